Context: an optimization exercise on an open-source flow, tuned for small area. The choices shown serve that exercise and are no tape-out recipe.
Where RTL was checked, it was by simulation tests only, not by an equivalence proof against the original.
The runs stand in the order in which they began. Some may have run side by side, so a run need not build on the results above it, and the first need not be the original design.
Some runs may be left out. An edit can pass the tests and still lose a function that they never use.
For runs 4 to 6, 8 and 9, only the layout was checked, not whether the RTL still works.
In runs 15 to 23 the design's own scripts or RTL, not TritonCTS, make the clock network.
The clock input has no modelled driver; a real chip could not lean on it and would need a root buffer or a full tree.
Power figures rest on the tool's default switching activity, not on a simulated workload.

`design/flow/config.mk`:
```
export PLATFORM = sky130hd
export DESIGN_NAME = fft_butterfly
export DESIGN_NICKNAME = fft_butterfly
export VERILOG_FILES = /design/flow/design.v
export SDC_FILE = /design/flow/constraint.sdc
export NUM_CORES = 4
export LEC_CHECK = 0
export CAP_MARGIN = 20
export CORE_MARGIN = 2
export CORE_UTILIZATION = 40
export SLEW_MARGIN = 20
```
`design/flow/constraint.sdc`:
```
create_clock -name core_clock -period 10.0 [get_ports {Clock}]
set_input_delay 2.0000 -clock core_clock [delete_from_list [all_inputs] [get_ports {Clock}]]
set_output_delay 2.0000 -clock core_clock [all_outputs]
set_load 0.01 [all_outputs]
```
`design/flow/design.v`:
```
module adder(output logic signed [7:0] result, 
                   input logic signed [7:0] a, b
);
    assign result = a + b;
endmodule
module signed_mult(output logic signed [15:0] result, 
                   input logic signed [7:0] a, b
);
    assign result = a * b;
endmodule
module mem (
    output logic [7:0] dout_re,    
    output logic [7:0] dout_im,    
    input  logic [2:0] address     
);
    always_comb begin
        case (address)
            3'd0: begin dout_re = 8'b01111111; dout_im = 8'b00000000; end  
            3'd1: begin dout_re = 8'b01011011; dout_im = 8'b10100101; end  
            3'd2: begin dout_re = 8'b00000000; dout_im = 8'b10000000; end  
            3'd3: begin dout_re = 8'b10100101; dout_im = 8'b10100101; end  
            3'd4: begin dout_re = 8'b10000000; dout_im = 8'b00000000; end  
            3'd5: begin dout_re = 8'b10100101; dout_im = 8'b01011011; end  
            3'd6: begin dout_re = 8'b01111111; dout_im = 8'b01111111; end  
            default: begin dout_re = 8'b01011011; dout_im = 8'b01011011; end  
        endcase
    end
endmodule
module debounce(
    input  logic clk,
    input  logic nReset,
    input  logic raw,
    output logic debounced
);
    parameter integer DEBOUNCE_TIME = 15;
    localparam integer CW = $clog2(DEBOUNCE_TIME + 1);
    logic [CW-1:0] counter;   
    logic        last_raw;
    always_ff @(posedge clk, negedge nReset) begin
        if (!nReset) begin
            counter    <= '0;
            last_raw   <= 1'b0;
            debounced  <= 1'b0;
        end else begin
            if (raw != last_raw) begin
                counter  <= '0;
                last_raw <= raw;
            end else if (counter < DEBOUNCE_TIME) begin
                counter <= counter + 1'b1;
            end else begin
                debounced <= raw;
            end
        end
    end
endmodule
module controller(
    output logic store_W, store_B, 
    output logic calc_ReWB, 
    output logic calc_ImY,
    output logic calc_ImZ,
    output logic store_A,
    output logic calc_ReZ2,
    output logic calc_ReZ,
    output logic calc_ReY,
    output logic display_ReY, display_ImY, display_ReZ, display_ImZ, clear,
    input  logic Clock,
    input  logic nReset,
    input  logic ReadyIn   
);
    typedef enum logic [4:0] {
        IDLE, WAITW, READW, WAITB, READB, 
        CALC_REWB, 
        CALC_IMY,  
        CALC_IMZ,    
        WAITA, 
        READA,      
        CALC_REZ2,  
        CALC_REZ,   
        CALC_REY,   
        DISPLAY_REY,
        DISPLAY_IMY,
        DISPLAY_REZ,
        DISPLAY_IMZ
    } state_t;
    state_t state;
    always_ff @(posedge Clock, negedge nReset) begin
        if (!nReset)
            state <= IDLE;
        else begin
            case (state)
                IDLE:      if (ReadyIn == 0) state <= WAITW; 
                WAITW:     if (ReadyIn == 1) state <= READW;
                READW:     if (ReadyIn == 0) state <= WAITB;
                WAITB:     if (ReadyIn == 1) state <= READB;
                READB:     state <= CALC_REWB;
                CALC_REWB: state <= CALC_IMY;
                CALC_IMY:  state <= CALC_IMZ;
                CALC_IMZ:  if (ReadyIn == 0) state <= WAITA;
                WAITA:     if (ReadyIn == 1) state <= READA;
                READA:     state <= CALC_REZ2;
                CALC_REZ2: state <= CALC_REZ;
                CALC_REZ:  state <= CALC_REY;
                CALC_REY:  state <= DISPLAY_REY;
                DISPLAY_REY: if (ReadyIn == 0) state <= DISPLAY_IMY;
                DISPLAY_IMY: if (ReadyIn == 1) state <= DISPLAY_REZ;
                DISPLAY_REZ: if (ReadyIn == 0) state <= DISPLAY_IMZ;
                DISPLAY_IMZ: if (ReadyIn == 1) state <= IDLE;
                default:   state <= IDLE;
            endcase
        end
    end
    always_comb begin
        clear       = 0;
        store_W     = 0;
        store_B     = 0;
        calc_ReWB   = 0;
        calc_ImY    = 0;
        calc_ImZ    = 0;
        store_A     = 0;
        calc_ReZ2   = 0;
        calc_ReZ    = 0;
        calc_ReY    = 0;
        display_ReY = 0;
        display_ImY = 0;
        display_ReZ = 0;
        display_ImZ = 0;
        case (state)
            IDLE:       clear = 1;
            READW:      store_W = 1;
            READB:      store_B = 1;
            CALC_REWB:  calc_ReWB = 1;
            CALC_IMY:   calc_ImY  = 1;
            CALC_IMZ:   calc_ImZ  = 1;
            READA:      store_A   = 1;
            CALC_REZ2:  calc_ReZ2 = 1;
            CALC_REZ:   calc_ReZ  = 1;
            CALC_REY:   calc_ReY  = 1;
            DISPLAY_REY: display_ReY = 1;
            DISPLAY_IMY: display_ImY = 1;
            DISPLAY_REZ: display_ReZ = 1;
            DISPLAY_IMZ: display_ImZ = 1;
            default:    ; 
        endcase
    end
endmodule
module datapath (
    output logic [7:0] result,
    input  logic [7:0] dataIn,
    input  logic       Clock, nReset,
    input  logic store_W, store_B, 
    input  logic calc_ReWB, calc_ImY, calc_ImZ, 
    input  logic store_A,
    input  logic calc_ReZ2, calc_ReZ, calc_ReY,
    input  logic display_ReY, display_ImY, display_ReZ, display_ImZ,
    input  logic clear
);
    logic signed [7:0] Re_W, Im_W, Re_A, Re_B, Re_WB, Re_WB_2, Re_Y, Im_Y, Re_Z, Im_Z;
    wire [7:0] ReW_mem, ImW_mem;
    mem mem_inst(.dout_re(ReW_mem), .dout_im(ImW_mem), .address(dataIn[2:0]));
    logic signed [7:0]  input_a, input_b;
    logic signed [15:0] mult_result;
    logic signed [7:0]  adder_result;
    signed_mult mult_inst(.result(mult_result), .a(input_a), .b(input_b));
    adder add_inst(.result(adder_result), .a(input_a), .b(input_b));
    always_ff @(posedge Clock or negedge nReset) begin
        if (!nReset) begin
            result <= 0;
            Re_W   <= 0;
            Im_W   <= 0;
            Re_A   <= 0;
            Re_B   <= 0;
            Re_WB  <= 0;
            Re_WB_2<= 0;
            Re_Y   <= 0;
            Im_Y   <= 0;
            Re_Z   <= 0;
            Im_Z   <= 0;
        end 
        else begin
            if(clear) 
                result <= 0;
            else if(store_W) begin
                Re_W  <= ReW_mem;
                Im_W  <= ImW_mem;
            end
            else if(store_B)   Re_B <= dataIn;
            else if(store_A)   Re_A <= dataIn;
            if (calc_ReWB)  Re_WB  <= mult_result[14:7];
            if (calc_ImY)   Im_Y   <= mult_result[14:7];
            if (calc_ImZ)   Im_Z   <= adder_result;
            if (calc_ReY)   Re_Y   <= adder_result;
            if (calc_ReZ2)  Re_WB_2<= adder_result;
            if (calc_ReZ)   Re_Z   <= adder_result;
            if      (display_ReY) result <= Re_Y;
            else if (display_ImY) result <= Im_Y;
            else if (display_ReZ) result <= Re_Z;
            else if (display_ImZ) result <= Im_Z;
        end
    end
    always_comb begin
        input_a  = '0;
        input_b  = '0;
        if (calc_ReWB) begin
            input_a = Re_W; 
            input_b = Re_B;
        end
        if (calc_ImY) begin
            input_a = Im_W;
            input_b = Re_B;
        end
        if (calc_ImZ) begin
            input_a = ~Im_Y;
            input_b = 1;
        end
        if (calc_ReY) begin
            input_a = Re_A;
            input_b = Re_WB;
        end
        if (calc_ReZ2) begin
            input_a = ~Re_WB;
            input_b = 1;
        end
        if (calc_ReZ) begin
            input_a = Re_A;
            input_b = Re_WB_2;
        end
    end
endmodule
module fft_butterfly(
    output logic [7:0] result,
    input  logic       Clock,
    input  logic       nReset,  
    input  logic       ReadyIn, 
    input  logic [7:0] dataIn
);
    logic debouncedReady;
    logic       store_W, store_B;
    logic       calc_ReWB, calc_ImY, calc_ImZ;
    logic       store_A;
    logic       calc_ReZ2, calc_ReZ, calc_ReY;
    logic       display_ReY, display_ImY, display_ReZ, display_ImZ;
    logic       clear;
    debounce debouncer (
        .clk(Clock),
        .nReset(nReset),
        .raw(ReadyIn),
        .debounced(debouncedReady)
    );
    controller ctrl (
        .store_W(store_W),
        .store_B(store_B),
        .calc_ReWB(calc_ReWB),
        .calc_ImY(calc_ImY),
        .calc_ImZ(calc_ImZ),
        .store_A(store_A),
        .calc_ReZ2(calc_ReZ2),
        .calc_ReZ(calc_ReZ),
        .calc_ReY(calc_ReY),
        .display_ReY(display_ReY),
        .display_ImY(display_ImY),
        .display_ReZ(display_ReZ),
        .display_ImZ(display_ImZ),
        .clear(clear),
        .Clock(Clock),
        .nReset(nReset),
        .ReadyIn(debouncedReady)
    );
    datapath datapath_inst ( 
        .result(result),
        .dataIn(dataIn),
        .Clock(Clock),
        .nReset(nReset),
        .store_W(store_W),
        .store_B(store_B),
        .calc_ReWB(calc_ReWB),
        .calc_ImY(calc_ImY),
        .calc_ImZ(calc_ImZ),
        .store_A(store_A),
        .calc_ReZ2(calc_ReZ2),
        .calc_ReZ(calc_ReZ),
        .calc_ReY(calc_ReY),
        .display_ReY(display_ReY),
        .display_ImY(display_ImY),
        .display_ReZ(display_ReZ),
        .display_ImZ(display_ImZ),
        .clear(clear)
    );
endmodule
```
`design/flow/run.sh`:
```
#!/bin/bash
# synth_recipe.tcl (not shown) runs the flow's synth.tcl, then flattens the netlist and writes it again
# the make line also repeats each setting of config.mk as NAME=value (left out here)
make -C /OpenROAD-flow-scripts/flow DESIGN_CONFIG=/design/flow/config.mk WORK_HOME=/design/flow/orfs CLKGATE_MAP_FILE= SYNTH_SCRIPT=/design/flow/synth_recipe.tcl finish
```
==> flow_summary.json, run 1 <==
{
  "run_status": "complete, no violations",
  "max_slew_margin_pct": 27.2,
  "crit_arrival_ps": 7450,
  "port-buffer-count": 18,
  "ys_seq_elements": 91,
  "instances_no_fill": 950,
  "via_count": 5073,
  "leakagePower_nw": 3.62,
  "met3_usage_pct": 2.96,
  "antenna_left": 0,
  "ys.flop_type": "dfrtp_1",
  "startpoint": "ctrl.state[2]",
  "powerDensity_nw_per_um2": 231,
  "synthSimpleGateAreaFrac_pct": 15.9,
  "coreArea_um2": 16700,
  "clk_latency_ps": 350,
  "synth_compound_area_share_pct": 11.2,
  "startpoint_type": "flop",
  "yosysSeqAreaShare_pct": 33.1,
  "worst_clock_skew_ps": 8.29,
  "stdcell_area_um2": 7520,
  "synthAdderAreaFrac_pct": 20.8,
  "worstMarginPinSlew_ps": 1090,
  "rr_worst_depth": 20,
  "synth_top_area_share_pct": 33.1,
  "wl_per_cell_um": 17.6,
  "yosysWarnings": 4,
  "path_class": "flop to flop",
  "final.setup.tns_ps": 0,
  "numCtsBuffers": 9,
  "worstSetupEndpointType": "flop",
  "synth_top_family_by_area": "adder cells",
  "start_util_pct": 41.2,
  "ctsHoldBuffers": 0,
  "grt.total_usage_pct": 19.4,
  "grt_pass1_vias": 5267,
  "totalWireLength_um": 16700,
  "grt_pass1_wl_um": 27600,
  "ir_drop_mv": 0.101,
  "dp.cells": 934,
  "fmax_mhz": 138,
  "post-route-period-util_pct": 72.3,
  "synth-xor-area-share_pct": 3.67,
  "fin_ws_ps": 2770,
  "muxShareOfSynthArea_pct": 8.76,
  "cts_resized": 0,
  "met2_usage_pct": 32.6,
  "place_ws_ps": 2880,
  "post_drt_via_cell_ratio": 5.34,
  "synth.avg_cell_area_um2": 9.55,
  "route.detailed.drc": 0,
  "layout-drive-gt1-share_pct": 12.1,
  "syn_area_um2": 6890,
  "synth.area.top_cells": "dfrtp_1, fa_1, mux2_2",
  "dieArea_um2": 18300,
  "die_w_um": 135,
  "synth_top_area_cell": "dfrtp_1",
  "ctsHtreeMaxLevel": 3,
  "synth_cell_type_count": 64,
  "min_period_ps": 7230,
  "clockBufferDepth": 2,
  "synth_edf_count": 0,
  "row_count": 47,
  "fin_nets": 820,
  "async_reset_ff_share_pct": 100,
  "maxCapViolCount": 0,
  "setup_viol_count_final": 0,
  "cts_tree": "built",
  "holdPathStages": 2,
  "required_ps": 10220,
  "hold_ws_ps": 491,
  "hold_path.class": "flop to flop",
  "ioPinCount": 19,
  "cp_max_fo": 24,
  "antennaDiodeCount": 0,
  "maxSlewViolCount": 0,
  "post_cts_buffers": 0,
  "antenna_found_initial": 0,
  "dr.pass1.iters": 5,
  "nFillCells": 1607,
  "final_hold_viol_count": 0,
  "grt_max_degree": 47,
  "area_delta_synth_final_pct": 9.17,
  "placed_area_um2": 7230,
  "synth.net_count": 816,
  "synth_cells": 721,
  "use_met1_pct": 26.1,
  "gp_congestion": 0.959,
  "rsz0062_at_grt": "no",
  "overflow": 0,
  "hold_start": "datapath_inst.Im_W[7]",
  "dp_hpwl_um": 13200,
  "die_h_um": 135,
  "yosys-top-cells-count": "nand2_1, dfrtp_1, nor2_1, inv_1, fa_1",
  "synthMostInstantiatedCell": "nand2_1",
  "clock_sinks": 91,
  "r2r_start": "ctrl.state[2]",
  "cts.reportedPaths.clkPinSlew_ps": 70,
  "grt-busiest-layer": "met2",
  "cts_root_buffer": "clkbuf_16",
  "drt_iter0_drc": 349
}
## kinds of logic (layout without fill, tap and decap cells)
kind of cell,count (synthesis),after routing
xor gates and xnor gates,28,28
buffers and inverters,114,123
muxes,54,54
adders and majority gates,84,84
and+or+nand+nor,243,243
AOI/OAI and AO/OA,107,107
DFF,91,91
## area by class of cell
type	count	area (um2)	share of cell area [%]
Clock buffer	9	225	3.00
Clock inverter	7	57.6	0.765
Inverter	86	323	4.29
Multi-Input combinational cell	516	4160	55.3
Sequential cell	91	2280	30.3
Tap cell	220	275	3.66
Timing Repair Buffer	21	200	2.66
## state kept, by name (all words and copies together), names as in the netlist
register and count:
datapath_inst.Re_B 8, debouncer.counter 4, datapath_inst.Re_Y 8, datapath_inst.Re_W 4, datapath_inst.Im_Z 8, datapath_inst.Re_WB 8, debouncer.debounced 1, datapath_inst.Re_WB_2 8
datapath_inst.Im_W 4, debouncer.last_raw 1, datapath_inst.Re_A 8, datapath_inst.Im_Y 8, ctrl.state 5, datapath_inst.result 8, datapath_inst.Re_Z 8
## stage by stage
stage	util, %	power [mW]
2_1_floorplan	-	1.15
3_3_place_gp	43.3	1.38
3_5_place_dp	43.3	1.42
4_1_cts	45.0	1.75
5_1_grt	45.0	1.87
6_report	45.0	1.74
## placed cells by master, fill, tap and decap left out, types with 6 or more instances in the layout
cell type | netlist | final
nand3_1 | 14 | 14
inv_1 | 81 | 81
a21oi_1 | 30 | 30
nor2_1 | 82 | 82
dfrtp_1 | 91 | 91
mux2_2 | 46 | 46
a21o_1 | 6 | 6
clkdlybuf4s50_1 | 0 | 17
xor2_1 | 9 | 9
xnor2_1 | 18 | 18
o21ai_0 | 17 | 17
mux2i_1 | 7 | 7
clkbuf_16 | 0 | 9
a22oi_1 | 15 | 15
nand2_1 | 100 | 100
nor2b_1 | 9 | 9
fa_1 | 51 | 51
ha_1 | 33 | 33
## final timing paths
check / endpoint / slack, ps
max: datapath_inst.Im_Y[7] / 2770
min: datapath_inst.Im_W[7] / 490
max reg2reg: datapath_inst.Im_Y[7] / 2770
min reg2reg: datapath_inst.Im_W[7] / 490
max in group asynchronous: datapath_inst.Re_Z[3] / 7320
min in group asynchronous: debouncer.counter[1] / 1660
## routing by layer
layer / vias up / share of wire, %
met5: - / 0
met4: 0 / 1.9
met3: 20 / 4.5
met2: 120 / 49
met1: 2541 / 45
li1: 2392 / -
## power by group
| group | internal, mW | switching (mW) |
|---|---|---|
| Sequential | 0.512 | 0.117 |
| Clock | 0.172 | 0.153 |
| Combinational | 0.322 | 0.461 |
| Total | 1.01 | 0.732 |
## worst max-delay path, cell delays in order (launching register included)
cell      delay (ps)
dfrtp_1          740
nand2_1          260
nor2_1           890
nand2_1          170
a221oi_2         540
inv_2            110
ha_1             280
fa_1             510
fa_1             530
fa_1             550
inv_1             50
fa_1             530
inv_1             40
ha_1             210
or3_1            380
a21oi_1          120
a21oi_1          170
o41ai_1          600
nor2_1           110
mux2i_1          200
nand3_1          100
==> inputs of run 2 (changes only) <==
==> design/flow/design.v (replaced) <==
module adder(output logic [7:0] result,
             input  logic [7:0] a, b,
             input  logic       cin
);
    assign result = a + b + {7'd0, cin};
endmodule
module signed_mult(output logic [7:0] result,
                   output logic       inexact,
                   input  logic [7:0] b,
                   input  logic [2:0] address
);
    logic [6:0]  u;
    logic [13:0] u91;
    logic [7:0]  f91, f127;
    assign u    = b[6:0];
    assign u91  = {u, 6'd0} + {2'd0, u, 4'd0} + {3'd0, u, 3'd0} + {5'd0, u, 1'b0} + {7'd0, u};
    assign f91  = {1'b0, u91[13:7]} + (b[7] ? 8'ha5 : 8'h00);
    assign f127 = {1'b0, u} - {7'd0, |u} + (b[7] ? 8'h81 : 8'h00);
    always_comb begin
        if (address[0])                   result = f91;
        else if (address[1] ^ address[2]) result = b;
        else                              result = f127;
    end
    assign inexact = address[0] & (|u);
endmodule
module mem (
    output logic neg,           
    output logic zero,          
    input  logic im,            
    input  logic [2:0] address
);
    always_comb begin
        case ({im, address})
            4'b0_000: begin neg = 0; zero = 0; end
            4'b0_001: begin neg = 0; zero = 0; end
            4'b0_010: begin neg = 0; zero = 1; end
            4'b0_011: begin neg = 1; zero = 0; end
            4'b0_100: begin neg = 1; zero = 0; end
            4'b0_101: begin neg = 1; zero = 0; end
            4'b0_110: begin neg = 0; zero = 0; end
            4'b0_111: begin neg = 0; zero = 0; end
            4'b1_000: begin neg = 0; zero = 1; end
            4'b1_001: begin neg = 1; zero = 0; end
            4'b1_010: begin neg = 1; zero = 0; end
            4'b1_011: begin neg = 1; zero = 0; end
            4'b1_100: begin neg = 0; zero = 1; end
            4'b1_101: begin neg = 0; zero = 0; end
            4'b1_110: begin neg = 0; zero = 0; end
            default:  begin neg = 0; zero = 0; end
        endcase
    end
endmodule
module debounce(
    input  logic clk,
    input  logic nReset,
    input  logic raw,
    output logic debounced
);
    logic [3:0] counter;
    logic       last_raw;
    always_ff @(posedge clk, negedge nReset) begin
        if (!nReset) begin
            counter   <= '0;
            last_raw  <= 1'b0;
            debounced <= 1'b0;
        end else begin
            if (raw != last_raw) begin
                counter  <= '0;
                last_raw <= raw;
            end else if (counter != 4'd15) begin
                counter <= counter + 1'b1;
            end else begin
                debounced <= raw;
            end
        end
    end
endmodule
module controller(
    output logic       load_W, load_B, load_A,
    output logic       show,       
    output logic [1:0] sel,        
    input  logic       Clock,
    input  logic       nReset,
    input  logic       ReadyIn     
);
    localparam logic [4:0]
        DREY   = 5'd0,  DIMY1 = 5'd1,  DIMY  = 5'd2,  DREZ1 = 5'd3,
        DREZ   = 5'd4,  DIMZ1 = 5'd5,  DIMZ  = 5'd6,  IDLEZ = 5'd7,
        IDLE   = 5'd8,  WAITW = 5'd9,  READW = 5'd10, WAITB = 5'd11,
        READB  = 5'd12, WB0   = 5'd13, WAITA = 5'd14, READA = 5'd15,
        C1     = 5'd16, C2    = 5'd17, C3    = 5'd18, DREY0 = 5'd19;
    logic [4:0] state;
    logic       adv;
    always_comb begin
        case (state)
            DREY, DREZ, IDLE, READW, WB0:  adv = !ReadyIn;
            DIMY, DIMZ, WAITW, WAITB, WAITA: adv = ReadyIn;
            default:                       adv = 1'b1;
        endcase
    end
    always_ff @(posedge Clock, negedge nReset) begin
        if (!nReset)
            state <= IDLE;
        else if (adv)
            state <= (state == DREY0) ? DREY : state + 1'b1;
    end
    assign load_W = (state == READW);
    assign load_B = (state == READB);
    assign load_A = (state == READA);
    assign show   = (state[4:3] == 2'b00);
    assign sel    = state[2:1];
endmodule
module datapath (
    output logic [7:0] result,
    input  logic [7:0] dataIn,
    input  logic       Clock,
    input  logic       load_W, load_B, load_A,
    input  logic       show,
    input  logic [1:0] sel
);
    logic [2:0] idx;
    logic [7:0] Re_B, Re_A;
    always_ff @(posedge Clock) begin
        if (load_W) idx  <= dataIn[2:0];
        if (load_B) Re_B <= dataIn;
        if (load_A) Re_A <= dataIn;
    end
    logic       wneg, wzero, inexact;
    logic [7:0] mag;
    mem mem_inst(.neg(wneg), .zero(wzero), .im(sel[0]), .address(idx));
    signed_mult mult_inst(.result(mag), .inexact(inexact), .b(Re_B), .address(idx));
    logic       t, k;
    logic [7:0] opa, opb, sum;
    assign t   = sel[1] ^ wneg;           
    assign k   = wneg & inexact;          
    assign opa = (show & !sel[0]) ? Re_A : 8'd0;
    assign opb = (show & !wzero) ? (mag ^ {8{t}}) : 8'd0;
    adder add_inst(.result(sum), .a(opa), .b(opb), .cin(show & !wzero & (t ^ k)));
    assign result = sum;
endmodule
module fft_butterfly(
    output logic [7:0] result,
    input  logic       Clock,
    input  logic       nReset,
    input  logic       ReadyIn,
    input  logic [7:0] dataIn
);
    logic debouncedReady;
    logic load_W, load_B, load_A, show;
    logic [1:0] sel;
    debounce debouncer (
        .clk(Clock), .nReset(nReset), .raw(ReadyIn), .debounced(debouncedReady)
    );
    controller ctrl (
        .load_W(load_W), .load_B(load_B), .load_A(load_A),
        .show(show), .sel(sel),
        .Clock(Clock), .nReset(nReset), .ReadyIn(debouncedReady)
    );
    datapath datapath_inst (
        .result(result), .dataIn(dataIn), .Clock(Clock),
        .load_W(load_W), .load_B(load_B), .load_A(load_A),
        .show(show), .sel(sel)
    );
endmodule
==> run 2 against run 1 <==
  * Die area shrank 50%
  * Sequential cell count shrank 61
  * Synthesized cell count is 48% lower
  * Fmax down 21%
  * Sequential share of layout area is 7.8 points lower
  * Wire length shrank 57%
  * Register-to-register slack improved by 5000 ps
  * Design area shrank 50%
  * Synthesized area decreased by 51%
  * Final cell count fell by 48%
  * Critical path type is now flop to output port
  * Via count decreased by 49%
  * Still clean on timing, DRC and antenna
  * Critical endpoint is now result[7]
  * Hold slack improved by 4.7 ps
==> flow_summary.json, run 2 <==
{
  "hold_end": "debouncer.debounced",
  "cts_resized": 0,
  "synth_edf_count": 19,
  "drt_iter0_drc": 112,
  "wl_per_cell_um": 14.5,
  "port-buffer-count": 18,
  "holdPathStages": 2,
  "totalWireLength_um": 7160,
  "synth_cells": 372,
  "via_count": 2588,
  "post_drt_via_cell_ratio": 5.25,
  "cpMostUsedCell": "xnor2_1",
  "final.setup.tns_ps": 0,
  "cts.reportedPaths.clkPinSlew_ps": 70,
  "grt_pass1_vias": 2559,
  "startpoint_type": "flop",
  "clk_latency_ps": 280,
  "ys.flop_type": "edfxtp_1",
  "row_count": 33,
  "hold_start": "debouncer.last_raw",
  "worst_clock_skew_ps": 4.54,
  "synth_cell_type_count": 57,
  "yosysSeqAreaShare_pct": 25.0,
  "required_ps": 8000,
  "run_status": "complete, no violations",
  "final_hold_viol_count": 0,
  "syn_area_um2": 3390,
  "ctsHtreeMaxLevel": 2,
  "slowest_delay_ps": 550,
  "maxSlewViolCount": 0,
  "worstSetupEndpointType": "output port",
  "critPathTopFamily": "adder cells",
  "r2r_setup_slack_ps": 7760,
  "dr.pass1.iters": 4,
  "crit_arrival_ps": 7100,
  "cts_root_buffer": "clkbuf_8",
  "setup_viol_count_final": 0,
  "clock_sinks": 30,
  "r2r_start": "ctrl.state[1]",
  "synth.area.top_cells": "ha_1, edfxtp_1, fa_1",
  "synthMostInstantiatedCell": "ha_1",
  "max_slew_margin_pct": 54.0,
  "rr_worst_depth": 8,
  "die_h_um": 96.0,
  "worstMarginPinSlew_ps": 690,
  "clockBufferDepth": 2,
  "die_w_um": 96.0,
  "grt.total_usage_pct": 16.9,
  "synth_top_area_share_pct": 18.8,
  "ioPinCount": 19,
  "overflow": 0,
  "antenna_left": 0,
  "gp_congestion": 0.838,
  "synth_top_area_cell": "ha_1",
  "final_common_cell": "ha_1",
  "antenna_found_initial": 0,
  "antennaDiodeCount": 0,
  "crit_slowest_cell": "clkdlybuf4s50_1",
  "ys_seq_elements": 30,
  "dp_hpwl_um": 6030,
  "start_util_pct": 41.2,
  "async_reset_ff_share_pct": 36.7,
  "fin_nets": 463,
  "maxCapViolCount": 0,
  "path_buf_inv": 3,
  "yosys-top-cells-count": "ha_1, inv_1, nand2_1, nor2_1, a21oi_1",
  "post_cts_buffers": 0,
  "route.detailed.drc": 0,
  "synth.avg_cell_area_um2": 9.11,
  "min_period_ps": 9100,
  "layout_common_cells": "ha_1, inv_1, nand2_1, nor2_1, a21oi_1",
  "area_delta_synth_final_pct": 11.3,
  "coreArea_um2": 8220,
  "dieArea_um2": 9220,
  "cts_tree": "built",
  "numCtsBuffers": 5,
  "hold_path.class": "flop to flop",
  "post-route-period-util_pct": 91.0,
  "rsz0062_at_grt": "no",
  "grt_max_degree": 23,
  "fmax_mhz": 110,
  "cp_max_fo": 6,
  "synth.net_count": 448,
  "grt_pass1_wl_um": 12100,
  "yosysWarnings": 5,
  "path_class": "flop to output port",
  "ctsHoldBuffers": 0,
  "layout-drive-gt1-share_pct": 5.67,
  "top_regs": "datapath_inst.Re_A: 8 flops, datapath_inst.Re_B: 8 flops, ctrl.state: 5 flops",
  "r2r_end": "ctrl.state[2]",
  "nFillCells": 789
}
## run 2: cell type report
type | count | area (um2) | area share [%]
multi-input cells | 296 | 2360 | 62.7
flip-flops and latches | 30 | 847 | 22.5
repair buffers | 19 | 188 | 4.98
inverters | 35 | 131 | 3.48
well taps | 105 | 131 | 3.48
clock buffers | 5 | 68.8 | 1.83
clock inverters | 3 | 40.0 | 1.06
## run 2: metrics by stage
stage / utilization [%] / setup WS, ps / area (um2) / hold WS (ps) / instances
2_1_floorplan: - / 2190 / 3390 / 463 / 372
3_3_place_gp: 44.5 / 1340 / 3660 / 475 / 485
3_5_place_dp: 44.6 / 1210 / 3660 / 484 / 485
4_1_cts: 45.9 / 868 / 3770 / 502 / 493
5_1_grt: 45.9 / 315 / 3770 / 521 / 493
6_report: 45.9 / 899 / 3770 / 496 / 493
## run 2: routing by layer
| metal | routed length [um] | vias up | GRT usage (%) |
|---|---|---|---|
| met2 | 3370 | 37 | 28.2 |
| li1 | - | 1337 | - |
| met5 | 0 | - | 0 |
| met1 | 3490 | 1204 | 23.4 |
| met3 | 176 | 10 | 1.64 |
| met4 | 116 | 0 | 4.64 |
## run 2: logic make-up (layout without fill, tap and decap cells)
family,after synthesis,after routing,synth area share (%)
fa+ha+maj,66,66,27.4
flops,30,30,25.0
xor+xnor,31,31,8.23
buf+inv,46,62,5.39
compound gates,80,80,15.1
simple gates,115,115,17.7
mux,4,4,1.22
## run 2: worst max-delay path by stage
stage,startpoint,to,slack (ps),cells past startpoint
6_report,datapath_inst.Re_B[2],result[7],900,27
5_1_grt,datapath_inst.Re_B[2],result[7],320,27
4_1_cts,datapath_inst.Re_B[2],result[7],870,27
3_5_place_dp,datapath_inst.Re_B[2],result[7],1210,27
3_3_place_gp,datapath_inst.Re_B[2],result[7],1340,27
2_1_floorplan,datapath_inst.Re_B[2],result[7],2190,26
## run 2: worst register-to-register path, stage by stage, from the launching register on
cell and delay [ps]:
dfrtp_1 540, inv_1 160, ha_1 230, o22a_1 230
or3_1 350, nand2_1 90, nand2_1 110, nand2_1 100
mux2_2 320
Power of run 2 is not shown: the default activity estimate is doubtful for this run.
==> inputs of run 3 (changes only) <==
--- a/design/flow/design.v
+++ b/design/flow/design.v
@@ -1,2 +1,3 @@
 module adder(output logic [7:0] result,
+             output logic       cout,
              input  logic [7:0] a, b,
@@ -4,22 +5,10 @@
 );
-    assign result = a + b + {7'd0, cin};
+    assign {cout, result} = {1'b0, a} + {1'b0, b} + {8'd0, cin};
 endmodule
-module signed_mult(output logic [7:0] result,
-                   output logic       inexact,
-                   input  logic [7:0] b,
+module signed_mult(output logic [7:0] m2,
+                   output logic       exact,    
                    input  logic [2:0] address
 );
-    logic [6:0]  u;
-    logic [13:0] u91;
-    logic [7:0]  f91, f127;
-    assign u    = b[6:0];
-    assign u91  = {u, 6'd0} + {2'd0, u, 4'd0} + {3'd0, u, 3'd0} + {5'd0, u, 1'b0} + {7'd0, u};
-    assign f91  = {1'b0, u91[13:7]} + (b[7] ? 8'ha5 : 8'h00);
-    assign f127 = {1'b0, u} - {7'd0, |u} + (b[7] ? 8'h81 : 8'h00);
-    always_comb begin
-        if (address[0])                   result = f91;
-        else if (address[1] ^ address[2]) result = b;
-        else                              result = f127;
-    end
-    assign inexact = address[0] & (|u);
+    assign m2    = address[0] ? 8'd182 : 8'd254;
+    assign exact = !address[0] & (address[1] ^ address[2]);
 endmodule
@@ -79,7 +68,8 @@
     output logic       load_W, load_B, load_A,
-    output logic       show,       
-    output logic [1:0] sel,        
+    output logic       step, last,   
+    output logic       show,         
+    output logic [1:0] sel,          
     input  logic       Clock,
     input  logic       nReset,
-    input  logic       ReadyIn     
+    input  logic       ReadyIn       
 );
@@ -89,4 +79,5 @@
         IDLE   = 5'd8,  WAITW = 5'd9,  READW = 5'd10, WAITB = 5'd11,
-        READB  = 5'd12, WB0   = 5'd13, WAITA = 5'd14, READA = 5'd15,
-        C1     = 5'd16, C2    = 5'd17, C3    = 5'd18, DREY0 = 5'd19;
+        READB  = 5'd15, S0    = 5'd16, S7    = 5'd23,
+        WB0    = 5'd24, WAITA = 5'd25, READA = 5'd26,
+        C1     = 5'd27, C2    = 5'd28, C3    = 5'd29, DREY0 = 5'd30;
     logic [4:0] state;
@@ -95,5 +86,5 @@
         case (state)
-            DREY, DREZ, IDLE, READW, WB0:  adv = !ReadyIn;
+            DREY, DREZ, IDLE, READW, WB0:    adv = !ReadyIn;
             DIMY, DIMZ, WAITW, WAITB, WAITA: adv = ReadyIn;
-            default:                       adv = 1'b1;
+            default:                         adv = 1'b1;
         endcase
@@ -103,4 +94,9 @@
             state <= IDLE;
-        else if (adv)
-            state <= (state == DREY0) ? DREY : state + 1'b1;
+        else if (adv) begin
+            case (state)
+                WAITB:   state <= READB;
+                DREY0:   state <= DREY;
+                default: state <= state + 1'b1;
+            endcase
+        end
     end
@@ -109,2 +105,4 @@
     assign load_A = (state == READA);
+    assign step   = (state[4:3] == 2'b10);
+    assign last   = (state == S7);
     assign show   = (state[4:3] == 2'b00);
@@ -117,2 +115,3 @@
     input  logic       load_W, load_B, load_A,
+    input  logic       step, last,
     input  logic       show,
@@ -121,20 +120,29 @@
     logic [2:0] idx;
-    logic [7:0] Re_B, Re_A;
+    logic [7:0] Re_A, Re_B;
+    logic       inexact;
+    logic [7:0] m2;
+    logic       exact;
+    signed_mult mult_inst(.m2(m2), .exact(exact), .address(idx));
+    logic       wneg, wzero;
+    mem mem_inst(.neg(wneg), .zero(wzero), .im(sel[0]), .address(idx));
+    logic       use_b, t, k, bit_b, cin, cout;
+    logic [7:0] opa, opb, sum;
+    assign use_b = show & !wzero;
+    assign t     = use_b & (sel[1] ^ wneg);    
+    assign k     = wneg & inexact;             
+    assign bit_b = step & Re_A[0];             
+    assign opa   = (show & !sel[0]) ? Re_A :
+                   bit_b ? (last ? ~m2 : m2) : 8'd0;
+    assign opb   = (use_b | step) ? (Re_B ^ {8{t}}) : 8'd0;
+    assign cin   = (use_b & (t ^ k)) | (last & bit_b);
+    adder add_inst(.result(sum), .cout(cout), .a(opa), .b(opb), .cin(cin));
     always_ff @(posedge Clock) begin
-        if (load_W) idx  <= dataIn[2:0];
-        if (load_B) Re_B <= dataIn;
-        if (load_A) Re_A <= dataIn;
+        if (load_W) idx <= dataIn[2:0];
+        if (load_B) inexact <= idx[0] & (|dataIn[6:0]);
+        if (load_B | load_A) Re_A <= dataIn;
+        else if (step)       Re_A <= {1'b0, Re_A[7:1]};
+        if (load_B)              Re_B <= exact ? dataIn : 8'd0;
+        else if (step & !exact)  Re_B <= {cout ^ (last & bit_b), sum[7:1]};
     end
-    logic       wneg, wzero, inexact;
-    logic [7:0] mag;
-    mem mem_inst(.neg(wneg), .zero(wzero), .im(sel[0]), .address(idx));
-    signed_mult mult_inst(.result(mag), .inexact(inexact), .b(Re_B), .address(idx));
-    logic       t, k;
-    logic [7:0] opa, opb, sum;
-    assign t   = sel[1] ^ wneg;           
-    assign k   = wneg & inexact;          
-    assign opa = (show & !sel[0]) ? Re_A : 8'd0;
-    assign opb = (show & !wzero) ? (mag ^ {8{t}}) : 8'd0;
-    adder add_inst(.result(sum), .a(opa), .b(opb), .cin(show & !wzero & (t ^ k)));
-    assign result = sum;
+    assign result = show ? sum : 8'd0;
 endmodule
@@ -148,3 +156,3 @@
     logic debouncedReady;
-    logic load_W, load_B, load_A, show;
+    logic load_W, load_B, load_A, step, last, show;
     logic [1:0] sel;
@@ -155,2 +163,3 @@
         .load_W(load_W), .load_B(load_B), .load_A(load_A),
+        .step(step), .last(last),
         .show(show), .sel(sel),
@@ -161,2 +170,3 @@
         .load_W(load_W), .load_B(load_B), .load_A(load_A),
+        .step(step), .last(last),
         .show(show), .sel(sel)
==> run 3 against run 2 <==
  * Utilization rose by 1.6 points
  * Clock skew grew 8.4 ps
  * Critical path depth fell by 14
  * Largest cell class unchanged
==> flow_summary.json, run 3 <==
{
  "wl_per_cell_um": 15.8,
  "ioPinCount": 19,
  "p_clk_share_pct": 16.3,
  "run_status": "complete, no violations",
  "synthMostInstantiatedCell": "nand2_1",
  "yosysSeqAreaShare_pct": 39.7,
  "worst_clock_skew_ps": 13.0,
  "powerDensity_nw_per_um2": 357,
  "fmax_mhz": 157,
  "fin_nets": 271,
  "drt_iter0_drc": 84,
  "synth.area.top_cells": "edfxtp_1, dfrtp_1, ha_1",
  "switchingPower_uw": 367,
  "row_count": 27,
  "crit_chain": "maj3_1 > nand2_1 > o21ai_0 > o21bai_1 > mux2i_1 > fa_1 > fa_1 > a21o_1 > a21oi_1 > o21ai_0 > xnor2_1 > nor2_1 > clkdlybuf4s50_1",
  "grt_max_degree": 18,
  "dieArea_um2": 6140,
  "final_hold_viol_count": 0,
  "setup_viol_count_final": 0,
  "startpoint_type": "flop",
  "nFillCells": 536,
  "synth_top_area_share_pct": 27.2,
  "top_regs": "datapath_inst.Re_A: 8 flops, datapath_inst.Re_B: 8 flops, ctrl.state: 5 flops",
  "layout-drive-gt1-share_pct": 7.72,
  "clk_latency_ps": 290,
  "maxSlewViolCount": 0,
  "post_cts_buffers": 0,
  "synth.net_count": 255,
  "path_class": "flop to output port",
  "crit_arrival_ps": 4370,
  "p_comb_share_pct": 55.9,
  "async_reset_ff_share_pct": 35.5,
  "leakagePower_nw": 1.08,
  "ctsHoldBuffers": 0,
  "instances_no_fill": 318,
  "synth.avg_cell_area_um2": 9.65,
  "numCtsBuffers": 5,
  "cts_tree": "built",
  "area_delta_synth_final_pct": 16.2,
  "cp_max_fo": 11,
  "maxCapViolCount": 0,
  "final_common_cell": "nand2_1",
  "clock_sinks": 31,
  "antenna_left": 0,
  "cts.reportedPaths.clkPinSlew_ps": 80,
  "intPower_uw": 549,
  "seq_power_share_pct": 27.9,
  "port-buffer-count": 18,
  "cts_root_buffer": "clkbuf_8",
  "rsz0062_at_grt": "no",
  "max_slew_margin_pct": 47.0,
  "gp_congestion": 0.842,
  "totalWireLength_um": 5010,
  "post_drt_via_cell_ratio": 5.39,
  "via_count": 1714,
  "swShare_pct": 40.1,
  "start_util_pct": 40.9,
  "layout_common_cells": "nand2_1, edfxtp_1, nor2_1",
  "yosys-top-cells-count": "nand2_1, edfxtp_1, nor2_1, o21ai_0, ha_1",
  "synth_top_area_cell": "edfxtp_1",
  "die_w_um": 78.3,
  "syn_area_um2": 2210,
  "min_period_ps": 6370,
  "hold_path.class": "flop to flop",
  "crit_slowest_cell": "clkdlybuf4s50_1",
  "grt_pass1_wl_um": 8290,
  "ys_seq_elements": 31,
  "grt_pass1_vias": 1690,
  "route.detailed.drc": 0,
  "cts_resized": 0,
  "fin_ws_ps": 3630,
  "antenna_found_initial": 0,
  "place_ws_ps": 4010,
  "ir_drop_mv": 0.196,
  "synth_cell_type_count": 45,
  "required_ps": 8000,
  "synth_cells": 229,
  "worstSetupEndpointType": "output port",
  "final.setup.tns_ps": 0,
  "yosysWarnings": 4,
  "ys.flop_type": "edfxtp_1",
  "synth_edf_count": 20,
  "antennaDiodeCount": 0,
  "die_h_um": 78.3,
  "multi_input_area_um2": 1250,
  "dr.pass1.iters": 4,
  "ctsHtreeMaxLevel": 2,
  "overflow": 0,
  "clockBufferDepth": 2,
  "post-route-period-util_pct": 63.7,
  "hold_ws_ps": 510,
  "regArea_um2": 877,
  "worstMarginPinSlew_ps": 793,
  "dp_hpwl_um": 3750,
  "coreArea_um2": 5410,
  "dp.cells": 310,
  "grt.total_usage_pct": 17.7,
  "slowest_delay_ps": 540
}
[run 3: worst paths after layout]
check | start | cells after the start | end | slack [ps]
hold reg to reg | debouncer.last_raw | 2 | debouncer.debounced | 510
setup reg to reg | ctrl.state[1] | 12 | datapath_inst.Re_B[5] | 6130
setup / recovery | ctrl.state[1] | 13 | result[6] | 3630
max in group asynchronous | nReset | 1 | ctrl.state[3] | 7600
min in group asynchronous | nReset | 1 | debouncer.last_raw | 2050
hold / removal | debouncer.last_raw | 2 | debouncer.debounced | 510
[run 3: layer usage]
layer | vias to the layer above | share of wire (%) | track usage, %
met5 | - | 0 | 0
met4 | 0 | 1.8 | 7.89
met3 | 8 | 2.8 | 3.33
met2 | 39 | 47 | 28.3
met1 | 806 | 48 | 23.5
li1 | 861 | - | -
[run 3: cells by family (layout without fill, tap and decap cells)]
group,count (synthesis),count (layout),synth area share [%]
AOI/OAI and AO/OA,59,59,17.1
and+or+nand+nor,73,73,15.6
muxes,19,19,9.22
DFF,31,31,39.7
adders and majority gates,16,16,9.62
xor gates and xnor gates,13,13,5.15
buffers and inverters,18,35,3.57
[run 3: critical path, delay by kind of cell, from the launching register on]
kind                       cells  cell delay [ps]
adders and majority gates      3             1330
AOI/OAI and AO/OA              5             1170
buffers and inverters          1              540
DFF                            1              510
muxes                          1              190
and+or+nand+nor                2              180
xor gates and xnor gates       1              160
[run 3: cell type report]
class | count | share of cell area, %
Timing Repair Buffer | 18 | 7.01
Clock buffer | 6 | 2.83
Clock inverter | 2 | 2.34
Multi-Input combinational cell | 180 | 48.9
Sequential cell | 31 | 34.1
Inverter | 9 | 1.32
Tap cell | 72 | 3.51
[run 3: per-stage QoR]
| step | instance area [um2] | total power, mW | util (%) |
|---|---|---|---|
| 6_report | 2570 | 0.916 | 47.5 |
| 5_1_grt | 2570 | 0.996 | 47.5 |
| 4_1_cts | 2570 | 0.923 | 47.5 |
| 3_5_place_dp | 2440 | 0.770 | 45.1 |
| 3_3_place_gp | 2440 | 0.768 | 45.1 |
| 2_1_floorplan | 2210 | 0.617 | - |
[run 3: power groups by stage]
stage / Clock (mW) / Sequential (mW) / Combinational, mW
5_1_grt: 0.159 / 0.262 / 0.575
2_1_floorplan: 0 / 0.227 / 0.390
3_5_place_dp: 0 / 0.257 / 0.512
3_3_place_gp: 0 / 0.256 / 0.512
6_report: 0.149 / 0.255 / 0.512
4_1_cts: 0.153 / 0.255 / 0.515
==> inputs of run 4 (changes only) <==
--- a/design/flow/design.v
+++ b/design/flow/design.v
@@ -5,3 +5,9 @@
 );
-    assign {cout, result} = {1'b0, a} + {1'b0, b} + {8'd0, cin};
+    logic [8:0] c;
+    assign c[0] = cin;
+    for (genvar i = 0; i < 8; i++) begin : g_fa
+        assign result[i] = a[i] ^ b[i] ^ c[i];
+        assign c[i+1]    = (a[i] & b[i]) | (a[i] & c[i]) | (b[i] & c[i]);
+    end
+    assign cout = c[8];
 endmodule
==> design/flow/flow/run.sh (new file) <==
#!/bin/bash
# Layout flow: the standard flow, with
#  - the smallest buffer on the ports;
#  - clock tree synthesis without dummy loads.
# Each tool's output is logged by ORFS under orfs/logs; make's output goes to
# flow.log here.
set -euo pipefail
W=$PWD
F=$W/flow
sed "s#^source \$::env(SCRIPTS_DIR)/synth_preamble.tcl\$#&\nlset abc_args 1 $F/abc_area.script#" \
    "$FLOW_HOME/scripts/synth.tcl" > synth_core.tcl
sed "s#^source \$::env(SCRIPTS_DIR)/synth.tcl\$#source $W/synth_core.tcl#" \
    synth_recipe.tcl > synth_area.tcl
grep -q "lset abc_args 1" synth_core.tcl
grep -q "synth_core.tcl" synth_area.tcl
CTS="-sink_clustering_enable -repair_clock_nets -dont_use_dummy_load"
[ -f "$F/cts_args" ] && CTS=$(cat "$F/cts_args")
bash standard.sh "SYNTH_SCRIPT=$W/synth_area.tcl" \
    "BUFFER_PORTS_ARGS=-buffer_cell sky130_fd_sc_hd__buf_1" \
    "CTS_ARGS=$CTS" finish > flow.log 2>&1
==> design/flow/flow/abc_area.script (new file) <==
strash
dch -f
map -a
strash
dch -f
map -a
strash
dch -f
map -a
topo
==> design/flow/standard.sh (new file) <==
#!/bin/bash
# synth_recipe.tcl (not shown) runs the flow's synth.tcl, then flattens the netlist and writes it again
# the make line also repeats each setting of config.mk as NAME=value (left out here)
make -C /OpenROAD-flow-scripts/flow DESIGN_CONFIG=/design/flow/config.mk WORK_HOME=/design/flow/orfs CLKGATE_MAP_FILE= SYNTH_SCRIPT=/design/flow/synth_recipe.tcl "${@:-finish}"
removed: design/flow/run.sh
==> run 4 against run 3 <==
  * Final cell count shrank 6.9%
  * Count of clock-buffer cells in the layout down 1
  * Critical path type unchanged
  * Via count shrank 11%
  * Design area is 17% lower
  * Fmax shrank 13%
  * Die area is 12% lower
  * Largest cell class unchanged
  * Hold slack got worse by 23 ps
  * Critical path depth up 7
==> flow_summary.json, run 4 <==
{
  "ctsHoldBuffers": 0,
  "nFillCells": 482,
  "run_status": "complete, no violations",
  "hold_path.class": "flop to flop",
  "drt_iter0_drc": 114,
  "synth_top_family_by_area": "simple AND/OR/NAND/NOR gates",
  "via_count": 1529,
  "post-route-period-util_pct": 73.4,
  "multi_input_area_um2": 898,
  "clockBufferDepth": 2,
  "final.setup.tns_ps": 0,
  "final_hold_viol_count": 0,
  "worstMarginPinSlew_ps": 832,
  "hold_ws_ps": 487,
  "crit_arrival_ps": 5340,
  "grt_pass1_wl_um": 6770,
  "synth.avg_cell_area_um2": 8.78,
  "synth_top_area_share_pct": 31.3,
  "fmax_mhz": 136,
  "post_drt_via_cell_ratio": 5.17,
  "clock_sinks": 31,
  "final_common_cell": "clkinv_1",
  "syn_area_um2": 1920,
  "ioPinCount": 19,
  "antennaDiodeCount": 0,
  "gp_congestion": 0.874,
  "ys.flop_type": "edfxtp_1",
  "route.detailed.drc": 0,
  "layout-drive-gt1-share_pct": 3.31,
  "cts_resized": 0,
  "synth_compound_area_share_pct": 16.3,
  "grt_pass1_vias": 1358,
  "synth.area.top_cells": "edfxtp_1, dfrtp_1, fa_1",
  "clk_latency_ps": 280,
  "numCtsBuffers": 5,
  "min_period_ps": 7340,
  "antenna_left": 0,
  "finish.utilization_pct": 45.4,
  "maxSlewViolCount": 0,
  "synth-xor-area-share_pct": 0.911,
  "grt_max_degree": 17,
  "cts.reportedPaths.clkPinSlew_ps": 60,
  "worst_clock_skew_ps": 10.7,
  "place_ws_ps": 2920,
  "cts_root_buffer": "clkbuf_8",
  "met2_usage_pct": 21.8,
  "synthSimpleGateAreaFrac_pct": 17.3,
  "row_count": 25,
  "rsz0062_at_grt": "no",
  "synth_cells": 219,
  "regArea_um2": 877,
  "cp_max_fo": 16,
  "antenna_found_initial": 0,
  "worstSetupEndpointType": "output port",
  "start_util_pct": 41.0,
  "synth_edf_count": 20,
  "r2r_setup_slack_ps": 4750,
  "synthAdderAreaFrac_pct": 12.2,
  "path_class": "flop to output port",
  "synth_top_area_cell": "edfxtp_1",
  "async_reset_ff_share_pct": 35.5,
  "grt-busiest-layer": "met1",
  "synth.net_count": 244,
  "port-buffer-count": 18,
  "die_h_um": 73.3,
  "wl_per_cell_um": 13.7,
  "max_slew_margin_pct": 44.4,
  "totalWireLength_um": 4060,
  "ctsHtreeMaxLevel": 2,
  "layout_common_cells": "clkinv_1, nand2_1, nor2_1",
  "fin_ws_ps": 2660,
  "met3_usage_pct": 4.25,
  "cts_tree": "built",
  "synthMostInstantiatedCell": "clkinv_1",
  "yosysWarnings": 4,
  "muxShareOfSynthArea_pct": 0,
  "grt.total_usage_pct": 17.3,
  "yosys-top-cells-count": "clkinv_1, nand2_1, nor2_1, o21ai_0, edfxtp_1",
  "fin_nets": 269,
  "required_ps": 8000,
  "use_met1_pct": 27.8,
  "dieArea_um2": 5380,
  "dr.pass1.iters": 4,
  "top_regs": "datapath_inst.Re_A: 8 flops, datapath_inst.Re_B: 8 flops, ctrl.state: 5 flops",
  "die_w_um": 73.3,
  "setup_viol_count_final": 0,
  "overflow": 0,
  "area_delta_synth_final_pct": 10.8,
  "yosysSeqAreaShare_pct": 45.6,
  "dp_hpwl_um": 3240,
  "maxCapViolCount": 0,
  "startpoint_type": "flop",
  "ys_seq_elements": 31,
  "post_cts_buffers": 0,
  "coreArea_um2": 4690,
  "synth_cell_type_count": 26
}
## run 4: changes by cell type after synthesis, moves of 8 or more
cell | before | now
a21o_1 | 9 | 0
clkinv_1 | 0 | 38
inv_1 | 9 | 0
mux2i_1 | 11 | 0
nand3_1 | 2 | 10
nor2_1 | 19 | 29
## run 4: area by class of cell
cell class | count | share of cell area, %
repair buffers | 19 | 3.53
well taps | 54 | 3.17
flip-flops and latches | 31 | 41.2
inverters | 38 | 6.70
multi-input cells | 149 | 42.2
clock buffers | 5 | 3.23
## run 4: path summary, 6_finish.rpt
| path | from | endpoint | cells after the start |
|---|---|---|---|
| min reg2reg | debouncer.counter[3] | debouncer.counter[3] | 1 |
| min in group asynchronous | nReset | debouncer.counter[2] | 1 |
| max in group asynchronous | nReset | ctrl.state[4] | 1 |
| max | ctrl.state[4] | result[7] | 20 |
| min | debouncer.counter[3] | debouncer.counter[3] | 1 |
| max reg2reg | ctrl.state[4] | datapath_inst.Re_B[6] | 19 |
## run 4: worst max-delay path, stage by stage, from the launching register on
cell and delay, ps:
dfrtp_1 420, nor2_1 150, clkinv_1 260, a211oi_1 410
nand3_1 450, o21ai_0 380, fa_1 240, fa_1 170
clkinv_1 70, fa_1 380, fa_1 390, fa_1 370
clkinv_1 60, fa_1 170, clkinv_1 80, fa_1 370
clkinv_1 60, fa_1 400, clkinv_1 70, nor2_1 40
buf_1 130
## run 4: stage by stage
| step | instance area [um2] | std cells |
|---|---|---|
| after floorplan | 1920 | 219 |
| after global placement | 2060 | 291 |
| after detailed placement | 2060 | 291 |
| after CTS | 2130 | 296 |
| after global routing | 2130 | 296 |
| final | 2130 | 296 |
## run 4: kinds of logic after synthesis
kind of cell               after synthesis
adders and majority gates               14
DFF                                     31
and+or+nand+nor                         81
AOI/OAI and AO/OA                       52
buffers and inverters                   39
xor gates and xnor gates                 2
## run 4: routing by layer
layer | vias to the layer above | routed length, um
li1 | 790 | -
met1 | 705 | 2190
met2 | 27 | 1640
met3 | 7 | 149
met4 | 0 | 76
met5 | - | 0
Power of run 4 is not shown: the default activity estimate is doubtful for this run.
==> inputs of run 5 (changes only) <==
--- a/design/flow/design.v
+++ b/design/flow/design.v
@@ -17,4 +17,4 @@
 );
-    assign m2    = address[0] ? 8'd182 : 8'd254;
     assign exact = !address[0] & (address[1] ^ address[2]);
+    assign m2    = address[0] ? 8'd182 : {7'b1111111, exact};
 endmodule
@@ -74,3 +74,4 @@
     output logic       load_W, load_B, load_A,
-    output logic       step, last,   
+    output logic       step, first, last,   
+    output logic [2:0] k,            
     output logic       show,         
@@ -112,3 +113,5 @@
     assign step   = (state[4:3] == 2'b10);
+    assign first  = (state == S0);
     assign last   = (state == S7);
+    assign k      = state[2:0];
     assign show   = (state[4:3] == 2'b00);
@@ -121,3 +124,4 @@
     input  logic       load_W, load_B, load_A,
-    input  logic       step, last,
+    input  logic       step, first, last,
+    input  logic [2:0] k,
     input  logic       show,
@@ -133,12 +137,12 @@
     mem mem_inst(.neg(wneg), .zero(wzero), .im(sel[0]), .address(idx));
-    logic       use_b, t, k, bit_b, cin, cout;
+    logic       use_b, t, ceil_b, bit_b, cin, cout;
     logic [7:0] opa, opb, sum;
-    assign use_b = show & !wzero;
-    assign t     = use_b & (sel[1] ^ wneg);    
-    assign k     = wneg & inexact;             
-    assign bit_b = step & Re_A[0];             
-    assign opa   = (show & !sel[0]) ? Re_A :
-                   bit_b ? (last ? ~m2 : m2) : 8'd0;
-    assign opb   = (use_b | step) ? (Re_B ^ {8{t}}) : 8'd0;
-    assign cin   = (use_b & (t ^ k)) | (last & bit_b);
+    assign use_b  = show & !wzero;
+    assign t      = use_b & (sel[1] ^ wneg);           
+    assign ceil_b = wneg & inexact & idx[0];           
+    assign bit_b  = step & Re_A[k];                    
+    assign opa    = (show & !sel[0]) ? Re_A :
+                    bit_b ? (last ? ~m2 : m2) : 8'd0;
+    assign opb    = (use_b | (step & !first)) ? (Re_B ^ {8{t}}) : 8'd0;
+    assign cin    = (use_b & (t ^ ceil_b)) | (step & (last ? bit_b : exact));
     adder add_inst(.result(sum), .cout(cout), .a(opa), .b(opb), .cin(cin));
@@ -146,7 +150,5 @@
         if (load_W) idx <= dataIn[2:0];
-        if (load_B) inexact <= idx[0] & (|dataIn[6:0]);
+        if (load_B) inexact <= |dataIn[6:0];
         if (load_B | load_A) Re_A <= dataIn;
-        else if (step)       Re_A <= {1'b0, Re_A[7:1]};
-        if (load_B)              Re_B <= exact ? dataIn : 8'd0;
-        else if (step & !exact)  Re_B <= {cout ^ (last & bit_b), sum[7:1]};
+        if (step) Re_B <= {cout ^ (last & bit_b), sum[7:1]};
     end
@@ -162,3 +164,4 @@
     logic debouncedReady;
-    logic load_W, load_B, load_A, step, last, show;
+    logic load_W, load_B, load_A, step, first, last, show;
+    logic [2:0] k;
     logic [1:0] sel;
@@ -169,3 +172,3 @@
         .load_W(load_W), .load_B(load_B), .load_A(load_A),
-        .step(step), .last(last),
+        .step(step), .first(first), .last(last), .k(k),
         .show(show), .sel(sel),
@@ -176,3 +179,3 @@
         .load_W(load_W), .load_B(load_B), .load_A(load_A),
-        .step(step), .last(last),
+        .step(step), .first(first), .last(last), .k(k),
         .show(show), .sel(sel)
==> design/flow/flow/cts_args (new file) <==
-repair_clock_nets -dont_use_dummy_load -buf_list sky130_fd_sc_hd__clkbuf_8 -root_buf sky130_fd_sc_hd__clkbuf_8 -sink_clustering_enable -sink_clustering_size 64 -sink_clustering_max_diameter 1000
==> run 5 against run 4 <==
  * Hold slack improved by 24 ps
  * Still clean
  * Register-to-register slack got worse by 150 ps
  * Final cell count fell by 4.1%
  * Worst setup slack got worse by 300 ps
  * Sequential share of layout area rose by 1.3 points
  * Count of clock-buffer cells in the layout did not move
  * Synthesized area fell by 2.9%
  * Clock skew rose by 2.9 ps
==> flow_summary.json, run 5 <==
{
  "synth.net_count": 235,
  "top_regs": "datapath_inst.Re_A: 8 flops, datapath_inst.Re_B: 8 flops, ctrl.state: 5 flops",
  "post_cts_buffers": 0,
  "synthMostInstantiatedCell": "clkinv_1",
  "clk_latency_ps": 280,
  "worst_clock_skew_ps": 13.6,
  "r2r_start": "ctrl.state[4]",
  "crit_slowest_cell": "nor2_1",
  "yosys-top-cells-count": "clkinv_1, nor2_1, o21ai_0, edfxtp_1, nand2_1",
  "max_slew_margin_pct": 36.7,
  "worstSetupEndpoint": "result[7]",
  "grt_pass1_wl_um": 6220,
  "dp_hpwl_um": 2700,
  "cts.reportedPaths.clkPinSlew_ps": 60,
  "syn_area_um2": 1870,
  "yosysWarnings": 4,
  "via_count": 1419,
  "synth.area.top_cells": "edfxtp_1, dfrtp_1, fa_1",
  "final_hold_viol_count": 0,
  "coreArea_um2": 4410,
  "route.detailed.drc": 0,
  "maxCapViolCount": 0,
  "final.setup.tns_ps": 0,
  "synth.avg_cell_area_um2": 8.89,
  "ys.flop_type": "edfxtp_1",
  "final_common_cell": "clkinv_1",
  "layout_common_cells": "clkinv_1, nor2_1, o21ai_0",
  "grt_max_degree": 12,
  "numCtsBuffers": 5,
  "grt.total_usage_pct": 15.6,
  "synth_top_area_share_pct": 32.2,
  "path_class": "flop to output port",
  "antenna_found_initial": 0,
  "hold_ws_ps": 511,
  "crit_chain": "clkinv_1 > nor2_1 > clkinv_1 > a31oi_1 > o21ai_0 > nor2_1 > clkinv_1 > o21ai_0 > fa_1 > clkinv_1 > fa_1 > fa_1 > fa_1 > clkinv_1 > fa_1 > clkinv_1 > fa_1 > clkinv_1 > fa_1 > clkinv_1 > nor2_1 > buf_1",
  "fmax_mhz": 131,
  "overflow": 0,
  "post_drt_via_cell_ratio": 5.00,
  "synth_cells": 210,
  "startpoint": "ctrl.state[4]",
  "totalWireLength_um": 3400,
  "synth_top_area_cell": "edfxtp_1",
  "path_buf_inv": 9,
  "layout-drive-gt1-share_pct": 3.02,
  "synth_edf_count": 20,
  "row_count": 24,
  "cts_root_buffer": "clkbuf_8",
  "die_w_um": 72.3,
  "ctsHtreeMaxLevel": 2,
  "dieArea_um2": 5230,
  "antenna_left": 0,
  "port-buffer-count": 18,
  "r2r_end": "datapath_inst.Re_B[6]",
  "worstMarginPinSlew_ps": 940,
  "hold_path.class": "flop to flop",
  "async_reset_ff_share_pct": 35.5,
  "fin_ws_ps": 2370,
  "start_util_pct": 42.3,
  "clockBufferDepth": 2,
  "place_ws_ps": 2630,
  "area_delta_synth_final_pct": 10.6,
  "rr_worst_depth": 19,
  "wl_per_cell_um": 12.0,
  "gp_congestion": 0.942,
  "ctsHoldBuffers": 0,
  "maxSlewViolCount": 0,
  "slowest_delay_ps": 710,
  "cts_resized": 0,
  "antennaDiodeCount": 0,
  "setup_viol_count_final": 0,
  "cpMostUsedCell": "clkinv_1",
  "required_ps": 8000,
  "worst-path-stages": 22,
  "stdcell_area_um2": 2060,
  "dr.pass1.iters": 4,
  "startpoint_type": "flop",
  "cts_tree": "built",
  "clock_sinks": 31,
  "post-route-period-util_pct": 76.3,
  "rsz0062_at_grt": "no",
  "drt_iter0_drc": 118,
  "critPathTopFamily": "adder cells",
  "placed_area_um2": 2000,
  "run_status": "complete, no violations",
  "min_period_ps": 7630,
  "ioPinCount": 19,
  "r2r_setup_slack_ps": 4600,
  "grt_pass1_vias": 1369,
  "cp_max_fo": 11,
  "die_h_um": 72.3,
  "fin_nets": 259,
  "worstSetupEndpointType": "output port",
  "synth_cell_type_count": 24,
  "crit_arrival_ps": 5630,
  "ys_seq_elements": 31,
  "yosysSeqAreaShare_pct": 47.0
}
==> run 5: worst reg2reg max path, delay by kind of cell, from the launching register on <==
| kind | cells | cell delay (ps) |
|---|---|---|
| adder cells (fa/ha/maj) | 7 | 2320 |
| AND/OR/NAND/NOR | 2 | 950 |
| buffers and inverters | 7 | 900 |
| AO/OA/AOI/OAI | 3 | 570 |
| flip-flops | 1 | 410 |
==> run 5: kinds of logic (layout without fill, tap and decap cells) <==
group | after synthesis | in the layout | synth area share, %
AOI/OAI and AO/OA | 50 | 50 | 14.8
buffers and inverters | 42 | 64 | 8.44
DFF | 31 | 31 | 47.0
and+or+nand+nor | 68 | 68 | 14.8
adders and majority gates | 14 | 14 | 12.6
xor gates and xnor gates | 5 | 5 | 2.35
==> run 5: worst min-delay path by stage <==
stage / start / slack [ps] / cells after the start / to
floorplan: debouncer.counter[3] / 470 / 1 / debouncer.counter[3]
global placement: debouncer.counter[3] / 500 / 1 / debouncer.counter[3]
detailed placement: debouncer.counter[3] / 500 / 1 / debouncer.counter[3]
CTS: debouncer.counter[3] / 510 / 1 / debouncer.counter[3]
global route: debouncer.counter[3] / 550 / 1 / debouncer.counter[3]
finish: debouncer.counter[3] / 510 / 1 / debouncer.counter[3]
==> run 5: per-layer routing <==
layer | part of all wire [%] | GRT usage (%)
met1 | 50 | 22.1
met2 | 43 | 22.9
met3 | 5.8 | 4.72
met4 | 1.5 | 5.03
met5 | 0 | 0
==> run 5: final cells by class <==
type / instances / area (um2)
tap: 52 / 65.1
timing repair buffer: 18 / 67.6
inverter: 41 / 154
fill: 445 / 2350
clock buffer: 5 / 68.8
sequential: 31 / 877
multi-input combinational: 137 / 832
==> run 5: stage by stage <==
| step | utilization [%] | cells |
|---|---|---|
| 6_report | 46.8 | 284 |
| 5_1_grt | 46.8 | 284 |
| 4_1_cts | 46.8 | 284 |
| 3_5_place_dp | 45.2 | 279 |
| 3_3_place_gp | 45.2 | 279 |
| 2_1_floorplan | - | 210 |
Power of run 5 is not shown: the default activity estimate is doubtful for this run.
==> inputs of run 6 (changes only) <==
==> design/flow/flow/cts_args (replaced) <==
-repair_clock_nets -dont_use_dummy_load -buf_list sky130_fd_sc_hd__clkbuf_4 -root_buf sky130_fd_sc_hd__clkbuf_4 -sink_clustering_enable -sink_clustering_size 64 -sink_clustering_max_diameter 1000
==> run 6 against run 5 <==
  * Still clean
  * Fmax shrank 0.95%
  * Sequential cell count is the same
  * Hold slack gained 4.6 ps
  * First-iteration DRC count shrank 4.2%
  * Synthesized area is the same
  * Sequential share of layout area grew 0.65 points
  * Non-clock buffer count is the same
  * Synthesized cell count is the same
  * Utilization shrank 0.71 points
  * Via count shrank 0.85%
  * Largest cell class unchanged
==> flow_summary.json, run 6 <==
{
  "antenna_found_initial": 0,
  "worstSetupEndpointType": "output port",
  "grt.total_usage_pct": 15.6,
  "ctsHtreeMaxLevel": 2,
  "port-buffer-count": 18,
  "rsz0062_at_grt": "no",
  "crit_chain": "clkinv_1 > nor2_1 > clkinv_1 > a31oi_1 > o21ai_0 > nor2_1 > clkinv_1 > o21ai_0 > fa_1 > clkinv_1 > fa_1 > fa_1 > fa_1 > clkinv_1 > fa_1 > clkinv_1 > fa_1 > clkinv_1 > fa_1 > clkinv_1 > nor2_1 > buf_1",
  "via_count": 1407,
  "wl_per_cell_um": 12.0,
  "cp_max_fo": 11,
  "startpoint_type": "flop",
  "hold_ws_ps": 516,
  "fmax_mhz": 130,
  "fin_nets": 259,
  "crit_arrival_ps": 5710,
  "route.detailed.drc": 0,
  "synth_cells": 210,
  "clk_latency_ps": 330,
  "min_period_ps": 7710,
  "synth_edf_count": 20,
  "setup_viol_count_final": 0,
  "ctsHoldBuffers": 0,
  "post-route-period-util_pct": 77.1,
  "top_regs": "datapath_inst.Re_A: 8 flops, datapath_inst.Re_B: 8 flops, ctrl.state: 5 flops",
  "final_common_cell": "clkinv_1",
  "clockBufferDepth": 2,
  "run_status": "complete, no violations",
  "clock_sinks": 31,
  "yosysSeqAreaShare_pct": 47.0,
  "synth.area.top_cells": "edfxtp_1, dfrtp_1, fa_1",
  "numCtsBuffers": 5,
  "synth.avg_cell_area_um2": 8.89,
  "dr.pass1.iters": 4,
  "path_class": "flop to output port",
  "hold_path.class": "flop to flop",
  "worst_clock_skew_ps": 21.1,
  "area_delta_synth_final_pct": 8.91,
  "yosysWarnings": 4,
  "drt_iter0_drc": 113,
  "final_hold_viol_count": 0,
  "ys_seq_elements": 31,
  "totalWireLength_um": 3390,
  "cts.reportedPaths.clkPinSlew_ps": 100,
  "dieArea_um2": 5230,
  "synth.net_count": 235,
  "syn_area_um2": 1870,
  "post_cts_buffers": 0,
  "synth_top_area_share_pct": 32.2,
  "die_h_um": 72.3,
  "layout-drive-gt1-share_pct": 3.02,
  "die_w_um": 72.3,
  "synthMostInstantiatedCell": "clkinv_1",
  "row_count": 24,
  "overflow": 0,
  "required_ps": 8000,
  "slowest_delay_ps": 700,
  "final.setup.tns_ps": 0,
  "cts_root_buffer": "clkbuf_4",
  "start_util_pct": 42.3,
  "crit_slowest_cell": "nor2_1",
  "path_buf_inv": 9,
  "grt_pass1_vias": 1371,
  "grt_max_degree": 12,
  "post_drt_via_cell_ratio": 4.95,
  "layout_common_cells": "clkinv_1, nor2_1, o21ai_0",
  "max_slew_margin_pct": 34.1,
  "synth_cell_type_count": 24,
  "antenna_left": 0,
  "dp.cells": 279,
  "cts_resized": 0,
  "finish.utilization_pct": 46.1,
  "gp_congestion": 0.942,
  "ioPinCount": 19,
  "cts_tree": "built",
  "grt_pass1_wl_um": 6210,
  "ys.flop_type": "edfxtp_1",
  "instances_no_fill": 284,
  "dp_hpwl_um": 2700,
  "async_reset_ff_share_pct": 35.5,
  "critPathTopFamily": "adder cells",
  "coreArea_um2": 4410,
  "cpMostUsedCell": "clkinv_1",
  "synth_top_area_cell": "edfxtp_1",
  "worstMarginPinSlew_ps": 978,
  "maxSlewViolCount": 0,
  "antennaDiodeCount": 0,
  "yosys-top-cells-count": "clkinv_1, nor2_1, o21ai_0, edfxtp_1, nand2_1",
  "maxCapViolCount": 0
}
## run 6: cell type report
cell class,count,area (um2)
fillers,454,2380
multi-input cells,137,832
well taps,52,65.1
clock buffers,5,37.5
repair buffers,18,67.6
flip-flops and latches,31,877
inverters,41,154
## run 6: path summary, 6_finish.rpt
kind | from | end | slack, ps | cells past startpoint
max | ctrl.state[4] | result[7] | 2290 | 22
max reg2reg | ctrl.state[4] | datapath_inst.Re_B[6] | 4580 | 19
min | debouncer.counter[3] | debouncer.counter[3] | 520 | 1
min in group asynchronous | nReset | debouncer.last_raw | 1640 | 1
max in group asynchronous | nReset | ctrl.state[1] | 7930 | 1
min reg2reg | debouncer.counter[3] | debouncer.counter[3] | 520 | 1
## run 6: layer usage
metal / routed length (um) / part of all wire [%] / global-route usage (%)
met5: 0 / 0 / 0
met3: 173 / 5.1 / 4.72
met2: 1470 / 43 / 22.9
met4: 54 / 1.6 / 5.03
met1: 1700 / 50 / 22.1
## run 6: worst reg2reg max path, cell delays in order (launching register included)
cell and delay, ps:
dfrtp_1 420, clkinv_1 170, nor2_1 700, clkinv_1 330
a31oi_1 260, o21ai_0 140, nor2_1 250, clkinv_1 140
o21ai_0 180, fa_1 250, clkinv_1 70, fa_1 380
fa_1 390, fa_1 370, clkinv_1 60, fa_1 160
clkinv_1 70, fa_1 360, clkinv_1 60, fa_1 420
## run 6: kinds of logic after synthesis
group                    synth area share, %
adder cells (fa/ha/maj)                 12.6
XOR/XNOR                                2.35
buffers and inverters                   8.44
flip-flops                              47.0
AO/OA/AOI/OAI                           14.8
AND/OR/NAND/NOR                         14.8
## run 6: per-stage QoR
stage | worst slack, ps | cell area (um2)
4_1_cts | 2250 | 2030
3_3_place_gp | 2650 | 2000
5_1_grt | 1720 | 2030
2_1_floorplan | 3450 | 1870
3_5_place_dp | 2630 | 2000
6_report | 2290 | 2030
Power of run 6 is not shown: the default activity estimate is doubtful for this run.
==> inputs of run 7 (changes only) <==
--- a/design/flow/design.v
+++ b/design/flow/design.v
@@ -55,5 +55,10 @@
     logic       last_raw;
+    always_ff @(posedge clk) begin
+        if (raw != last_raw)
+            counter <= '0;
+        else if (counter != 4'd15)
+            counter <= counter + 1'b1;
+    end
     always_ff @(posedge clk, negedge nReset) begin
         if (!nReset) begin
-            counter   <= '0;
             last_raw  <= 1'b0;
@@ -61,10 +66,5 @@
         end else begin
-            if (raw != last_raw) begin
-                counter  <= '0;
-                last_raw <= raw;
-            end else if (counter != 4'd15) begin
-                counter <= counter + 1'b1;
-            end else begin
+            last_raw <= raw;
+            if (raw == last_raw && counter == 4'd15)
                 debounced <= raw;
-            end
         end
@@ -83,15 +83,62 @@
     localparam logic [4:0]
-        DREY   = 5'd0,  DIMY1 = 5'd1,  DIMY  = 5'd2,  DREZ1 = 5'd3,
-        DREZ   = 5'd4,  DIMZ1 = 5'd5,  DIMZ  = 5'd6,  IDLEZ = 5'd7,
-        IDLE   = 5'd8,  WAITW = 5'd9,  READW = 5'd10, WAITB = 5'd11,
-        READB  = 5'd15, S0    = 5'd16, S7    = 5'd23,
-        WB0    = 5'd24, WAITA = 5'd25, READA = 5'd26,
-        C1     = 5'd27, C2    = 5'd28, C3    = 5'd29, DREY0 = 5'd30;
-    logic [4:0] state;
-    logic       adv;
+        IDLE   = 5'd8,
+        WAITW  = 5'd9,
+        READW  = 5'd10,
+        WAITB  = 5'd11,
+        READB  = 5'd15,
+        S0     = 5'd16,
+        S1     = 5'd17,
+        S2     = 5'd18,
+        S3     = 5'd19,
+        S4     = 5'd20,
+        S5     = 5'd21,
+        S6     = 5'd22,
+        S7     = 5'd23,
+        WB0    = 5'd24,
+        WAITA  = 5'd25,
+        READA  = 5'd26,
+        C1     = 5'd27,
+        C2     = 5'd28,
+        C3     = 5'd29,
+        DREY0  = 5'd30,
+        DREY   = 5'd0,
+        DIMY1  = 5'd1,
+        DIMY   = 5'd2,
+        DREZ1  = 5'd3,
+        DREZ   = 5'd4,
+        DIMZ1  = 5'd5,
+        DIMZ   = 5'd6,
+        IDLEZ  = 5'd7;
+    logic [4:0] state, next;
     always_comb begin
         case (state)
-            DREY, DREZ, IDLE, READW, WB0:    adv = !ReadyIn;
-            DIMY, DIMZ, WAITW, WAITB, WAITA: adv = ReadyIn;
-            default:                         adv = 1'b1;
+            IDLE  : next = !ReadyIn ? WAITW : IDLE;
+            WAITW : next = ReadyIn ? READW : WAITW;
+            READW : next = !ReadyIn ? WAITB : READW;
+            WAITB : next = ReadyIn ? READB : WAITB;
+            READB : next = S0;
+            S0    : next = S1;
+            S1    : next = S2;
+            S2    : next = S3;
+            S3    : next = S4;
+            S4    : next = S5;
+            S5    : next = S6;
+            S6    : next = S7;
+            S7    : next = WB0;
+            WB0   : next = !ReadyIn ? WAITA : WB0;
+            WAITA : next = ReadyIn ? READA : WAITA;
+            READA : next = C1;
+            C1    : next = C2;
+            C2    : next = C3;
+            C3    : next = DREY0;
+            DREY0 : next = DREY;
+            DREY  : next = !ReadyIn ? DIMY1 : DREY;
+            DIMY1 : next = DIMY;
+            DIMY  : next = ReadyIn ? DREZ1 : DIMY;
+            DREZ1 : next = DREZ;
+            DREZ  : next = !ReadyIn ? DIMZ1 : DREZ;
+            DIMZ1 : next = DIMZ;
+            DIMZ  : next = ReadyIn ? IDLEZ : DIMZ;
+            IDLEZ : next = IDLE;
+            default: next = 5'bx;
         endcase
@@ -101,9 +148,4 @@
             state <= IDLE;
-        else if (adv) begin
-            case (state)
-                WAITB:   state <= READB;
-                DREY0:   state <= DREY;
-                default: state <= state + 1'b1;
-            endcase
-        end
+        else
+            state <= next;
     end
@@ -112,3 +154,3 @@
     assign load_A = (state == READA);
-    assign step   = (state[4:3] == 2'b10);
+    assign step   = (state[4:3] == 2'd2);
     assign first  = (state == S0);
@@ -116,4 +158,15 @@
     assign k      = state[2:0];
-    assign show   = (state[4:3] == 2'b00);
-    assign sel    = state[2:1];
+    always_comb begin
+        case (state)
+            DREY  : begin show = 1'b1; sel = 2'd0; end
+            DIMY1 : begin show = 1'b1; sel = 2'd0; end
+            DIMY  : begin show = 1'b1; sel = 2'd1; end
+            DREZ1 : begin show = 1'b1; sel = 2'd1; end
+            DREZ  : begin show = 1'b1; sel = 2'd2; end
+            DIMZ1 : begin show = 1'b1; sel = 2'd2; end
+            DIMZ  : begin show = 1'b1; sel = 2'd3; end
+            IDLEZ : begin show = 1'b1; sel = 2'd3; end
+            default: begin show = 1'b0; sel = 2'bx; end
+        endcase
+    end
 endmodule
==> run 7 against run 6 <==
  * First-iteration DRC count decreased by 56%
  * Worst setup slack better by 38 ps
  * Critical path type unchanged
  * Count of clock-buffer cells in the layout unchanged
  * Synthesized cell count down 1.9%
  * Non-clock buffer count rose by 1
  * Die area fell by 3.7%
  * Fmax grew 0.49%
  * Final cell count shrank 0.70%
  * Synthesized area decreased by 4.0%
  * Clock skew rose by 11 ps
  * Sequential share of layout area increased by 0.35 points
  * Design area down 3.1%
==> flow_summary.json, run 7 <==
{
  "ioPinCount": 19,
  "path_class": "flop to output port",
  "clk_latency_ps": 340,
  "maxCapViolCount": 0,
  "synth_top_area_cell": "edfxtp_1",
  "port-buffer-count": 18,
  "clock_sinks": 31,
  "wl_met2_um": 1570,
  "grt_max_degree": 15,
  "maxSlewViolCount": 0,
  "clockBufferDepth": 2,
  "final.setup.tns_ps": 0,
  "overflow": 0,
  "run_status": "complete, no violations",
  "dr.pass1.iters": 4,
  "wl_per_cell_um": 12.6,
  "layout_common_cells": "nor2_1, clkinv_1, nand2_1",
  "async_reset_ff_share_pct": 22.6,
  "antenna_found_initial": 0,
  "startpoint_type": "flop",
  "top_regs": "datapath_inst.Re_A: 8 flops, datapath_inst.Re_B: 8 flops, ctrl.state: 5 flops",
  "totalWireLength_um": 3560,
  "setup_viol_count_final": 0,
  "grt.total_usage_pct": 16.3,
  "synth.net_count": 226,
  "hold_path.class": "flop to flop",
  "wl_met1_um": 1790,
  "synth_cell_type_count": 28,
  "synth.avg_cell_area_um2": 8.70,
  "cts_tree": "built",
  "antenna_left": 0,
  "synth.area.top_cells": "edfxtp_1, fa_1, nor2_1",
  "ctsHoldBuffers": 0,
  "dieArea_um2": 5030,
  "r2r_start": "ctrl.state[4]",
  "rsz0062_at_grt": "no",
  "worstSetupEndpointType": "output port",
  "yosys-top-cells-count": "nor2_1, clkinv_1, nand2_1, edfxtp_1, o21ai_0",
  "gp_congestion": 0.903,
  "syn_area_um2": 1790,
  "top_layer": "met4",
  "die_w_um": 71.0,
  "row_count": 24,
  "start_util_pct": 41.5,
  "cts_resized": 0,
  "fmax_mhz": 130,
  "post_drt_via_cell_ratio": 5.03,
  "ys_seq_elements": 31,
  "via_count": 1418,
  "yosysSeqAreaShare_pct": 47.8,
  "fin_nets": 252,
  "coreArea_um2": 4320,
  "final_hold_viol_count": 0,
  "worstMarginPinSlew_ps": 473,
  "r2r_setup_slack_ps": 4630,
  "ctsHtreeMaxLevel": 2,
  "numCtsBuffers": 5,
  "crit_arrival_ps": 5670,
  "worst_clock_skew_ps": 31.9,
  "dp_hpwl_um": 2820,
  "drt_iter0_drc": 50,
  "max_slew_margin_pct": 68.4,
  "synth_edf_count": 20,
  "startpoint": "ctrl.state[4]",
  "post_cts_buffers": 0,
  "cts_root_buffer": "clkbuf_4",
  "layout-drive-gt1-share_pct": 3.91,
  "synthMostInstantiatedCell": "nor2_1",
  "hold_ws_ps": 478,
  "final_common_cell": "nor2_1",
  "cts.reportedPaths.clkPinSlew_ps": 100,
  "die_h_um": 71.0,
  "nFillCells": 439,
  "grt_pass1_wl_um": 6380,
  "post-route-period-util_pct": 76.7,
  "route.detailed.drc": 0,
  "hold_start": "debouncer.counter[1]",
  "powerDensity_nw_per_um2": 259,
  "ir_drop_mv": 0.0757,
  "ys.flop_type": "edfxtp_1",
  "area_delta_synth_final_pct": 9.91,
  "min_period_ps": 7670,
  "leakagePower_nw": 0.702,
  "synth_top_area_share_pct": 33.5,
  "required_ps": 8000,
  "synth_cells": 206,
  "met3_length_um": 131,
  "grt_pass1_vias": 1365,
  "cp_max_fo": 14,
  "antennaDiodeCount": 0,
  "yosysWarnings": 4
}
## run 7: cell families (layout without fill, tap and decap cells)
family                     Yosys count  in the layout  synth area share, %
DFF                                 31             31                 47.8
and+or+nand+nor                     85             85                 19.3
buffers and inverters               34             58                 7.12
adders and majority gates            9              9                 9.63
xor gates and xnor gates             2              2                0.977
AOI/OAI and AO/OA                   45             45                 15.2
## run 7: area by class of cell
cell class / count / area (um2) / area share [%]
tap: 52 / 65.1 / 3.30
timing repair buffer: 19 / 75.1 / 3.81
inverter: 34 / 128 / 6.48
clock buffer: 5 / 37.5 / 1.90
multi-input combinational: 141 / 808 / 41.0
sequential: 31 / 857 / 43.5
## run 7: where the power goes
| group | switching [mW] | internal, mW |
|---|---|---|
| Sequential | 0.0216 | 0.174 |
| Combinational | 0.163 | 0.0885 |
| Clock | 0.0395 | 0.0234 |
| Total | 0.224 | 0.286 |
## run 7: metrics by stage
| stage | instances | util (%) | instance area [um2] | total power [mW] | setup WS (ps) |
|---|---|---|---|---|---|
| 2_1_floorplan | 206 | - | 1790 | 0.384 | 3270 |
| 4_1_cts | 282 | 45.6 | 1970 | 0.515 | 2260 |
| 6_report | 282 | 45.6 | 1970 | 0.510 | 2330 |
| 5_1_grt | 282 | 45.6 | 1970 | 0.562 | 1760 |
| 3_3_place_gp | 277 | 44.7 | 1930 | 0.449 | 2720 |
| 3_5_place_dp | 277 | 44.7 | 1930 | 0.451 | 2630 |
## run 7: worst max-delay path: stages (launching register included)
cell	delay [ps]
dfrtp_1	430
nor2_1	160
clkinv_1	340
nor2_1	490
o21ai_0	160
nand2_1	130
nand3_1	240
o21a_1	280
nand2_1	100
o21ai_0	110
fa_1	430
fa_1	370
clkinv_1	60
fa_1	170
fa_1	180
fa_1	170
clkinv_1	70
fa_1	360
clkinv_1	60
fa_1	160
clkinv_1	70
fa_1	500
clkinv_1	60
nor2_1	90
buf_1	170
## run 7: path summary, 6_finish.rpt
kind / depth (start not counted) / endpoint
max: 24 / result[7]
min: 2 / debouncer.counter[1]
max reg2reg: 23 / datapath_inst.Re_B[6]
min reg2reg: 2 / debouncer.counter[1]
max in group asynchronous: 1 / ctrl.state[3]
min in group asynchronous: 1 / debouncer.last_raw
## run 7: per-layer routing
layer  up-vias  global-route usage (%)
met3         6                    4.27
met2        28                    25.5
met5         -                       0
met1       630                    21.9
li1        754                       -
met4         0                    6.29
==> inputs of run 8 (changes only) <==
--- a/design/flow/design.v
+++ b/design/flow/design.v
@@ -58,3 +58,3 @@
             counter <= '0;
-        else if (counter != 4'd15)
+        else
             counter <= counter + 1'b1;
==> design/flow/flow/abc_area.script (replaced) <==
&get -n
&st
&syn2
&dch -f
&nf -a -R 1000
&st
&syn2
&dch -f
&nf -a -R 1000
&put
==> run 8 against run 7 <==
  * Still clean on timing, DRC and antenna
  * Via count decreased by 6.1%
  * Clock power decreased by 2%
  * First-iteration DRC count up 98%
  * Synthesized area did not move
  * Sequential share of layout area hardly changed
  * Clock skew fell by 11 ps
  * Sequential cell count unchanged
  * Count of clock-buffer cells in the layout unchanged
  * Sequential power is about 30% higher
  * Combinational power increased by 24%
  * Register-to-register slack improved by 240 ps
  * Critical path type unchanged
  * Largest cell class is now multi-input gates
  * Largest power group unchanged
==> flow_summary.json, run 8 <==
{
  "top_regs": "datapath_inst.Re_A: 8 flops, datapath_inst.Re_B: 8 flops, ctrl.state: 5 flops",
  "async_reset_ff_share_pct": 22.6,
  "synth_top_area_share_pct": 33.5,
  "leakagePower_nw": 0.705,
  "setup_viol_count_final": 0,
  "r2r_setup_slack_ps": 4870,
  "post_cts_buffers": 0,
  "path_class": "flop to output port",
  "startpoint_type": "flop",
  "area_delta_synth_final_pct": 9.84,
  "overflow": 0,
  "wl_per_cell_um": 13.4,
  "max_slew_margin_pct": 53.2,
  "numCtsBuffers": 5,
  "yosysWarnings": 4,
  "ctsHoldBuffers": 0,
  "critPathTopFamily": "adder cells",
  "gp_congestion": 0.790,
  "totalWireLength_um": 3430,
  "final_hold_viol_count": 0,
  "layout-drive-gt1-share_pct": 3.94,
  "maxCapViolCount": 0,
  "r2r_start": "ctrl.state[4]",
  "instances_no_fill": 255,
  "rsz0062_at_grt": "no",
  "clock_sinks": 31,
  "grt_max_degree": 21,
  "row_count": 24,
  "synth_top_area_cell": "edfxtp_1",
  "min_period_ps": 7460,
  "coreArea_um2": 4320,
  "cts.reportedPaths.clkPinSlew_ps": 90,
  "cp_max_fo": 17,
  "antenna_left": 0,
  "maxSlewViolCount": 0,
  "worstMarginPinSlew_ps": 697,
  "crit_chain": "or2_0 > nor2_1 > a21oi_1 > o21ai_0 > o21ai_0 > a21oi_1 > fa_1 > fa_1 > clkinv_1 > fa_1 > fa_1 > fa_1 > clkinv_1 > fa_1 > clkinv_1 > fa_1 > clkinv_1 > fa_1 > and2_0 > buf_1",
  "hold_start": "debouncer.counter[0]",
  "grt_pass1_vias": 1172,
  "post-route-period-util_pct": 74.6,
  "cts_tree": "built",
  "crit_arrival_ps": 5460,
  "route.detailed.drc": 0,
  "stdcell_area_um2": 1970,
  "ys_seq_elements": 31,
  "holdPathStages": 1,
  "die_h_um": 71.0,
  "die_w_um": 71.0,
  "final_common_cell": "nor2_1",
  "grt.total_usage_pct": 14.7,
  "antenna_found_initial": 0,
  "synth.area.top_cells": "edfxtp_1, fa_1, dfrtp_1",
  "worst_clock_skew_ps": 20.9,
  "start_util_pct": 41.5,
  "antennaDiodeCount": 0,
  "synth_cell_type_count": 33,
  "ctsHtreeMaxLevel": 2,
  "synthMostInstantiatedCell": "nor2_1",
  "synth_cells": 180,
  "layout_common_cells": "nor2_1, edfxtp_1, a21oi_1",
  "dieArea_um2": 5030,
  "drt_iter0_drc": 99,
  "dp.cells": 250,
  "crit_slowest_cell": "dfrtp_1",
  "synth.net_count": 200,
  "synth_edf_count": 20,
  "yosysSeqAreaShare_pct": 47.8,
  "worstSetupEndpointType": "output port",
  "path_buf_inv": 5,
  "run_status": "complete, no violations",
  "ioPinCount": 19,
  "post_drt_via_cell_ratio": 5.22,
  "cts_root_buffer": "clkbuf_4",
  "r2r_end": "datapath_inst.Re_B[6]",
  "slowest_delay_ps": 550,
  "port-buffer-count": 18,
  "fmax_mhz": 134,
  "required_ps": 8000,
  "hold_end": "debouncer.counter[0]",
  "clockBufferDepth": 2,
  "rr_worst_depth": 18,
  "synth.avg_cell_area_um2": 9.96,
  "dr.pass1.iters": 4,
  "hold_path.class": "flop to flop",
  "cpMostUsedCell": "fa_1",
  "dp_hpwl_um": 2570,
  "fin_nets": 225,
  "ys.flop_type": "edfxtp_1",
  "syn_area_um2": 1790,
  "final.setup.tns_ps": 0,
  "ir_drop_mv": 0.107,
  "clk_latency_ps": 330,
  "cts_resized": 0,
  "yosys-top-cells-count": "nor2_1, edfxtp_1, a21oi_1, o21ai_0, nand2_1",
  "powerDensity_nw_per_um2": 319,
  "placed_area_um2": 1930,
  "via_count": 1332,
  "grt_pass1_wl_um": 5690
}
## run 8: layout make-up
class                           count  area [um2]
Fill cell                         432        2350
Tap cell                           52        65.1
Timing Repair Buffer               18        67.6
Sequential cell                    31         857
Clock buffer                        5        37.5
Inverter                           12        45.0
Multi-Input combinational cell    137         897
## run 8: per-stage QoR
step                hold WS, ps  worst slack (ps)  utilization [%]  total power [mW]
detailed placement          438              2660             44.5             0.569
finish                      450              2540             45.5             0.628
floorplan                   418              3180                -             0.485
global route                490              2030             45.5             0.693
CTS                         456              2260             45.4             0.631
global placement            436              2760             44.5             0.568
## run 8: how the worst max path moves through the flow
stage	cells after the start	to	startpoint
floorplan	19	result[7]	ctrl.state[1]
global route	20	result[7]	ctrl.state[4]
detailed placement	20	result[7]	ctrl.state[1]
global placement	20	result[7]	ctrl.state[1]
CTS	20	result[7]	ctrl.state[1]
finish	20	result[7]	ctrl.state[4]
## run 8: kinds of logic (layout without fill, tap and decap cells)
logic type	Yosys count	in the layout	synth area share [%]
adder cells (fa/ha/maj)	9	9	9.63
buffers and inverters	12	35	2.51
AND/OR/NAND/NOR	68	68	18.1
multiplexers	4	4	3.00
XOR/XNOR	7	7	3.42
AO/OA/AOI/OAI	49	49	15.5
flip-flops	31	31	47.8
## run 8: report_power, final
part | leakage, nW | internal, mW | switching [mW]
clock | 0.0230 | 0.0234 | 0.0380
combinational | 0.379 | 0.129 | 0.182
sequential | 0.303 | 0.201 | 0.0546
## run 8: routing by layer
layer	vias up	GRT usage, %	part of all wire (%)
met4	0	5.66	1.6
met1	603	22.4	53
met5	-	0	0
met2	32	19.7	41
li1	692	-	-
met3	5	4.27	4.8
==> inputs of run 9 (changes only) <==
==> design/flow/flow/abc_area.script (replaced) <==
&get -n
&st
&dch -f
&nf -a -R 1000
&st
&dch -f
&nf -a -R 1000
&put
==> run 9 against run 8 <==
  * Utilization down 0.53 points
  * Synthesized area down 1.7%
  * Critical path depth up 1
  * Final cell count down 0.39%
  * Highest routed layer unchanged
  * Clock skew down 2.5 ps
  * Fmax down 7.4%
  * Largest power group unchanged
==> flow_summary.json, run 9 <==
{
  "run_status": "complete, no violations",
  "powerDensity_nw_per_um2": 290,
  "ir_drop_mv": 0.131,
  "yosysSeqAreaShare_pct": 48.6,
  "syn_area_um2": 1760,
  "fin_nets": 224,
  "totalWireLength_um": 3750,
  "max_slew_margin_pct": 48.4,
  "cts_tree": "built",
  "die_h_um": 70.4,
  "antenna_left": 0,
  "clock_sinks": 31,
  "final.setup.tns_ps": 0,
  "ys_seq_elements": 31,
  "holdPathStages": 1,
  "cts.reportedPaths.clkPinSlew_ps": 100,
  "grt_pass1_vias": 1369,
  "synth.area.top_cells": "edfxtp_1, fa_1, dfrtp_1",
  "startpoint_type": "flop",
  "antennaDiodeCount": 0,
  "coreArea_um2": 4290,
  "post-route-period-util_pct": 80.5,
  "layout-drive-gt1-share_pct": 2.97,
  "setup_viol_count_final": 0,
  "synth_top_area_share_pct": 34.1,
  "ctsHtreeMaxLevel": 2,
  "top_regs": "datapath_inst.Re_A: 8 flops, datapath_inst.Re_B: 8 flops, ctrl.state: 5 flops",
  "dr.pass1.iters": 5,
  "path_class": "flop to output port",
  "hold_path.class": "flop to flop",
  "worst_clock_skew_ps": 18.4,
  "post_drt_via_cell_ratio": 5.44,
  "final_hold_viol_count": 0,
  "worstSetupEndpointType": "output port",
  "die_w_um": 70.4,
  "place_ws_ps": 2270,
  "area_delta_synth_final_pct": 9.65,
  "gp_congestion": 0.829,
  "post_cts_buffers": 0,
  "async_reset_ff_share_pct": 22.6,
  "instances_no_fill": 254,
  "cp_max_fo": 15,
  "port-buffer-count": 18,
  "start_util_pct": 41.1,
  "dp.cells": 249,
  "layout_common_cells": "nor2_1, nand2_1, edfxtp_1",
  "ioPinCount": 19,
  "wl_per_cell_um": 14.7,
  "grt_max_degree": 16,
  "synth.avg_cell_area_um2": 9.85,
  "cts_resized": 0,
  "fin_ws_ps": 1950,
  "crit_arrival_ps": 6050,
  "numCtsBuffers": 5,
  "clk_latency_ps": 330,
  "maxCapViolCount": 0,
  "drt_iter0_drc": 57,
  "fmax_mhz": 124,
  "maxSlewViolCount": 0,
  "yosysWarnings": 4,
  "dp_hpwl_um": 2860,
  "yosys-top-cells-count": "nand2_1, nor2_1, edfxtp_1, a21oi_1, o21ai_0",
  "rr_worst_depth": 19,
  "clockBufferDepth": 2,
  "synth_cell_type_count": 33,
  "synth_top_area_cell": "edfxtp_1",
  "hold_ws_ps": 464,
  "cts_root_buffer": "clkbuf_4",
  "worstMarginPinSlew_ps": 766,
  "synth_cells": 179,
  "ctsHoldBuffers": 0,
  "ys.flop_type": "edfxtp_1",
  "overflow": 0,
  "required_ps": 8000,
  "grt.total_usage_pct": 16.6,
  "row_count": 24,
  "synth_edf_count": 20,
  "rsz0062_at_grt": "no",
  "synth.net_count": 199,
  "via_count": 1383,
  "antenna_found_initial": 0,
  "route.detailed.drc": 0,
  "dieArea_um2": 4950,
  "min_period_ps": 8050,
  "grt_pass1_wl_um": 6410,
  "leakagePower_nw": 0.691
}
-- run 9: layout make-up --
type	count	area, um2
Sequential cell	31	857
Clock buffer	5	37.5
Tap cell	52	65.1
Multi-Input combinational cell	139	872
Timing Repair Buffer	18	67.6
Inverter	9	33.8
Fill cell	417	2360
-- run 9: cell families after synthesis --
family	after synthesis	share of synthesized area, %
fa+ha+maj	9	9.79
simple gates	81	21.9
xor+xnor	7	3.48
compound gates	41	13.6
mux	1	0.639
buf+inv	9	1.92
flops	31	48.6
-- run 9: final timing paths --
check | endpoint | from | slack, ps
max | result[7] | ctrl.state[4] | 1950
min | debouncer.counter[0] | debouncer.counter[0] | 460
max reg2reg | datapath_inst.Re_B[6] | ctrl.state[4] | 4270
min reg2reg | debouncer.counter[0] | debouncer.counter[0] | 460
max in group asynchronous | ctrl.state[3] | nReset | 8160
min in group asynchronous | debouncer.debounced | nReset | 1540
-- run 9: power by group --
group          leakage (nW)  total [mW]  internal (mW)  switching (mW)
Sequential            0.300       0.215          0.179          0.0353
Clock                0.0230      0.0618         0.0234          0.0383
Combinational         0.368       0.285          0.107           0.178
-- run 9: critical path: stages, from the launching register on --
cell and delay, ps:
dfrtp_1 560, or2_0 450, nor2_1 500, o21ai_0 160, and2_0 240, o21ai_0 140
o21ai_0 350, a21oi_1 290, fa_1 220, fa_1 170, clkinv_1 80, fa_1 390
fa_1 410, fa_1 390, clkinv_1 60, fa_1 160, clkinv_1 70, fa_1 360
clkinv_1 60, fa_1 410, and2_0 140, buf_1 120
-- run 9: metrics by stage --
stage	area [um2]	total power, mW	utilization [%]
final	1930	0.562	45.0
after global routing	1930	0.615	45.0
after CTS	1930	0.566	45.0
after detailed placement	1900	0.503	44.1
after global placement	1900	0.495	44.1
after floorplan	1760	0.417	-
-- run 9: metal layers --
| metal | part of all wire (%) | global-route usage, % |
|---|---|---|
| met1 | 45 | 21.1 |
| met5 | 0 | 0 |
| met2 | 48 | 27.4 |
| met4 | 1.4 | 5.13 |
| met3 | 5.8 | 4.76 |
==> inputs of run 10 (changes only) <==
--- a/design/flow/design.v
+++ b/design/flow/design.v
@@ -58,3 +58,3 @@
             counter <= '0;
-        else
+        else if (counter != 4'd15)
             counter <= counter + 1'b1;
==> design/flow/flow/abc_area.script (replaced) <==
&get -n
&st
&syn2
&dch -f
&nf -a -R 1000
&st
&syn2
&dch -f
&nf -a -R 1000
&put
==> run 10 against run 9 <==
  * Wire length down 4.2%
  * Synthesized cell count down 5.6%
  * Highest routed layer unchanged
  * Register-to-register slack worse by 130 ps
  * Critical endpoint unchanged
  * Final cell count decreased by 3.9%
==> flow_summary.json, run 10 <==
{
  "worst_clock_skew_ps": 12.3,
  "wl_per_cell_um": 14.7,
  "startpoint_type": "flop",
  "cpMostUsedCell": "fa_1",
  "synth.avg_cell_area_um2": 10.4,
  "post_cts_buffers": 0,
  "synth_cells": 169,
  "fmax_mhz": 122,
  "antenna_left": 0,
  "async_reset_ff_share_pct": 22.6,
  "critPathTopFamily": "adder cells",
  "rsz0062_at_grt": "no",
  "clk_latency_ps": 320,
  "crit_arrival_ps": 6190,
  "layout_common_cells": "edfxtp_1, nand2_1, a21oi_1, buf_1, nor2_1",
  "yosysWarnings": 4,
  "cts.reportedPaths.clkPinSlew_ps": 80,
  "path_buf_inv": 5,
  "synth.net_count": 189,
  "multi_input_area_um2": 862,
  "slowest_delay_ps": 820,
  "grt_pass1_vias": 1302,
  "crit_slowest_cell": "o21ai_0",
  "ioPinCount": 19,
  "dieArea_um2": 4940,
  "antenna_found_initial": 0,
  "min_period_ps": 8190,
  "fin_nets": 214,
  "run_status": "complete, no violations",
  "final_hold_viol_count": 0,
  "cts_resized": 0,
  "clockBufferDepth": 2,
  "post-route-period-util_pct": 81.9,
  "start_util_pct": 40.9,
  "layout-drive-gt1-share_pct": 4.17,
  "nFillCells": 425,
  "die_w_um": 70.3,
  "top_regs": "datapath_inst.Re_A: 8 flops, datapath_inst.Re_B: 8 flops, ctrl.state: 5 flops",
  "area_delta_synth_final_pct": 9.69,
  "instances_no_fill": 244,
  "grt_pass1_wl_um": 6220,
  "dr.pass1.iters": 4,
  "synth_edf_count": 20,
  "cts_root_buffer": "clkbuf_4",
  "dp_hpwl_um": 2740,
  "coreArea_um2": 4290,
  "synthMostInstantiatedCell": "edfxtp_1",
  "ctsHoldBuffers": 0,
  "crit_chain": "nor2_1 > a31oi_1 > nor3_1 > a21oi_1 > o21ai_0 > and2_0 > nand2_1 > o21ai_0 > fa_1 > fa_1 > clkinv_1 > fa_1 > fa_1 > fa_1 > clkinv_1 > fa_1 > clkinv_1 > fa_1 > clkinv_1 > fa_1 > and2_0 > buf_1",
  "numCtsBuffers": 5,
  "synth_top_area_share_pct": 34.2,
  "maxSlewViolCount": 0,
  "antennaDiodeCount": 0,
  "via_count": 1359,
  "maxCapViolCount": 0,
  "worstMarginPinSlew_ps": 1020,
  "clock_sinks": 31,
  "gp_congestion": 0.815,
  "synth_top_area_cell": "edfxtp_1",
  "final.setup.tns_ps": 0,
  "path_class": "flop to output port",
  "finish.utilization_pct": 44.9,
  "cts_tree": "built",
  "synth.area.top_cells": "edfxtp_1, fa_1, dfrtp_1",
  "route.detailed.drc": 0,
  "totalWireLength_um": 3590,
  "final_common_cell": "edfxtp_1",
  "port-buffer-count": 18,
  "dp.cells": 239,
  "syn_area_um2": 1760,
  "post_drt_via_cell_ratio": 5.57,
  "cp_max_fo": 9,
  "yosysSeqAreaShare_pct": 48.8,
  "overflow": 0,
  "grt.total_usage_pct": 16.3,
  "row_count": 24,
  "synth_cell_type_count": 34,
  "yosys-top-cells-count": "edfxtp_1, a21oi_1, nand2_1, nor2_1, o21ai_0",
  "worstSetupEndpointType": "output port",
  "r2r_setup_slack_ps": 4140,
  "required_ps": 8000,
  "drt_iter0_drc": 44,
  "hold_path.class": "flop to flop",
  "die_h_um": 70.3,
  "max_slew_margin_pct": 31.5,
  "setup_viol_count_final": 0,
  "ctsHtreeMaxLevel": 2,
  "ys.flop_type": "edfxtp_1",
  "ys_seq_elements": 31,
  "grt_max_degree": 20,
  "regArea_um2": 857
}
## run 10: cell count changes after synthesis, moves of 2 or more
cell      delta
mux4_2       +2
and2_0       -2
nor2_1       -4
nor3_1       -4
xnor2_1      +2
mux2i_1      +2
nand2_1      -3
a222oi_1     -2
nor2b_1      -5
nor4_1       +2
## run 10: cell type report
class	instances	area share, %
clock buffers	5	1.95
repair buffers	18	3.51
inverters	10	1.95
flip-flops and latches	31	44.5
well taps	52	3.38
multi-input cells	128	44.7
## run 10: cells by family (layout without fill, tap and decap cells)
family                   Yosys count  after routing  synth area share (%)
AO/OA/AOI/OAI                     41             41                  13.3
XOR/XNOR                           9              9                  4.49
adder cells (fa/ha/maj)            9              9                  9.83
buffers and inverters             10             33                  2.14
flip-flops                        31             31                  48.8
multiplexers                       5              5                  4.34
AND/OR/NAND/NOR                   64             64                  17.1
## run 10: path summary, 6_finish.rpt
kind / start / end / depth (start not counted)
setup / recovery: ctrl.state[4] / result[7] / 22
hold / removal: debouncer.counter[3] / debouncer.counter[2] / 2
setup reg to reg: ctrl.state[4] / datapath_inst.Re_B[6] / 20
hold reg to reg: debouncer.counter[3] / debouncer.counter[2] / 2
max in group asynchronous: nReset / ctrl.state[3] / 1
min in group asynchronous: nReset / debouncer.debounced / 1
## run 10: routing by layer
| metal | track usage (%) | vias up | share of wire [%] |
|---|---|---|---|
| li1 | - | 659 | - |
| met1 | 21.8 | 662 | 45 |
| met2 | 24.7 | 30 | 49 |
| met3 | 4.04 | 8 | 3.6 |
| met4 | 7.91 | 0 | 2.3 |
| met5 | 0 | - | 0 |
## run 10: worst reg2reg max path, stage by stage (launching register included)
cell and delay [ps]:
dfrtp_1 470, nor2_1 510, a31oi_1 160, nor3_1 190
a21oi_1 100, o21ai_0 820, and2_0 380, nand2_1 80
o21ai_0 110, fa_1 240, fa_1 170, clkinv_1 70
fa_1 380, fa_1 390, fa_1 380, clkinv_1 60
fa_1 160, clkinv_1 80, fa_1 380, clkinv_1 70
fa_1 420
## run 10: per-stage QoR
step | area [um2] | hold slack (ps) | setup WS (ps)
after floorplan | 1760 | 488 | 3000
after global placement | 1890 | 503 | 2220
after detailed placement | 1890 | 517 | 2170
after CTS | 1930 | 533 | 1800
after global routing | 1930 | 556 | 1250
final | 1930 | 532 | 1810
Power of run 10 is not shown: the default activity estimate is doubtful for this run.
==> inputs of run 11 (changes only) <==
--- a/design/flow/design.v
+++ b/design/flow/design.v
@@ -58,3 +58,3 @@
             counter <= '0;
-        else if (counter != 4'd15)
+        else
             counter <= counter + 1'b1;
@@ -86,3 +86,3 @@
         READW  = 5'd10,
-        WAITB  = 5'd11,
+        WAITB  = 5'd14,
         READB  = 5'd15,
@@ -99,6 +99,6 @@
         READA  = 5'd26,
-        C1     = 5'd27,
-        C2     = 5'd28,
+        C1     = 5'd28,
+        C2     = 5'd27,
         C3     = 5'd29,
-        DREY0  = 5'd30,
+        DREY0  = 5'd31,
         DREY   = 5'd0,
@@ -203,3 +203,3 @@
         if (load_W) idx <= dataIn[2:0];
-        if (load_B) inexact <= |dataIn[6:0];
+        if (first) inexact <= |Re_A[6:0];
         if (load_B | load_A) Re_A <= dataIn;
==> design/flow/flow/abc_area.script (replaced) <==
&get -n
&st
&syn2
&dch -f
&nf -a -R 1000
&st
&syn2
&dch -f
&nf -a -R 1000
&put
strash
dch -f
map -a
topo
==> run 11 against run 10 <==
  * Global-route usage down 1.8 points
  * Utilization up 1.9 points
  * Design area down 0.84%
  * Register-to-register slack about the same
  * Fmax about the same
  * Wire length down 8.6%
  * Final cell count up 9.4%
  * Clock skew up 11 ps
  * First-iteration DRC count up 120%
  * Non-clock buffer count unchanged
  * Worst setup slack worse by 7.3 ps
  * Hold slack worse by 56 ps
  * Critical path type unchanged
  * Highest routed layer unchanged
==> flow_summary.json, run 11 <==
{
  "layout_common_cells": "nor2_1, clkinv_1, nand2_1, a21oi_1, edfxtp_1",
  "grt_pass1_vias": 1232,
  "path_class": "flop to output port",
  "synth_top_family_by_area": "compound AO/OA/AOI/OAI gates",
  "totalWireLength_um": 3280,
  "area_delta_synth_final_pct": 10.0,
  "maxCapViolCount": 0,
  "final.setup.tns_ps": 0,
  "dieArea_um2": 4880,
  "synth.area.top_cells": "edfxtp_1, fa_1, dfrtp_1",
  "dp_hpwl_um": 2530,
  "top_regs": "datapath_inst.Re_A: 8 flops, datapath_inst.Re_B: 8 flops, ctrl.state: 5 flops",
  "start_util_pct": 42.5,
  "synth.net_count": 214,
  "ys_seq_elements": 31,
  "muxShareOfSynthArea_pct": 0,
  "synth_top_area_cell": "edfxtp_1",
  "worst_clock_skew_ps": 23.3,
  "post_cts_buffers": 0,
  "clockBufferDepth": 2,
  "hold_start": "debouncer.counter[0]",
  "fmax_mhz": 122,
  "syn_area_um2": 1740,
  "synth_top_area_share_pct": 34.6,
  "numCtsBuffers": 5,
  "max_slew_margin_pct": 35.3,
  "layout-drive-gt1-share_pct": 3.69,
  "cts.reportedPaths.clkPinSlew_ps": 100,
  "required_ps": 8000,
  "overflow": 0,
  "ioPinCount": 19,
  "hold_path.class": "flop to flop",
  "worstSetupEndpointType": "output port",
  "post_drt_via_cell_ratio": 5.11,
  "run_status": "complete, no violations",
  "synthAdderAreaFrac_pct": 9.94,
  "synth_cell_type_count": 24,
  "synthSimpleGateAreaFrac_pct": 15.6,
  "final_hold_viol_count": 0,
  "synth_cells": 194,
  "clk_latency_ps": 330,
  "synthMostInstantiatedCell": "nor2_1",
  "wl_per_cell_um": 12.3,
  "grt.total_usage_pct": 14.5,
  "r2r_setup_slack_ps": 4150,
  "gp_congestion": 0.854,
  "clock_sinks": 31,
  "dr.pass1.iters": 4,
  "final_common_cell": "nor2_1",
  "die_w_um": 69.9,
  "rr_worst_depth": 23,
  "die_h_um": 69.9,
  "startpoint_type": "flop",
  "holdPathStages": 1,
  "async_reset_ff_share_pct": 22.6,
  "ys.flop_type": "edfxtp_1",
  "via_count": 1364,
  "synth_compound_area_share_pct": 16.2,
  "r2r_start": "ctrl.state[4]",
  "r2r_end": "datapath_inst.Re_B[7]",
  "yosysSeqAreaShare_pct": 49.4,
  "synth-xor-area-share_pct": 1.51,
  "synth.avg_cell_area_um2": 8.95,
  "cts_resized": 0,
  "yosysWarnings": 4,
  "grt_pass1_wl_um": 5530,
  "ctsHtreeMaxLevel": 2,
  "ctsHoldBuffers": 0,
  "min_period_ps": 8200,
  "row_count": 23,
  "cp_max_fo": 10,
  "yosys-top-cells-count": "nor2_1, clkinv_1, a21oi_1, edfxtp_1, nand2_1",
  "setup_viol_count_final": 0,
  "post-route-period-util_pct": 82.0,
  "maxSlewViolCount": 0,
  "drt_iter0_drc": 96,
  "synth_edf_count": 20,
  "cts_root_buffer": "clkbuf_4",
  "crit_arrival_ps": 6200,
  "fin_nets": 239,
  "antenna_found_initial": 0,
  "antenna_left": 0,
  "hold_end": "debouncer.counter[0]",
  "antennaDiodeCount": 0,
  "coreArea_um2": 4090,
  "cts_tree": "built",
  "worstMarginPinSlew_ps": 969,
  "port-buffer-count": 18,
  "nFillCells": 397,
  "route.detailed.drc": 0,
  "rsz0062_at_grt": "no",
  "grt_max_degree": 12
}
[run 11: cell count changes after synthesis, sizes merged, moves of 3 or more]
cell	previous run	this run
xnor2	6	1
o21ai	11	17
nand2b	3	0
nand3	7	3
and2	5	1
nor2	17	37
a21o	4	0
clkinv	10	34
a2111oi	0	3
a31oi	2	6
[run 11: how the worst max path moves through the flow]
stage           endpoint           from  depth (start not counted)
2_1_floorplan  result[7]  ctrl.state[4]                         24
3_3_place_gp   result[7]  ctrl.state[4]                         25
3_5_place_dp   result[7]  ctrl.state[4]                         25
4_1_cts        result[7]  ctrl.state[4]                         25
5_1_grt        result[7]  ctrl.state[4]                         25
6_report       result[7]  ctrl.state[4]                         25
[run 11: cell families after synthesis]
kind of cell,Yosys count
buffers and inverters,34
AO/OA/AOI/OAI,50
AND/OR/NAND/NOR,67
flip-flops,31
XOR/XNOR,3
adder cells (fa/ha/maj),9
[run 11: metrics by stage]
stage	cells	hold WS [ps]	util, %	instance area (um2)	worst slack, ps
2_1_floorplan	194	430	-	1740	2800
6_report	267	476	46.8	1910	1800
4_1_cts	267	486	46.8	1910	1750
3_3_place_gp	262	453	45.8	1870	2240
5_1_grt	267	505	46.8	1910	1220
3_5_place_dp	262	461	45.8	1870	2100
[run 11: layer usage]
| metal | up-vias | GRT usage (%) | part of all wire, % |
|---|---|---|---|
| met3 | 8 | 4.33 | 5.0 |
| li1 | 703 | - | - |
| met4 | 0 | 5.56 | 1.7 |
| met5 | - | 0 | 0 |
| met2 | 42 | 21.1 | 44 |
| met1 | 611 | 20.4 | 49 |
[run 11: worst max-delay path, cell delays in order, from the launching register on]
cell	delay [ps]
dfrtp_1	450
nor2_1	240
clkinv_1	320
nor2_1	370
clkinv_1	190
a21oi_1	150
a21oi_1	80
nor3_1	680
clkinv_1	150
nand2_1	240
a21oi_1	130
fa_1	420
fa_1	370
clkinv_1	60
fa_1	170
fa_1	180
fa_1	170
clkinv_1	70
fa_1	360
clkinv_1	60
fa_1	150
clkinv_1	70
fa_1	500
clkinv_1	60
nor2_1	90
buf_1	160
[run 11: final cells by class]
type	count	area [um2]	share of cell area (%)
flip-flops and latches	31	857	44.9
repair buffers	18	67.6	3.54
clock buffers	5	37.5	1.96
multi-input cells	129	758	39.7
well taps	50	62.6	3.27
inverters	34	128	6.68
Power of run 11 is not shown: the default activity estimate is doubtful for this run.
==> inputs of run 12 (changes only) <==
==> design/flow/flow/abc_area.script (replaced) <==
&get -n
&st
&syn2
&dch -f
&nf -a -R 1000
&st
&syn2
&dch -f
&nf -a -R 1000
&put
==> run 12 against run 11 <==
  * Clock skew decreased by 12 ps
  * Die area down 0.89%
  * Worst setup slack better by 170 ps
  * Sequential cell count is the same
  * Global-route usage rose by 1.2 points
  * Critical path type unchanged
  * Via count fell by 2.3%
  * Critical endpoint unchanged
  * Wire length is 2.5% higher
  * Synthesized cell count fell by 12%
  * Non-clock buffer count did not move
  * Highest routed layer unchanged
==> flow_summary.json, run 12 <==
{
  "via_count": 1333,
  "post-route-period-util_pct": 80.3,
  "grt_pass1_wl_um": 5930,
  "antennaDiodeCount": 0,
  "startpoint_type": "flop",
  "grt_max_degree": 18,
  "synthMostInstantiatedCell": "a21oi_1",
  "dp_hpwl_um": 2620,
  "top_regs": "datapath_inst.Re_A: 8 flops, datapath_inst.Re_B: 8 flops, ctrl.state: 5 flops",
  "max_slew_margin_pct": 34.6,
  "yosys-top-cells-count": "a21oi_1, edfxtp_1, nor2_1, clkinv_1, nand2_1",
  "ys_seq_elements": 31,
  "dp.cells": 238,
  "dr.pass1.iters": 4,
  "synth_edf_count": 20,
  "antenna_left": 0,
  "dieArea_um2": 4840,
  "grt_pass1_vias": 1245,
  "worstMarginPinSlew_ps": 974,
  "fin_nets": 215,
  "start_util_pct": 42.4,
  "clk_latency_ps": 320,
  "row_count": 23,
  "cp_max_fo": 13,
  "synth_top_area_cell": "edfxtp_1",
  "min_period_ps": 8030,
  "cts_resized": 0,
  "clockBufferDepth": 2,
  "worstSetupEndpointType": "output port",
  "cts_root_buffer": "clkbuf_4",
  "grt.total_usage_pct": 15.7,
  "totalWireLength_um": 3360,
  "post_drt_via_cell_ratio": 5.49,
  "async_reset_ff_share_pct": 22.6,
  "ctsHoldBuffers": 0,
  "syn_area_um2": 1720,
  "crit_arrival_ps": 6030,
  "die_w_um": 69.6,
  "yosysWarnings": 4,
  "crit_chain": "nor2_1 > a31oi_1 > nor3_1 > a21oi_1 > o21ai_0 > and2_0 > nand2_1 > o21ai_0 > fa_1 > fa_1 > clkinv_1 > fa_1 > fa_1 > fa_1 > clkinv_1 > fa_1 > clkinv_1 > fa_1 > clkinv_1 > fa_1 > and2_0 > buf_1",
  "final_hold_viol_count": 0,
  "synth_cell_type_count": 31,
  "die_h_um": 69.6,
  "layout-drive-gt1-share_pct": 3.11,
  "gp_congestion": 0.806,
  "setup_viol_count_final": 0,
  "synth.avg_cell_area_um2": 10.1,
  "coreArea_um2": 4060,
  "fmax_mhz": 125,
  "run_status": "complete, no violations",
  "wl_per_cell_um": 13.8,
  "slowest_delay_ps": 640,
  "route.detailed.drc": 0,
  "overflow": 0,
  "cts_tree": "built",
  "ioPinCount": 19,
  "worst_clock_skew_ps": 11.5,
  "ctsHtreeMaxLevel": 2,
  "area_delta_synth_final_pct": 9.75,
  "path_class": "flop to output port",
  "layout_common_cells": "a21oi_1, edfxtp_1, nor2_1",
  "synth.area.top_cells": "edfxtp_1, fa_1, dfrtp_1",
  "hold_path.class": "flop to flop",
  "maxCapViolCount": 0,
  "maxSlewViolCount": 0,
  "drt_iter0_drc": 56,
  "crit_slowest_cell": "o21ai_0",
  "port-buffer-count": 18,
  "antenna_found_initial": 0,
  "cts.reportedPaths.clkPinSlew_ps": 90,
  "ys.flop_type": "edfxtp_1",
  "clock_sinks": 31,
  "synth_cells": 170,
  "post_cts_buffers": 0,
  "yosysSeqAreaShare_pct": 49.8,
  "final.setup.tns_ps": 0,
  "rsz0062_at_grt": "no",
  "numCtsBuffers": 5,
  "cpMostUsedCell": "fa_1",
  "required_ps": 8000,
  "final_common_cell": "a21oi_1",
  "synth.net_count": 190,
  "instances_no_fill": 243,
  "synth_top_area_share_pct": 34.9
}
## run 12: changes by cell type in the layout (fill, tap and decap cells not counted), sizes merged, moves of 3 or more
cell,change
clkinv,-22
and2,+4
a21o,+3
a31oi,-4
nor3,+8
o21ai,-7
nand2,-8
xnor2,+3
a21oi,+4
nor2b,+3
nor2,-18
## run 12: cell families after synthesis
kind of cell | share of synthesized area, %
buf+inv | 2.62
compound gates | 15.8
xor+xnor | 3.56
fa+ha+maj | 10.0
simple gates | 17.0
flops | 49.8
mux | 1.16
## run 12: layout make-up
| class | count | area, um2 |
|---|---|---|
| Clock buffer | 5 | 37.5 |
| Fill cell | 394 | 2170 |
| Inverter | 12 | 45.0 |
| Multi-Input combinational cell | 127 | 818 |
| Sequential cell | 31 | 857 |
| Tap cell | 50 | 62.6 |
| Timing Repair Buffer | 18 | 67.6 |
## run 12: metal layers
layer	GRT usage (%)	share of wire, %
met1	19.7	43
met2	25.2	48
met3	5.38	7.2
met4	5.88	1.5
met5	0	0
## run 12: path summary, 6_finish.rpt
kind,depth (start not counted),endpoint,start,slack [ps]
max reg2reg,20,datapath_inst.Re_B[6],ctrl.state[4],4300
max,22,result[7],ctrl.state[4],1970
min reg2reg,1,debouncer.counter[0],debouncer.counter[0],450
min,1,debouncer.counter[0],debouncer.counter[0],450
min in group asynchronous,1,ctrl.state[0],nReset,1560
max in group asynchronous,1,ctrl.state[3],nReset,8120
## run 12: stage by stage
step / cell area [um2] / util (%) / hold slack [ps] / setup WS, ps
finish: 1890 / 46.5 / 451 / 1970
global route: 1890 / 46.5 / 492 / 1430
CTS: 1890 / 46.5 / 456 / 1940
detailed placement: 1850 / 45.6 / 435 / 2330
global placement: 1850 / 45.6 / 439 / 2430
floorplan: 1720 / - / 418 / 3040
## run 12: worst max-delay path, delay by kind of cell, from the launching register on
kind	cells	cell delay [ps]
compound gates	4	990
fa+ha+maj	8	2470
simple gates	5	1320
flops	1	520
buf+inv	5	390
Power of run 12 is not shown: the default activity estimate is doubtful for this run.
==> inputs of run 13 (changes only) <==
==> design/flow/flow/abc_area.script (replaced) <==
&get -n
&st
&deepsyn -T 60
&syn2
&dch -f
&nf -a -R 1000
&st
&syn2
&dch -f
&nf -a -R 1000
&put
==> run 13 against run 12 <==
  * Still clean on timing, DRC and antenna
  * Synthesized area is 2.7% lower
  * Wire length is 2.1% higher
  * Synthesized cell count is 4.7% lower
  * Via count is 2.2% lower
  * Design area is 2.2% lower
  * Fmax is 5.1% higher
  * Worst setup slack better by 390 ps
  * Sequential cell count stayed put
  * Die area is 2.5% lower
  * Sequential share of layout area is 1.0 points higher
  * Non-clock buffer count stayed put
==> flow_summary.json, run 13 <==
{
  "path_class": "flop to output port",
  "fin_nets": 207,
  "layout_common_cells": "nor2_1, edfxtp_1, a21oi_1",
  "crit_arrival_ps": 5640,
  "r2r_setup_slack_ps": 4690,
  "clock_sinks": 31,
  "synth.net_count": 182,
  "yosysWarnings": 4,
  "fmax_mhz": 131,
  "drt_iter0_drc": 77,
  "synth.area.top_cells": "edfxtp_1, fa_1, dfrtp_1",
  "dieArea_um2": 4720,
  "final.setup.tns_ps": 0,
  "synth_cells": 162,
  "start_util_pct": 41.9,
  "nFillCells": 384,
  "worstMarginPinSlew_ps": 701,
  "top_regs": "datapath_inst.Re_A: 8 flops, datapath_inst.Re_B: 8 flops, ctrl.state: 5 flops",
  "worst_clock_skew_ps": 16.5,
  "cts.reportedPaths.clkPinSlew_ps": 100,
  "ctsHtreeMaxLevel": 2,
  "ys_seq_elements": 31,
  "startpoint_type": "flop",
  "clk_latency_ps": 330,
  "wl_per_cell_um": 14.6,
  "r2r_end": "datapath_inst.Re_B[6]",
  "synth_edf_count": 20,
  "min_period_ps": 7640,
  "maxCapViolCount": 0,
  "antenna_left": 0,
  "final_common_cell": "nor2_1",
  "ys.flop_type": "edfxtp_1",
  "overflow": 0,
  "layout-drive-gt1-share_pct": 3.78,
  "post_drt_via_cell_ratio": 5.55,
  "clockBufferDepth": 2,
  "dp_hpwl_um": 2600,
  "run_status": "complete, no violations",
  "grt_pass1_wl_um": 5820,
  "rr_worst_depth": 18,
  "synth_cell_type_count": 31,
  "grt.total_usage_pct": 17.3,
  "synth.avg_cell_area_um2": 10.3,
  "cts_resized": 0,
  "synth_top_area_share_pct": 35.9,
  "final_hold_viol_count": 0,
  "async_reset_ff_share_pct": 22.6,
  "holdPathStages": 1,
  "numCtsBuffers": 5,
  "totalWireLength_um": 3440,
  "die_h_um": 68.7,
  "dr.pass1.iters": 4,
  "yosysSeqAreaShare_pct": 51.2,
  "antenna_found_initial": 0,
  "synthMostInstantiatedCell": "nor2_1",
  "area_delta_synth_final_pct": 10.3,
  "ioPinCount": 19,
  "post-route-period-util_pct": 76.4,
  "syn_area_um2": 1670,
  "die_w_um": 68.7,
  "via_count": 1304,
  "r2r_start": "ctrl.state[1]",
  "maxSlewViolCount": 0,
  "row_count": 23,
  "startpoint": "ctrl.state[1]",
  "antennaDiodeCount": 0,
  "cts_tree": "built",
  "hold_path.class": "flop to flop",
  "port-buffer-count": 18,
  "gp_congestion": 0.966,
  "synth_top_area_cell": "edfxtp_1",
  "cts_root_buffer": "clkbuf_4",
  "ctsHoldBuffers": 0,
  "worstSetupEndpointType": "output port",
  "coreArea_um2": 4000,
  "grt_pass1_vias": 1282,
  "post_cts_buffers": 0,
  "setup_viol_count_final": 0,
  "max_slew_margin_pct": 52.9,
  "cp_max_fo": 18,
  "grt_max_degree": 19,
  "required_ps": 8000,
  "rsz0062_at_grt": "no",
  "worstSetupEndpoint": "result[7]",
  "yosys-top-cells-count": "nor2_1, edfxtp_1, a21oi_1, clkinv_1, nand2_1",
  "route.detailed.drc": 0
}
[run 13: cells by family after synthesis]
family | after synthesis | synth area share (%)
AOI/OAI and AO/OA | 41 | 14.4
xor gates and xnor gates | 8 | 4.18
DFF | 31 | 51.2
buffers and inverters | 12 | 2.69
muxes | 2 | 1.20
adders and majority gates | 9 | 10.3
and+or+nand+nor | 59 | 16.0
[run 13: cell type report]
cell class	instances	area [um2]	share of cell area, %
well taps	50	62.6	3.39
inverters	12	45.0	2.44
multi-input cells	119	777	42.1
flip-flops and latches	31	857	46.4
clock buffers	5	37.5	2.03
repair buffers	18	67.6	3.66
[run 13: per-layer routing]
metal  vias up  wire length, um  track usage [%]
li1        625                -                -
met1       608             1490             22.0
met2        64             1600             27.2
met3         7              274             5.03
met4         0               75             8.58
met5         -                0                0
[run 13: metrics by stage]
step | utilization [%] | instances | setup WS, ps | instance area, um2 | hold slack, ps
floorplan | - | 162 | 3360 | 1670 | 418
global placement | 45.1 | 230 | 2910 | 1800 | 427
detailed placement | 45.1 | 230 | 2770 | 1800 | 440
CTS | 46.0 | 235 | 2360 | 1840 | 461
global route | 46.2 | 235 | 1900 | 1850 | 491
finish | 46.2 | 235 | 2360 | 1850 | 456
[run 13: worst min-delay path by stage]
stage / slack [ps] / start / to
2_1_floorplan: 420 / debouncer.counter[0] / debouncer.counter[0]
3_3_place_gp: 430 / debouncer.counter[0] / debouncer.counter[0]
3_5_place_dp: 440 / debouncer.counter[0] / debouncer.counter[0]
4_1_cts: 460 / debouncer.counter[0] / debouncer.counter[0]
5_1_grt: 490 / debouncer.counter[0] / debouncer.counter[0]
6_report: 460 / debouncer.counter[0] / debouncer.counter[0]
[run 13: critical path: stages, from the launching register on]
cell and delay [ps]:
dfrtp_1 680, clkinv_1 220, nor3_1 630, nand3_1 270, a21oi_1 280, o21ai_0 110, nand2_1 130, fa_1 200
fa_1 170, clkinv_1 70, fa_1 380, fa_1 390, fa_1 380, clkinv_1 60, fa_1 160, clkinv_1 70
fa_1 360, clkinv_1 60, fa_1 420, and2_0 140, buf_1 120
Power of run 13 is not shown: the default activity estimate is doubtful for this run.
==> inputs of run 14 (changes only) <==
==> design/flow/design.v (replaced) <==
module adder(output logic [7:0] result,
             output logic       cout,
             input  logic [7:0] a, b,
             input  logic       cin
);
    logic [8:0] c;
    assign c[0] = cin;
    for (genvar i = 0; i < 8; i++) begin : g_fa
        assign result[i] = a[i] ^ b[i] ^ c[i];
        assign c[i+1]    = (a[i] & b[i]) | (a[i] & c[i]) | (b[i] & c[i]);
    end
    assign cout = c[8];
endmodule
module signed_mult(output logic [7:0] m2,
                   output logic       exact,    
                   input  logic [2:0] address
);
    assign exact = !address[0] & (address[1] ^ address[2]);
    assign m2    = address[0] ? 8'd182 : {7'b1111111, exact};
endmodule
module mem (
    output logic neg,           
    output logic zero,          
    input  logic im,            
    input  logic [2:0] address
);
    always_comb begin
        case ({im, address})
            4'b0_000: begin neg = 0; zero = 0; end
            4'b0_001: begin neg = 0; zero = 0; end
            4'b0_010: begin neg = 0; zero = 1; end
            4'b0_011: begin neg = 1; zero = 0; end
            4'b0_100: begin neg = 1; zero = 0; end
            4'b0_101: begin neg = 1; zero = 0; end
            4'b0_110: begin neg = 0; zero = 0; end
            4'b0_111: begin neg = 0; zero = 0; end
            4'b1_000: begin neg = 0; zero = 1; end
            4'b1_001: begin neg = 1; zero = 0; end
            4'b1_010: begin neg = 1; zero = 0; end
            4'b1_011: begin neg = 1; zero = 0; end
            4'b1_100: begin neg = 0; zero = 1; end
            4'b1_101: begin neg = 0; zero = 0; end
            4'b1_110: begin neg = 0; zero = 0; end
            default:  begin neg = 0; zero = 0; end
        endcase
    end
endmodule
module debounce(
    input  logic clk,
    input  logic nReset,
    input  logic raw,
    output logic debounced
);
    logic [3:0] counter;
    logic       last_raw;
    always_ff @(posedge clk) begin
        if (raw != last_raw)
            counter <= '0;
        else
            counter <= counter + 1'b1;
    end
    always_ff @(posedge clk, negedge nReset) begin
        if (!nReset) begin
            last_raw  <= 1'b0;
            debounced <= 1'b0;
        end else begin
            last_raw <= raw;
            if (raw == last_raw && counter == 4'd15)
                debounced <= raw;
        end
    end
endmodule
module controller(
    output logic       load_W,       
    output logic       load_Ra,      
    output logic       step, first, last,   
    output logic [2:0] k,            
    output logic       show,         
    output logic [1:0] sel,          
    input  logic       Clock,
    input  logic       nReset,
    input  logic       ReadyIn       
);
    logic [4:0] state, next;
    assign next[0] = (!state[0] & !state[1] & !ReadyIn) | (!state[0] & state[1] & !state[3] & ReadyIn) | (!state[0] & !state[3] & state[4]) | (state[0] & state[1] & !state[2] & state[3]) | (!state[1] & state[2] & state[3]) | (!state[1] & state[3] & !ReadyIn) | (!state[0] & state[2] & state[3] & ReadyIn);
    assign next[1] = (state[0] & !state[1] & !state[3]) | (!state[0] & state[1] & !state[3]) | (state[0] & !state[1] & ReadyIn) | (!state[0] & state[1] & !state[4]) | (!state[1] & state[2] & state[3]);
    assign next[2] = (state[0] & state[1] & !state[2]) | (state[0] & !state[1] & state[2]) | (!state[0] & state[2] & !state[3]) | (!state[0] & state[1] & state[3] & !ReadyIn) | (!state[0] & state[2] & !state[4]) | (state[1] & !state[2] & state[3] & state[4]);
    assign next[3] = (state[0] & state[1] & state[2] & !state[3]) | (!state[0] & state[3]) | (!state[2] & state[3]) | (!state[1] & state[3]);
    assign next[4] = (!state[3] & state[4]) | (!state[1] & state[4]) | (!state[2] & state[4]) | (state[0] & state[1] & state[3] & !state[4]);
    always_ff @(posedge Clock, negedge nReset) begin
        if (!nReset)
            state <= 5'd8;    
        else
            state <= next;
    end
    assign load_W  = (!state[2] & state[3] & !state[4]);
    assign load_Ra = (state[3] & !state[4]) | (!state[0] & !state[2] & state[3]);
    assign step    = (!state[3] & state[4]);
    assign first   = (!state[0] & !state[1] & !state[2]);
    assign last    = (state[0] & state[1] & state[2]);
    assign k       = state[2:0];
    assign show    = (!state[3] & !state[4]);
    assign sel[0]  = (state[1]);
    assign sel[1]  = (state[2]);
endmodule
module datapath (
    output logic [7:0] result,
    input  logic [7:0] dataIn,
    input  logic       Clock,
    input  logic       load_W, load_Ra,
    input  logic       step, first, last,
    input  logic [2:0] k,
    input  logic       show,
    input  logic [1:0] sel
);
    logic [2:0] idx;
    logic [7:0] Re_A, Re_B;
    logic       inexact;
    logic [7:0] m2;
    logic       exact;
    signed_mult mult_inst(.m2(m2), .exact(exact), .address(idx));
    logic       wneg, wzero;
    mem mem_inst(.neg(wneg), .zero(wzero), .im(sel[0]), .address(idx));
    logic       t, ceil_b, bit_b, cin, cout;
    logic [7:0] opa, opb, sum;
    assign t      = sel[1] ^ wneg;                     
    assign ceil_b = wneg & inexact & idx[0];           
    assign bit_b  = Re_A[k];                           
    assign opa    = step ? (bit_b ? (last ? ~m2 : m2) : 8'd0) :
                    sel[0] ? 8'd0 : Re_A;
    assign opb    = step ? (first ? 8'd0 : Re_B) :
                    wzero ? 8'd0 : (Re_B ^ {8{t}});
    assign cin    = step ? (last ? bit_b : exact) : (!wzero & (t ^ ceil_b));
    adder add_inst(.result(sum), .cout(cout), .a(opa), .b(opb), .cin(cin));
    always_ff @(posedge Clock) begin
        if (load_W) idx <= dataIn[2:0];
        if (step) inexact <= |Re_A[6:0];
        if (load_Ra) Re_A <= dataIn;
        if (step) Re_B <= {cout ^ (last & bit_b), sum[7:1]};
    end
    assign result = show ? sum : 8'd0;
endmodule
module fft_butterfly(
    output logic [7:0] result,
    input  logic       Clock,
    input  logic       nReset,
    input  logic       ReadyIn,
    input  logic [7:0] dataIn
);
    logic debouncedReady;
    logic load_W, load_Ra, step, first, last, show;
    logic [2:0] k;
    logic [1:0] sel;
    debounce debouncer (
        .clk(Clock), .nReset(nReset), .raw(ReadyIn), .debounced(debouncedReady)
    );
    controller ctrl (
        .load_W(load_W), .load_Ra(load_Ra),
        .step(step), .first(first), .last(last), .k(k),
        .show(show), .sel(sel),
        .Clock(Clock), .nReset(nReset), .ReadyIn(debouncedReady)
    );
    datapath datapath_inst (
        .result(result), .dataIn(dataIn), .Clock(Clock),
        .load_W(load_W), .load_Ra(load_Ra),
        .step(step), .first(first), .last(last), .k(k),
        .show(show), .sel(sel)
    );
endmodule
==> design/flow/flow/abc_area.script (replaced) <==
&get -n
&st
&deepsyn -J 100 -T 120
&syn2
&dch -f
&nf -a -R 1000
&st
&syn2
&dch -f
&nf -a -R 1000
&put
==> run 14 against run 13 <==
  * Final cell count is 5.5% lower
  * Hold slack worse by 2.8 ps
  * Sequential share of layout area is 0.90 points higher
  * Synthesized area is 1.8% lower
  * Design area is 1.9% lower
  * Synthesized cell count is 8.0% lower
  * Still clean
  * Critical path type unchanged
  * Sequential cell count stayed put
==> flow_summary.json, run 14 <==
{
  "grt_pass1_vias": 1166,
  "grt-busiest-layer": "met2",
  "regArea_um2": 857,
  "run_status": "complete, no violations",
  "grt.total_usage_pct": 16.5,
  "ctsHoldBuffers": 0,
  "dr.pass1.iters": 4,
  "dieArea_um2": 4640,
  "post-route-period-util_pct": 75.9,
  "port-buffer-count": 18,
  "synthMostInstantiatedCell": "edfxtp_1",
  "multi_input_area_um2": 768,
  "yosysSeqAreaShare_pct": 52.1,
  "worstMarginPinSlew_ps": 732,
  "grt_pass1_wl_um": 5470,
  "antennaDiodeCount": 0,
  "top_regs": "datapath_inst.Re_A: 8 flops, datapath_inst.Re_B: 8 flops, ctrl.state: 5 flops",
  "crit_slowest_cell": "dfrtp_1",
  "ioPinCount": 19,
  "area_delta_synth_final_pct": 10.2,
  "cts_root_buffer": "clkbuf_4",
  "antenna_left": 0,
  "synth.net_count": 169,
  "cts.reportedPaths.clkPinSlew_ps": 90,
  "final_hold_viol_count": 0,
  "overflow": 0,
  "gp_congestion": 0.868,
  "syn_area_um2": 1640,
  "numCtsBuffers": 5,
  "wl_per_cell_um": 14.5,
  "max_slew_margin_pct": 51.2,
  "fmax_mhz": 132,
  "ys.flop_type": "edfxtp_1",
  "synth_top_area_share_pct": 36.5,
  "rsz0062_at_grt": "no",
  "final_common_cell": "edfxtp_1",
  "row_count": 23,
  "setup_viol_count_final": 0,
  "clk_latency_ps": 330,
  "synth.avg_cell_area_um2": 11.0,
  "clockBufferDepth": 2,
  "stdcell_area_um2": 1810,
  "placed_area_um2": 1770,
  "hold_path.class": "flop to flop",
  "totalWireLength_um": 3220,
  "antenna_found_initial": 0,
  "start_util_pct": 41.4,
  "ctsHtreeMaxLevel": 2,
  "dp_hpwl_um": 2410,
  "synth_top_area_cell": "edfxtp_1",
  "min_period_ps": 7590,
  "cpMostUsedCell": "fa_1",
  "yosys-top-cells-count": "edfxtp_1, nor2_1, nand2_1, o21ai_0, a21oi_1",
  "worstSetupEndpointType": "output port",
  "maxCapViolCount": 0,
  "startpoint_type": "flop",
  "post_cts_buffers": 0,
  "drt_iter0_drc": 46,
  "async_reset_ff_share_pct": 22.6,
  "synth_cells": 149,
  "clock_sinks": 31,
  "cp_max_fo": 13,
  "layout_common_cells": "edfxtp_1, buf_1, nor2_1",
  "slowest_delay_ps": 600,
  "worst_clock_skew_ps": 9.44,
  "coreArea_um2": 3970,
  "post_drt_via_cell_ratio": 5.30,
  "path_class": "flop to output port",
  "synth.area.top_cells": "edfxtp_1, fa_1, dfrtp_1",
  "use_met1_pct": 21.1,
  "die_h_um": 68.1,
  "yosysWarnings": 4,
  "ys_seq_elements": 31,
  "fin_nets": 194,
  "nFillCells": 364,
  "layout-drive-gt1-share_pct": 4.07,
  "grt_max_degree": 19,
  "cts_resized": 0,
  "crit_arrival_ps": 5590,
  "maxSlewViolCount": 0,
  "via_count": 1177,
  "met2_usage_pct": 25.8,
  "die_w_um": 68.1,
  "required_ps": 8000,
  "synth_cell_type_count": 30,
  "synth_edf_count": 20,
  "met3_usage_pct": 4.77,
  "route.detailed.drc": 0,
  "cts_tree": "built",
  "crit_chain": "mux4_2 > o21ai_0 > a21oi_1 > a21o_1 > fa_1 > fa_1 > fa_1 > fa_1 > fa_1 > fa_1 > clkinv_1 > fa_1 > fa_1 > nor3_1 > buf_1",
  "final.setup.tns_ps": 0
}
-- run 14: changes by cell type after synthesis, sizes merged, moves of 3 or more --
| cell | delta |
|---|---|
| o21ai | +6 |
| nor2 | -7 |
| clkinv | -7 |
| a21o | +3 |
| nand2 | +3 |
| a21oi | -8 |
| nor3 | -3 |
| and2 | +3 |
-- run 14: critical path: cells and delay by family (launching register included) --
kind	cells	cell delay [ps]
compound gates	3	630
mux	1	540
flops	1	600
simple gates	1	210
fa+ha+maj	8	3020
buf+inv	2	250
-- run 14: layout make-up --
| cell class | count | share of cell area (%) |
|---|---|---|
| Sequential cell | 31 | 47.3 |
| Timing Repair Buffer | 18 | 3.73 |
| Multi-Input combinational cell | 113 | 42.4 |
| Clock buffer | 5 | 2.07 |
| Tap cell | 50 | 3.45 |
| Inverter | 5 | 1.04 |
-- run 14: kinds of logic after synthesis --
family                   Yosys count  synth area share [%]
buffers and inverters              5                  1.14
XOR/XNOR                           8                  4.26
flip-flops                        31                  52.1
adder cells (fa/ha/maj)            9                  10.5
multiplexers                       3                  2.59
AO/OA/AOI/OAI                     41                  14.7
AND/OR/NAND/NOR                   52                  14.7
-- run 14: worst paths after layout --
kind / startpoint / endpoint / slack, ps / depth (start not counted)
min: debouncer.counter[0] / debouncer.counter[0] / 450 / 1
max in group asynchronous: nReset / ctrl.state[3] / 8140 / 1
min in group asynchronous: nReset / ctrl.state[4] / 1550 / 1
max reg2reg: ctrl.state[0] / datapath_inst.Re_B[6] / 4950 / 14
min reg2reg: debouncer.counter[0] / debouncer.counter[0] / 450 / 1
max: ctrl.state[0] / result[7] / 2410 / 15
-- run 14: stage by stage --
| stage | instances | setup slack [ps] | utilization [%] | hold WS [ps] |
|---|---|---|---|---|
| after floorplan | 149 | 3180 | - | 418 |
| after detailed placement | 217 | 2810 | 44.7 | 440 |
| after CTS | 222 | 2430 | 45.6 | 456 |
| final | 222 | 2410 | 45.6 | 453 |
| after global placement | 217 | 2830 | 44.7 | 431 |
| after global routing | 222 | 2070 | 45.6 | 469 |
-- run 14: per-layer routing --
| metal | routed length, um | vias up |
|---|---|---|
| met3 | 149 | 6 |
| met5 | 0 | - |
| met2 | 1510 | 23 |
| met1 | 1500 | 560 |
| li1 | - | 588 |
| met4 | 58 | 0 |
Power of run 14 is not shown: the default activity estimate is doubtful for this run.
==> inputs of run 15 (changes only) <==
==> design/flow/flow/run.sh (replaced) <==
#!/bin/bash
# Layout flow: the standard flow, with
#  - the smallest buffer on the ports;
#  - a one-level clock tree (flow/clock_tree.tcl) in place of ORFS's CTS.
# ORFS logs each step under orfs/logs; make's output goes to flow_*.log and
# the clock tree step's to clock_tree.log, here.
set -euo pipefail
W=$PWD
F=$W/flow
sed "s#^source \$::env(SCRIPTS_DIR)/synth_preamble.tcl\$#&\nlset abc_args 1 $F/abc_area.script#" \
    "$FLOW_HOME/scripts/synth.tcl" > synth_core.tcl
sed "s#^source \$::env(SCRIPTS_DIR)/synth.tcl\$#source $W/synth_core.tcl#" \
    synth_recipe.tcl > synth_area.tcl
grep -q "lset abc_args 1" synth_core.tcl
grep -q "synth_core.tcl" synth_area.tcl
VARS=("SYNTH_SCRIPT=$W/synth_area.tcl" "BUFFER_PORTS_ARGS=-buffer_cell sky130_fd_sc_hd__buf_1")
bash standard.sh "${VARS[@]}" place > flow_place.log 2>&1
export RESULTS=$W/orfs/results/sky130hd/fft_butterfly/base
export CLOCK_GROUPS=$(cat "$F/clock_groups")
openroad -no_init -exit "$F/clock_tree.tcl" > clock_tree.log 2>&1
bash standard.sh "${VARS[@]}" finish > flow_finish.log 2>&1
==> design/flow/flow/clock_groups (new file) <==
4
==> design/flow/flow/clock_tree.tcl (new file) <==
set P $::env(FLOW_HOME)/platforms/sky130hd
set R $::env(RESULTS)
read_lef $P/lef/sky130_fd_sc_hd.tlef
read_lef $P/lef/sky130_fd_sc_hd_merged.lef
read_liberty $P/lib/sky130_fd_sc_hd__tt_025C_1v80.lib
read_db $R/3_place.odb
read_sdc $R/3_place.sdc
source $P/setRC.tcl

set block [ord::get_db_block]
set clk [$block findNet Clock]
set master [[ord::get_db] findMaster sky130_fd_sc_hd__clkbuf_4]
set sinks {}
foreach it [$clk getITerms] {
  set inst [$it getInst]
  lappend sinks [list [lindex [$inst getLocation] 0] [lindex [$inst getLocation] 1] $it]
}
set sinks [lsort -integer -index 0 $sinks]
set n [llength $sinks]
set groups $::env(CLOCK_GROUPS)
puts "clock sinks: $n, groups: $groups"
for {set g 0} {$g < $groups} {incr g} {
  set buf [odb::dbInst_create $block $master clkbuf_root_$g]
  set net [odb::dbNet_create $block clknet_root_$g]
  $net setSigType CLOCK
  set sx 0; set sy 0; set m 0
  for {set i [expr {$g * $n / $groups}]} {$i < [expr {($g + 1) * $n / $groups}]} {incr i} {
    set it [lindex $sinks $i 2]
    $it disconnect
    $it connect $net
    incr sx [lindex $sinks $i 0]; incr sy [lindex $sinks $i 1]; incr m
  }
  [$buf findITerm A] connect $clk
  [$buf findITerm X] connect $net
  $buf setLocation [expr {$sx / $m}] [expr {$sy / $m}]
  $buf setPlacementStatus PLACED
}
set_propagated_clock [all_clocks]
detailed_placement
check_placement -verbose
estimate_parasitics -placement
report_clock_skew
report_worst_slack -min
report_worst_slack -max
report_check_types -max_slew -max_capacitance -violators
write_db $R/4_1_cts.odb
write_sdc $R/4_cts.sdc
removed: design/flow/flow/cts_args
==> run 15 against run 14 <==
  * Hold slack got worse by 4.5 ps
  * Final cell count shrank 0.45%
  * Sequential share of layout area grew 0.20 points
  * First-iteration DRC count unchanged
  * Design area is 0.41% lower
  * Die area stayed put
  * Utilization decreased by 0.19 points
  * Largest cell class unchanged
  * Synthesized cell count is the same
  * Sequential cell count stayed put
==> flow_summary.json, run 15 <==
{
  "run_status": "complete, no violations",
  "ys_seq_elements": 31,
  "route.detailed.drc": 0,
  "rsz0062_at_grt": "no",
  "synth_compound_area_share_pct": 14.7,
  "final_common_cell": "edfxtp_1",
  "antennaDiodeCount": 0,
  "ioPinCount": 19,
  "antenna_found_initial": 0,
  "synthAdderAreaFrac_pct": 10.5,
  "cp_max_fo": 13,
  "start_util_pct": 41.4,
  "synth_cell_type_count": 30,
  "critPathTopFamily": "adder cells",
  "wl_per_cell_um": 14.2,
  "setup_viol_count_final": 0,
  "area_delta_synth_final_pct": 9.74,
  "slowest_delay_ps": 600,
  "maxCapViolCount": 0,
  "synthSimpleGateAreaFrac_pct": 14.7,
  "maxSlewViolCount": 0,
  "synth.avg_cell_area_um2": 11.0,
  "path_class": "flop to output port",
  "drt_iter0_drc": 46,
  "crit_chain": "mux4_2 > o21ai_0 > a21oi_1 > a21o_1 > fa_1 > fa_1 > fa_1 > fa_1 > fa_1 > fa_1 > clkinv_1 > fa_1 > fa_1 > nor3_1 > buf_1",
  "async_reset_ff_share_pct": 22.6,
  "synth-xor-area-share_pct": 4.26,
  "synth.net_count": 169,
  "antenna_left": 0,
  "post-route-period-util_pct": 74.3,
  "worstMarginPinSlew_ps": 717,
  "min_period_ps": 7430,
  "die_w_um": 68.1,
  "gp_congestion": 0.868,
  "synth_edf_count": 20,
  "synthMostInstantiatedCell": "edfxtp_1",
  "instances_no_fill": 221,
  "yosys-top-cells-count": "edfxtp_1, nor2_1, nand2_1, o21ai_0, a21oi_1",
  "yosysSeqAreaShare_pct": 52.1,
  "crit_arrival_ps": 5430,
  "dieArea_um2": 4640,
  "top_regs": "datapath_inst.Re_A: 8 flops, datapath_inst.Re_B: 8 flops, ctrl.state: 5 flops",
  "worstSetupEndpointType": "output port",
  "row_count": 23,
  "cpMostUsedCell": "fa_1",
  "grt_pass1_wl_um": 5380,
  "final_hold_viol_count": 0,
  "totalWireLength_um": 3130,
  "muxShareOfSynthArea_pct": 2.59,
  "nFillCells": 364,
  "final.setup.tns_ps": 0,
  "required_ps": 8000,
  "grt_max_degree": 19,
  "dp_hpwl_um": 2410,
  "coreArea_um2": 3970,
  "die_h_um": 68.1,
  "ys.flop_type": "edfxtp_1",
  "worst_clock_skew_ps": 27.9,
  "yosysWarnings": 4,
  "port-buffer-count": 18,
  "synth_top_family_by_area": "compound AO/OA/AOI/OAI gates",
  "cts.reportedPaths.clkPinSlew_ps": 100,
  "syn_area_um2": 1640,
  "synth_top_area_cell": "edfxtp_1",
  "fin_nets": 193,
  "layout_common_cells": "edfxtp_1, buf_1, nor2_1",
  "max_slew_margin_pct": 52.2,
  "post_drt_via_cell_ratio": 5.29,
  "dp.cells": 217,
  "hold_path.class": "flop to flop",
  "startpoint_type": "flop",
  "synth_top_area_share_pct": 36.5,
  "crit_slowest_cell": "dfrtp_1",
  "fmax_mhz": 135,
  "dr.pass1.iters": 4,
  "grt_pass1_vias": 1169,
  "clk_latency_ps": 160,
  "path_buf_inv": 2,
  "overflow": 0,
  "layout-drive-gt1-share_pct": 3.51,
  "synth.area.top_cells": "edfxtp_1, fa_1, dfrtp_1",
  "synth_cells": 149,
  "finish.utilization_pct": 45.4,
  "grt.total_usage_pct": 14.9,
  "via_count": 1170
}
==> run 15: cell counts after synthesis <==
No cell type changed its count.
==> run 15: per-stage QoR <==
step	setup slack, ps	area, um2	hold WS (ps)
after floorplan	3180	1640	418
after detailed placement	2810	1770	440
after global placement	2830	1770	431
final	2570	1800	449
after global routing	2240	1800	468
==> run 15: metal layers <==
layer	share of wire, %	global-route usage (%)	vias up
met5	0	0	-
met4	1.7	2.00	0
met3	5.0	1.48	5
met2	48	26.8	28
met1	46	19.9	554
li1	-	-	583
==> run 15: cell families (layout without fill, tap and decap cells) <==
group	Yosys count	in the layout
fa+ha+maj	9	9
compound gates	41	41
buf+inv	5	27
flops	31	31
xor+xnor	8	8
simple gates	52	52
mux	3	3
==> run 15: path summary, 6_finish.rpt <==
| kind | start | depth (start not counted) | slack, ps | end |
|---|---|---|---|---|
| max in group asynchronous | nReset | 1 | 8000 | ctrl.state[3] |
| max | ctrl.state[0] | 15 | 2570 | result[7] |
| min | debouncer.counter[0] | 1 | 450 | debouncer.counter[0] |
| max reg2reg | ctrl.state[0] | 14 | 4930 | datapath_inst.Re_B[6] |
| min in group asynchronous | nReset | 1 | 1700 | ctrl.state[0] |
| min reg2reg | debouncer.counter[0] | 1 | 450 | debouncer.counter[0] |
==> run 15: layout make-up <==
cell class                 count  area [um2]  area share [%]
sequential                    31         857            47.5
tap                           50        62.6            3.47
timing repair buffer          18        67.6            3.74
multi-input combinational    113         768            42.6
inverter                       5        18.8            1.04
buffer                         4        30.0            1.66
==> run 15: worst register-to-register path, stage by stage (launching register included) <==
cell and delay [ps]:
dfrtp_1 600, mux4_2 540, o21ai_0 330, a21oi_1 110, a21o_1 190, fa_1 440, fa_1 400, fa_1 400
fa_1 400, fa_1 400, fa_1 380, clkinv_1 70, fa_1 170, fa_1 440, clkinv_1 60
Power of run 15 is not shown: the default activity estimate is doubtful for this run.
==> inputs of run 16 (changes only) <==
==> design/flow/flow/clock_groups (replaced) <==
3
==> run 16 against run 15 <==
  * Still clean
  * Synthesized cell count did not move
  * Via count is 1.3% lower
  * Utilization fell by 0.19 points
  * Final cell count fell by 0.45%
  * Synthesized area stayed put
  * Wire length decreased by 2.1%
  * First-iteration DRC count up 61%
  * Fmax barely moved
  * Hold slack gained 2.6 ps
  * Design area down 0.42%
  * Largest cell class unchanged
  * Highest routed layer unchanged
==> flow_summary.json, run 16 <==
{
  "grt_pass1_wl_um": 5340,
  "start_util_pct": 41.4,
  "die_w_um": 68.1,
  "synth.area.top_cells": "edfxtp_1, fa_1, dfrtp_1",
  "totalWireLength_um": 3070,
  "ys_seq_elements": 31,
  "layout-drive-gt1-share_pct": 2.94,
  "final_common_cell": "edfxtp_1",
  "coreArea_um2": 3970,
  "synth.avg_cell_area_um2": 11.0,
  "required_ps": 8000,
  "fin_nets": 192,
  "maxCapViolCount": 0,
  "overflow": 0,
  "yosys-top-cells-count": "edfxtp_1, nor2_1, nand2_1, o21ai_0, a21oi_1",
  "slowest_delay_ps": 600,
  "route.detailed.drc": 0,
  "top_regs": "datapath_inst.Re_A: 8 flops, datapath_inst.Re_B: 8 flops, ctrl.state: 5 flops",
  "hold_path.class": "flop to flop",
  "syn_area_um2": 1640,
  "setup_viol_count_final": 0,
  "rsz0062_at_grt": "no",
  "via_count": 1155,
  "antenna_left": 0,
  "grt.total_usage_pct": 14.8,
  "yosysWarnings": 4,
  "post_drt_via_cell_ratio": 5.25,
  "dr.pass1.iters": 4,
  "grt_pass1_vias": 1155,
  "worstSetupEndpointType": "output port",
  "dieArea_um2": 4640,
  "final_hold_viol_count": 0,
  "maxSlewViolCount": 0,
  "final.setup.tns_ps": 0,
  "worstMarginPinSlew_ps": 717,
  "post-route-period-util_pct": 74.3,
  "synth_cells": 149,
  "max_slew_margin_pct": 52.2,
  "nFillCells": 368,
  "port-buffer-count": 18,
  "gp_congestion": 0.868,
  "synth_top_area_share_pct": 36.5,
  "synth_cell_type_count": 30,
  "worst_clock_skew_ps": 18.0,
  "clk_latency_ps": 170,
  "ys.flop_type": "edfxtp_1",
  "path_class": "flop to output port",
  "dp_hpwl_um": 2410,
  "crit_arrival_ps": 5430,
  "cpMostUsedCell": "fa_1",
  "antenna_found_initial": 0,
  "cp_max_fo": 13,
  "layout_common_cells": "edfxtp_1, buf_1, nor2_1",
  "synthMostInstantiatedCell": "edfxtp_1",
  "synth_top_area_cell": "edfxtp_1",
  "crit_slowest_cell": "dfrtp_1",
  "drt_iter0_drc": 74,
  "row_count": 23,
  "die_h_um": 68.1,
  "antennaDiodeCount": 0,
  "yosysSeqAreaShare_pct": 52.1,
  "synth_edf_count": 20,
  "grt_max_degree": 19,
  "crit_chain": "mux4_2 > o21ai_0 > a21oi_1 > a21o_1 > fa_1 > fa_1 > fa_1 > fa_1 > fa_1 > fa_1 > clkinv_1 > fa_1 > fa_1 > nor3_1 > buf_1",
  "fmax_mhz": 135,
  "cts.reportedPaths.clkPinSlew_ps": 100,
  "ioPinCount": 19,
  "min_period_ps": 7430,
  "wl_per_cell_um": 13.9,
  "async_reset_ff_share_pct": 22.6,
  "run_status": "complete, no violations",
  "startpoint_type": "flop",
  "synth.net_count": 169,
  "area_delta_synth_final_pct": 9.28
}
## run 16: critical path, delay by kind of cell (launching register included)
kind / cells / cell delay, ps
and+or+nand+nor: 1 / 210
muxes: 1 / 540
buffers and inverters: 2 / 250
DFF: 1 / 600
AOI/OAI and AO/OA: 3 / 630
adders and majority gates: 8 / 3030
## run 16: logic make-up after synthesis
kind of cell	synth area share, %
AOI/OAI and AO/OA	14.7
xor gates and xnor gates	4.26
adders and majority gates	10.5
buffers and inverters	1.14
DFF	52.1
muxes	2.59
and+or+nand+nor	14.7
## run 16: worst paths after layout
path / start / to / slack (ps) / cells past startpoint
max: ctrl.state[0] / result[7] / 2570 / 15
min: debouncer.counter[0] / debouncer.counter[0] / 450 / 1
max reg2reg: ctrl.state[0] / datapath_inst.Re_B[6] / 4950 / 14
min reg2reg: debouncer.counter[0] / debouncer.counter[0] / 450 / 1
max in group asynchronous: nReset / ctrl.state[3] / 8000 / 1
min in group asynchronous: nReset / ctrl.state[2] / 1700 / 1
## run 16: area by class of cell
class                      count  area (um2)  area share [%]
buffer                         3        22.5            1.25
sequential                    31         857            47.7
tap                           50        62.6            3.48
timing repair buffer          18        67.6            3.76
inverter                       5        18.8            1.04
multi-input combinational    113         768            42.8
## run 16: metal layers
metal  global-route usage, %  vias up  wire length (um)
met5                       0        -                 0
met4                    1.25        0                27
met3                    1.32        2               133
met2                    27.2       28              1520
met1                    19.7      544              1390
li1                        -      581                 -
## run 16: per-stage QoR
stage / hold slack [ps] / setup slack [ps] / utilization [%] / cell area [um2] / std cells
after global routing: 473 / 2220 / 45.2 / 1800 / 220
after global placement: 431 / 2830 / 44.7 / 1770 / 217
after detailed placement: 440 / 2810 / 44.7 / 1770 / 217
final: 451 / 2570 / 45.2 / 1800 / 220
after floorplan: 418 / 3180 / - / 1640 / 149
Power of run 16 is not shown: the default activity estimate is doubtful for this run.
==> inputs of run 17 (changes only) <==
--- a/design/flow/design.v
+++ b/design/flow/design.v
@@ -55,4 +55,6 @@
     logic       last_raw;
-    always_ff @(posedge clk) begin
-        if (raw != last_raw)
+    always_ff @(posedge clk, negedge nReset) begin
+        if (!nReset)
+            counter <= '0;
+        else if (raw != last_raw)
             counter <= '0;
@@ -75,2 +77,3 @@
     output logic       load_Ra,      
+    output logic       clr_B,        
     output logic       step, first, last,   
@@ -97,2 +100,3 @@
     assign load_Ra = (state[3] & !state[4]) | (!state[0] & !state[2] & state[3]);
+    assign clr_B   = (state[3] & !state[4]);
     assign step    = (!state[3] & state[4]);
@@ -109,3 +113,3 @@
     input  logic       Clock,
-    input  logic       load_W, load_Ra,
+    input  logic       load_W, load_Ra, clr_B,
     input  logic       step, first, last,
@@ -130,3 +134,3 @@
                     sel[0] ? 8'd0 : Re_A;
-    assign opb    = step ? (first ? 8'd0 : Re_B) :
+    assign opb    = step ? Re_B :
                     wzero ? 8'd0 : (Re_B ^ {8{t}});
@@ -138,3 +142,4 @@
         if (load_Ra) Re_A <= dataIn;
-        if (step) Re_B <= {cout ^ (last & bit_b), sum[7:1]};
+        if (clr_B)     Re_B <= 8'd0;
+        else if (step) Re_B <= {cout ^ (last & bit_b), sum[7:1]};
     end
@@ -150,3 +155,3 @@
     logic debouncedReady;
-    logic load_W, load_Ra, step, first, last, show;
+    logic load_W, load_Ra, clr_B, step, first, last, show;
     logic [2:0] k;
@@ -157,3 +162,3 @@
     controller ctrl (
-        .load_W(load_W), .load_Ra(load_Ra),
+        .load_W(load_W), .load_Ra(load_Ra), .clr_B(clr_B),
         .step(step), .first(first), .last(last), .k(k),
@@ -164,3 +169,3 @@
         .result(result), .dataIn(dataIn), .Clock(Clock),
-        .load_W(load_W), .load_Ra(load_Ra),
+        .load_W(load_W), .load_Ra(load_Ra), .clr_B(clr_B),
         .step(step), .first(first), .last(last), .k(k),
--- a/design/flow/flow/run.sh
+++ b/design/flow/flow/run.sh
@@ -3,3 +3,5 @@
 #  - the smallest buffer on the ports;
-#  - a one-level clock tree (flow/clock_tree.tcl) in place of ORFS's CTS.
+#  - a one-level clock tree (flow/clock_tree.tcl) in place of ORFS's CTS,
+#    with as few buffers as keep the estimated worst clock-pin slew under
+#    flow/slew_target (ns).
 # ORFS logs each step under orfs/logs; make's output goes to flow_*.log and
@@ -18,3 +20,3 @@
 export RESULTS=$W/orfs/results/sky130hd/fft_butterfly/base
-export CLOCK_GROUPS=$(cat "$F/clock_groups")
+export SLEW_TARGET=$(cat "$F/slew_target")
 openroad -no_init -exit "$F/clock_tree.tcl" > clock_tree.log 2>&1
==> design/flow/flow/clock_tree.tcl (replaced) <==
set P $::env(FLOW_HOME)/platforms/sky130hd
set R $::env(RESULTS)
read_lef $P/lef/sky130_fd_sc_hd.tlef
read_lef $P/lef/sky130_fd_sc_hd_merged.lef
read_liberty $P/lib/sky130_fd_sc_hd__tt_025C_1v80.lib
read_db $R/3_place.odb
read_sdc $R/3_place.sdc
source $P/setRC.tcl
set slew_target $::env(SLEW_TARGET)

set block [ord::get_db_block]
set clk [$block findNet Clock]
set sinks {}
foreach it [$clk getITerms] {
  set inst [$it getInst]
  set bb [$inst getBBox]
  lappend sinks [list [expr {([$bb xMin] + [$bb xMax]) / 2}] [expr {([$bb yMin] + [$bb yMax]) / 2}] $it]
}
set n [llength $sinks]

# balanced k-means: capacity ceil(n/g) per group
proc cluster {sinks g} {
  set n [llength $sinks]
  set cap [expr {($n + $g - 1) / $g}]
  set sorted [lsort -integer -index 0 $sinks]
  set centers {}
  for {set c 0} {$c < $g} {incr c} {
    set s [lindex $sorted [expr {int(($c + 0.5) * $n / $g)}]]
    lappend centers [list [lindex $s 0] [lindex $s 1]]
  }
  for {set iter 0} {$iter < 20} {incr iter} {
    set pairs {}
    set i 0
    foreach s $sinks {
      set c 0
      foreach ctr $centers {
        set d [expr {abs([lindex $s 0] - [lindex $ctr 0]) + abs([lindex $s 1] - [lindex $ctr 1])}]
        lappend pairs [list $d $i $c]
        incr c
      }
      incr i
    }
    set pairs [lsort -integer -index 0 $pairs]
    array unset asg; array unset cnt
    for {set c 0} {$c < $g} {incr c} { set cnt($c) 0 }
    foreach p $pairs {
      lassign $p d i c
      if {[info exists asg($i)] || $cnt($c) >= $cap} continue
      set asg($i) $c; incr cnt($c)
    }
    set newc {}
    for {set c 0} {$c < $g} {incr c} {
      set sx 0; set sy 0; set m 0
      for {set i 0} {$i < $n} {incr i} {
        if {$asg($i) == $c} { incr sx [lindex $sinks $i 0]; incr sy [lindex $sinks $i 1]; incr m }
      }
      lappend newc [list [expr {$sx / $m}] [expr {$sy / $m}]]
    }
    set centers $newc
  }
  set groups {}
  for {set c 0} {$c < $g} {incr c} {
    set mem {}
    for {set i 0} {$i < $n} {incr i} { if {$asg($i) == $c} { lappend mem [lindex $sinks $i 2] } }
    lappend groups [list [lindex $centers $c] $mem]
  }
  return $groups
}

proc build {groups cell} {
  set block [ord::get_db_block]
  set clk [$block findNet Clock]
  set master [[ord::get_db] findMaster $cell]
  set made {}
  set g 0
  foreach grp $groups {
    lassign $grp ctr mem
    set buf [odb::dbInst_create $block $master clkbuf_root_$g]
    set net [odb::dbNet_create $block clknet_root_$g]
    $net setSigType CLOCK
    foreach it $mem { $it disconnect; $it connect $net }
    [$buf findITerm A] connect $clk
    [$buf findITerm X] connect $net
    $buf setLocation [lindex $ctr 0] [lindex $ctr 1]
    $buf setPlacementStatus PLACED
    lappend made [list $buf $net $mem]
    incr g
  }
  return $made
}

proc unbuild {made} {
  set block [ord::get_db_block]
  set clk [$block findNet Clock]
  foreach m $made {
    lassign $m buf net mem
    foreach it $mem { $it disconnect; $it connect $clk }
    odb::dbInst_destroy $buf
    odb::dbNet_destroy $net
  }
}

proc worst_clk_slew {} {
  estimate_parasitics -placement
  set w 0
  foreach p [all_registers -clock_pins] {
    set s [get_property $p slew_max]
    if {$s > $w} { set w $s }
  }
  return $w
}

set_propagated_clock [all_clocks]
set done 0
foreach cfg {{3 sky130_fd_sc_hd__clkbuf_4} {4 sky130_fd_sc_hd__clkbuf_4} {4 sky130_fd_sc_hd__clkbuf_8}} {
  lassign $cfg g cell
  set made [build [cluster $sinks $g] $cell]
  set w [worst_clk_slew]
  puts "clock tree: $g x $cell, estimated worst clock-pin slew $w"
  if {$w < $slew_target || $cell eq "sky130_fd_sc_hd__clkbuf_8"} { set done 1; break }
  unbuild $made
}
detailed_placement
check_placement -verbose
estimate_parasitics -placement
puts "worst clock-pin slew after legalisation: [worst_clk_slew]"
report_clock_skew
report_worst_slack -min
report_worst_slack -max
write_db $R/4_1_cts.odb
write_sdc $R/4_cts.sdc
==> design/flow/flow/slew_target (new file) <==
0.095
removed: design/flow/flow/clock_groups
==> run 17 against run 16 <==
  * Still clean on timing, DRC and antenna
  * Hold slack improved by 15 ps
  * Wire length increased by 11%
  * First-iteration DRC count decreased by 31%
  * Synthesized area increased by 1.4%
  * Synthesized cell count increased by 8.1%
  * Global-route usage increased by 0.54 points
  * Critical path type unchanged
  * Critical path depth increased by 2
==> flow_summary.json, run 17 <==
{
  "async_reset_ff_share_pct": 35.5,
  "hold_path.class": "flop to flop",
  "synth-xor-area-share_pct": 4.20,
  "instances_no_fill": 233,
  "met3_length_um": 150,
  "worstSetupEndpointType": "output port",
  "maxCapViolCount": 0,
  "worst_clock_skew_ps": 9.51,
  "holdPathStages": 1,
  "min_period_ps": 7670,
  "yosys-top-cells-count": "nor2_1, a21oi_1, nand2_1, edfxtp_1, dfrtp_1",
  "grt_pass1_vias": 1185,
  "final_hold_viol_count": 0,
  "drt_iter0_drc": 51,
  "antennaDiodeCount": 0,
  "wl_per_cell_um": 14.6,
  "gp_congestion": 0.864,
  "dieArea_um2": 4700,
  "synthMostInstantiatedCell": "nor2_1",
  "synth_top_area_share_pct": 21.6,
  "wl_met2_um": 1620,
  "port-buffer-count": 18,
  "synth_cell_type_count": 36,
  "grt_pass1_wl_um": 5600,
  "top_regs": "datapath_inst.Re_A: 8 flops, datapath_inst.Re_B: 8 flops, ctrl.state: 5 flops",
  "row_count": 23,
  "grt_max_degree": 21,
  "rr_worst_depth": 16,
  "synthSimpleGateAreaFrac_pct": 14.6,
  "synth_top_area_cell": "edfxtp_1",
  "layout_common_cells": "nor2_1, buf_1, a21oi_1",
  "clk_latency_ps": 130,
  "post_drt_via_cell_ratio": 5.52,
  "synth.avg_cell_area_um2": 10.4,
  "cp_max_fo": 12,
  "cts.reportedPaths.clkPinSlew_ps": 60,
  "synth.net_count": 181,
  "ioPinCount": 19,
  "die_w_um": 68.6,
  "via_count": 1287,
  "dp_hpwl_um": 2550,
  "max_slew_margin_pct": 43.2,
  "path_class": "flop to output port",
  "final_common_cell": "nor2_1",
  "required_ps": 8000,
  "grt.total_usage_pct": 15.3,
  "fmax_mhz": 130,
  "layout-drive-gt1-share_pct": 3.28,
  "synth_cells": 161,
  "syn_area_um2": 1670,
  "fin_nets": 205,
  "synthAdderAreaFrac_pct": 11.0,
  "crit_arrival_ps": 5670,
  "wl_met1_um": 1570,
  "dp.cells": 229,
  "synth.area.top_cells": "edfxtp_1, dfrtp_1, dfxtp_1",
  "rsz0062_at_grt": "no",
  "startpoint_type": "flop",
  "antenna_found_initial": 0,
  "top_layer": "met4",
  "antenna_left": 0,
  "run_status": "complete, no violations",
  "ys.flop_type": "edfxtp_1",
  "synth_compound_area_share_pct": 19.2,
  "setup_viol_count_final": 0,
  "coreArea_um2": 4000,
  "synth_top_family_by_area": "compound AO/OA/AOI/OAI gates",
  "yosysWarnings": 4,
  "maxSlewViolCount": 0,
  "synth_edf_count": 12,
  "start_util_pct": 41.7,
  "ys_seq_elements": 31,
  "muxShareOfSynthArea_pct": 2.03,
  "post-route-period-util_pct": 76.7,
  "yosysSeqAreaShare_pct": 47.8,
  "route.detailed.drc": 0,
  "dr.pass1.iters": 4,
  "worstMarginPinSlew_ps": 852,
  "overflow": 0,
  "die_h_um": 68.6,
  "area_delta_synth_final_pct": 11.1,
  "final.setup.tns_ps": 0,
  "totalWireLength_um": 3390
}
run 17: cell count changes in the layout (fill, tap and decap cells not counted), moves of 3 or more:
cell	previous run	this run
a21oi_1	11	15
edfxtp_1	20	12
dfxtp_1	4	8
nor2_1	17	23
o21ai_0	14	9
clkbuf_8	0	4
dfrtp_1	6	10
a22o_1	0	5
clkbuf_4	3	0
run 17: through the flow:
stage / utilization [%] / worst slack (ps) / instance area, um2 / hold slack, ps
after floorplan: - / 2990 / 1670 / 433
after global placement: 44.9 / 2580 / 1800 / 448
after detailed placement: 44.9 / 2490 / 1800 / 464
after global routing: 46.3 / 1980 / 1850 / 484
final: 46.3 / 2330 / 1850 / 466
run 17: cells by family after synthesis:
kind of cell             after synthesis
multiplexers                           2
AND/OR/NAND/NOR                       55
buffers and inverters                  5
flip-flops                            31
XOR/XNOR                               8
AO/OA/AOI/OAI                         50
adder cells (fa/ha/maj)               10
run 17: worst max-delay path, stage by stage, from the launching register on:
cell and delay [ps]:
dfstp_2 660, clkinv_1 140, nand2_1 220, clkinv_1 350
o21ai_0 190, a31oi_1 140, a221o_1 430, fa_1 440
fa_1 390, fa_1 400, fa_1 400, fa_1 400
fa_1 380, clkinv_1 60, fa_1 170, fa_1 420
nor3_1 200, buf_1 170
run 17: path summary, 6_finish.rpt:
| check | slack (ps) | startpoint | end |
|---|---|---|---|
| worst max register to register | 4580 | ctrl.state[3] | datapath_inst.Re_B[6] |
| worst max-delay path | 2330 | ctrl.state[3] | result[7] |
| min in group asynchronous | 1850 | nReset | ctrl.state[2] |
| max in group asynchronous | 7780 | nReset | debouncer.debounced |
| worst min-delay path | 470 | debouncer.counter[0] | debouncer.counter[0] |
| worst min register to register | 470 | debouncer.counter[0] | debouncer.counter[0] |
run 17: cell type report:
cell class,count,area [um2]
Fill cell,371,2150
Multi-Input combinational cell,125,851
Sequential cell,31,797
Timing Repair Buffer,18,67.6
Tap cell,50,62.6
Buffer,4,55.1
Inverter,5,18.8
run 17: per-layer routing:
metal	vias to the layer above	track usage, %
met5	-	0
met1	619	22.6
met4	0	2.00
met3	5	1.79
met2	25	25.0
li1	638	-
Power of run 17 is not shown: the default activity estimate is doubtful for this run.
==> inputs of run 18 (changes only) <==
==> design/flow/flow/slew_target (replaced) <==
0.100
==> run 18 against run 17 <==
  * Highest routed layer unchanged
  * Synthesized cell count stayed put
  * Sequential share of layout area increased by 0.59 points
  * Fmax fell by 0.57%
  * Register-to-register slack about the same
  * Worst setup slack lost 44 ps
  * Still clean
  * Final cell count unchanged
  * Global-route usage is the same
  * Critical endpoint unchanged
==> flow_summary.json, run 18 <==
{
  "run_status": "complete, no violations",
  "start_util_pct": 41.7,
  "worstMarginPinSlew_ps": 861,
  "crit_arrival_ps": 5710,
  "grt_pass1_vias": 1186,
  "min_period_ps": 7710,
  "critPathTopFamily": "adder cells",
  "final.setup.tns_ps": 0,
  "nFillCells": 372,
  "grt_pass1_wl_um": 5600,
  "synth_top_area_cell": "edfxtp_1",
  "crit_chain": "clkinv_1 > nand2_1 > clkinv_1 > o21ai_0 > a31oi_1 > a221o_1 > fa_1 > fa_1 > fa_1 > fa_1 > fa_1 > fa_1 > clkinv_1 > fa_1 > fa_1 > nor3_1 > buf_1",
  "cpMostUsedCell": "fa_1",
  "synth_edf_count": 12,
  "rr_worst_depth": 16,
  "yosys-top-cells-count": "nor2_1, a21oi_1, nand2_1, edfxtp_1, dfrtp_1",
  "gp_congestion": 0.864,
  "layout-drive-gt1-share_pct": 3.28,
  "wl_per_cell_um": 14.5,
  "post_drt_via_cell_ratio": 5.51,
  "maxCapViolCount": 0,
  "row_count": 23,
  "path_class": "flop to output port",
  "dp_hpwl_um": 2550,
  "antenna_found_initial": 0,
  "grt.total_usage_pct": 15.3,
  "die_w_um": 68.6,
  "synth_cell_type_count": 36,
  "cp_max_fo": 12,
  "yosysWarnings": 4,
  "dieArea_um2": 4700,
  "hold_ws_ps": 469,
  "fmax_mhz": 130,
  "post-route-period-util_pct": 77.1,
  "top_regs": "datapath_inst.Re_A: 8 flops, datapath_inst.Re_B: 8 flops, ctrl.state: 5 flops",
  "ys.flop_type": "edfxtp_1",
  "max_slew_margin_pct": 42.6,
  "r2r_end": "datapath_inst.Re_B[6]",
  "final_hold_viol_count": 0,
  "die_h_um": 68.6,
  "hold_end": "debouncer.counter[0]",
  "hold_start": "debouncer.counter[0]",
  "cts.reportedPaths.clkPinSlew_ps": 80,
  "synth_top_area_share_pct": 21.6,
  "maxSlewViolCount": 0,
  "rsz0062_at_grt": "no",
  "fin_nets": 205,
  "synthMostInstantiatedCell": "nor2_1",
  "antenna_left": 0,
  "slowest_delay_ps": 670,
  "layout_common_cells": "nor2_1, buf_1, a21oi_1",
  "r2r_setup_slack_ps": 4570,
  "worst_clock_skew_ps": 14.9,
  "crit_slowest_cell": "dfstp_2",
  "via_count": 1284,
  "final_common_cell": "nor2_1",
  "totalWireLength_um": 3380,
  "syn_area_um2": 1670,
  "hold_path.class": "flop to flop",
  "required_ps": 8000,
  "holdPathStages": 1,
  "async_reset_ff_share_pct": 35.5,
  "yosysSeqAreaShare_pct": 47.8,
  "overflow": 0,
  "area_delta_synth_final_pct": 9.61,
  "drt_iter0_drc": 54,
  "route.detailed.drc": 0,
  "port-buffer-count": 18,
  "synth.net_count": 181,
  "path_buf_inv": 4,
  "r2r_start": "ctrl.state[3]",
  "synth.avg_cell_area_um2": 10.4,
  "worstSetupEndpointType": "output port",
  "coreArea_um2": 4000,
  "grt_max_degree": 21,
  "setup_viol_count_final": 0,
  "dr.pass1.iters": 4,
  "ys_seq_elements": 31,
  "startpoint": "ctrl.state[3]",
  "ioPinCount": 19,
  "startpoint_type": "flop",
  "synth_cells": 161,
  "antennaDiodeCount": 0,
  "synth.area.top_cells": "edfxtp_1, dfrtp_1, dfxtp_1",
  "clk_latency_ps": 150
}
[run 18: metrics by stage]
step	setup WS (ps)	instances	utilization, %	instance area, um2
floorplan	2990	161	-	1670
global placement	2580	229	44.9	1800
detailed placement	2490	229	44.9	1800
global route	1940	233	45.7	1830
finish	2290	233	45.7	1830
[run 18: logic make-up after synthesis]
family                     count (synthesis)  share of synthesized area (%)
AOI/OAI and AO/OA                         50                           19.2
DFF                                       31                           47.8
and+or+nand+nor                           55                           14.6
buffers and inverters                      5                           1.13
adders and majority gates                 10                           11.0
xor gates and xnor gates                   8                           4.20
muxes                                      2                           2.03
[run 18: worst max path at each step]
| stage | endpoint | slack [ps] | depth (start not counted) |
|---|---|---|---|
| 5_1_grt | result[7] | 1940 | 17 |
| 3_5_place_dp | result[7] | 2490 | 17 |
| 2_1_floorplan | result[7] | 2990 | 16 |
| 3_3_place_gp | result[7] | 2580 | 16 |
| 6_report | result[7] | 2290 | 17 |
[run 18: routing by layer]
metal	part of all wire, %	global-route usage (%)	up-vias
li1	-	-	638
met1	46	22.6	615
met2	47	25.0	25
met3	4.6	1.79	6
met4	1.5	2.00	0
met5	0	0	-
[run 18: layout make-up]
type	count	area, um2	area share (%)
inverters	5	18.8	1.03
repair buffers	18	67.6	3.70
plain buffers	4	30.0	1.64
multi-input cells	125	851	46.6
flip-flops and latches	31	797	43.6
well taps	50	62.6	3.42
Power of run 18 is not shown: the default activity estimate is doubtful for this run.
==> inputs of run 19 (changes only) <==
==> design/flow/flow/slew_target (replaced) <==
0.115
==> run 19 against run 18 <==
  * Final cell count fell by 0.43%
  * First-iteration DRC count shrank 19%
  * Critical endpoint unchanged
  * Sequential cell count is the same
  * Critical path depth stayed put
  * Register-to-register slack about the same
  * Hold slack improved by 5.2 ps
  * Synthesized area is the same
  * Still clean
  * Synthesized cell count is the same
  * Die area unchanged
  * Worst setup slack got worse by 22 ps
==> flow_summary.json, run 19 <==
{
  "synth.net_count": 181,
  "synth_top_area_cell": "edfxtp_1",
  "die_h_um": 68.6,
  "crit_chain": "clkinv_1 > nand2_1 > clkinv_1 > o21ai_0 > a31oi_1 > a221o_1 > fa_1 > fa_1 > fa_1 > fa_1 > fa_1 > fa_1 > clkinv_1 > fa_1 > fa_1 > nor3_1 > buf_1",
  "start_util_pct": 41.7,
  "placed_area_um2": 1800,
  "post-route-period-util_pct": 77.4,
  "layout-drive-gt1-share_pct": 2.75,
  "totalWireLength_um": 3370,
  "final_hold_viol_count": 0,
  "synthMostInstantiatedCell": "nor2_1",
  "crit_arrival_ps": 5740,
  "worst_clock_skew_ps": 5.76,
  "yosysWarnings": 4,
  "crit_slowest_cell": "dfstp_2",
  "overflow": 0,
  "path_class": "flop to output port",
  "grt_pass1_vias": 1189,
  "run_status": "complete, no violations",
  "hold_ws_ps": 474,
  "required_ps": 8000,
  "synth_cell_type_count": 36,
  "setup_viol_count_final": 0,
  "hold_path.class": "flop to flop",
  "slowest_delay_ps": 670,
  "layout_common_cells": "nor2_1, buf_1, a21oi_1",
  "area_delta_synth_final_pct": 9.16,
  "yosysSeqAreaShare_pct": 47.8,
  "drt_iter0_drc": 44,
  "worstSetupEndpointType": "output port",
  "yosys-top-cells-count": "nor2_1, a21oi_1, nand2_1, edfxtp_1, dfrtp_1",
  "dp.cells": 229,
  "worstMarginPinSlew_ps": 876,
  "clk_latency_ps": 170,
  "port-buffer-count": 18,
  "synth_top_area_share_pct": 21.6,
  "rsz0062_at_grt": "no",
  "grt_max_degree": 21,
  "synth_cells": 161,
  "min_period_ps": 7740,
  "gp_congestion": 0.864,
  "stdcell_area_um2": 1820,
  "synth_edf_count": 12,
  "post_drt_via_cell_ratio": 5.53,
  "antennaDiodeCount": 0,
  "startpoint_type": "flop",
  "dieArea_um2": 4700,
  "fin_nets": 204,
  "row_count": 23,
  "max_slew_margin_pct": 41.6,
  "antenna_left": 0,
  "synth.area.top_cells": "edfxtp_1, dfrtp_1, dfxtp_1",
  "fmax_mhz": 129,
  "maxCapViolCount": 0,
  "synth.avg_cell_area_um2": 10.4,
  "async_reset_ff_share_pct": 35.5,
  "final.setup.tns_ps": 0,
  "syn_area_um2": 1670,
  "ys.flop_type": "edfxtp_1",
  "antenna_found_initial": 0,
  "instances_no_fill": 232,
  "cts.reportedPaths.clkPinSlew_ps": 110,
  "cpMostUsedCell": "fa_1",
  "top_regs": "datapath_inst.Re_A: 8 flops, datapath_inst.Re_B: 8 flops, ctrl.state: 5 flops",
  "grt.total_usage_pct": 15.3,
  "via_count": 1283,
  "ys_seq_elements": 31,
  "maxSlewViolCount": 0,
  "ioPinCount": 19,
  "dr.pass1.iters": 4,
  "route.detailed.drc": 0,
  "die_w_um": 68.6,
  "final_common_cell": "nor2_1",
  "dp_hpwl_um": 2550,
  "grt_pass1_wl_um": 5610,
  "coreArea_um2": 4000,
  "cp_max_fo": 12,
  "wl_per_cell_um": 14.5
}
run 19: changes by cell type in the layout (fill, tap and decap cells not counted):
| cell | previous run | this run |
|---|---|---|
| clkbuf_4 | 4 | 3 |
run 19: path summary, 6_finish.rpt:
| check | start | endpoint | slack (ps) | depth (start not counted) |
|---|---|---|---|---|
| worst max-delay path | ctrl.state[3] | result[7] | 2260 | 17 |
| worst max register to register | ctrl.state[3] | datapath_inst.Re_B[6] | 4570 | 16 |
| worst min-delay path | debouncer.counter[0] | debouncer.counter[0] | 470 | 1 |
| max in group asynchronous | nReset | ctrl.state[0] | 7830 | 1 |
| worst min register to register | debouncer.counter[0] | debouncer.counter[0] | 470 | 1 |
| min in group asynchronous | nReset | debouncer.counter[1] | 1790 | 1 |
run 19: through the flow:
stage	utilization, %	setup slack (ps)
2_1_floorplan	-	2990
3_3_place_gp	44.9	2580
3_5_place_dp	44.9	2490
5_1_grt	45.5	1910
6_report	45.5	2260
run 19: cells by family (layout without fill, tap and decap cells):
family,count (synthesis),in the layout,synth area share [%]
adder cells (fa/ha/maj),10,10,11.0
AND/OR/NAND/NOR,55,55,14.6
multiplexers,2,2,2.03
AO/OA/AOI/OAI,50,50,19.2
buffers and inverters,5,26,1.13
XOR/XNOR,8,8,4.20
flip-flops,31,31,47.8
run 19: cell type report:
| type | instances | area (um2) |
|---|---|---|
| multi-input cells | 125 | 851 |
| plain buffers | 3 | 22.5 |
| repair buffers | 18 | 67.6 |
| inverters | 5 | 18.8 |
| well taps | 50 | 62.6 |
| fillers | 377 | 2180 |
| flip-flops and latches | 31 | 797 |
run 19: metal layers:
layer / up-vias / GRT usage (%) / wire, um
met5: - / 0 / 0
met4: 0 / 2.00 / 43
met3: 5 / 1.30 / 132
met2: 25 / 25.1 / 1620
met1: 617 / 22.7 / 1580
li1: 636 / - / -
run 19: critical path: cells and delay by family (launching register included):
kind	cells	cell delay, ps
simple gates	2	420
buf+inv	4	720
compound gates	3	760
flops	1	670
fa+ha+maj	8	3000
Power of run 19 is not shown: the default activity estimate is doubtful for this run.
==> inputs of run 20 (changes only) <==
--- a/design/flow/design.v
+++ b/design/flow/design.v
@@ -55,6 +55,4 @@
     logic       last_raw;
-    always_ff @(posedge clk, negedge nReset) begin
-        if (!nReset)
-            counter <= '0;
-        else if (raw != last_raw)
+    always_ff @(posedge clk) begin
+        if (raw != last_raw)
             counter <= '0;
@@ -77,3 +75,2 @@
     output logic       load_Ra,      
-    output logic       clr_B,        
     output logic       step, first, last,   
@@ -87,5 +84,5 @@
     logic [4:0] state, next;
-    assign next[0] = (!state[0] & !state[1] & !ReadyIn) | (!state[0] & state[1] & !state[3] & ReadyIn) | (!state[0] & !state[3] & state[4]) | (state[0] & state[1] & !state[2] & state[3]) | (!state[1] & state[2] & state[3]) | (!state[1] & state[3] & !ReadyIn) | (!state[0] & state[2] & state[3] & ReadyIn);
-    assign next[1] = (state[0] & !state[1] & !state[3]) | (!state[0] & state[1] & !state[3]) | (state[0] & !state[1] & ReadyIn) | (!state[0] & state[1] & !state[4]) | (!state[1] & state[2] & state[3]);
-    assign next[2] = (state[0] & state[1] & !state[2]) | (state[0] & !state[1] & state[2]) | (!state[0] & state[2] & !state[3]) | (!state[0] & state[1] & state[3] & !ReadyIn) | (!state[0] & state[2] & !state[4]) | (state[1] & !state[2] & state[3] & state[4]);
+    assign next[0] = (!state[0] & !state[1] & !ReadyIn) | (!state[0] & state[1] & !state[3] & ReadyIn) | (!state[0] & !state[3] & state[4]) | (!state[0] & state[1] & state[4]) | (!state[1] & state[3] & !ReadyIn) | (!state[1] & state[2] & state[3]) | (!state[0] & state[2] & state[3] & ReadyIn);
+    assign next[1] = (state[0] & !state[1] & !state[3]) | (!state[0] & state[1]) | (state[0] & !state[1] & state[2]) | (state[0] & !state[1] & ReadyIn);
+    assign next[2] = (state[0] & state[1] & !state[2]) | (!state[1] & state[2]) | (!state[0] & state[2]) | (!state[0] & state[1] & state[3] & !state[4] & !ReadyIn);
     assign next[3] = (state[0] & state[1] & state[2] & !state[3]) | (!state[0] & state[3]) | (!state[2] & state[3]) | (!state[1] & state[3]);
@@ -100,3 +97,2 @@
     assign load_Ra = (state[3] & !state[4]) | (!state[0] & !state[2] & state[3]);
-    assign clr_B   = (state[3] & !state[4]);
     assign step    = (!state[3] & state[4]);
@@ -113,3 +109,3 @@
     input  logic       Clock,
-    input  logic       load_W, load_Ra, clr_B,
+    input  logic       load_W, load_Ra,
     input  logic       step, first, last,
@@ -134,3 +130,3 @@
                     sel[0] ? 8'd0 : Re_A;
-    assign opb    = step ? Re_B :
+    assign opb    = step ? (first ? 8'd0 : Re_B) :
                     wzero ? 8'd0 : (Re_B ^ {8{t}});
@@ -142,4 +138,3 @@
         if (load_Ra) Re_A <= dataIn;
-        if (clr_B)     Re_B <= 8'd0;
-        else if (step) Re_B <= {cout ^ (last & bit_b), sum[7:1]};
+        if (step) Re_B <= {cout ^ (last & bit_b), sum[7:1]};
     end
@@ -155,3 +150,3 @@
     logic debouncedReady;
-    logic load_W, load_Ra, clr_B, step, first, last, show;
+    logic load_W, load_Ra, step, first, last, show;
     logic [2:0] k;
@@ -162,3 +157,3 @@
     controller ctrl (
-        .load_W(load_W), .load_Ra(load_Ra), .clr_B(clr_B),
+        .load_W(load_W), .load_Ra(load_Ra),
         .step(step), .first(first), .last(last), .k(k),
@@ -169,3 +164,3 @@
         .result(result), .dataIn(dataIn), .Clock(Clock),
-        .load_W(load_W), .load_Ra(load_Ra), .clr_B(clr_B),
+        .load_W(load_W), .load_Ra(load_Ra),
         .step(step), .first(first), .last(last), .k(k),
==> run 20 against run 19 <==
  * Still clean
  * Global-route usage is 1.5 points lower
  * Critical path depth unchanged
  * Synthesized area down 2.6%
  * Clock skew rose by 11 ps
  * First-iteration DRC count grew 9.1%
  * Final cell count is 6.9% lower
  * Design area down 2.0%
  * Die area fell by 2.5%
  * Synthesized cell count down 11%
  * Register-to-register slack better by 340 ps
  * Hold slack lost 18 ps
  * Sequential cell count stayed put
==> flow_summary.json, run 20 <==
{
  "instances_no_fill": 216,
  "die_w_um": 67.7,
  "min_period_ps": 7430,
  "die_h_um": 67.7,
  "stdcell_area_um2": 1780,
  "placed_area_um2": 1750,
  "worstMarginPinSlew_ps": 670,
  "layout-drive-gt1-share_pct": 3.61,
  "dieArea_um2": 4580,
  "start_util_pct": 41.2,
  "post-route-period-util_pct": 74.3,
  "path_buf_inv": 4,
  "antenna_left": 0,
  "drt_iter0_drc": 48,
  "ys_seq_elements": 31,
  "synth_cells": 144,
  "worstSetupEndpointType": "output port",
  "yosysWarnings": 4,
  "worst_clock_skew_ps": 16.3,
  "fin_ws_ps": 2570,
  "row_count": 23,
  "via_count": 1139,
  "gp_congestion": 0.819,
  "post_drt_via_cell_ratio": 5.27,
  "top_regs": "datapath_inst.Re_A: 8 flops, datapath_inst.Re_B: 8 flops, ctrl.state: 5 flops",
  "ys.flop_type": "edfxtp_1",
  "nFillCells": 373,
  "rsz0062_at_grt": "no",
  "final.setup.tns_ps": 0,
  "yosys-top-cells-count": "edfxtp_1, nand2_1, o21ai_0, nor2_1, fa_1",
  "totalWireLength_um": 2960,
  "grt_pass1_wl_um": 4910,
  "area_delta_synth_final_pct": 9.87,
  "fmax_mhz": 135,
  "critPathTopFamily": "adder cells",
  "synth.avg_cell_area_um2": 11.3,
  "synthMostInstantiatedCell": "edfxtp_1",
  "hold_path.class": "flop to flop",
  "ioPinCount": 19,
  "synth.area.top_cells": "edfxtp_1, fa_1, dfrtp_1",
  "crit_arrival_ps": 5430,
  "final_common_cell": "edfxtp_1",
  "crit_chain": "clkinv_1 > nand2_1 > clkinv_1 > nand2_1 > a21oi_1 > a21o_1 > fa_1 > fa_1 > fa_1 > fa_1 > fa_1 > fa_1 > clkinv_1 > fa_1 > fa_1 > nor3_1 > buf_1",
  "synth_top_area_cell": "edfxtp_1",
  "dp_hpwl_um": 2250,
  "run_status": "complete, no violations",
  "cts.reportedPaths.clkPinSlew_ps": 80,
  "syn_area_um2": 1620,
  "final_hold_viol_count": 0,
  "regArea_um2": 857,
  "layout_common_cells": "edfxtp_1, buf_1, nand2_1",
  "synth_top_area_share_pct": 37.0,
  "antennaDiodeCount": 0,
  "yosysSeqAreaShare_pct": 52.8,
  "async_reset_ff_share_pct": 22.6,
  "grt_max_degree": 17,
  "maxCapViolCount": 0,
  "maxSlewViolCount": 0,
  "synth.net_count": 164,
  "multi_input_area_um2": 739,
  "dr.pass1.iters": 4,
  "port-buffer-count": 18,
  "grt_pass1_vias": 1077,
  "path_class": "flop to output port",
  "antenna_found_initial": 0,
  "cpMostUsedCell": "fa_1",
  "fin_nets": 188,
  "clk_latency_ps": 160,
  "overflow": 0,
  "place_ws_ps": 2790,
  "wl_per_cell_um": 13.7,
  "required_ps": 8000,
  "setup_viol_count_final": 0,
  "crit_slowest_cell": "dfstp_2",
  "slowest_delay_ps": 620,
  "synth_cell_type_count": 31,
  "cp_max_fo": 13,
  "max_slew_margin_pct": 55.3,
  "grt.total_usage_pct": 13.8,
  "dp.cells": 212,
  "synth_edf_count": 20,
  "startpoint_type": "flop",
  "coreArea_um2": 3940,
  "route.detailed.drc": 0
}
-- run 20: changes by cell type in the layout (fill, tap and decap cells not counted), sizes merged, moves of 3 or more --
cell    before  now
dfxtp        8    4
mux2i        0    3
o21ai        9   14
dfrtp       10    6
edfxtp      12   20
a21oi       15    7
nor2        23   13
a22o         5    1
-- run 20: cell type report --
type	instances	area share (%)
multi-input combinational	106	41.5
tap	50	3.51
buffer	4	1.68
sequential	31	48.1
inverter	7	1.47
timing repair buffer	18	3.79
-- run 20: metal layers --
layer	share of wire [%]	global-route usage (%)	vias up
li1	-	-	561
met1	48	20.4	550
met2	46	22.3	26
met3	4.9	1.67	2
met4	0.54	1.53	0
met5	0	0	-
-- run 20: metrics by stage --
stage / util, % / hold WS, ps
floorplan: - / 418
global placement: 44.5 / 430
detailed placement: 44.5 / 443
global route: 45.2 / 468
finish: 45.2 / 456
-- run 20: worst paths after layout --
path / slack (ps) / cells past startpoint / to / from
setup / recovery: 2570 / 17 / result[7] / ctrl.state[3]
setup reg to reg: 4910 / 16 / datapath_inst.Re_B[6] / ctrl.state[3]
max in group asynchronous: 7970 / 1 / ctrl.state[3] / nReset
min in group asynchronous: 1730 / 1 / ctrl.state[0] / nReset
hold reg to reg: 460 / 1 / debouncer.counter[0] / debouncer.counter[0]
hold / removal: 460 / 1 / debouncer.counter[0] / debouncer.counter[0]
-- run 20: worst reg2reg max path, delay by kind of cell, from the launching register on --
family	cells	cell delay (ps)
buf+inv	4	700
simple gates	2	390
flops	1	620
fa+ha+maj	8	3010
compound gates	2	240
-- run 20: kinds of logic (layout without fill, tap and decap cells) --
group	count (synthesis)	in the layout	synth area share, %
adder cells (fa/ha/maj)	9	9	10.6
AND/OR/NAND/NOR	49	49	14.1
XOR/XNOR	8	8	4.32
flip-flops	31	31	52.8
multiplexers	4	4	3.24
AO/OA/AOI/OAI	36	36	13.3
buffers and inverters	7	29	1.62
Power of run 20 is not shown: the default activity estimate is doubtful for this run.
==> inputs of run 21 (changes only) <==
==> design/flow/flow/slew_target (replaced) <==
0.120
==> run 21 against run 20 <==
  * Clock skew decreased by 11 ps
  * Sequential cell count unchanged
  * Highest routed layer unchanged
  * Global-route usage decreased by 0.11 points
==> flow_summary.json, run 21 <==
{
  "row_count": 23,
  "path_class": "flop to output port",
  "crit_slowest_cell": "dfstp_2",
  "dieArea_um2": 4580,
  "min_period_ps": 7460,
  "cp_max_fo": 13,
  "ioPinCount": 19,
  "synth_cell_type_count": 31,
  "dp_hpwl_um": 2250,
  "grt_pass1_wl_um": 4870,
  "area_delta_synth_final_pct": 9.41,
  "via_count": 1128,
  "die_w_um": 67.7,
  "startpoint_type": "flop",
  "antenna_left": 0,
  "r2r_end": "datapath_inst.Re_B[6]",
  "die_h_um": 67.7,
  "layout_common_cells": "edfxtp_1, buf_1, nand2_1",
  "worstSetupEndpointType": "output port",
  "worst-path-stages": 17,
  "layout-drive-gt1-share_pct": 3.03,
  "nFillCells": 367,
  "worst_clock_skew_ps": 5.09,
  "route.detailed.drc": 0,
  "synth_top_area_cell": "edfxtp_1",
  "yosysSeqAreaShare_pct": 52.8,
  "grt_pass1_vias": 1063,
  "ys.flop_type": "edfxtp_1",
  "drt_iter0_drc": 69,
  "syn_area_um2": 1620,
  "antennaDiodeCount": 0,
  "coreArea_um2": 3940,
  "clk_latency_ps": 160,
  "worstMarginPinSlew_ps": 680,
  "required_ps": 8000,
  "startpoint": "ctrl.state[3]",
  "grt.total_usage_pct": 13.7,
  "final_hold_viol_count": 0,
  "async_reset_ff_share_pct": 22.6,
  "wl_per_cell_um": 13.4,
  "fin_nets": 187,
  "synth.area.top_cells": "edfxtp_1, fa_1, dfrtp_1",
  "cpMostUsedCell": "fa_1",
  "synth_edf_count": 20,
  "synthMostInstantiatedCell": "edfxtp_1",
  "synth.net_count": 164,
  "crit_chain": "clkinv_1 > nand2_1 > clkinv_1 > nand2_1 > a21oi_1 > a21o_1 > fa_1 > fa_1 > fa_1 > fa_1 > fa_1 > fa_1 > clkinv_1 > fa_1 > fa_1 > nor3_1 > buf_1",
  "max_slew_margin_pct": 54.7,
  "synth_top_area_share_pct": 37.0,
  "maxCapViolCount": 0,
  "top_regs": "datapath_inst.Re_A: 8 flops, datapath_inst.Re_B: 8 flops, ctrl.state: 5 flops",
  "synth_cells": 144,
  "gp_congestion": 0.819,
  "synth.avg_cell_area_um2": 11.3,
  "final.setup.tns_ps": 0,
  "ys_seq_elements": 31,
  "fmax_mhz": 134,
  "final_common_cell": "edfxtp_1",
  "worstSetupEndpoint": "result[7]",
  "rr_worst_depth": 16,
  "yosysWarnings": 4,
  "post-route-period-util_pct": 74.6,
  "r2r_start": "ctrl.state[3]",
  "crit_arrival_ps": 5460,
  "rsz0062_at_grt": "no",
  "cts.reportedPaths.clkPinSlew_ps": 110,
  "run_status": "complete, no violations",
  "post_drt_via_cell_ratio": 5.25,
  "path_buf_inv": 4,
  "critPathTopFamily": "adder cells",
  "totalWireLength_um": 2880,
  "antenna_found_initial": 0,
  "r2r_setup_slack_ps": 4910,
  "dr.pass1.iters": 4,
  "port-buffer-count": 18,
  "grt_max_degree": 17,
  "yosys-top-cells-count": "edfxtp_1, nand2_1, o21ai_0, nor2_1, fa_1",
  "slowest_delay_ps": 620,
  "setup_viol_count_final": 0,
  "start_util_pct": 41.2,
  "maxSlewViolCount": 0,
  "overflow": 0,
  "hold_path.class": "flop to flop"
}
[run 21: layer usage]
metal | wire, um | up-vias | part of all wire, % | GRT usage [%]
li1 | - | 560 | - | -
met3 | 127 | 2 | 4.4 | 1.33
met2 | 1300 | 22 | 45 | 21.8
met1 | 1430 | 544 | 50 | 20.9
met4 | 21 | 0 | 0.73 | 1.02
met5 | 0 | - | 0 | 0
[run 21: worst min path at each step]
stage | start | to | slack, ps | depth (start not counted)
after global routing | debouncer.counter[0] | debouncer.counter[0] | 470 | 1
after detailed placement | debouncer.counter[0] | debouncer.counter[0] | 440 | 1
final | debouncer.counter[0] | debouncer.counter[0] | 460 | 1
after global placement | debouncer.counter[0] | debouncer.counter[0] | 430 | 1
after floorplan | debouncer.counter[0] | debouncer.counter[0] | 420 | 1
[run 21: metrics by stage]
stage | worst slack [ps] | area, um2 | cells | utilization [%] | hold slack (ps)
final | 2540 | 1780 | 215 | 45.0 | 457
after global routing | 2160 | 1780 | 215 | 45.0 | 472
after detailed placement | 2790 | 1750 | 212 | 44.5 | 443
after global placement | 2800 | 1750 | 212 | 44.5 | 430
after floorplan | 3220 | 1620 | 144 | - | 418
[run 21: final cells by class]
| cell class | instances | area, um2 | share of cell area (%) |
|---|---|---|---|
| inverter | 7 | 26.3 | 1.48 |
| tap | 50 | 62.6 | 3.52 |
| timing repair buffer | 18 | 67.6 | 3.81 |
| buffer | 3 | 22.5 | 1.27 |
| sequential | 31 | 857 | 48.3 |
| multi-input combinational | 106 | 739 | 41.6 |
[run 21: logic make-up after synthesis]
group,count (synthesis),synth area share [%]
buf+inv,7,1.62
compound gates,36,13.3
flops,31,52.8
xor+xnor,8,4.32
simple gates,49,14.1
mux,4,3.24
fa+ha+maj,9,10.6
[run 21: worst register-to-register path, delay by kind of cell, from the launching register on]
kind	cells	cell delay [ps]
buffers and inverters	4	700
DFF	1	620
and+or+nand+nor	2	390
adders and majority gates	8	3010
AOI/OAI and AO/OA	2	240
Power of run 21 is not shown: the default activity estimate is doubtful for this run.
==> inputs of run 22 (changes only) <==
--- a/design/flow/design.v
+++ b/design/flow/design.v
@@ -55,4 +55,6 @@
     logic       last_raw;
-    always_ff @(posedge clk) begin
-        if (raw != last_raw)
+    always_ff @(posedge clk, negedge nReset) begin
+        if (!nReset)
+            counter <= '0;
+        else if (raw != last_raw)
             counter <= '0;
@@ -75,2 +77,3 @@
     output logic       load_Ra,      
+    output logic       clr_B,        
     output logic       step, first, last,   
@@ -97,2 +100,3 @@
     assign load_Ra = (state[3] & !state[4]) | (!state[0] & !state[2] & state[3]);
+    assign clr_B   = (state[3] & !state[4]);
     assign step    = (!state[3] & state[4]);
@@ -109,3 +113,3 @@
     input  logic       Clock,
-    input  logic       load_W, load_Ra,
+    input  logic       load_W, load_Ra, clr_B,
     input  logic       step, first, last,
@@ -130,3 +134,3 @@
                     sel[0] ? 8'd0 : Re_A;
-    assign opb    = step ? (first ? 8'd0 : Re_B) :
+    assign opb    = step ? Re_B :
                     wzero ? 8'd0 : (Re_B ^ {8{t}});
@@ -138,3 +142,4 @@
         if (load_Ra) Re_A <= dataIn;
-        if (step) Re_B <= {cout ^ (last & bit_b), sum[7:1]};
+        if (clr_B)     Re_B <= 8'd0;
+        else if (step) Re_B <= {cout ^ (last & bit_b), sum[7:1]};
     end
@@ -150,3 +155,3 @@
     logic debouncedReady;
-    logic load_W, load_Ra, step, first, last, show;
+    logic load_W, load_Ra, clr_B, step, first, last, show;
     logic [2:0] k;
@@ -157,3 +162,3 @@
     controller ctrl (
-        .load_W(load_W), .load_Ra(load_Ra),
+        .load_W(load_W), .load_Ra(load_Ra), .clr_B(clr_B),
         .step(step), .first(first), .last(last), .k(k),
@@ -164,3 +169,3 @@
         .result(result), .dataIn(dataIn), .Clock(Clock),
-        .load_W(load_W), .load_Ra(load_Ra),
+        .load_W(load_W), .load_Ra(load_Ra), .clr_B(clr_B),
         .step(step), .first(first), .last(last), .k(k),
==> design/flow/flow/slew_target (replaced) <==
0.115
==> run 22 against run 21 <==
  * Critical path type unchanged
  * Design area grew 2.2%
  * Register-to-register slack worse by 80 ps
  * Sequential share of layout area down 4.3 points
  * Still clean on timing, DRC and antenna
==> flow_summary.json, run 22 <==
{
  "run_status": "complete, no violations",
  "min_period_ps": 7520,
  "synth_edf_count": 12,
  "post_drt_via_cell_ratio": 5.42,
  "synth_top_area_share_pct": 21.7,
  "synth.area.top_cells": "edfxtp_1, dfrtp_1, dfxtp_1",
  "route.detailed.drc": 0,
  "row_count": 23,
  "startpoint_type": "flop",
  "synth.avg_cell_area_um2": 10.2,
  "slowest_delay_ps": 630,
  "critPathTopFamily": "adder cells",
  "rr_worst_depth": 15,
  "ys.flop_type": "edfxtp_1",
  "drt_iter0_drc": 57,
  "path_buf_inv": 3,
  "synthMostInstantiatedCell": "nor2_1",
  "r2r_start": "ctrl.state[3]",
  "die_h_um": 68.5,
  "dr.pass1.iters": 4,
  "rsz0062_at_grt": "no",
  "final.setup.tns_ps": 0,
  "totalWireLength_um": 3480,
  "layout_common_cells": "nor2_1, buf_1, a21oi_1",
  "via_count": 1269,
  "antennaDiodeCount": 0,
  "dp_hpwl_um": 2710,
  "ioPinCount": 19,
  "coreArea_um2": 4000,
  "cp_max_fo": 9,
  "worstSetupEndpointType": "output port",
  "async_reset_ff_share_pct": 35.5,
  "holdPathStages": 1,
  "gp_congestion": 0.888,
  "overflow": 0,
  "clk_latency_ps": 170,
  "required_ps": 8000,
  "r2r_setup_slack_ps": 4830,
  "area_delta_synth_final_pct": 9.19,
  "yosysSeqAreaShare_pct": 48.0,
  "die_w_um": 68.5,
  "worstSetupEndpoint": "result[7]",
  "worst-path-stages": 16,
  "yosysWarnings": 4,
  "crit_arrival_ps": 5520,
  "layout-drive-gt1-share_pct": 2.17,
  "crit_chain": "clkinv_1 > nand2_1 > o311ai_0 > a21oi_1 > a21oi_1 > fa_1 > fa_1 > fa_1 > fa_1 > fa_1 > fa_1 > clkinv_1 > fa_1 > fa_1 > nor3_1 > buf_1",
  "dieArea_um2": 4690,
  "syn_area_um2": 1660,
  "port-buffer-count": 18,
  "crit_slowest_cell": "dfstp_2",
  "top_regs": "datapath_inst.Re_A: 8 flops, datapath_inst.Re_B: 8 flops, ctrl.state: 5 flops",
  "synth_cells": 163,
  "final_common_cell": "nor2_1",
  "grt_max_degree": 15,
  "startpoint": "ctrl.state[3]",
  "final_hold_viol_count": 0,
  "hold_path.class": "flop to flop",
  "r2r_end": "datapath_inst.Re_B[6]",
  "post-route-period-util_pct": 75.2,
  "maxSlewViolCount": 0,
  "maxCapViolCount": 0,
  "nFillCells": 397,
  "worstMarginPinSlew_ps": 758,
  "worst_clock_skew_ps": 7.36,
  "max_slew_margin_pct": 49.4,
  "path_class": "flop to output port",
  "synth_cell_type_count": 28,
  "grt_pass1_wl_um": 5930,
  "antenna_found_initial": 0,
  "yosys-top-cells-count": "nor2_1, a21oi_1, o21ai_0, edfxtp_1, nand2_1",
  "fin_nets": 206,
  "synth.net_count": 183,
  "grt_pass1_vias": 1261,
  "antenna_left": 0,
  "grt.total_usage_pct": 16.5,
  "ys_seq_elements": 31,
  "synth_top_area_cell": "edfxtp_1",
  "cts.reportedPaths.clkPinSlew_ps": 100,
  "setup_viol_count_final": 0,
  "fmax_mhz": 133,
  "cpMostUsedCell": "fa_1",
  "start_util_pct": 41.5,
  "wl_per_cell_um": 14.9
}
run 22: logic make-up (layout without fill, tap and decap cells):
family	after synthesis	after routing	synth area share [%]
buffers and inverters	7	28	1.58
adders and majority gates	9	9	10.4
AOI/OAI and AO/OA	51	51	18.8
DFF	31	31	48.0
muxes	3	3	1.88
and+or+nand+nor	52	52	14.1
xor gates and xnor gates	10	10	5.27
run 22: how the worst min path moves through the flow:
stage / startpoint / end / slack [ps]
3_5_place_dp: debouncer.counter[0] / debouncer.counter[0] / 470
5_1_grt: datapath_inst.Re_B[7] / datapath_inst.Re_B[7] / 500
2_1_floorplan: debouncer.counter[0] / debouncer.counter[0] / 430
3_3_place_gp: debouncer.counter[0] / debouncer.counter[0] / 450
6_report: debouncer.counter[0] / debouncer.counter[0] / 480
run 22: per-stage QoR:
| stage | worst slack, ps | hold WS (ps) | cells | util (%) | cell area [um2] |
|---|---|---|---|---|---|
| after floorplan | 3160 | 433 | 163 | - | 1660 |
| after global placement | 2820 | 448 | 231 | 44.8 | 1790 |
| after detailed placement | 2680 | 470 | 231 | 44.8 | 1790 |
| after global routing | 2030 | 498 | 234 | 45.4 | 1810 |
| final | 2480 | 484 | 234 | 45.4 | 1810 |
run 22: routing by layer:
| metal | vias to the layer above | wire [um] | track usage (%) |
|---|---|---|---|
| li1 | 627 | - | - |
| met1 | 626 | 1650 | 23.1 |
| met2 | 14 | 1700 | 28.8 |
| met3 | 2 | 99 | 1.15 |
| met4 | 0 | 29 | 1.50 |
| met5 | - | 0 | 0 |
run 22: cell type report:
| cell class | instances | area (um2) | share of cell area [%] |
|---|---|---|---|
| buffer | 3 | 22.5 | 1.24 |
| inverter | 7 | 26.3 | 1.45 |
| multi-input combinational | 125 | 838 | 46.2 |
| sequential | 31 | 797 | 43.9 |
| tap | 50 | 62.6 | 3.45 |
| timing repair buffer | 18 | 67.6 | 3.72 |
Power of run 22 is not shown: the default activity estimate is doubtful for this run.
==> inputs of run 23 (changes only) <==
--- a/design/flow/design.v
+++ b/design/flow/design.v
@@ -55,6 +55,4 @@
     logic       last_raw;
-    always_ff @(posedge clk, negedge nReset) begin
-        if (!nReset)
-            counter <= '0;
-        else if (raw != last_raw)
+    always_ff @(posedge clk) begin
+        if (raw != last_raw)
             counter <= '0;
@@ -77,3 +75,2 @@
     output logic       load_Ra,      
-    output logic       clr_B,        
     output logic       step, first, last,   
@@ -87,7 +84,7 @@
     logic [4:0] state, next;
-    assign next[0] = (!state[0] & !state[1] & !ReadyIn) | (!state[0] & state[1] & !state[3] & ReadyIn) | (!state[0] & !state[3] & state[4]) | (!state[0] & state[1] & state[4]) | (!state[1] & state[3] & !ReadyIn) | (!state[1] & state[2] & state[3]) | (!state[0] & state[2] & state[3] & ReadyIn);
-    assign next[1] = (state[0] & !state[1] & !state[3]) | (!state[0] & state[1]) | (state[0] & !state[1] & state[2]) | (state[0] & !state[1] & ReadyIn);
+    assign next[0] = (!state[0] & !state[1] & !ReadyIn) | (!state[0] & state[1] & !state[3] & ReadyIn) | (!state[1] & state[2] & state[3]) | (!state[0] & state[1] & state[4]) | (!state[0] & !state[3] & state[4]) | (!state[1] & state[3] & !ReadyIn) | (!state[0] & state[2] & state[3] & ReadyIn);
+    assign next[1] = (state[0] & !state[1] & !state[3]) | (!state[0] & state[1]) | (state[0] & !state[1] & ReadyIn) | (state[0] & !state[1] & state[2]);
     assign next[2] = (state[0] & state[1] & !state[2]) | (!state[1] & state[2]) | (!state[0] & state[2]) | (!state[0] & state[1] & state[3] & !state[4] & !ReadyIn);
-    assign next[3] = (state[0] & state[1] & state[2] & !state[3]) | (!state[0] & state[3]) | (!state[2] & state[3]) | (!state[1] & state[3]);
-    assign next[4] = (!state[3] & state[4]) | (!state[1] & state[4]) | (!state[2] & state[4]) | (state[0] & state[1] & state[3] & !state[4]);
+    assign next[3] = (state[0] & state[1] & state[2] & !state[3]) | (!state[1] & state[3]) | (!state[2] & state[3]) | (!state[0] & state[3]);
+    assign next[4] = (!state[3] & state[4]) | (!state[2] & state[4]) | (state[0] & state[2] & state[3] & !state[4]);
     always_ff @(posedge Clock, negedge nReset) begin
@@ -99,4 +96,3 @@
     assign load_W  = (!state[2] & state[3] & !state[4]);
-    assign load_Ra = (state[3] & !state[4]) | (!state[0] & !state[2] & state[3]);
-    assign clr_B   = (state[3] & !state[4]);
+    assign load_Ra = (state[1] & state[3] & !state[4]) | (!state[0] & !state[2] & state[3]);
     assign step    = (!state[3] & state[4]);
@@ -113,3 +109,3 @@
     input  logic       Clock,
-    input  logic       load_W, load_Ra, clr_B,
+    input  logic       load_W, load_Ra,
     input  logic       step, first, last,
@@ -134,3 +130,3 @@
                     sel[0] ? 8'd0 : Re_A;
-    assign opb    = step ? Re_B :
+    assign opb    = step ? (first ? 8'd0 : Re_B) :
                     wzero ? 8'd0 : (Re_B ^ {8{t}});
@@ -142,4 +138,3 @@
         if (load_Ra) Re_A <= dataIn;
-        if (clr_B)     Re_B <= 8'd0;
-        else if (step) Re_B <= {cout ^ (last & bit_b), sum[7:1]};
+        if (step) Re_B <= {cout ^ (last & bit_b), sum[7:1]};
     end
@@ -155,3 +150,3 @@
     logic debouncedReady;
-    logic load_W, load_Ra, clr_B, step, first, last, show;
+    logic load_W, load_Ra, step, first, last, show;
     logic [2:0] k;
@@ -162,3 +157,3 @@
     controller ctrl (
-        .load_W(load_W), .load_Ra(load_Ra), .clr_B(clr_B),
+        .load_W(load_W), .load_Ra(load_Ra),
         .step(step), .first(first), .last(last), .k(k),
@@ -169,3 +164,3 @@
         .result(result), .dataIn(dataIn), .Clock(Clock),
-        .load_W(load_W), .load_Ra(load_Ra), .clr_B(clr_B),
+        .load_W(load_W), .load_Ra(load_Ra),
         .step(step), .first(first), .last(last), .k(k),
==> design/flow/flow/slew_target (replaced) <==
0.120
==> run 23 against run 22 <==
  * Utilization shrank 0.45 points
  * Design area fell by 2.4%
  * Clock skew is essentially flat
  * Die area shrank 2.5%
  * Register-to-register slack improved by 70 ps
  * Worst setup slack better by 50 ps
  * Sequential cell count unchanged
  * Critical path depth grew 1
  * Synthesized cell count decreased by 8.6%
  * Critical path type unchanged
==> flow_summary.json, run 23 <==
{
  "run_status": "complete, no violations",
  "synth_top_area_cell": "edfxtp_1",
  "antenna_left": 0,
  "antenna_found_initial": 0,
  "dr.pass1.iters": 4,
  "rsz0062_at_grt": "no",
  "worstSetupEndpointType": "output port",
  "max_slew_margin_pct": 55.6,
  "hold_path.class": "flop to flop",
  "synth_cell_type_count": 27,
  "worst-path-stages": 17,
  "worstSetupEndpoint": "result[7]",
  "nFillCells": 402,
  "totalWireLength_um": 3090,
  "wl_per_cell_um": 14.0,
  "yosys-top-cells-count": "edfxtp_1, nor2_1, o21ai_0, nand2_1, a21oi_1",
  "row_count": 23,
  "startpoint": "ctrl.state[3]",
  "post-route-period-util_pct": 74.7,
  "area_delta_synth_final_pct": 9.44,
  "clk_latency_ps": 170,
  "top_regs": "datapath_inst.Re_A: 8 flops, datapath_inst.Re_B: 8 flops, ctrl.state: 5 flops",
  "synth_cells": 149,
  "maxCapViolCount": 0,
  "start_util_pct": 41.0,
  "route.detailed.drc": 0,
  "grt_pass1_vias": 1134,
  "slowest_delay_ps": 600,
  "yosysSeqAreaShare_pct": 53.0,
  "post_drt_via_cell_ratio": 5.37,
  "drt_iter0_drc": 49,
  "fmax_mhz": 134,
  "dieArea_um2": 4570,
  "via_count": 1181,
  "required_ps": 8000,
  "final.setup.tns_ps": 0,
  "synthMostInstantiatedCell": "edfxtp_1",
  "worst_clock_skew_ps": 7.31,
  "crit_chain": "clkinv_1 > nand2_1 > clkinv_1 > o21ai_0 > a21oi_1 > a21o_1 > fa_1 > fa_1 > fa_1 > fa_1 > fa_1 > fa_1 > clkinv_1 > fa_1 > fa_1 > nor3_1 > buf_1",
  "synth_top_area_share_pct": 37.1,
  "final_common_cell": "edfxtp_1",
  "cts.reportedPaths.clkPinSlew_ps": 100,
  "crit_arrival_ps": 5470,
  "ioPinCount": 19,
  "layout_common_cells": "edfxtp_1, buf_1, nor2_1",
  "overflow": 0,
  "coreArea_um2": 3940,
  "gp_congestion": 0.818,
  "dp_hpwl_um": 2430,
  "r2r_end": "datapath_inst.Re_B[6]",
  "synth_edf_count": 20,
  "path_buf_inv": 4,
  "crit_slowest_cell": "dfstp_2",
  "grt.total_usage_pct": 14.9,
  "cpMostUsedCell": "fa_1",
  "async_reset_ff_share_pct": 22.6,
  "synth.avg_cell_area_um2": 10.9,
  "port-buffer-count": 18,
  "min_period_ps": 7470,
  "dp.cells": 217,
  "r2r_setup_slack_ps": 4900,
  "path_class": "flop to output port",
  "grt_max_degree": 12,
  "synth.area.top_cells": "edfxtp_1, fa_1, dfrtp_1",
  "rr_worst_depth": 16,
  "r2r_start": "ctrl.state[3]",
  "cp_max_fo": 11,
  "ys_seq_elements": 31,
  "final_hold_viol_count": 0,
  "layout-drive-gt1-share_pct": 2.35,
  "critPathTopFamily": "adder cells",
  "fin_nets": 192,
  "worstMarginPinSlew_ps": 665,
  "ys.flop_type": "edfxtp_1",
  "antennaDiodeCount": 0,
  "instances_no_fill": 220,
  "die_h_um": 67.6,
  "maxSlewViolCount": 0,
  "startpoint_type": "flop",
  "synth.net_count": 169,
  "syn_area_um2": 1620,
  "setup_viol_count_final": 0,
  "die_w_um": 67.6,
  "hold_start": "debouncer.counter[0]",
  "grt_pass1_wl_um": 5380,
  "yosysWarnings": 4
}
-- run 23: cell types whose count changed in the layout (fill, tap and decap cells not counted), sizes merged, moves of 3 or more --
cell | previous run | this run
edfxtp | 12 | 20
dfxtp | 8 | 4
dfrtp | 10 | 6
a31oi | 6 | 2
a21oi | 16 | 12
nor2 | 20 | 17
a22o | 5 | 0
-- run 23: logic make-up after synthesis --
kind of cell / synth area share [%]
flops: 53.0
buf+inv: 1.62
xor+xnor: 4.33
compound gates: 13.6
fa+ha+maj: 10.7
mux: 1.31
simple gates: 15.5
-- run 23: worst min-delay path by stage --
stage	end	cells after the start	slack, ps
after global routing	debouncer.counter[0]	1	490
after detailed placement	debouncer.counter[0]	1	450
final	debouncer.counter[0]	1	460
after floorplan	debouncer.counter[0]	1	420
after global placement	debouncer.counter[0]	1	430
-- run 23: final cells by class --
class                           count  area, um2  share of cell area [%]
Multi-Input combinational cell    111        734                    41.5
Timing Repair Buffer               18       67.6                    3.82
Tap cell                           50       62.6                    3.53
Inverter                            7       26.3                    1.48
Buffer                              3       22.5                    1.27
Sequential cell                    31        857                    48.4
-- run 23: routing by layer --
metal  GRT usage [%]  vias up  wire length [um]
li1                -      584                 -
met1            19.8      570              1370
met2            27.5       25              1540
met3           0.833        2               146
met4            1.79        0                36
met5               0        -                 0
-- run 23: per-stage QoR --
step           util, %  hold WS (ps)  instance area [um2]  setup slack, ps
2_1_floorplan        -           418                 1620             3200
3_3_place_gp      44.3           427                 1750             2750
3_5_place_dp      44.3           453                 1750             2730
5_1_grt           44.9           489                 1770             2200
6_report          44.9           464                 1770             2530
Power of run 23 is not shown: the default activity estimate is doubtful for this run.

re-timing with driven ports:
No port has a modelled driver above. Below, the same layouts with a new extraction and two added sets of constraints. Step 1 assumes that a clkbuf_16 drives the clock port and a buf_2 every other input. Step 2 moves the port delays by t, midway between the first and last clock arrival at a register: inputs arrive t later, outputs are due t later. That takes back most of the time a late clock gives input paths. a / b / c = ideal ports / drivers / drivers and shift; a / b = the first two.
run	t, ns	setup WS [ns]	clock arrival spread, ns
run 1	0.379	2.768 / 2.768 / 2.768	0.009 / 0.008
run 2	0.301	0.899 / 0.873 / 1.174	0.005 / 0.004
run 3	0.309	3.628 / 3.600 / 3.909	0.013 / 0.013
run 4	0.306	2.664 / 2.637 / 2.943	0.011 / 0.011
run 5	0.298	2.366 / 2.341 / 2.639	0.014 / 0.014
run 6	0.340	2.293 / 2.270 / 2.610	0.022 / 0.022
run 7	0.345	2.330 / 2.305 / 2.650	0.032 / 0.032
run 8	0.344	2.544 / 2.521 / 2.864	0.021 / 0.021
run 9	0.345	1.946 / 1.922 / 2.267	0.018 / 0.018
run 10	0.338	1.806 / 1.782 / 2.120	0.012 / 0.012
run 11	0.341	1.798 / 1.775 / 2.116	0.024 / 0.024
run 12	0.341	1.973 / 1.949 / 2.290	0.011 / 0.012
run 13	0.350	2.364 / 2.339 / 2.689	0.017 / 0.017
run 14	0.351	2.407 / 2.382 / 2.733	0.010 / 0.009
run 15	0.187	2.567 / 2.530 / 2.717	0.028 / 0.028
run 16	0.191	2.571 / 2.537 / 2.728	0.018 / 0.018
run 17	0.174	2.330 / 2.277 / 2.451	0.010 / 0.010
run 18	0.191	2.286 / 2.242 / 2.433	0.015 / 0.015
run 19	0.201	2.264 / 2.228 / 2.429	0.006 / 0.006
run 20	0.194	2.567 / 2.525 / 2.718	0.016 / 0.017
run 21	0.198	2.540 / 2.505 / 2.703	0.006 / 0.006
run 22	0.200	2.478 / 2.441 / 2.641	0.008 / 0.007
run 23	0.203	2.528 / 2.491 / 2.693	0.007 / 0.007
After both steps setup and hold are still met in every run listed.
